This design comes from an exercise in tuning for small area on the open sky130 flow, not from production work.
At most, simulation tests tie the RTL to the original design; equivalence was not proved.
The runs stand in the order in which they began. Some may have run side by side, so a run need not build on the results above it, and the first need not be the original design.
Not every run is shown, and edits may drop behaviour that the tests do not exercise.
Only the layout flow was run in runs 4 to 8; the RTL was not checked for function there.
No driver is modelled on the clock port, so clocking that relies on it looks cheaper here than on a real chip.

--- flow/constraint.sdc ---
create_clock -name core_clock -period 8.0 [get_ports {clk}]
set_input_delay 1.6000 -clock core_clock [delete_from_list [all_inputs] [get_ports {clk}]]
set_output_delay 1.6000 -clock core_clock [all_outputs]
set_load 0.01 [all_outputs]
--- flow/design.v ---
module MULTI_32bit(clk, rst,A, B, F);
   input clk, rst;
   input [31:0]A;
   input [31:0]B;
   output [31:0]F;
   reg [31:0]F;
reg [62:0] P1;
reg [66:0] P2;
reg [31:1] P3;
wire [1:0]sign;
wire [49:0]mantissa;
assign sign = A[31]+B[31];
always @ ( posedge clk )
begin
	P1[0] <= (sign == 1'b1) ? 1'b1 : 1'b0;
	P1[31:1] <= A[30:0];
	P1[62:32] <= B[30:0];
	P2[0] <= P1[0];
	P2[50:1] <= P1[23:1] * P1[54:32];
	P2[58:51] <= P1[31:24];
	P2[66:59] <= P1[62:55];
	F[31] <= P2[0];
	F[30:0] <= P3[31:1];
end
always @ (*)
begin
	if(P2[50:24] == 0) begin
	   P3[23:1] = P2[23:1];
	   P3[31:24] = P2[58:51] + P2[66:59] - 8'b01111111 + 8'h00;
	end
	else if(P2[50] == 1) begin
	   P3[23:1] = P2[49:27];
	   P3[31:24] = P2[58:51] + P2[66:59] - 8'b01111111 + 8'h1a;
	end
	else if(P2[49] == 1) begin
	   P3[23:1] = P2[48:26];
	   P3[31:24] = P2[58:51] + P2[66:59] - 8'b01111111 + 8'h19;
	end
	else if(P2[48] == 1) begin
	   P3[23:1] = P2[47:25];
	   P3[31:24] = P2[58:51] + P2[66:59] - 8'b01111111 + 8'h18;
	end
	else if(P2[47] == 1) begin
	   P3[23:1] = P2[46:24];
	   P3[31:24] = P2[58:51] + P2[66:59] - 8'b01111111 + 8'h17;
	end			
	else if(P2[46] == 1) begin
	   P3[23:1] = P2[45:23];
	   P3[31:24] = P2[58:51] + P2[66:59] - 8'b01111111 + 8'h16;
	end	
	else if(P2[45] == 1) begin
	   P3[23:1] = P2[44:22];
	   P3[31:24] = P2[58:51] + P2[66:59] - 8'b01111111 + 8'h15;
	end	
	else if(P2[44] == 1) begin
	   P3[23:1] = P2[43:21];
	   P3[31:24] = P2[58:51] + P2[66:59] - 8'b01111111 + 8'h14;
	end
	else if(P2[43] == 1) begin
	   P3[23:1] = P2[42:20];
	   P3[31:24] = P2[58:51] + P2[66:59] - 8'b01111111 + 8'h13;
	end
	else if(P2[42] == 1) begin
	   P3[23:1] = P2[41:19];
	   P3[31:24] = P2[58:51] + P2[66:59] - 8'b01111111 + 8'h12;
	end
	else if(P2[41] == 1) begin
	   P3[23:1] = P2[40:18];
	   P3[31:24] = P2[58:51] + P2[66:59] - 8'b01111111 + 8'h11;
	end
	else if(P2[40] == 1) begin
	   P3[23:1] = P2[39:17];
	   P3[31:24] = P2[58:51] + P2[66:59] - 8'b01111111 + 8'h10;
	end
	else if(P2[39] == 1) begin
	   P3[23:1] = P2[38:16];
	   P3[31:24] = P2[58:51] + P2[66:59] - 8'b01111111 + 8'h0f;
	end
	else if(P2[38] == 1) begin
	   P3[23:1] = P2[37:15];
	   P3[31:24] = P2[58:51] + P2[66:59] - 8'b01111111 + 8'h0e;
	end
	else if(P2[37] == 1) begin
	   P3[23:1] = P2[36:14];
	   P3[31:24] = P2[58:51] + P2[66:59] - 8'b01111111 + 8'h0d;
	end
	else if(P2[36] == 1) begin
	   P3[23:1] = P2[35:13];
	   P3[31:24] = P2[58:51] + P2[66:59] - 8'b01111111 + 8'h0c;
	end
	else if(P2[35] == 1) begin
	   P3[23:1] = P2[34:12];
	   P3[31:24] = P2[58:51] + P2[66:59] - 8'b01111111 + 8'h0b;
	end
	else if(P2[34] == 1) begin
	   P3[23:1] = P2[33:11];
	   P3[31:24] = P2[58:51] + P2[66:59] - 8'b01111111 + 8'h0a;
	end
	else if(P2[33] == 1) begin
	   P3[23:1] = P2[32:10];
	   P3[31:24] = P2[58:51] + P2[66:59] - 8'b01111111 + 8'h09;
	end
	else if(P2[32] == 1) begin
	   P3[23:1] = P2[31:09];
	   P3[31:24] = P2[58:51] + P2[66:59] - 8'b01111111 + 8'h08;
	end
	else if(P2[31] == 1) begin
	   P3[23:1] = P2[30:08];
	   P3[31:24] = P2[58:51] + P2[66:59] - 8'b01111111 + 8'h07;
	end
	else if(P2[30] == 1) begin
	   P3[23:1] = P2[29:07];
	   P3[31:24] = P2[58:51] + P2[66:59] - 8'b01111111 + 8'h06;
	end
	else if(P2[29] == 1) begin
	   P3[23:1] = P2[28:06];
	   P3[31:24] = P2[58:51] + P2[66:59] - 8'b01111111 + 8'h05;
	end
	else if(P2[28] == 1) begin
	   P3[23:1] = P2[27:05];
	   P3[31:24] = P2[58:51] + P2[66:59] - 8'b01111111 + 8'h04;
	end
	else if(P2[27] == 1) begin
	   P3[23:1] = P2[26:04];
	   P3[31:24] = P2[58:51] + P2[66:59] - 8'b01111111 + 8'h03;
	end
	else if(P2[26] == 1) begin
	   P3[23:1] = P2[25:03];
	   P3[31:24] = P2[58:51] + P2[66:59] - 8'b01111111 + 8'h02;
	end
	else begin
	   P3[23:1] = P2[24:02];
	   P3[31:24] = P2[58:51] + P2[66:59] - 8'b01111111 + 8'h01;
	end
end
endmodule
--- flow/config.mk ---
export PLATFORM = sky130hd
export DESIGN_NAME = MULTI_32bit
export DESIGN_NICKNAME = MULTI_32bit
export VERILOG_FILES = /design/flow/design.v
export SDC_FILE = /design/flow/constraint.sdc
export NUM_CORES = 4
export LEC_CHECK = 0
export CAP_MARGIN = 20
export CORE_MARGIN = 2
export CORE_UTILIZATION = 40
export SLEW_MARGIN = 20
--- flow/run.sh ---
#!/bin/bash
# synth_recipe.tcl (not shown) runs the flow's synth.tcl, then flattens the netlist and writes it again
# the make line also repeats each setting of config.mk as NAME=value (left out here)
make -C /OpenROAD-flow-scripts/flow DESIGN_CONFIG=/design/flow/config.mk WORK_HOME=/design/flow/orfs CLKGATE_MAP_FILE= SYNTH_SCRIPT=/design/flow/synth_recipe.tcl finish
==> summary.txt, run 1 <==
- Port Buffers: 96
- Postcts setup bufs: 0
- Clock transition at path regs: around 0.070 ns
- Detailed-router iteration count before antenna repair: 9
- Worst endpoint required time: between 8 and 9 ns
- Starting density of the core: ~40%
- CP Data Arrival Time: a little under 8 ns
- Die area: ~73000 um^2
- Unrepaired setup endpoints after global routing: no
- Wirelength, routed: roughly 87000 um
- Buf/Inv on CP: 6
- Fin area: about 30000 um^2
- Status: finished clean
- CP cell instances: buf_4 > nand2_1 > fa_1 > inv_1 > fa_1 > inv_1 > fa_1 > inv_1 > fa_1 > fa_1 > fa_1 > inv_1 > fa_1 > inv_1 > ha_1 > a21o_1 > a21oi_1 > o21ai_0 > a21oi_1 > o41a_2 > o211ai_2 > a311oi_1 > xnor2_1
- Hold endpoint: P2[54]$_DFF_P_
- Vias post-DR: 24.4k
- Fillers: 7020
- Final core occ: between 40% and 50%
- Placed Area: 29900 um^2
- Mux contribution to synthesized area: less than 1%
- Clock Sinks: ~160
- Reg2reg end: P2[45]$_DFF_P_
- CP Launch Type: register
- Initial DRC Count: approximately 2.4k
- First-pass GRT wire length: between 100000 and 150000 um
- Antenna cells: 0
- Most common cell after layout, fill and taps aside: inv_1
- Final setup vio count: 0
- FF/Latch Area: roughly 3200 um^2
- Core box area: about 70000 um^2
- Worst slew margin: ~5.7%
- R2R Setup Slk: about 0.58 ns
- Max Clk Rate: 135 MHz
- Initial antenna violation count: 2
- Reg2reg start: P1[41]$_DFF_P_
- Multi-input gate area: 21800 um^2
- Synth Area in Compound Gates: approximately 18%
- Post-Synth XOR/XNOR Area: around 2.5%
- Final period util: roughly 90%
- Setup tns final: 0 ns
- CP Class: register to register
- CTS tree: built
- Min-Delay Path Class: register to register
- Ys async rst share: 0%
- Routed wl met2: between 30000 and 40000 um
- Cells after synthesis: 3414
- Most frequent cells in the layout: inv_1 (543), nand2_1 (443), fa_1 (439), and2_1 (230), ha_1 (203)
- Simple-Gate Fraction of Synth Area: between 10% and 20%
- Slew at the pin closest to its max-slew limit: approximately 1.4 ns
- Sequential-to-total area share from yosys stat: between 10 and 15%
- Share of layout cells above drive strength 1: around 4.6%
- WL/cell: slightly above 20 um
- Largest family of logic cells by synthesized area: adder cells
- Worst R2R Path Depth: 23
- Routed wl met3: between 7000 and 8000 um
- Avg Inst Size Synth: just over 8 um^2
- H-tree levels: 4
- Crit end category: register
- Adder-Cell Fraction of Synth Area: between 40% and 50%
- Largest net degree at the start of global routing: 61
- Top Ports: between 90 and 100
- Vias in the first global route: ~25k
- Grt ovf: 0
- Final hold viol count: 0
- Gp weighted congestion: between 0.9 and 1
- Most frequent CP cell: fa_1
- Ys flop type: dfxtp_1
- HPWL Detailed: ~64000 um
- Worst path max stage delay: approximately 0.84 ns
- Gr usage total: 24.1%
- Yosys Warn Count: 1
- Vias per cell: approximately 5.7
- Clock Latency Late Sink: between 0.5 and 0.6 ns
- Layout Skew: just under 0.03 ns
- Fin crit period: approximately 7.4 ns
- Crit-path leading delay family: adder cells
- Die Y: 269 um
- Hold buffers post-CTS: 0
- Post-synth EDFFs: 0
- Seq cells post-synth: roughly 160
- Width of the die: 269 um
- Inserted Clock Buffers: 17
- Final #Nets: around 4k
- Crit. Startpoint: P1[41]$_DFF_P_
- DRC errors left: 0
- Top Metal Used: met4
- Max Cap Viol: 0
- Slowest cell on crit path: dfxtp_1
- PostCTS Resize Cnt: 0
- Max clock buf depth: 2
- Post-synthesis cell type count: 85
- CP max FO: 17
- Synth-to-Final Area Change: 8.30%
- Max-slew violations: 0
- Hold path depth: 0
- M1 WL: roughly 36000 um
- Site Rows: 97
- Clk root buf: clkbuf_16
- ANT nets after route: 0
- Worst Min Path Start: P1[27]$_DFF_P_
- Synth Cell Area: around 28000 um^2
-- per-layer routing --
| layer | up-vias | track usage, % |
|---|---|---|
| met5 | - | 0 |
| li1 | 11000 | - |
| met3 | 257 | 4.51 |
| met1 | 12000 | 31.6 |
| met2 | 1124 | 38.8 |
| met4 | 0 | 10.4 |
-- worst register-to-register path, stage by stage (launching register included) --
cell	delay [ns]
dfxtp_1	0.84
buf_4	0.29
nand2_1	0.08
fa_1	0.55
inv_1	0.06
fa_1	0.53
inv_1	0.05
fa_1	0.49
inv_1	0.05
fa_1	0.60
fa_1	0.45
fa_1	0.49
inv_1	0.05
fa_1	0.47
inv_1	0.04
ha_1	0.37
a21o_1	0.23
a21oi_1	0.27
o21ai_0	0.18
a21oi_1	0.40
o41a_2	0.25
o211ai_2	0.12
a311oi_1	0.34
xnor2_1	0.15
-- worst max path at each step --
stage / to / slack, ns / cells after the start
after CTS: P2[45]$_DFF_P_ / 0.56 / 23
after global placement: P2[43]$_DFF_P_ / 0.63 / 23
after detailed placement: P2[45]$_DFF_P_ / 0.59 / 23
final: P2[45]$_DFF_P_ / 0.58 / 23
after global routing: P2[45]$_DFF_P_ / 0.19 / 23
after floorplan: P2[45]$_DFF_P_ / 1.51 / 24
-- through the flow --
step	hold WS (ns)	worst slack (ns)	cells
after floorplan	0.310	1.51	3414
after global placement	0.310	0.633	4269
after detailed placement	0.313	0.591	4269
after CTS	0.331	0.557	4301
after global routing	0.336	0.191	4301
final	0.329	0.582	4301
-- final cells by class --
class / instances / share of cell area (%)
Multi-Input combinational cell: 2436 / 71.6
Sequential cell: 158 / 10.4
Inverter: 552 / 6.80
Timing Repair Buffer: 183 / 5.29
Tap cell: 940 / 3.86
Clock buffer: 17 / 1.39
Clock inverter: 15 / 0.656
-- logic make-up (layout without fill, tap and decap cells) --
logic type	count (synthesis)	in the layout
simple gates	960	960
compound gates	730	730
mux	26	26
xor+xnor	78	78
flops	158	158
buf+inv	820	767
fa+ha+maj	642	642
-- synth_stat cells, types with 20 or more instances --
master    count  share of area (%)
o31ai_1      31               0.83
buf_2        22               0.39
o311ai_0     24               0.75
dfxtp_1     158                 11
fa_1        439                 31
mux2i_1      20               0.71
and2_1      230                5.1
a211oi_1     59                1.6
o21ai_0      99                1.8
a31oi_1      31               0.69
o221ai_1     24               0.75
clkbuf_1    222                3.0
o211ai_1     27               0.72
nor3_1       39               0.69
xnor2_1      63                2.0
inv_1       543                7.2
a221oi_1     38                1.2
nor2_1      128                1.7
nand3_1      32               0.57
ha_1        203                9.0
o22ai_1      26               0.58
nor2b_1      27               0.60
nand2_1     443                5.9
a21oi_1     192                3.4
-- registers in the layout, summed over array words and instances (netlist names) --
register / flops
P1: 63
P2: 63
F: 32
Power of run 1 is left out: the tool's default activity adds up to more than one toggle a clock period on the data nets, which glitch-free logic cannot reach.
==> run 2: too many edits to list; what changed since run 1 <==
flow/design.v: 136 -> 2558 lines; modules unchanged: 0
  MULTI_32bit: edited, 136 -> 2526 lines, shown in part
  fa_cell: new, 6 lines
  ha_cell: new, 6 lines
  xnor_cell: new, 5 lines
  xor_cell: new, 5 lines
  or_cell: new, 5 lines
  nor_cell: new, 5 lines
==> module MULTI_32bit as of run 2, first 56 of 2526 lines <==
module MULTI_32bit(clk, rst, A, B, F);
  input clk, rst;
  input [31:0] A;
  input [31:0] B;
  output reg [31:0] F;
  wire [45:0] prod;
  wire pp_0_0 = ~(A[0] & B[0]);
  wire pp_0_1 = ~(A[0] & B[1]);
  wire pp_0_2 = ~(A[0] & B[2]);
  wire pp_0_3 = ~(A[0] & B[3]);
  wire pp_0_4 = ~(A[0] & B[4]);
  wire pp_0_5 = ~(A[0] & B[5]);
  wire pp_0_6 = ~(A[0] & B[6]);
  wire pp_0_7 = ~(A[0] & B[7]);
  wire pp_0_8 = ~(A[0] & B[8]);
  wire pp_0_9 = ~(A[0] & B[9]);
  wire pp_0_10 = ~(A[0] & B[10]);
  wire pp_0_11 = ~(A[0] & B[11]);
  wire pp_0_12 = ~(A[0] & B[12]);
  wire pp_0_13 = ~(A[0] & B[13]);
  wire pp_0_14 = ~(A[0] & B[14]);
  wire pp_0_15 = ~(A[0] & B[15]);
  wire pp_0_16 = ~(A[0] & B[16]);
  wire pp_0_17 = ~(A[0] & B[17]);
  wire pp_0_18 = ~(A[0] & B[18]);
  wire pp_0_19 = ~(A[0] & B[19]);
  wire pp_0_20 = ~(A[0] & B[20]);
  wire pp_0_21 = ~(A[0] & B[21]);
  wire pp_0_22 = ~(A[0] & B[22]);
  wire pp_1_0 = ~(A[1] & B[0]);
  wire pp_1_1 = ~(A[1] & B[1]);
  wire pp_1_2 = ~(A[1] & B[2]);
  wire pp_1_3 = ~(A[1] & B[3]);
  wire pp_1_4 = ~(A[1] & B[4]);
  wire pp_1_5 = ~(A[1] & B[5]);
  wire pp_1_6 = ~(A[1] & B[6]);
  wire pp_1_7 = ~(A[1] & B[7]);
  wire pp_1_8 = ~(A[1] & B[8]);
  wire pp_1_9 = ~(A[1] & B[9]);
  wire pp_1_10 = ~(A[1] & B[10]);
  wire pp_1_11 = ~(A[1] & B[11]);
  wire pp_1_12 = ~(A[1] & B[12]);
  wire pp_1_13 = ~(A[1] & B[13]);
  wire pp_1_14 = ~(A[1] & B[14]);
  wire pp_1_15 = ~(A[1] & B[15]);
  wire pp_1_16 = ~(A[1] & B[16]);
  wire pp_1_17 = ~(A[1] & B[17]);
  wire pp_1_18 = ~(A[1] & B[18]);
  wire pp_1_19 = ~(A[1] & B[19]);
  wire pp_1_20 = ~(A[1] & B[20]);
  wire pp_1_21 = ~(A[1] & B[21]);
  wire pp_1_22 = ~(A[1] & B[22]);
  wire pp_2_0 = ~(A[2] & B[0]);
  wire pp_2_1 = ~(A[2] & B[1]);
  wire pp_2_2 = ~(A[2] & B[2]);
  wire pp_2_3 = ~(A[2] & B[3]);
==> module fa_cell as of run 2 <==
module fa_cell(a, b, c, s, co);
  input a, b, c;
  output s, co;
  assign s = a ^ b ^ c;
  assign co = (a & b) | (a & c) | (b & c);
endmodule
==> module ha_cell as of run 2 <==
module ha_cell(a, b, s, co);
  input a, b;
  output s, co;
  assign s = a ^ b;
  assign co = a & b;
endmodule
==> module xnor_cell as of run 2 <==
module xnor_cell(a, b, y);
  input a, b;
  output y;
  assign y = ~(a ^ b);
endmodule
==> module xor_cell as of run 2 <==
module xor_cell(a, b, y);
  input a, b;
  output y;
  assign y = a ^ b;
endmodule
==> module or_cell as of run 2 <==
module or_cell(a, b, y);
  input a, b;
  output y;
  assign y = a | b;
endmodule
==> module nor_cell as of run 2 <==
module nor_cell(a, b, y);
  input a, b;
  output y;
  assign y = ~(a | b);
endmodule
--- a/flow/config.mk
+++ b/flow/config.mk
@@ -11 +11,3 @@
 export SLEW_MARGIN = 20
+export SYNTH_HIERARCHICAL = 1
+export SYNTH_MINIMUM_KEEP_SIZE = 0
==> run 2 against run 1 <==
Critical endpoint is now r1p[45]$_DFF_P_. Critical path type is now input port to register. Synthesized cell count is 46% lower. Sequential cell count is 39 lower. Via count is 43% lower. Worst setup slack worse by 0.36 ns. Final area is 29% lower. Largest cell class unchanged.
==> summary.txt, run 2 <==
- Setup ws final: between 0.2 and 0.25 ns
- Gr usage total: roughly 22%
- Gp weighted congestion: 0.901
- Non-Filler Instances: 2615
- Worst path max stage delay: 0.57 ns
- Antenna cells: 0
- Vias in the first global route: about 16k
- Most numerous cell in the Yosys netlist: nand2_1
- Postcts setup bufs: 0
- Placed Cells incl. Taps: 2583
- Most common cell after layout, fill and taps aside: nand2_1
- WL/cell: about 19 um
- Synth top area share: between 40% and 50%
- Top Ports: 98
- Unrepaired setup endpoints after global routing: no
- Wirelength, routed: slightly above 50000 um
- Final hold viol count: 0
- Final core occ: between 40% and 50%
- Slew at the pin closest to its max-slew limit: approximately 0.92 ns
- Most flops, register: r1p
- Share of layout cells above drive strength 1: 11.0%
- Multi-input gate area: 15200 um^2
- Seq cells post-synth: 119
- Max Cap Viol: 0
- Clock Latency Late Sink: 0.41 ns
- CP Class: input port to register
- Yosys Warn Count: 7
- Die Y: between 200 and 250 um
- Min-Delay Path Class: register to register
- Die area: about 47000 um^2
- Final period util: between 90% and 100%
- Starting density of the core: 40.3%
- Buf/Inv on CP: 4
- Post-synthesis cell type count: 59
- Synth-to-Final Area Change: 19.4%
- Max-slew violations: 0
- Site Rows: between 70 and 80
- Clock Sinks: roughly 120
- Vias per cell: roughly 5.4
- Top Registers: r1p (46), F (32), r2 (32)
- Area leader, netlist: fa_1
- Width of the die: 217 um
- Post-synth EDFFs: 0
- CP cell instances: clkdlybuf4s50_1 > buf_4 > buf_6 > nand2_1 > fa_1 > fa_1 > fa_1 > fa_1 > fa_1 > fa_1 > xor2_1 > a21oi_1 > o21ai_0 > a221oi_2 > o21ai_1 > buf_4 > a31o_2 > o31a_1 > a31o_2 > nand3_1 > nand2_1 > ha_1 > or2_2
- Ys flop type: dfxtp_1
- Most frequent CP cell: fa_1
- R2R Setup Slk: about 3.9 ns
- Avg Inst Size Synth: between 9 and 10 um^2
- Crit-path leading delay family: adder cells
- CP Data Arrival Time: around 8.1 ns
- Setup WS pre-CTS: -0.454 ns
- ANT nets after route: 0
- Top cells by area, synth: fa_1 (49%), dfxtp_1 (13%), nand2_1 (12%)
- Detailed-router iteration count before antenna repair: 5
- Largest net degree at the start of global routing: 37
- DRC errors left: 0
- Cells after synthesis: between 1.5k and 2k
- CP Launch Type: input port
- Initial antenna violation count: 0
- Clk root buf: clkbuf_16
- HPWL Detailed: slightly above 40000 um
- Slowest cell on crit path: clkdlybuf4s50_1
- Final #Nets: roughly 2.6k
- FF/Latch Area: ~2400 um^2
- Worst slew margin: between 30% and 40%
- Ys async rst share: 0%
- Final setup vio count: 0
- Crit end category: register
- Sequential-to-total area share from yosys stat: a little over an eighth
- Worst endpoint required time: 8.30 ns
- Synth Cell Area: about 18000 um^2
- Max Clk Rate: approximately 130 MHz
- First-pass GRT wire length: between 80000 and 90000 um
- Grt ovf: 0
- Most frequent cells in the layout: nand2_1 (558), fa_1 (442), buf_4 (132), dfxtp_1 (119)
- Initial DRC Count: about 1.1k
- Vias post-DR: about 14k
- H-tree levels: 4
- Clock transition at path regs: about 0.06 ns
- Status: finished clean
- Max FFs per register: 46
- Top cells by count, synth: nand2_1 (558), fa_1 (442), dfxtp_1 (119), clkbuf_1 (98), nor2_1 (93)
- Fillers: roughly 4.2k
- Port Buffers: between 90 and 100
- Inserted Clock Buffers: 17
- Core box area: approximately 45000 um^2
- Fin crit period: a little under 8 ns
- Layout Skew: about 0.011 ns
- CTS tree: built
- CP max FO: 18
- Max clock buf depth: 2
[run 2: changes by cell type in the layout (fill, tap and decap cells not counted), moves of 45 or more]
| cell | previous run | this run |
|---|---|---|
| and2_1 | 230 | 2 |
| buf_4 | 87 | 132 |
| ha_1 | 203 | 40 |
| nand2_1 | 443 | 558 |
| a21oi_1 | 192 | 35 |
| a211oi_1 | 59 | 5 |
| o21ai_0 | 99 | 30 |
| mux2i_1 | 20 | 86 |
| inv_1 | 543 | 38 |
[run 2: routing by layer]
metal,GRT usage (%),share of wire (%),vias to the layer above
met1,29.0,42,7110
met3,4.04,7.8,92
met4,5.71,2.3,0
met2,37.8,48,630
li1,-,-,6165
met5,0,0,-
[run 2: cell families after synthesis]
group	after synthesis	synth area share [%]
adders and majority gates	482	51.4
and+or+nand+nor	719	15.7
buffers and inverters	153	3.51
muxes	92	5.10
AOI/OAI and AO/OA	171	6.37
xor gates and xnor gates	101	4.86
DFF	119	13.1
[run 2: area by class of cell]
cell class | instances | area share (%)
clock buffer | 17 | 1.96
clock inverter | 15 | 1.10
sequential | 119 | 11.0
inverter | 41 | 0.731
tap | 600 | 3.45
timing repair buffer | 258 | 11.7
multi-input combinational | 1565 | 70.1
[run 2: per-module statistics from Yosys (local to each module, per instance)]
module	copies in the design	cell area (um^2)	cells	flip-flops and latches
nor_cell	44	3.75	1	0
fa_cell	440	20.0	1	0
or_cell	22	6.26	1	0
MULTI_32bit	1	8510	1265	119
xor_cell	44	8.76	1	0
xnor_cell	22	8.76	1	0
[run 2: through the flow]
step	hold WS [ns]	instance area [um^2]	setup TNS (ns)
after floorplan	0.310	18200	0
after detailed placement	0.312	21000	-3.28
after global placement	0.313	21000	-0.506
after CTS	0.322	21700	0
final	0.321	21700	0
after global routing	0.323	21700	0
[run 2: worst paths after layout]
path                         from              end  cells after the start
setup / recovery             A[2]  r1p[45]$_DFF_P_                     23
hold / removal     r2[20]$_DFF_P_    F[20]$_DFF_P_                      0
setup reg to reg  r1p[38]$_DFF_P_   r2[30]$_DFF_P_                      9
hold reg to reg    r2[20]$_DFF_P_    F[20]$_DFF_P_                      0
[run 2: timing repair]
| item | 4_1_cts | 5_1_grt |
|---|---|---|
| endpoints found under the hold margin | 0 | 0 |
| setup endpoints to repair | 1 | 9 |
| gates resized for setup | 1 | 14 |
| hold buffers | 0 | 0 |
| pin swaps | 0 | 0 |
Power of run 2 is not shown: the default activity estimate is doubtful for this run.
==> run 3: changes to the inputs <==
--- a/flow/config.mk
+++ b/flow/config.mk
@@ -9,3 +9,4 @@
 export CORE_MARGIN = 2
-export CORE_UTILIZATION = 40
+export CORE_UTILIZATION = 55
+export CTS_BUF_LIST = sky130_fd_sc_hd__clkbuf_4
 export SLEW_MARGIN = 20
==> run 3 against run 2 <==
Still clean on timing, DRC and antenna. Synthesized area unchanged. Synthesized cell count unchanged. Clock-buffer cell count is the same. Sequential share of layout area grew 0.32 points. Global-route usage grew 8.4 points. Clock skew up 0.010 ns. Critical path type unchanged. Highest routed layer unchanged.
==> summary.txt, run 3 <==
- Clk root buf: clkbuf_4
- Status: finished clean
- Avg Inst Size Synth: 9.91 um^2
- Multi-input gate area: 15200 um^2
- Worst slew margin: 42.6%
- Largest net degree at the start of global routing: 37
- Post-synth EDFFs: 0
- Site Rows: 66
- Max FFs per register: 46
- Die area: 34600 um^2
- Core box area: approximately 33000 um^2
- Width of the die: between 150 and 200 um
- Wirelength, routed: between 40000 and 50000 um
- Max Clk Rate: around 130 MHz
- Top Ports: 98
- Vias in the first global route: between 15k and 20k
- DRC errors left: 0
- WL/cell: about 20 um
- Clock Sinks: 119
- Initial DRC Count: approximately 960
- Fin crit period: just under 8 ns
- Port Buffers: 96
- Vias per cell: about 5.7
- Die Y: around 190 um
- Max-slew violations: 0
- CTS tree: built
- Sequential-to-total area share from yosys stat: a little over an eighth
- H-tree levels: 4
- First-pass GRT wire length: around 80000 um
- Postcts setup bufs: 0
- Top cells by count, synth: nand2_1 (558), fa_1 (442), dfxtp_1 (119), clkbuf_1 (98), nor2_1 (93)
- Max clock buf depth: 2
- Ys flop type: dfxtp_1
- Gp weighted congestion: between 0.8 and 0.9
- Ys async rst share: 0%
- Post-synthesis cell type count: around 60
- Final setup vio count: 0
- Fillers: 2770
- Setup ws final: slightly below 0.3 ns
- Starting density of the core: between 50% and 60%
- Detailed-router iteration count before antenna repair: 5
- FF/Latch Area: 2380 um^2
- Unrepaired setup endpoints after global routing: no
- Synth-to-Final Area Change: 16.0%
- Inserted Clock Buffers: 17
- Worst endpoint required time: approximately 8.4 ns
- Min-Delay Path Class: register to register
- Setup WS pre-CTS: -0.315 ns
- Slew at the pin closest to its max-slew limit: 0.839 ns
- Clock Latency Late Sink: around 0.53 ns
- CP Data Arrival Time: 8.12 ns
- Layout Skew: approximately 0.022 ns
- ANT nets after route: 0
- Grt ovf: 0
- Final hold viol count: 0
- Final core occ: between 60 and 70%
- Share of layout cells above drive strength 1: between 10% and 20%
- Clock transition at path regs: 0.10 ns
- CP Class: input port to register
- Gr usage total: 30.6%
- Yosys Warn Count: 7
- Vias post-DR: ~14k
- Area leader, netlist: fa_1
- CP Launch Type: input port
- HPWL Detailed: 39900 um
- Most frequent cells in the layout: nand2_1 (558), fa_1 (442), buf_4 (122), dfxtp_1 (119), clkdlybuf4s50_1 (95)
- Initial antenna violation count: 1
- Synth Cell Area: 18200 um^2
- Final #Nets: 2542
- Most numerous cell in the Yosys netlist: nand2_1
- CP max FO: 7
- Most flops, register: r1p
- Synth top area share: approximately 49%
- Seq cells post-synth: 119
- Most common cell after layout, fill and taps aside: nand2_1
- Hold buffers post-CTS: 0
- PostCTS Resize Cnt: 0
- Top cells by area, synth: fa_1 (49%), dfxtp_1 (13%), nand2_1 (12%)
- Final period util: a little over nine tenths
- Crit end category: register
- Max Cap Viol: 0
- Top Registers: r1p (46), F (32), r2 (32)
- Cells after synthesis: 1837
-- run 3: cell counts after synthesis --
No cell type changed its count.
-- run 3: cells by family after synthesis --
logic type / after synthesis / share of synthesized area, %
AOI/OAI and AO/OA: 171 / 6.37
xor gates and xnor gates: 101 / 4.86
adders and majority gates: 482 / 51.4
buffers and inverters: 153 / 3.51
DFF: 119 / 13.1
muxes: 92 / 5.10
and+or+nand+nor: 719 / 15.7
-- run 3: path summary, 6_finish.rpt --
check | slack (ns) | start | endpoint | cells after the start
max | 0.29 | A[4] | r1p[45]$_DFF_P_ | 22
min | 0.33 | r2[2]$_DFF_P_ | F[2]$_DFF_P_ | 0
max reg2reg | 3.93 | r1p[38]$_DFF_P_ | r2[30]$_DFF_P_ | 9
min reg2reg | 0.33 | r2[2]$_DFF_P_ | F[2]$_DFF_P_ | 0
-- run 3: critical path, stage by stage --
cell and delay, ns:
clkdlybuf4s50_1 0.52, buf_12 0.13, nand2_1 0.08, fa_1 0.46, fa_1 0.62, fa_1 0.45
fa_1 0.41, fa_1 0.53, fa_1 0.42, fa_1 0.48, xor2_1 0.19, a21oi_1 0.19
o21ai_0 0.16, a2111oi_1 0.43, a211oi_1 0.09, a31o_2 0.24, o31a_1 0.26, a31o_2 0.27
nand3_1 0.08, nand2_1 0.05, ha_1 0.16, or2_2 0.28
-- run 3: modules after synthesis (local to each module, per instance) --
module | flops+latches | cell area (um^2) | times used | cells inside
MULTI_32bit | 119 | 8510 | 1 | 1265
fa_cell | 0 | 20.0 | 440 | 1
nor_cell | 0 | 3.75 | 44 | 1
or_cell | 0 | 6.26 | 22 | 1
xnor_cell | 0 | 8.76 | 22 | 1
xor_cell | 0 | 8.76 | 44 | 1
-- run 3: area by class of cell --
cell class | count | share of cell area, %
diodes | 1 | 0.0119
well taps | 442 | 2.62
inverters | 41 | 0.753
clock inverters | 15 | 0.842
clock buffers | 17 | 0.604
flip-flops and latches | 119 | 11.3
repair buffers | 250 | 11.9
multi-input cells | 1565 | 72.0
-- run 3: per-stage QoR --
stage                     instances  instance area (um^2)  hold WS (ns)  setup TNS (ns)
final                          2450                 21100         0.335               0
after global routing           2450                 21100         0.337               0
after CTS                      2449                 21100         0.331               0
after detailed placement       2417                 20800         0.312           -1.10
after global placement         2417                 20800         0.310          -0.523
after floorplan                1837                 18200         0.310               0
-- run 3: layer usage --
metal  global-route usage [%]  share of wire [%]  up-vias
met2                     52.3                 49      623
met3                     4.72                8.4       75
met5                        0                  0        -
li1                         -                  -     6150
met1                     40.9                 40     7106
met4                     8.03                1.8        0
Power of run 3 is not shown: the default activity estimate is doubtful for this run.
==> run 4: too many edits to list; what changed since run 3 <==
flow/design.v: 2558 -> 2083 lines; modules unchanged: 6
  MULTI_32bit: edited, 2526 -> 2029 lines, shown in part
  bsel: new, 7 lines
  aoi22_cell: new, 5 lines
  bsel1: new, 5 lines
  bsel_pos: new, 5 lines
==> module MULTI_32bit as of run 4, first 37 of 2029 lines <==
module MULTI_32bit(clk, rst, A, B, F);
  input clk, rst;
  input [31:0] A;
  input [31:0] B;
  output reg [31:0] F;
  wire [45:0] prod;
  wire bone_0 = B[0] ^ 1'b0;
  wire btwo_0 = (B[1] & ~B[0] & ~1'b0) | (~B[1] & B[0] & 1'b0);
  wire bneg_0 = B[1] & ~(B[0] & 1'b0);
  wire bnegc_0 = ~bneg_0;
  wire pp_0_0;
  bsel1 u_pp_0_0 (.a(A[0]), .s(bone_0), .neg(bneg_0), .y(pp_0_0));
  wire pp_0_1;
  bsel u_pp_0_1 (.a0(A[1]), .a1(A[0]), .one(bone_0), .two(btwo_0), .neg(bneg_0), .y(pp_0_1));
  wire pp_0_2;
  bsel u_pp_0_2 (.a0(A[2]), .a1(A[1]), .one(bone_0), .two(btwo_0), .neg(bneg_0), .y(pp_0_2));
  wire pp_0_3;
  bsel u_pp_0_3 (.a0(A[3]), .a1(A[2]), .one(bone_0), .two(btwo_0), .neg(bneg_0), .y(pp_0_3));
  wire pp_0_4;
  bsel u_pp_0_4 (.a0(A[4]), .a1(A[3]), .one(bone_0), .two(btwo_0), .neg(bneg_0), .y(pp_0_4));
  wire pp_0_5;
  bsel u_pp_0_5 (.a0(A[5]), .a1(A[4]), .one(bone_0), .two(btwo_0), .neg(bneg_0), .y(pp_0_5));
  wire pp_0_6;
  bsel u_pp_0_6 (.a0(A[6]), .a1(A[5]), .one(bone_0), .two(btwo_0), .neg(bneg_0), .y(pp_0_6));
  wire pp_0_7;
  bsel u_pp_0_7 (.a0(A[7]), .a1(A[6]), .one(bone_0), .two(btwo_0), .neg(bneg_0), .y(pp_0_7));
  wire pp_0_8;
  bsel u_pp_0_8 (.a0(A[8]), .a1(A[7]), .one(bone_0), .two(btwo_0), .neg(bneg_0), .y(pp_0_8));
  wire pp_0_9;
  bsel u_pp_0_9 (.a0(A[9]), .a1(A[8]), .one(bone_0), .two(btwo_0), .neg(bneg_0), .y(pp_0_9));
  wire pp_0_10;
  bsel u_pp_0_10 (.a0(A[10]), .a1(A[9]), .one(bone_0), .two(btwo_0), .neg(bneg_0), .y(pp_0_10));
  wire pp_0_11;
  bsel u_pp_0_11 (.a0(A[11]), .a1(A[10]), .one(bone_0), .two(btwo_0), .neg(bneg_0), .y(pp_0_11));
  wire pp_0_12;
  bsel u_pp_0_12 (.a0(A[12]), .a1(A[11]), .one(bone_0), .two(btwo_0), .neg(bneg_0), .y(pp_0_12));
  wire pp_0_13;
==> module bsel as of run 4 <==
module bsel(a0, a1, one, two, neg, y);
  input a0, a1, one, two, neg;
  output y;
  wire t;
  aoi22_cell u_aoi (.a0(a0), .a1(a1), .one(one), .two(two), .y(t));
  xor_cell u_x (.a(t), .b(neg), .y(y));
endmodule
==> module aoi22_cell as of run 4 <==
module aoi22_cell(a0, a1, one, two, y);
  input a0, a1, one, two;
  output y;
  assign y = ~((one & a0) | (two & a1));
endmodule
==> module bsel1 as of run 4 <==
module bsel1(a, s, neg, y);
  input a, s, neg;
  output y;
  assign y = ~(s & a) ^ neg;
endmodule
==> module bsel_pos as of run 4 <==
module bsel_pos(a0, a1, one, two, y);
  input a0, a1, one, two;
  output y;
  assign y = ~((one & a0) | (two & a1));
endmodule
==> run 4 against run 3 <==
Still clean. Synthesized area up 0.23%. Final cell count down 2.9%. Via count up 5.4%. Hold slack worse by 0.0010 ns. Clock skew down 0.0067 ns. Routed wire length up 8.0%. Highest routed layer unchanged.
==> summary.txt, run 4 <==
- Most frequent cells in the layout: xor2_1 (316), a22oi_2 (264), fa_1 (221), dfxtp_1 (119), nor2_1 (112)
- Sequential-to-total area share from yosys stat: a little over an eighth
- Seq cells post-synth: 119
- Clk root buf: clkbuf_4
- Yosys Warn Count: 7
- Post-synthesis cell type count: 76
- Clock Sinks: between 100 and 150
- Fin crit period: 7.74 ns
- Synth top area share: 24.3%
- Vias in the first global route: 15.0k
- Die area: around 35000 um^2
- First-pass GRT wire length: approximately 84000 um
- Crit end category: register
- Most numerous cell in the Yosys netlist: xor2_1
- Slew at the pin closest to its max-slew limit: about 1 ns
- Gr usage total: 31.7%
- Top Ports: between 90 and 100
- Vias per cell: between 6 and 7
- Initial DRC Count: 1198
- Final core occ: about two thirds
- CP Launch Type: input port
- Cells after synthesis: 1728
- Final period util: a little over nine tenths
- Vias post-DR: between 10k and 15k
- Clock transition at path regs: 0.10 ns
- Area leader, netlist: fa_1
- Most common cell after layout, fill and taps aside: xor2_1
- Synth Cell Area: between 15000 and 20000 um^2
- Site Rows: 66
- Top cells by area, synth: fa_1 (24%), a22oi_2 (18%), xor2_1 (15%)
- Gp weighted congestion: 0.905
- Min-Delay Path Class: register to register
- Final setup vio count: 0
- Synth-to-Final Area Change: 15.7%
- WL/cell: approximately 22 um
- Inserted Clock Buffers: 17
- Starting density of the core: 55.9%
- Ys async rst share: 0%
- Worst slew margin: between 30% and 40%
- Share of layout cells above drive strength 1: 23.5%
- Max clock buf depth: 2
- Unrepaired setup endpoints after global routing: no
- CP Data Arrival Time: approximately 8 ns
- Most flops, register: r1p
- Hold buffers post-CTS: 0
- Worst endpoint required time: 8.45 ns
- Grt ovf: 0
- Layout Skew: 0.0151 ns
- Status: finished clean
- Top Registers: r1p (46), F (32), r2 (32)
- Clock Latency Late Sink: roughly 0.53 ns
- CP max FO: 6
- Avg Inst Size Synth: between 10 and 15 um^2
- Ys flop type: dfxtp_1
- Max FFs per register: 46
- Core box area: between 30000 and 40000 um^2
- ANT nets after route: 0
- CP Class: input port to register
- Top cells by count, synth: xor2_1 (316), a22oi_2 (264), fa_1 (221), dfxtp_1 (119), nor2_1 (113)
- H-tree levels: 4
- Die Y: approximately 190 um
- Detailed-router iteration count before antenna repair: 5
- HPWL Detailed: 39700 um
- Final hold viol count: 0
- DRC errors left: 0
- Width of the die: between 150 and 200 um
- Largest net degree at the start of global routing: between 60 and 70
- Max Clk Rate: approximately 130 MHz
- Final #Nets: around 2.3k
- Max Cap Viol: 0
- Post-synth EDFFs: 0
- Initial antenna violation count: 2
- Max-slew violations: 0
- Port Buffers: 96
- CTS tree: built
- Wirelength, routed: about 53000 um
run 4: cell count changes after synthesis, moves of 23 or more:
cell	delta
mux2i_1	-48
a22oi_2	+264
xor2_1	+265
ha_1	+23
nand2_1	-493
clkbuf_1	-85
fa_1	-221
run 4: modules after synthesis, one instance, submodules excluded, excerpt:
module | flops+latches | times used | cell area [um^2] | cells inside
nor_cell | 0 | 44 | 3.75 | 1
xnor_cell | 0 | 31 | 8.76 | 1
bsel1 | 0 | 22 | 12.5 | 2
xor_cell | 0 | 287 | 8.76 | 1
or_cell | 0 | 31 | 6.26 | 1
ha_cell | 0 | 11 | 12.5 | 1
aoi22_cell | 0 | 242 | 12.5 | 1
bsel_pos | 0 | 22 | 12.5 | 1
MULTI_32bit | 119 | 1 | 7000 | 797
fa_cell | 0 | 219 | 20.0 | 1
run 4: worst max-delay path, stage by stage:
cell,delay (ns)
clkdlybuf4s50_1,0.59
nand2b_1,0.11
o21ai_2,0.33
a22oi_2,0.10
xor2_1,0.26
fa_1,0.50
fa_1,0.49
fa_1,0.41
fa_1,0.53
fa_1,0.45
xor2_1,0.21
nand4_1,0.18
nor2_1,0.08
a2111oi_0,0.57
o41ai_2,0.29
a41o_1,0.35
a31o_2,0.27
a41oi_1,0.29
a21oi_1,0.12
ha_1,0.19
nor2_1,0.12
xnor2_1,0.14
run 4: routing by layer:
layer | wire length, um | up-vias | global-route usage, %
met1 | 22800 | 7362 | 42.7
met2 | 25200 | 602 | 53.0
met5 | 0 | - | 0
met4 | 1170 | 0 | 9.04
li1 | - | 6640 | -
met3 | 3900 | 107 | 4.87
run 4: stage by stage:
step	instances	instance area (um^2)	setup WS, ns	setup TNS (ns)	hold WS, ns
2_1_floorplan	1728	18200	0.0455	0	0.310
3_3_place_gp	2344	20800	-0.164	-0.427	0.310
3_5_place_dp	2344	20800	-0.317	-1.36	0.312
4_1_cts	2376	21100	0.275	0	0.334
5_1_grt	2377	21100	0.0304	0	0.330
6_report	2378	21100	0.256	0	0.334
run 4: cell families (layout without fill, tap and decap cells):
family,after synthesis,in the layout,share of synthesized area (%)
buffers and inverters,86,292,2.08
muxes,56,56,3.20
other,0,2,0
and+or+nand+nor,305,305,8.05
DFF,119,119,13.1
adders and majority gates,284,284,28.6
xor gates and xnor gates,376,376,18.1
AOI/OAI and AO/OA,502,502,27.0
run 4: path summary, 6_finish.rpt:
check        cells after the start  slack (ns)         endpoint            start
max                             22        0.26  r1p[45]$_DFF_P_             B[3]
min                              0        0.33     F[8]$_DFF_P_    r2[8]$_DFF_P_
max reg2reg                     12        3.72   r2[30]$_DFF_P_  r1p[45]$_DFF_P_
min reg2reg                      0        0.33     F[8]$_DFF_P_    r2[8]$_DFF_P_
run 4: area by class of cell:
type	count	area, um^2
antenna	2	5.00
clock buffer	17	128
clock inverter	15	133
fill	2727	11500
inverter	53	201
multi-input combinational	1523	15500
sequential	119	2380
tap	442	553
timing repair buffer	207	2160
run 4: timing repair:
action	in CTS	in global routing
gates resized for setup	0	2
setup endpoints to repair	0	1
setup buffers	0	0
Power of run 4 is left out: the tool's default activity adds up to more than one toggle a clock period on the data nets, which glitch-free logic cannot reach.
==> run 5: changes to the inputs <==
==> flow/flow/run.sh (new file) <==
#!/bin/bash
# Own layout flow: the standard ORFS flow (standard.sh, unchanged synthesis) with
#  - port buffers of a small buffer cell instead of the default delay buffer,
#  - every combinational cell set to its smallest drive strength after floorplan,
#    so that the later repair steps only upsize what timing, slew and load need.
set -euo pipefail
W=$(pwd)
export POST_FLOORPLAN_TCL=$W/flow/downsize.tcl
if [[ -f $W/flow/port_buffer ]]; then
  export BUFFER_PORTS_ARGS="-buffer_cell $(cat $W/flow/port_buffer)"
fi
bash standard.sh > $W/standard_flow.log 2>&1
==> flow/flow/downsize.tcl (new file) <==
# Generated table: each combinational cell -> the smallest-area cell with the same footprint and function.
set downsize_map [dict create \
  sky130_fd_sc_hd__a2111o_2 sky130_fd_sc_hd__a2111o_1 \
  sky130_fd_sc_hd__a2111o_4 sky130_fd_sc_hd__a2111o_1 \
  sky130_fd_sc_hd__a2111oi_1 sky130_fd_sc_hd__a2111oi_0 \
  sky130_fd_sc_hd__a2111oi_2 sky130_fd_sc_hd__a2111oi_0 \
  sky130_fd_sc_hd__a2111oi_4 sky130_fd_sc_hd__a2111oi_0 \
  sky130_fd_sc_hd__a211o_2 sky130_fd_sc_hd__a211o_1 \
  sky130_fd_sc_hd__a211o_4 sky130_fd_sc_hd__a211o_1 \
  sky130_fd_sc_hd__a211oi_2 sky130_fd_sc_hd__a211oi_1 \
  sky130_fd_sc_hd__a211oi_4 sky130_fd_sc_hd__a211oi_1 \
  sky130_fd_sc_hd__a21bo_4 sky130_fd_sc_hd__a21bo_1 \
  sky130_fd_sc_hd__a21boi_2 sky130_fd_sc_hd__a21boi_0 \
  sky130_fd_sc_hd__a21boi_4 sky130_fd_sc_hd__a21boi_0 \
  sky130_fd_sc_hd__a21o_2 sky130_fd_sc_hd__a21o_1 \
  sky130_fd_sc_hd__a21o_4 sky130_fd_sc_hd__a21o_1 \
  sky130_fd_sc_hd__a21oi_2 sky130_fd_sc_hd__a21oi_1 \
  sky130_fd_sc_hd__a21oi_4 sky130_fd_sc_hd__a21oi_1 \
  sky130_fd_sc_hd__a221o_2 sky130_fd_sc_hd__a221o_1 \
  sky130_fd_sc_hd__a221o_4 sky130_fd_sc_hd__a221o_1 \
  sky130_fd_sc_hd__a221oi_2 sky130_fd_sc_hd__a221oi_1 \
  sky130_fd_sc_hd__a221oi_4 sky130_fd_sc_hd__a221oi_1 \
  sky130_fd_sc_hd__a22o_2 sky130_fd_sc_hd__a22o_1 \
  sky130_fd_sc_hd__a22o_4 sky130_fd_sc_hd__a22o_1 \
  sky130_fd_sc_hd__a22oi_2 sky130_fd_sc_hd__a22oi_1 \
  sky130_fd_sc_hd__a22oi_4 sky130_fd_sc_hd__a22oi_1 \
  sky130_fd_sc_hd__a2bb2o_2 sky130_fd_sc_hd__a2bb2o_1 \
  sky130_fd_sc_hd__a2bb2o_4 sky130_fd_sc_hd__a2bb2o_1 \
  sky130_fd_sc_hd__a2bb2oi_2 sky130_fd_sc_hd__a2bb2oi_1 \
  sky130_fd_sc_hd__a2bb2oi_4 sky130_fd_sc_hd__a2bb2oi_1 \
  sky130_fd_sc_hd__a311o_2 sky130_fd_sc_hd__a311o_1 \
  sky130_fd_sc_hd__a311o_4 sky130_fd_sc_hd__a311o_1 \
  sky130_fd_sc_hd__a311oi_2 sky130_fd_sc_hd__a311oi_1 \
  sky130_fd_sc_hd__a311oi_4 sky130_fd_sc_hd__a311oi_1 \
  sky130_fd_sc_hd__a31o_4 sky130_fd_sc_hd__a31o_1 \
  sky130_fd_sc_hd__a31oi_2 sky130_fd_sc_hd__a31oi_1 \
  sky130_fd_sc_hd__a31oi_4 sky130_fd_sc_hd__a31oi_1 \
  sky130_fd_sc_hd__a32o_2 sky130_fd_sc_hd__a32o_1 \
  sky130_fd_sc_hd__a32o_4 sky130_fd_sc_hd__a32o_1 \
  sky130_fd_sc_hd__a32oi_2 sky130_fd_sc_hd__a32oi_1 \
  sky130_fd_sc_hd__a32oi_4 sky130_fd_sc_hd__a32oi_1 \
  sky130_fd_sc_hd__a41o_2 sky130_fd_sc_hd__a41o_1 \
  sky130_fd_sc_hd__a41o_4 sky130_fd_sc_hd__a41o_1 \
  sky130_fd_sc_hd__a41oi_2 sky130_fd_sc_hd__a41oi_1 \
  sky130_fd_sc_hd__a41oi_4 sky130_fd_sc_hd__a41oi_1 \
  sky130_fd_sc_hd__and2_2 sky130_fd_sc_hd__and2_0 \
  sky130_fd_sc_hd__and2_4 sky130_fd_sc_hd__and2_0 \
  sky130_fd_sc_hd__and2b_2 sky130_fd_sc_hd__and2b_1 \
  sky130_fd_sc_hd__and2b_4 sky130_fd_sc_hd__and2b_1 \
  sky130_fd_sc_hd__and3_2 sky130_fd_sc_hd__and3_1 \
  sky130_fd_sc_hd__and3_4 sky130_fd_sc_hd__and3_1 \
  sky130_fd_sc_hd__and3b_2 sky130_fd_sc_hd__and3b_1 \
  sky130_fd_sc_hd__and3b_4 sky130_fd_sc_hd__and3b_1 \
  sky130_fd_sc_hd__and4_2 sky130_fd_sc_hd__and4_1 \
  sky130_fd_sc_hd__and4_4 sky130_fd_sc_hd__and4_1 \
  sky130_fd_sc_hd__and4b_2 sky130_fd_sc_hd__and4b_1 \
  sky130_fd_sc_hd__and4b_4 sky130_fd_sc_hd__and4b_1 \
  sky130_fd_sc_hd__and4bb_4 sky130_fd_sc_hd__and4bb_1 \
  sky130_fd_sc_hd__buf_12 sky130_fd_sc_hd__buf_1 \
  sky130_fd_sc_hd__buf_16 sky130_fd_sc_hd__buf_1 \
  sky130_fd_sc_hd__buf_2 sky130_fd_sc_hd__buf_1 \
  sky130_fd_sc_hd__buf_4 sky130_fd_sc_hd__buf_1 \
  sky130_fd_sc_hd__buf_6 sky130_fd_sc_hd__buf_1 \
  sky130_fd_sc_hd__buf_8 sky130_fd_sc_hd__buf_1 \
  sky130_fd_sc_hd__bufbuf_16 sky130_fd_sc_hd__buf_1 \
  sky130_fd_sc_hd__bufbuf_8 sky130_fd_sc_hd__buf_1 \
  sky130_fd_sc_hd__bufinv_16 sky130_fd_sc_hd__inv_1 \
  sky130_fd_sc_hd__bufinv_8 sky130_fd_sc_hd__inv_1 \
  sky130_fd_sc_hd__clkbuf_16 sky130_fd_sc_hd__clkbuf_1 \
  sky130_fd_sc_hd__clkbuf_2 sky130_fd_sc_hd__clkbuf_1 \
  sky130_fd_sc_hd__clkbuf_4 sky130_fd_sc_hd__clkbuf_1 \
  sky130_fd_sc_hd__clkbuf_8 sky130_fd_sc_hd__clkbuf_1 \
  sky130_fd_sc_hd__clkinv_16 sky130_fd_sc_hd__clkinv_1 \
  sky130_fd_sc_hd__clkinv_2 sky130_fd_sc_hd__clkinv_1 \
  sky130_fd_sc_hd__clkinv_4 sky130_fd_sc_hd__clkinv_1 \
  sky130_fd_sc_hd__clkinv_8 sky130_fd_sc_hd__clkinv_1 \
  sky130_fd_sc_hd__clkinvlp_2 sky130_fd_sc_hd__inv_1 \
  sky130_fd_sc_hd__clkinvlp_4 sky130_fd_sc_hd__inv_1 \
  sky130_fd_sc_hd__ebufn_2 sky130_fd_sc_hd__ebufn_1 \
  sky130_fd_sc_hd__ebufn_4 sky130_fd_sc_hd__ebufn_1 \
  sky130_fd_sc_hd__ebufn_8 sky130_fd_sc_hd__ebufn_1 \
  sky130_fd_sc_hd__einvn_1 sky130_fd_sc_hd__einvn_0 \
  sky130_fd_sc_hd__einvn_2 sky130_fd_sc_hd__einvn_0 \
  sky130_fd_sc_hd__einvn_4 sky130_fd_sc_hd__einvn_0 \
  sky130_fd_sc_hd__einvn_8 sky130_fd_sc_hd__einvn_0 \
  sky130_fd_sc_hd__einvp_2 sky130_fd_sc_hd__einvp_1 \
  sky130_fd_sc_hd__einvp_4 sky130_fd_sc_hd__einvp_1 \
  sky130_fd_sc_hd__einvp_8 sky130_fd_sc_hd__einvp_1 \
  sky130_fd_sc_hd__fa_2 sky130_fd_sc_hd__fa_1 \
  sky130_fd_sc_hd__fa_4 sky130_fd_sc_hd__fa_1 \
  sky130_fd_sc_hd__ha_2 sky130_fd_sc_hd__ha_1 \
  sky130_fd_sc_hd__ha_4 sky130_fd_sc_hd__ha_1 \
  sky130_fd_sc_hd__inv_12 sky130_fd_sc_hd__inv_1 \
  sky130_fd_sc_hd__inv_16 sky130_fd_sc_hd__inv_1 \
  sky130_fd_sc_hd__inv_4 sky130_fd_sc_hd__inv_1 \
  sky130_fd_sc_hd__inv_6 sky130_fd_sc_hd__inv_1 \
  sky130_fd_sc_hd__inv_8 sky130_fd_sc_hd__inv_1 \
  sky130_fd_sc_hd__maj3_2 sky130_fd_sc_hd__maj3_1 \
  sky130_fd_sc_hd__maj3_4 sky130_fd_sc_hd__maj3_1 \
  sky130_fd_sc_hd__mux2_4 sky130_fd_sc_hd__mux2_1 \
  sky130_fd_sc_hd__mux2_8 sky130_fd_sc_hd__mux2_1 \
  sky130_fd_sc_hd__mux2i_2 sky130_fd_sc_hd__mux2i_1 \
  sky130_fd_sc_hd__mux2i_4 sky130_fd_sc_hd__mux2i_1 \
  sky130_fd_sc_hd__mux4_1 sky130_fd_sc_hd__mux4_2 \
  sky130_fd_sc_hd__mux4_4 sky130_fd_sc_hd__mux4_2 \
  sky130_fd_sc_hd__nand2_2 sky130_fd_sc_hd__nand2_1 \
  sky130_fd_sc_hd__nand2_4 sky130_fd_sc_hd__nand2_1 \
  sky130_fd_sc_hd__nand2_8 sky130_fd_sc_hd__nand2_1 \
  sky130_fd_sc_hd__nand2b_2 sky130_fd_sc_hd__nand2b_1 \
  sky130_fd_sc_hd__nand2b_4 sky130_fd_sc_hd__nand2b_1 \
  sky130_fd_sc_hd__nand3_2 sky130_fd_sc_hd__nand3_1 \
  sky130_fd_sc_hd__nand3_4 sky130_fd_sc_hd__nand3_1 \
  sky130_fd_sc_hd__nand3b_2 sky130_fd_sc_hd__nand3b_1 \
  sky130_fd_sc_hd__nand3b_4 sky130_fd_sc_hd__nand3b_1 \
  sky130_fd_sc_hd__nand4_2 sky130_fd_sc_hd__nand4_1 \
  sky130_fd_sc_hd__nand4_4 sky130_fd_sc_hd__nand4_1 \
  sky130_fd_sc_hd__nand4b_2 sky130_fd_sc_hd__nand4b_1 \
  sky130_fd_sc_hd__nand4b_4 sky130_fd_sc_hd__nand4b_1 \
  sky130_fd_sc_hd__nand4bb_2 sky130_fd_sc_hd__nand4bb_1 \
  sky130_fd_sc_hd__nand4bb_4 sky130_fd_sc_hd__nand4bb_1 \
  sky130_fd_sc_hd__nor2_2 sky130_fd_sc_hd__nor2_1 \
  sky130_fd_sc_hd__nor2_4 sky130_fd_sc_hd__nor2_1 \
  sky130_fd_sc_hd__nor2_8 sky130_fd_sc_hd__nor2_1 \
  sky130_fd_sc_hd__nor2b_2 sky130_fd_sc_hd__nor2b_1 \
  sky130_fd_sc_hd__nor2b_4 sky130_fd_sc_hd__nor2b_1 \
  sky130_fd_sc_hd__nor3_2 sky130_fd_sc_hd__nor3_1 \
  sky130_fd_sc_hd__nor3_4 sky130_fd_sc_hd__nor3_1 \
  sky130_fd_sc_hd__nor3b_2 sky130_fd_sc_hd__nor3b_1 \
  sky130_fd_sc_hd__nor3b_4 sky130_fd_sc_hd__nor3b_1 \
  sky130_fd_sc_hd__nor4_2 sky130_fd_sc_hd__nor4_1 \
  sky130_fd_sc_hd__nor4_4 sky130_fd_sc_hd__nor4_1 \
  sky130_fd_sc_hd__nor4b_2 sky130_fd_sc_hd__nor4b_1 \
  sky130_fd_sc_hd__nor4b_4 sky130_fd_sc_hd__nor4b_1 \
  sky130_fd_sc_hd__nor4bb_2 sky130_fd_sc_hd__nor4bb_1 \
  sky130_fd_sc_hd__nor4bb_4 sky130_fd_sc_hd__nor4bb_1 \
  sky130_fd_sc_hd__o2111a_2 sky130_fd_sc_hd__o2111a_1 \
  sky130_fd_sc_hd__o2111a_4 sky130_fd_sc_hd__o2111a_1 \
  sky130_fd_sc_hd__o2111ai_2 sky130_fd_sc_hd__o2111ai_1 \
  sky130_fd_sc_hd__o2111ai_4 sky130_fd_sc_hd__o2111ai_1 \
  sky130_fd_sc_hd__o211a_4 sky130_fd_sc_hd__o211a_1 \
  sky130_fd_sc_hd__o211ai_2 sky130_fd_sc_hd__o211ai_1 \
  sky130_fd_sc_hd__o211ai_4 sky130_fd_sc_hd__o211ai_1 \
  sky130_fd_sc_hd__o21a_2 sky130_fd_sc_hd__o21a_1 \
  sky130_fd_sc_hd__o21a_4 sky130_fd_sc_hd__o21a_1 \
  sky130_fd_sc_hd__o21ai_2 sky130_fd_sc_hd__o21ai_0 \
  sky130_fd_sc_hd__o21ai_4 sky130_fd_sc_hd__o21ai_0 \
  sky130_fd_sc_hd__o21ba_4 sky130_fd_sc_hd__o21ba_1 \
  sky130_fd_sc_hd__o21bai_2 sky130_fd_sc_hd__o21bai_1 \
  sky130_fd_sc_hd__o21bai_4 sky130_fd_sc_hd__o21bai_1 \
  sky130_fd_sc_hd__o221a_4 sky130_fd_sc_hd__o221a_1 \
  sky130_fd_sc_hd__o221ai_2 sky130_fd_sc_hd__o221ai_1 \
  sky130_fd_sc_hd__o221ai_4 sky130_fd_sc_hd__o221ai_1 \
  sky130_fd_sc_hd__o22a_2 sky130_fd_sc_hd__o22a_1 \
  sky130_fd_sc_hd__o22a_4 sky130_fd_sc_hd__o22a_1 \
  sky130_fd_sc_hd__o22ai_2 sky130_fd_sc_hd__o22ai_1 \
  sky130_fd_sc_hd__o22ai_4 sky130_fd_sc_hd__o22ai_1 \
  sky130_fd_sc_hd__o2bb2a_2 sky130_fd_sc_hd__o2bb2a_1 \
  sky130_fd_sc_hd__o2bb2a_4 sky130_fd_sc_hd__o2bb2a_1 \
  sky130_fd_sc_hd__o2bb2ai_2 sky130_fd_sc_hd__o2bb2ai_1 \
  sky130_fd_sc_hd__o2bb2ai_4 sky130_fd_sc_hd__o2bb2ai_1 \
  sky130_fd_sc_hd__o311a_2 sky130_fd_sc_hd__o311a_1 \
  sky130_fd_sc_hd__o311a_4 sky130_fd_sc_hd__o311a_1 \
  sky130_fd_sc_hd__o311ai_2 sky130_fd_sc_hd__o311ai_0 \
  sky130_fd_sc_hd__o311ai_4 sky130_fd_sc_hd__o311ai_0 \
  sky130_fd_sc_hd__o31a_2 sky130_fd_sc_hd__o31a_1 \
  sky130_fd_sc_hd__o31a_4 sky130_fd_sc_hd__o31a_1 \
  sky130_fd_sc_hd__o31ai_2 sky130_fd_sc_hd__o31ai_1 \
  sky130_fd_sc_hd__o31ai_4 sky130_fd_sc_hd__o31ai_1 \
  sky130_fd_sc_hd__o32a_2 sky130_fd_sc_hd__o32a_1 \
  sky130_fd_sc_hd__o32a_4 sky130_fd_sc_hd__o32a_1 \
  sky130_fd_sc_hd__o32ai_2 sky130_fd_sc_hd__o32ai_1 \
  sky130_fd_sc_hd__o32ai_4 sky130_fd_sc_hd__o32ai_1 \
  sky130_fd_sc_hd__o41a_2 sky130_fd_sc_hd__o41a_1 \
  sky130_fd_sc_hd__o41a_4 sky130_fd_sc_hd__o41a_1 \
  sky130_fd_sc_hd__o41ai_2 sky130_fd_sc_hd__o41ai_1 \
  sky130_fd_sc_hd__o41ai_4 sky130_fd_sc_hd__o41ai_1 \
  sky130_fd_sc_hd__or2_4 sky130_fd_sc_hd__or2_0 \
  sky130_fd_sc_hd__or2b_2 sky130_fd_sc_hd__or2b_1 \
  sky130_fd_sc_hd__or2b_4 sky130_fd_sc_hd__or2b_1 \
  sky130_fd_sc_hd__or3_2 sky130_fd_sc_hd__or3_1 \
  sky130_fd_sc_hd__or3_4 sky130_fd_sc_hd__or3_1 \
  sky130_fd_sc_hd__or3b_4 sky130_fd_sc_hd__or3b_1 \
  sky130_fd_sc_hd__or4_2 sky130_fd_sc_hd__or4_1 \
  sky130_fd_sc_hd__or4_4 sky130_fd_sc_hd__or4_1 \
  sky130_fd_sc_hd__or4b_4 sky130_fd_sc_hd__or4b_1 \
  sky130_fd_sc_hd__or4bb_2 sky130_fd_sc_hd__or4bb_1 \
  sky130_fd_sc_hd__or4bb_4 sky130_fd_sc_hd__or4bb_1 \
  sky130_fd_sc_hd__xnor2_2 sky130_fd_sc_hd__xnor2_1 \
  sky130_fd_sc_hd__xnor2_4 sky130_fd_sc_hd__xnor2_1 \
  sky130_fd_sc_hd__xnor3_2 sky130_fd_sc_hd__xnor3_1 \
  sky130_fd_sc_hd__xnor3_4 sky130_fd_sc_hd__xnor3_1 \
  sky130_fd_sc_hd__xor2_2 sky130_fd_sc_hd__xor2_1 \
  sky130_fd_sc_hd__xor2_4 sky130_fd_sc_hd__xor2_1 \
  sky130_fd_sc_hd__xor3_2 sky130_fd_sc_hd__xor3_1 \
  sky130_fd_sc_hd__xor3_4 sky130_fd_sc_hd__xor3_1 \
]
set n_down 0
set area_before 0.0
foreach inst [[ord::get_db_block] getInsts] {
  set m [[$inst getMaster] getName]
  if {[dict exists $downsize_map $m]} {
    replace_cell [$inst getName] [dict get $downsize_map $m]
    incr n_down
  }
}
puts "downsize.tcl: set $n_down instances to their smallest cell"
==> flow/standard.sh (new file) <==
#!/bin/bash
# synth_recipe.tcl (not shown) runs the flow's synth.tcl, then flattens the netlist and writes it again
# the make line also repeats each setting of config.mk as NAME=value (left out here)
make -C /OpenROAD-flow-scripts/flow DESIGN_CONFIG=/design/flow/config.mk WORK_HOME=/design/flow/orfs CLKGATE_MAP_FILE= SYNTH_SCRIPT=/design/flow/synth_recipe.tcl "${@:-finish}"
removed: flow/run.sh
==> run 5 against run 4 <==
Sequential share of layout area grew 0.84 points. Register-to-register slack improved by 0.13 ns. Die area stayed put. Hold slack worse by 0.012 ns. First-iteration DRC count increased by 24%. Critical endpoint unchanged.
==> summary.txt, run 5 <==
- Status: finished clean
- Final setup vio count: 0
- Layout Skew: 0.0227 ns
- R2R Setup Slk: slightly below 4 ns
- Clock Latency Late Sink: roughly 0.52 ns
- Inserted Clock Buffers: 17
- Initial DRC Count: 1484
- Initial antenna violation count: 1
- Max Cap Viol: 0
- Die Y: 186 um
- CP cell instances: clkdlybuf4s50_1 > nand3b_1 > o21ai_1 > buf_4 > a22oi_1 > xor2_1 > fa_1 > fa_1 > fa_1 > fa_1 > fa_1 > xor2_1 > nand4_1 > o41ai_1 > a41o_1 > a31o_2 > a41oi_1 > a21oi_1 > ha_1 > nor2_1 > xnor2_1
- CP Data Arrival Time: roughly 8.1 ns
- Max FFs per register: 46
- Synth-to-Final Area Change: 7.67%
- CP Class: input port to register
- Vias in the first global route: between 10k and 15k
- Hold buffers post-CTS: 0
- Post-synth EDFFs: 0
- Top cells by count, synth: xor2_1 (316), a22oi_2 (264), fa_1 (221), dfxtp_1 (119), nor2_1 (113)
- Starting density of the core: between 50% and 60%
- Synth Cell Area: between 15000 and 20000 um^2
- Final #Nets: 2266
- Max Clk Rate: 130 MHz
- Max clock buf depth: 2
- Sequential-to-total area share from yosys stat: about an eighth
- Slowest cell on crit path: o41ai_1
- Unrepaired setup endpoints after global routing: no
- CTS tree: built
- Worst path max stage delay: roughly 0.97 ns
- Port Buffers: 96
- ANT nets after route: 0
- Die area: 34600 um^2
- Final core occ: between 60% and 70%
- Width of the die: between 150 and 200 um
- Worst slew margin: around a quarter
- Vias per cell: 6.16
- Final hold viol count: 0
- Most numerous cell in the Yosys netlist: xor2_1
- Worst endpoint required time: ~8.4 ns
- Clk root buf: clkbuf_4
- WL/cell: between 20 and 25 um
- Crit end category: register
- Crit-path leading delay family: adder cells
- Cells after synthesis: roughly 1.7k
- Vias post-DR: 14.6k
- Core box area: approximately 33000 um^2
- Top Registers: r1p (46), F (32), r2 (32)
- Most frequent CP cell: fa_1
- Fin crit period: approximately 7.7 ns
- CP Launch Type: input port
- Wirelength, routed: 52200 um
- Site Rows: 66
- Seq cells post-synth: about 120
- Share of layout cells above drive strength 1: 8.50%
- Yosys Warn Count: 7
- Min-Delay Path Class: register to register
- First-pass GRT wire length: around 83000 um
- Largest net degree at the start of global routing: 62
- Clock Sinks: ~120
- Top Ports: 98
- Most flops, register: r1p
- Most frequent cells in the layout: xor2_1 (316), a22oi_1 (272), fa_1 (221), dfxtp_1 (119), nor2_1 (114)
- DRC errors left: 0
- Max-slew violations: 0
- Slew at the pin closest to its max-slew limit: about 1.1 ns
- Gr usage total: 31.0%
- Avg Inst Size Synth: 10.6 um^2
- Final period util: approximately 96%
- Synth top area share: around 24%
- CP max FO: 6
- HPWL Detailed: about 38000 um
- Most common cell after layout, fill and taps aside: xor2_1
- Postcts setup bufs: 0
- Top cells by area, synth: fa_1 (24%), a22oi_2 (18%), xor2_1 (15%)
- Clock transition at path regs: 0.12 ns
- Area leader, netlist: fa_1
- H-tree levels: 4
- Buf/Inv on CP: 2
- PostCTS Resize Cnt: 0
- Grt ovf: 0
- Post-synthesis cell type count: 76
- Ys flop type: dfxtp_1
- Gp weighted congestion: about 0.91
- Detailed-router iteration count before antenna repair: 7
- Ys async rst share: 0%
## run 5: cell counts after synthesis
Identical to the previous run, type by type.
## run 5: cells by family (layout without fill, tap and decap cells)
logic type | Yosys count | count (layout) | share of synthesized area [%]
buf+inv | 86 | 287 | 2.08
other cells | 0 | 1 | 0
xor+xnor | 376 | 376 | 18.1
simple gates | 305 | 305 | 8.05
mux | 56 | 56 | 3.20
compound gates | 502 | 502 | 27.0
fa+ha+maj | 284 | 284 | 28.6
flops | 119 | 119 | 13.1
## run 5: layout make-up
class                      count  area, um^2
tap                          442         553
sequential                   119        2380
timing repair buffer         202        2080
inverter                      53         199
clock buffer                  18         135
fill                        2851       13000
clock inverter                14         173
multi-input combinational   1523       14100
antenna                        1        2.50
## run 5: worst paths after layout
path	depth (start not counted)	start	endpoint
worst min-delay path	0	r2[19]$_DFF_P_	F[19]$_DFF_P_
worst max register to register	12	r1p[45]$_DFF_P_	r2[30]$_DFF_P_
worst min register to register	0	r2[19]$_DFF_P_	F[19]$_DFF_P_
worst max-delay path	21	B[3]	r1p[45]$_DFF_P_
## run 5: layer usage
| layer | share of wire [%] | GRT usage, % |
|---|---|---|
| met1 | 42 | 42.0 |
| met2 | 47 | 50.2 |
| met4 | 2.3 | 9.70 |
| met3 | 8.4 | 5.83 |
| met5 | 0 | 0 |
## run 5: metrics by stage
stage	setup TNS (ns)	std cells	instance area, um^2	hold slack [ns]	setup slack, ns
2_1_floorplan	0	1728	18200	0.310	0.0455
3_3_place_gp	-0.309	2339	19300	0.310	-0.140
3_5_place_dp	-0.334	2339	19300	0.312	-0.130
4_1_cts	0	2371	19600	0.336	0.403
5_1_grt	0	2372	19600	0.336	0.0671
6_report	0	2372	19600	0.322	0.319
## run 5: Yosys stat by module (local to each module, per instance), excerpt
module	flops+latches	cells
MULTI_32bit	119	797
xnor_cell	0	1
xor_cell	0	1
bsel1	0	2
or_cell	0	1
ha_cell	0	1
Power of run 5 is left out for the same reason.
==> run 6: changes to the inputs <==
==> flow/flow/port_buffer (new file) <==
sky130_fd_sc_hd__buf_1
==> run 6 against run 5 <==
Register-to-register slack lost 0.05 ns. Global-route usage shrank 0.079 points. Clock skew shrank 0.0032 ns. Synthesized cell count is the same. Fmax grew 2.2%. Clock-buffer cell count shrank 1. Critical path type unchanged. Highest routed layer unchanged.
==> summary.txt, run 6 <==
- Final hold viol count: 0
- Slowest cell on crit path: fa_1
- Unrepaired setup endpoints after global routing: no
- CTS tree: built
- CP Data Arrival Time: around 8 ns
- Most frequent cells in the layout: xor2_1 (316), a22oi_1 (272), fa_1 (221), dfxtp_1 (119), nor2_1 (114)
- Vias in the first global route: 14.9k
- Worst endpoint required time: around 8.5 ns
- WL/cell: approximately 22 um
- ANT nets after route: 0
- Final #Nets: approximately 2.3k
- Final period util: about 94%
- Port Buffers: 96
- CP Class: input port to register
- Initial DRC Count: approximately 1.4k
- HPWL Detailed: ~38000 um
- R2R Setup Slk: approximately 3.8 ns
- CP Launch Type: input port
- Post-Synth XOR/XNOR Area: 18.1%
- Gr usage total: 30.9%
- CP cell instances: clkbuf_2 > ha_1 > nand2b_1 > inv_1 > xor2_1 > fa_1 > fa_1 > fa_1 > fa_1 > fa_1 > xor2_1 > nand4_1 > nor2_1 > a2111oi_0 > o41ai_1 > buf_4 > a41o_1 > a211oi_1 > nor2_1 > a221o_1 > ha_1 > nor2_1 > xnor2_1
- Site Rows: 66
- Starting density of the core: approximately 56%
- Simple-Gate Fraction of Synth Area: ~8%
- Worst slew margin: a little under two fifths
- Gp weighted congestion: around 0.9
- Synth-to-Final Area Change: 2.78%
- Clk root buf: clkbuf_4
- Max-slew violations: 0
- Worst path max stage delay: between 0.5 and 0.6 ns
- Crit path to: r1p[37]$_DFF_P_
- Reg2reg start: r1p[45]$_DFF_P_
- Buf/Inv on CP: 3
- Setup WS pre-CTS: about 0.065 ns
- Synth Area in Compound Gates: roughly 27%
- Mux contribution to synthesized area: under 10%
- Reg2reg end: r2[30]$_DFF_P_
- Vias per cell: between 6 and 7
- Clock transition at path regs: 0.12 ns
- Clock Latency Late Sink: approximately 0.53 ns
- Max clock buf depth: 2
- Seq cells post-synth: ~120
- Crit. Startpoint: B[1]
- Most flops, register: r1p
- Max Clk Rate: 133 MHz
- Area leader, netlist: fa_1
- Avg Inst Size Synth: about 11 um^2
- Setup ws final: 0.483 ns
- Post-synth EDFFs: 0
- Inserted Clock Buffers: 17
- PostCTS Resize Cnt: 0
- Hold buffers post-CTS: 0
- Largest family of logic cells by synthesized area: adder cells
- Hold_ws: ~0.32 ns
- Status: finished clean
- Most numerous cell in the Yosys netlist: xor2_1
- Fillers: around 3.0k
- Vias post-DR: about 15k
- Synth Cell Area: roughly 18000 um^2
- Top cells by area, synth: fa_1 (24%), a22oi_2 (18%), xor2_1 (15%)
- Wirelength, routed: between 50000 and 60000 um
- Min-Delay Path Class: register to register
- Synth top area share: about a quarter
- CP max FO: 10
- WP depth: 23
- Crit-path leading delay family: adder cells
- Most common cell after layout, fill and taps aside: xor2_1
- Top cells by count, synth: xor2_1 (316), a22oi_2 (264), fa_1 (221), dfxtp_1 (119), nor2_1 (113)
- Max FFs per register: 46
- Top Registers: r1p (46), F (32), r2 (32)
- Adder-Cell Fraction of Synth Area: between 20% and 30%
- Cells after synthesis: 1728
- Ys async rst share: 0%
- Ys flop type: dfxtp_1
- Initial antenna violation count: 2
- Die area: 34600 um^2
- Postcts setup bufs: 0
- Layout Skew: around 0.02 ns
- Detailed-router iteration count before antenna repair: 6
- Non-Filler Instances: 2362
- Die Y: ~190 um
- Max Cap Viol: 0
- Clock Sinks: roughly 120
- Post-synthesis cell type count: between 70 and 80
- Worst R2R Path Depth: 12
- Fin crit period: ~7.5 ns
- Width of the die: between 150 and 200 um
- Setup tns final: 0 ns
- Top Ports: 98
- Share of layout cells above drive strength 1: 8.03%
- First-pass GRT wire length: just over 80000 um
- Crit end category: register
- Core box area: between 30000 and 40000 um^2
- Largest net degree at the start of global routing: between 60 and 70
- Grt ovf: 0
- Final setup vio count: 0
- Sequential-to-total area share from yosys stat: 13.1%
- Placed Cells incl. Taps: between 2k and 2.5k
- DRC errors left: 0
- H-tree levels: 4
- Yosys Warn Count: 7
- Most frequent CP cell: fa_1
- Slew at the pin closest to its max-slew limit: ~0.94 ns
==> run 6: cell counts after synthesis <==
No cell type changed its count.
==> run 6: per-module statistics from Yosys (local to each module, per instance), a selection <==
module | copies in the design | cells inside | flip-flops and latches | area, um^2
aoi22_cell | 242 | 1 | 0 | 12.5
fa_cell | 219 | 1 | 0 | 20.0
bsel1 | 22 | 2 | 0 | 12.5
bsel_pos | 22 | 1 | 0 | 12.5
or_cell | 31 | 1 | 0 | 6.26
nor_cell | 44 | 1 | 0 | 3.75
MULTI_32bit | 1 | 797 | 119 | 7000
xnor_cell | 31 | 1 | 0 | 8.76
==> run 6: area by class of cell <==
type	count	area, um^2	share of cell area (%)
inverter	53	199	1.06
clock inverter	15	145	0.774
sequential	119	2380	12.7
clock buffer	17	128	0.681
antenna	2	5.00	0.0267
multi-input combinational	1523	14100	75.3
timing repair buffer	191	1210	6.47
tap	442	553	2.95
==> run 6: cells by family (layout without fill, tap and decap cells) <==
group	count (synthesis)	in the layout
AND/OR/NAND/NOR	305	305
AO/OA/AOI/OAI	502	502
XOR/XNOR	376	376
multiplexers	56	56
adder cells (fa/ha/maj)	284	284
buffers and inverters	86	276
flip-flops	119	119
other	0	2
==> run 6: worst min-delay path by stage <==
| stage | startpoint | endpoint | slack (ns) | cells past startpoint |
|---|---|---|---|---|
| finish | r2[23]$_DFF_P_ | F[23]$_DFF_P_ | 0.32 | 0 |
| global route | r2[23]$_DFF_P_ | F[23]$_DFF_P_ | 0.32 | 0 |
| CTS | r2[23]$_DFF_P_ | F[23]$_DFF_P_ | 0.33 | 0 |
| detailed placement | r2[28]$_DFF_P_ | F[28]$_DFF_P_ | 0.31 | 0 |
| global placement | r2[29]$_DFF_P_ | F[29]$_DFF_P_ | 0.31 | 0 |
| floorplan | r2[0]$_DFF_P_ | F[0]$_DFF_P_ | 0.31 | 0 |
==> run 6: metal layers <==
layer	GRT usage, %	vias to the layer above	wire, um
li1	-	6596	-
met1	42.1	7131	22000
met2	50.6	750	23800
met3	5.24	82	4690
met4	8.94	0	1140
met5	0	-	0
==> run 6: worst register-to-register path: cells and delay by family, from the launching register on <==
family	cells	cell delay, ns
AO/OA/AOI/OAI	4	0.70
XOR/XNOR	1	0.16
adder cells (fa/ha/maj)	1	0.64
buffers and inverters	3	1.40
flip-flops	1	0.32
AND/OR/NAND/NOR	3	0.90
==> run 6: metrics by stage <==
stage          area (um^2)  utilization [%]
3_3_place_gp         18500             56.6
5_1_grt              18700             57.5
6_report             18700             57.5
3_5_place_dp         18500             56.6
2_1_floorplan        18200                -
4_1_cts              18700             57.4
Power of run 6 is left out for the same reason.
==> run 7: changes to the inputs <==
--- a/flow/design.v
+++ b/flow/design.v
@@ -5,627 +5,636 @@
   output reg [31:0] F;
+  reg [22:0] r1a, r1b;
+  reg [7:0] r1e;
+  reg r1s;
+  always @(posedge clk) begin
+    r1a <= A[22:0];
+    r1b <= B[22:0];
+    r1e <= A[30:23] + B[30:23] + 8'd151;  
+    r1s <= A[31] ^ B[31];
+  end
   wire [45:0] prod;
-  wire bone_0 = B[0] ^ 1'b0;
-  wire btwo_0 = (B[1] & ~B[0] & ~1'b0) | (~B[1] & B[0] & 1'b0);
-  wire bneg_0 = B[1] & ~(B[0] & 1'b0);
+  wire bone_0 = r1b[0] ^ 1'b0;
+  wire btwo_0 = (r1b[1] & ~r1b[0] & ~1'b0) | (~r1b[1] & r1b[0] & 1'b0);
+  wire bneg_0 = r1b[1] & ~(r1b[0] & 1'b0);
   wire bnegc_0 = ~bneg_0;
   wire pp_0_0;
-  bsel1 u_pp_0_0 (.a(A[0]), .s(bone_0), .neg(bneg_0), .y(pp_0_0));
+  bsel1 u_pp_0_0 (.a(r1a[0]), .s(bone_0), .neg(bneg_0), .y(pp_0_0));
   wire pp_0_1;
-  bsel u_pp_0_1 (.a0(A[1]), .a1(A[0]), .one(bone_0), .two(btwo_0), .neg(bneg_0), .y(pp_0_1));
+  bsel u_pp_0_1 (.a0(r1a[1]), .a1(r1a[0]), .one(bone_0), .two(btwo_0), .neg(bneg_0), .y(pp_0_1));
   wire pp_0_2;
-  bsel u_pp_0_2 (.a0(A[2]), .a1(A[1]), .one(bone_0), .two(btwo_0), .neg(bneg_0), .y(pp_0_2));
+  bsel u_pp_0_2 (.a0(r1a[2]), .a1(r1a[1]), .one(bone_0), .two(btwo_0), .neg(bneg_0), .y(pp_0_2));
   wire pp_0_3;
-  bsel u_pp_0_3 (.a0(A[3]), .a1(A[2]), .one(bone_0), .two(btwo_0), .neg(bneg_0), .y(pp_0_3));
+  bsel u_pp_0_3 (.a0(r1a[3]), .a1(r1a[2]), .one(bone_0), .two(btwo_0), .neg(bneg_0), .y(pp_0_3));
   wire pp_0_4;
-  bsel u_pp_0_4 (.a0(A[4]), .a1(A[3]), .one(bone_0), .two(btwo_0), .neg(bneg_0), .y(pp_0_4));
+  bsel u_pp_0_4 (.a0(r1a[4]), .a1(r1a[3]), .one(bone_0), .two(btwo_0), .neg(bneg_0), .y(pp_0_4));
   wire pp_0_5;
-  bsel u_pp_0_5 (.a0(A[5]), .a1(A[4]), .one(bone_0), .two(btwo_0), .neg(bneg_0), .y(pp_0_5));
+  bsel u_pp_0_5 (.a0(r1a[5]), .a1(r1a[4]), .one(bone_0), .two(btwo_0), .neg(bneg_0), .y(pp_0_5));
   wire pp_0_6;
-  bsel u_pp_0_6 (.a0(A[6]), .a1(A[5]), .one(bone_0), .two(btwo_0), .neg(bneg_0), .y(pp_0_6));
+  bsel u_pp_0_6 (.a0(r1a[6]), .a1(r1a[5]), .one(bone_0), .two(btwo_0), .neg(bneg_0), .y(pp_0_6));
   wire pp_0_7;
-  bsel u_pp_0_7 (.a0(A[7]), .a1(A[6]), .one(bone_0), .two(btwo_0), .neg(bneg_0), .y(pp_0_7));
+  bsel u_pp_0_7 (.a0(r1a[7]), .a1(r1a[6]), .one(bone_0), .two(btwo_0), .neg(bneg_0), .y(pp_0_7));
   wire pp_0_8;
-  bsel u_pp_0_8 (.a0(A[8]), .a1(A[7]), .one(bone_0), .two(btwo_0), .neg(bneg_0), .y(pp_0_8));
+  bsel u_pp_0_8 (.a0(r1a[8]), .a1(r1a[7]), .one(bone_0), .two(btwo_0), .neg(bneg_0), .y(pp_0_8));
   wire pp_0_9;
-  bsel u_pp_0_9 (.a0(A[9]), .a1(A[8]), .one(bone_0), .two(btwo_0), .neg(bneg_0), .y(pp_0_9));
+  bsel u_pp_0_9 (.a0(r1a[9]), .a1(r1a[8]), .one(bone_0), .two(btwo_0), .neg(bneg_0), .y(pp_0_9));
   wire pp_0_10;
-  bsel u_pp_0_10 (.a0(A[10]), .a1(A[9]), .one(bone_0), .two(btwo_0), .neg(bneg_0), .y(pp_0_10));
+  bsel u_pp_0_10 (.a0(r1a[10]), .a1(r1a[9]), .one(bone_0), .two(btwo_0), .neg(bneg_0), .y(pp_0_10));
   wire pp_0_11;
-  bsel u_pp_0_11 (.a0(A[11]), .a1(A[10]), .one(bone_0), .two(btwo_0), .neg(bneg_0), .y(pp_0_11));
+  bsel u_pp_0_11 (.a0(r1a[11]), .a1(r1a[10]), .one(bone_0), .two(btwo_0), .neg(bneg_0), .y(pp_0_11));
   wire pp_0_12;
-  bsel u_pp_0_12 (.a0(A[12]), .a1(A[11]), .one(bone_0), .two(btwo_0), .neg(bneg_0), .y(pp_0_12));
+  bsel u_pp_0_12 (.a0(r1a[12]), .a1(r1a[11]), .one(bone_0), .two(btwo_0), .neg(bneg_0), .y(pp_0_12));
   wire pp_0_13;
-  bsel u_pp_0_13 (.a0(A[13]), .a1(A[12]), .one(bone_0), .two(btwo_0), .neg(bneg_0), .y(pp_0_13));
+  bsel u_pp_0_13 (.a0(r1a[13]), .a1(r1a[12]), .one(bone_0), .two(btwo_0), .neg(bneg_0), .y(pp_0_13));
   wire pp_0_14;
-  bsel u_pp_0_14 (.a0(A[14]), .a1(A[13]), .one(bone_0), .two(btwo_0), .neg(bneg_0), .y(pp_0_14));
+  bsel u_pp_0_14 (.a0(r1a[14]), .a1(r1a[13]), .one(bone_0), .two(btwo_0), .neg(bneg_0), .y(pp_0_14));
   wire pp_0_15;
-  bsel u_pp_0_15 (.a0(A[15]), .a1(A[14]), .one(bone_0), .two(btwo_0), .neg(bneg_0), .y(pp_0_15));
+  bsel u_pp_0_15 (.a0(r1a[15]), .a1(r1a[14]), .one(bone_0), .two(btwo_0), .neg(bneg_0), .y(pp_0_15));
   wire pp_0_16;
-  bsel u_pp_0_16 (.a0(A[16]), .a1(A[15]), .one(bone_0), .two(btwo_0), .neg(bneg_0), .y(pp_0_16));
+  bsel u_pp_0_16 (.a0(r1a[16]), .a1(r1a[15]), .one(bone_0), .two(btwo_0), .neg(bneg_0), .y(pp_0_16));
   wire pp_0_17;
-  bsel u_pp_0_17 (.a0(A[17]), .a1(A[16]), .one(bone_0), .two(btwo_0), .neg(bneg_0), .y(pp_0_17));
+  bsel u_pp_0_17 (.a0(r1a[17]), .a1(r1a[16]), .one(bone_0), .two(btwo_0), .neg(bneg_0), .y(pp_0_17));
   wire pp_0_18;
-  bsel u_pp_0_18 (.a0(A[18]), .a1(A[17]), .one(bone_0), .two(btwo_0), .neg(bneg_0), .y(pp_0_18));
+  bsel u_pp_0_18 (.a0(r1a[18]), .a1(r1a[17]), .one(bone_0), .two(btwo_0), .neg(bneg_0), .y(pp_0_18));
   wire pp_0_19;
-  bsel u_pp_0_19 (.a0(A[19]), .a1(A[18]), .one(bone_0), .two(btwo_0), .neg(bneg_0), .y(pp_0_19));
+  bsel u_pp_0_19 (.a0(r1a[19]), .a1(r1a[18]), .one(bone_0), .two(btwo_0), .neg(bneg_0), .y(pp_0_19));
   wire pp_0_20;
-  bsel u_pp_0_20 (.a0(A[20]), .a1(A[19]), .one(bone_0), .two(btwo_0), .neg(bneg_0), .y(pp_0_20));
+  bsel u_pp_0_20 (.a0(r1a[20]), .a1(r1a[19]), .one(bone_0), .two(btwo_0), .neg(bneg_0), .y(pp_0_20));
   wire pp_0_21;
-  bsel u_pp_0_21 (.a0(A[21]), .a1(A[20]), .one(bone_0), .two(btwo_0), .neg(bneg_0), .y(pp_0_21));
+  bsel u_pp_0_21 (.a0(r1a[21]), .a1(r1a[20]), .one(bone_0), .two(btwo_0), .neg(bneg_0), .y(pp_0_21));
   wire pp_0_22;
-  bsel u_pp_0_22 (.a0(A[22]), .a1(A[21]), .one(bone_0), .two(btwo_0), .neg(bneg_0), .y(pp_0_22));
+  bsel u_pp_0_22 (.a0(r1a[22]), .a1(r1a[21]), .one(bone_0), .two(btwo_0), .neg(bneg_0), .y(pp_0_22));
   wire pp_0_23;
-  bsel1 u_pp_0_23 (.a(A[22]), .s(btwo_0), .neg(bneg_0), .y(pp_0_23));
-  wire bone_1 = B[2] ^ B[1];
-  wire btwo_1 = (B[3] & ~B[2] & ~B[1]) | (~B[3] & B[2] & B[1]);
-  wire bneg_1 = B[3] & ~(B[2] & B[1]);
+  bsel1 u_pp_0_23 (.a(r1a[22]), .s(btwo_0), .neg(bneg_0), .y(pp_0_23));
+  wire bone_1 = r1b[2] ^ r1b[1];
+  wire btwo_1 = (r1b[3] & ~r1b[2] & ~r1b[1]) | (~r1b[3] & r1b[2] & r1b[1]);
+  wire bneg_1 = r1b[3] & ~(r1b[2] & r1b[1]);
   wire bnegc_1 = ~bneg_1;
   wire pp_1_0;
-  bsel1 u_pp_1_0 (.a(A[0]), .s(bone_1), .neg(bneg_1), .y(pp_1_0));
+  bsel1 u_pp_1_0 (.a(r1a[0]), .s(bone_1), .neg(bneg_1), .y(pp_1_0));
   wire pp_1_1;
-  bsel u_pp_1_1 (.a0(A[1]), .a1(A[0]), .one(bone_1), .two(btwo_1), .neg(bneg_1), .y(pp_1_1));
+  bsel u_pp_1_1 (.a0(r1a[1]), .a1(r1a[0]), .one(bone_1), .two(btwo_1), .neg(bneg_1), .y(pp_1_1));
   wire pp_1_2;
-  bsel u_pp_1_2 (.a0(A[2]), .a1(A[1]), .one(bone_1), .two(btwo_1), .neg(bneg_1), .y(pp_1_2));
+  bsel u_pp_1_2 (.a0(r1a[2]), .a1(r1a[1]), .one(bone_1), .two(btwo_1), .neg(bneg_1), .y(pp_1_2));
   wire pp_1_3;
-  bsel u_pp_1_3 (.a0(A[3]), .a1(A[2]), .one(bone_1), .two(btwo_1), .neg(bneg_1), .y(pp_1_3));
+  bsel u_pp_1_3 (.a0(r1a[3]), .a1(r1a[2]), .one(bone_1), .two(btwo_1), .neg(bneg_1), .y(pp_1_3));
   wire pp_1_4;
-  bsel u_pp_1_4 (.a0(A[4]), .a1(A[3]), .one(bone_1), .two(btwo_1), .neg(bneg_1), .y(pp_1_4));
+  bsel u_pp_1_4 (.a0(r1a[4]), .a1(r1a[3]), .one(bone_1), .two(btwo_1), .neg(bneg_1), .y(pp_1_4));
   wire pp_1_5;
-  bsel u_pp_1_5 (.a0(A[5]), .a1(A[4]), .one(bone_1), .two(btwo_1), .neg(bneg_1), .y(pp_1_5));
+  bsel u_pp_1_5 (.a0(r1a[5]), .a1(r1a[4]), .one(bone_1), .two(btwo_1), .neg(bneg_1), .y(pp_1_5));
   wire pp_1_6;
-  bsel u_pp_1_6 (.a0(A[6]), .a1(A[5]), .one(bone_1), .two(btwo_1), .neg(bneg_1), .y(pp_1_6));
+  bsel u_pp_1_6 (.a0(r1a[6]), .a1(r1a[5]), .one(bone_1), .two(btwo_1), .neg(bneg_1), .y(pp_1_6));
   wire pp_1_7;
-  bsel u_pp_1_7 (.a0(A[7]), .a1(A[6]), .one(bone_1), .two(btwo_1), .neg(bneg_1), .y(pp_1_7));
+  bsel u_pp_1_7 (.a0(r1a[7]), .a1(r1a[6]), .one(bone_1), .two(btwo_1), .neg(bneg_1), .y(pp_1_7));
   wire pp_1_8;
-  bsel u_pp_1_8 (.a0(A[8]), .a1(A[7]), .one(bone_1), .two(btwo_1), .neg(bneg_1), .y(pp_1_8));
+  bsel u_pp_1_8 (.a0(r1a[8]), .a1(r1a[7]), .one(bone_1), .two(btwo_1), .neg(bneg_1), .y(pp_1_8));
   wire pp_1_9;
-  bsel u_pp_1_9 (.a0(A[9]), .a1(A[8]), .one(bone_1), .two(btwo_1), .neg(bneg_1), .y(pp_1_9));
+  bsel u_pp_1_9 (.a0(r1a[9]), .a1(r1a[8]), .one(bone_1), .two(btwo_1), .neg(bneg_1), .y(pp_1_9));
   wire pp_1_10;
-  bsel u_pp_1_10 (.a0(A[10]), .a1(A[9]), .one(bone_1), .two(btwo_1), .neg(bneg_1), .y(pp_1_10));
+  bsel u_pp_1_10 (.a0(r1a[10]), .a1(r1a[9]), .one(bone_1), .two(btwo_1), .neg(bneg_1), .y(pp_1_10));
   wire pp_1_11;
-  bsel u_pp_1_11 (.a0(A[11]), .a1(A[10]), .one(bone_1), .two(btwo_1), .neg(bneg_1), .y(pp_1_11));
+  bsel u_pp_1_11 (.a0(r1a[11]), .a1(r1a[10]), .one(bone_1), .two(btwo_1), .neg(bneg_1), .y(pp_1_11));
   wire pp_1_12;
-  bsel u_pp_1_12 (.a0(A[12]), .a1(A[11]), .one(bone_1), .two(btwo_1), .neg(bneg_1), .y(pp_1_12));
+  bsel u_pp_1_12 (.a0(r1a[12]), .a1(r1a[11]), .one(bone_1), .two(btwo_1), .neg(bneg_1), .y(pp_1_12));
   wire pp_1_13;
-  bsel u_pp_1_13 (.a0(A[13]), .a1(A[12]), .one(bone_1), .two(btwo_1), .neg(bneg_1), .y(pp_1_13));
+  bsel u_pp_1_13 (.a0(r1a[13]), .a1(r1a[12]), .one(bone_1), .two(btwo_1), .neg(bneg_1), .y(pp_1_13));
   wire pp_1_14;
-  bsel u_pp_1_14 (.a0(A[14]), .a1(A[13]), .one(bone_1), .two(btwo_1), .neg(bneg_1), .y(pp_1_14));
+  bsel u_pp_1_14 (.a0(r1a[14]), .a1(r1a[13]), .one(bone_1), .two(btwo_1), .neg(bneg_1), .y(pp_1_14));
   wire pp_1_15;
-  bsel u_pp_1_15 (.a0(A[15]), .a1(A[14]), .one(bone_1), .two(btwo_1), .neg(bneg_1), .y(pp_1_15));
+  bsel u_pp_1_15 (.a0(r1a[15]), .a1(r1a[14]), .one(bone_1), .two(btwo_1), .neg(bneg_1), .y(pp_1_15));
   wire pp_1_16;
-  bsel u_pp_1_16 (.a0(A[16]), .a1(A[15]), .one(bone_1), .two(btwo_1), .neg(bneg_1), .y(pp_1_16));
+  bsel u_pp_1_16 (.a0(r1a[16]), .a1(r1a[15]), .one(bone_1), .two(btwo_1), .neg(bneg_1), .y(pp_1_16));
   wire pp_1_17;
-  bsel u_pp_1_17 (.a0(A[17]), .a1(A[16]), .one(bone_1), .two(btwo_1), .neg(bneg_1), .y(pp_1_17));
+  bsel u_pp_1_17 (.a0(r1a[17]), .a1(r1a[16]), .one(bone_1), .two(btwo_1), .neg(bneg_1), .y(pp_1_17));
   wire pp_1_18;
-  bsel u_pp_1_18 (.a0(A[18]), .a1(A[17]), .one(bone_1), .two(btwo_1), .neg(bneg_1), .y(pp_1_18));
+  bsel u_pp_1_18 (.a0(r1a[18]), .a1(r1a[17]), .one(bone_1), .two(btwo_1), .neg(bneg_1), .y(pp_1_18));
   wire pp_1_19;
-  bsel u_pp_1_19 (.a0(A[19]), .a1(A[18]), .one(bone_1), .two(btwo_1), .neg(bneg_1), .y(pp_1_19));
+  bsel u_pp_1_19 (.a0(r1a[19]), .a1(r1a[18]), .one(bone_1), .two(btwo_1), .neg(bneg_1), .y(pp_1_19));
   wire pp_1_20;
-  bsel u_pp_1_20 (.a0(A[20]), .a1(A[19]), .one(bone_1), .two(btwo_1), .neg(bneg_1), .y(pp_1_20));
+  bsel u_pp_1_20 (.a0(r1a[20]), .a1(r1a[19]), .one(bone_1), .two(btwo_1), .neg(bneg_1), .y(pp_1_20));
   wire pp_1_21;
-  bsel u_pp_1_21 (.a0(A[21]), .a1(A[20]), .one(bone_1), .two(btwo_1), .neg(bneg_1), .y(pp_1_21));
+  bsel u_pp_1_21 (.a0(r1a[21]), .a1(r1a[20]), .one(bone_1), .two(btwo_1), .neg(bneg_1), .y(pp_1_21));
   wire pp_1_22;
-  bsel u_pp_1_22 (.a0(A[22]), .a1(A[21]), .one(bone_1), .two(btwo_1), .neg(bneg_1), .y(pp_1_22));
+  bsel u_pp_1_22 (.a0(r1a[22]), .a1(r1a[21]), .one(bone_1), .two(btwo_1), .neg(bneg_1), .y(pp_1_22));
   wire pp_1_23;
-  bsel1 u_pp_1_23 (.a(A[22]), .s(btwo_1), .neg(bneg_1), .y(pp_1_23));
-  wire bone_2 = B[4] ^ B[3];
-  wire btwo_2 = (B[5] & ~B[4] & ~B[3]) | (~B[5] & B[4] & B[3]);
-  wire bneg_2 = B[5] & ~(B[4] & B[3]);
+  bsel1 u_pp_1_23 (.a(r1a[22]), .s(btwo_1), .neg(bneg_1), .y(pp_1_23));
+  wire bone_2 = r1b[4] ^ r1b[3];
+  wire btwo_2 = (r1b[5] & ~r1b[4] & ~r1b[3]) | (~r1b[5] & r1b[4] & r1b[3]);
+  wire bneg_2 = r1b[5] & ~(r1b[4] & r1b[3]);
   wire bnegc_2 = ~bneg_2;
   wire pp_2_0;
-  bsel1 u_pp_2_0 (.a(A[0]), .s(bone_2), .neg(bneg_2), .y(pp_2_0));
+  bsel1 u_pp_2_0 (.a(r1a[0]), .s(bone_2), .neg(bneg_2), .y(pp_2_0));
   wire pp_2_1;
-  bsel u_pp_2_1 (.a0(A[1]), .a1(A[0]), .one(bone_2), .two(btwo_2), .neg(bneg_2), .y(pp_2_1));
+  bsel u_pp_2_1 (.a0(r1a[1]), .a1(r1a[0]), .one(bone_2), .two(btwo_2), .neg(bneg_2), .y(pp_2_1));
   wire pp_2_2;
-  bsel u_pp_2_2 (.a0(A[2]), .a1(A[1]), .one(bone_2), .two(btwo_2), .neg(bneg_2), .y(pp_2_2));
+  bsel u_pp_2_2 (.a0(r1a[2]), .a1(r1a[1]), .one(bone_2), .two(btwo_2), .neg(bneg_2), .y(pp_2_2));
   wire pp_2_3;
-  bsel u_pp_2_3 (.a0(A[3]), .a1(A[2]), .one(bone_2), .two(btwo_2), .neg(bneg_2), .y(pp_2_3));
+  bsel u_pp_2_3 (.a0(r1a[3]), .a1(r1a[2]), .one(bone_2), .two(btwo_2), .neg(bneg_2), .y(pp_2_3));
   wire pp_2_4;
-  bsel u_pp_2_4 (.a0(A[4]), .a1(A[3]), .one(bone_2), .two(btwo_2), .neg(bneg_2), .y(pp_2_4));
+  bsel u_pp_2_4 (.a0(r1a[4]), .a1(r1a[3]), .one(bone_2), .two(btwo_2), .neg(bneg_2), .y(pp_2_4));
   wire pp_2_5;
-  bsel u_pp_2_5 (.a0(A[5]), .a1(A[4]), .one(bone_2), .two(btwo_2), .neg(bneg_2), .y(pp_2_5));
+  bsel u_pp_2_5 (.a0(r1a[5]), .a1(r1a[4]), .one(bone_2), .two(btwo_2), .neg(bneg_2), .y(pp_2_5));
   wire pp_2_6;
-  bsel u_pp_2_6 (.a0(A[6]), .a1(A[5]), .one(bone_2), .two(btwo_2), .neg(bneg_2), .y(pp_2_6));
+  bsel u_pp_2_6 (.a0(r1a[6]), .a1(r1a[5]), .one(bone_2), .two(btwo_2), .neg(bneg_2), .y(pp_2_6));
   wire pp_2_7;
-  bsel u_pp_2_7 (.a0(A[7]), .a1(A[6]), .one(bone_2), .two(btwo_2), .neg(bneg_2), .y(pp_2_7));
+  bsel u_pp_2_7 (.a0(r1a[7]), .a1(r1a[6]), .one(bone_2), .two(btwo_2), .neg(bneg_2), .y(pp_2_7));
   wire pp_2_8;
-  bsel u_pp_2_8 (.a0(A[8]), .a1(A[7]), .one(bone_2), .two(btwo_2), .neg(bneg_2), .y(pp_2_8));
+  bsel u_pp_2_8 (.a0(r1a[8]), .a1(r1a[7]), .one(bone_2), .two(btwo_2), .neg(bneg_2), .y(pp_2_8));
   wire pp_2_9;
-  bsel u_pp_2_9 (.a0(A[9]), .a1(A[8]), .one(bone_2), .two(btwo_2), .neg(bneg_2), .y(pp_2_9));
+  bsel u_pp_2_9 (.a0(r1a[9]), .a1(r1a[8]), .one(bone_2), .two(btwo_2), .neg(bneg_2), .y(pp_2_9));
   wire pp_2_10;
-  bsel u_pp_2_10 (.a0(A[10]), .a1(A[9]), .one(bone_2), .two(btwo_2), .neg(bneg_2), .y(pp_2_10));
+  bsel u_pp_2_10 (.a0(r1a[10]), .a1(r1a[9]), .one(bone_2), .two(btwo_2), .neg(bneg_2), .y(pp_2_10));
   wire pp_2_11;
-  bsel u_pp_2_11 (.a0(A[11]), .a1(A[10]), .one(bone_2), .two(btwo_2), .neg(bneg_2), .y(pp_2_11));
+  bsel u_pp_2_11 (.a0(r1a[11]), .a1(r1a[10]), .one(bone_2), .two(btwo_2), .neg(bneg_2), .y(pp_2_11));
   wire pp_2_12;
-  bsel u_pp_2_12 (.a0(A[12]), .a1(A[11]), .one(bone_2), .two(btwo_2), .neg(bneg_2), .y(pp_2_12));
+  bsel u_pp_2_12 (.a0(r1a[12]), .a1(r1a[11]), .one(bone_2), .two(btwo_2), .neg(bneg_2), .y(pp_2_12));
   wire pp_2_13;
-  bsel u_pp_2_13 (.a0(A[13]), .a1(A[12]), .one(bone_2), .two(btwo_2), .neg(bneg_2), .y(pp_2_13));
+  bsel u_pp_2_13 (.a0(r1a[13]), .a1(r1a[12]), .one(bone_2), .two(btwo_2), .neg(bneg_2), .y(pp_2_13));
   wire pp_2_14;
-  bsel u_pp_2_14 (.a0(A[14]), .a1(A[13]), .one(bone_2), .two(btwo_2), .neg(bneg_2), .y(pp_2_14));
+  bsel u_pp_2_14 (.a0(r1a[14]), .a1(r1a[13]), .one(bone_2), .two(btwo_2), .neg(bneg_2), .y(pp_2_14));
   wire pp_2_15;
-  bsel u_pp_2_15 (.a0(A[15]), .a1(A[14]), .one(bone_2), .two(btwo_2), .neg(bneg_2), .y(pp_2_15));
+  bsel u_pp_2_15 (.a0(r1a[15]), .a1(r1a[14]), .one(bone_2), .two(btwo_2), .neg(bneg_2), .y(pp_2_15));
   wire pp_2_16;
-  bsel u_pp_2_16 (.a0(A[16]), .a1(A[15]), .one(bone_2), .two(btwo_2), .neg(bneg_2), .y(pp_2_16));
+  bsel u_pp_2_16 (.a0(r1a[16]), .a1(r1a[15]), .one(bone_2), .two(btwo_2), .neg(bneg_2), .y(pp_2_16));
   wire pp_2_17;
-  bsel u_pp_2_17 (.a0(A[17]), .a1(A[16]), .one(bone_2), .two(btwo_2), .neg(bneg_2), .y(pp_2_17));
+  bsel u_pp_2_17 (.a0(r1a[17]), .a1(r1a[16]), .one(bone_2), .two(btwo_2), .neg(bneg_2), .y(pp_2_17));
   wire pp_2_18;
-  bsel u_pp_2_18 (.a0(A[18]), .a1(A[17]), .one(bone_2), .two(btwo_2), .neg(bneg_2), .y(pp_2_18));
+  bsel u_pp_2_18 (.a0(r1a[18]), .a1(r1a[17]), .one(bone_2), .two(btwo_2), .neg(bneg_2), .y(pp_2_18));
   wire pp_2_19;
-  bsel u_pp_2_19 (.a0(A[19]), .a1(A[18]), .one(bone_2), .two(btwo_2), .neg(bneg_2), .y(pp_2_19));
+  bsel u_pp_2_19 (.a0(r1a[19]), .a1(r1a[18]), .one(bone_2), .two(btwo_2), .neg(bneg_2), .y(pp_2_19));
   wire pp_2_20;
-  bsel u_pp_2_20 (.a0(A[20]), .a1(A[19]), .one(bone_2), .two(btwo_2), .neg(bneg_2), .y(pp_2_20));
+  bsel u_pp_2_20 (.a0(r1a[20]), .a1(r1a[19]), .one(bone_2), .two(btwo_2), .neg(bneg_2), .y(pp_2_20));
   wire pp_2_21;
-  bsel u_pp_2_21 (.a0(A[21]), .a1(A[20]), .one(bone_2), .two(btwo_2), .neg(bneg_2), .y(pp_2_21));
+  bsel u_pp_2_21 (.a0(r1a[21]), .a1(r1a[20]), .one(bone_2), .two(btwo_2), .neg(bneg_2), .y(pp_2_21));
   wire pp_2_22;
-  bsel u_pp_2_22 (.a0(A[22]), .a1(A[21]), .one(bone_2), .two(btwo_2), .neg(bneg_2), .y(pp_2_22));
+  bsel u_pp_2_22 (.a0(r1a[22]), .a1(r1a[21]), .one(bone_2), .two(btwo_2), .neg(bneg_2), .y(pp_2_22));
   wire pp_2_23;
-  bsel1 u_pp_2_23 (.a(A[22]), .s(btwo_2), .neg(bneg_2), .y(pp_2_23));
-  wire bone_3 = B[6] ^ B[5];
-  wire btwo_3 = (B[7] & ~B[6] & ~B[5]) | (~B[7] & B[6] & B[5]);
-  wire bneg_3 = B[7] & ~(B[6] & B[5]);
+  bsel1 u_pp_2_23 (.a(r1a[22]), .s(btwo_2), .neg(bneg_2), .y(pp_2_23));
+  wire bone_3 = r1b[6] ^ r1b[5];
+  wire btwo_3 = (r1b[7] & ~r1b[6] & ~r1b[5]) | (~r1b[7] & r1b[6] & r1b[5]);
+  wire bneg_3 = r1b[7] & ~(r1b[6] & r1b[5]);
   wire bnegc_3 = ~bneg_3;
   wire pp_3_0;
-  bsel1 u_pp_3_0 (.a(A[0]), .s(bone_3), .neg(bneg_3), .y(pp_3_0));
+  bsel1 u_pp_3_0 (.a(r1a[0]), .s(bone_3), .neg(bneg_3), .y(pp_3_0));
   wire pp_3_1;
-  bsel u_pp_3_1 (.a0(A[1]), .a1(A[0]), .one(bone_3), .two(btwo_3), .neg(bneg_3), .y(pp_3_1));
+  bsel u_pp_3_1 (.a0(r1a[1]), .a1(r1a[0]), .one(bone_3), .two(btwo_3), .neg(bneg_3), .y(pp_3_1));
   wire pp_3_2;
-  bsel u_pp_3_2 (.a0(A[2]), .a1(A[1]), .one(bone_3), .two(btwo_3), .neg(bneg_3), .y(pp_3_2));
+  bsel u_pp_3_2 (.a0(r1a[2]), .a1(r1a[1]), .one(bone_3), .two(btwo_3), .neg(bneg_3), .y(pp_3_2));
   wire pp_3_3;
-  bsel u_pp_3_3 (.a0(A[3]), .a1(A[2]), .one(bone_3), .two(btwo_3), .neg(bneg_3), .y(pp_3_3));
+  bsel u_pp_3_3 (.a0(r1a[3]), .a1(r1a[2]), .one(bone_3), .two(btwo_3), .neg(bneg_3), .y(pp_3_3));
   wire pp_3_4;
-  bsel u_pp_3_4 (.a0(A[4]), .a1(A[3]), .one(bone_3), .two(btwo_3), .neg(bneg_3), .y(pp_3_4));
+  bsel u_pp_3_4 (.a0(r1a[4]), .a1(r1a[3]), .one(bone_3), .two(btwo_3), .neg(bneg_3), .y(pp_3_4));
   wire pp_3_5;
-  bsel u_pp_3_5 (.a0(A[5]), .a1(A[4]), .one(bone_3), .two(btwo_3), .neg(bneg_3), .y(pp_3_5));
+  bsel u_pp_3_5 (.a0(r1a[5]), .a1(r1a[4]), .one(bone_3), .two(btwo_3), .neg(bneg_3), .y(pp_3_5));
   wire pp_3_6;
-  bsel u_pp_3_6 (.a0(A[6]), .a1(A[5]), .one(bone_3), .two(btwo_3), .neg(bneg_3), .y(pp_3_6));
+  bsel u_pp_3_6 (.a0(r1a[6]), .a1(r1a[5]), .one(bone_3), .two(btwo_3), .neg(bneg_3), .y(pp_3_6));
   wire pp_3_7;
-  bsel u_pp_3_7 (.a0(A[7]), .a1(A[6]), .one(bone_3), .two(btwo_3), .neg(bneg_3), .y(pp_3_7));
+  bsel u_pp_3_7 (.a0(r1a[7]), .a1(r1a[6]), .one(bone_3), .two(btwo_3), .neg(bneg_3), .y(pp_3_7));
   wire pp_3_8;
-  bsel u_pp_3_8 (.a0(A[8]), .a1(A[7]), .one(bone_3), .two(btwo_3), .neg(bneg_3), .y(pp_3_8));
+  bsel u_pp_3_8 (.a0(r1a[8]), .a1(r1a[7]), .one(bone_3), .two(btwo_3), .neg(bneg_3), .y(pp_3_8));
   wire pp_3_9;
-  bsel u_pp_3_9 (.a0(A[9]), .a1(A[8]), .one(bone_3), .two(btwo_3), .neg(bneg_3), .y(pp_3_9));
+  bsel u_pp_3_9 (.a0(r1a[9]), .a1(r1a[8]), .one(bone_3), .two(btwo_3), .neg(bneg_3), .y(pp_3_9));
   wire pp_3_10;
-  bsel u_pp_3_10 (.a0(A[10]), .a1(A[9]), .one(bone_3), .two(btwo_3), .neg(bneg_3), .y(pp_3_10));
+  bsel u_pp_3_10 (.a0(r1a[10]), .a1(r1a[9]), .one(bone_3), .two(btwo_3), .neg(bneg_3), .y(pp_3_10));
   wire pp_3_11;
-  bsel u_pp_3_11 (.a0(A[11]), .a1(A[10]), .one(bone_3), .two(btwo_3), .neg(bneg_3), .y(pp_3_11));
+  bsel u_pp_3_11 (.a0(r1a[11]), .a1(r1a[10]), .one(bone_3), .two(btwo_3), .neg(bneg_3), .y(pp_3_11));
   wire pp_3_12;
-  bsel u_pp_3_12 (.a0(A[12]), .a1(A[11]), .one(bone_3), .two(btwo_3), .neg(bneg_3), .y(pp_3_12));
+  bsel u_pp_3_12 (.a0(r1a[12]), .a1(r1a[11]), .one(bone_3), .two(btwo_3), .neg(bneg_3), .y(pp_3_12));
   wire pp_3_13;
-  bsel u_pp_3_13 (.a0(A[13]), .a1(A[12]), .one(bone_3), .two(btwo_3), .neg(bneg_3), .y(pp_3_13));
+  bsel u_pp_3_13 (.a0(r1a[13]), .a1(r1a[12]), .one(bone_3), .two(btwo_3), .neg(bneg_3), .y(pp_3_13));
   wire pp_3_14;
-  bsel u_pp_3_14 (.a0(A[14]), .a1(A[13]), .one(bone_3), .two(btwo_3), .neg(bneg_3), .y(pp_3_14));
+  bsel u_pp_3_14 (.a0(r1a[14]), .a1(r1a[13]), .one(bone_3), .two(btwo_3), .neg(bneg_3), .y(pp_3_14));
   wire pp_3_15;
-  bsel u_pp_3_15 (.a0(A[15]), .a1(A[14]), .one(bone_3), .two(btwo_3), .neg(bneg_3), .y(pp_3_15));
+  bsel u_pp_3_15 (.a0(r1a[15]), .a1(r1a[14]), .one(bone_3), .two(btwo_3), .neg(bneg_3), .y(pp_3_15));
   wire pp_3_16;
-  bsel u_pp_3_16 (.a0(A[16]), .a1(A[15]), .one(bone_3), .two(btwo_3), .neg(bneg_3), .y(pp_3_16));
+  bsel u_pp_3_16 (.a0(r1a[16]), .a1(r1a[15]), .one(bone_3), .two(btwo_3), .neg(bneg_3), .y(pp_3_16));
   wire pp_3_17;
-  bsel u_pp_3_17 (.a0(A[17]), .a1(A[16]), .one(bone_3), .two(btwo_3), .neg(bneg_3), .y(pp_3_17));
+  bsel u_pp_3_17 (.a0(r1a[17]), .a1(r1a[16]), .one(bone_3), .two(btwo_3), .neg(bneg_3), .y(pp_3_17));
   wire pp_3_18;
-  bsel u_pp_3_18 (.a0(A[18]), .a1(A[17]), .one(bone_3), .two(btwo_3), .neg(bneg_3), .y(pp_3_18));
+  bsel u_pp_3_18 (.a0(r1a[18]), .a1(r1a[17]), .one(bone_3), .two(btwo_3), .neg(bneg_3), .y(pp_3_18));
   wire pp_3_19;
-  bsel u_pp_3_19 (.a0(A[19]), .a1(A[18]), .one(bone_3), .two(btwo_3), .neg(bneg_3), .y(pp_3_19));
+  bsel u_pp_3_19 (.a0(r1a[19]), .a1(r1a[18]), .one(bone_3), .two(btwo_3), .neg(bneg_3), .y(pp_3_19));
   wire pp_3_20;
-  bsel u_pp_3_20 (.a0(A[20]), .a1(A[19]), .one(bone_3), .two(btwo_3), .neg(bneg_3), .y(pp_3_20));
+  bsel u_pp_3_20 (.a0(r1a[20]), .a1(r1a[19]), .one(bone_3), .two(btwo_3), .neg(bneg_3), .y(pp_3_20));
   wire pp_3_21;
-  bsel u_pp_3_21 (.a0(A[21]), .a1(A[20]), .one(bone_3), .two(btwo_3), .neg(bneg_3), .y(pp_3_21));
+  bsel u_pp_3_21 (.a0(r1a[21]), .a1(r1a[20]), .one(bone_3), .two(btwo_3), .neg(bneg_3), .y(pp_3_21));
   wire pp_3_22;
-  bsel u_pp_3_22 (.a0(A[22]), .a1(A[21]), .one(bone_3), .two(btwo_3), .neg(bneg_3), .y(pp_3_22));
+  bsel u_pp_3_22 (.a0(r1a[22]), .a1(r1a[21]), .one(bone_3), .two(btwo_3), .neg(bneg_3), .y(pp_3_22));
   wire pp_3_23;
-  bsel1 u_pp_3_23 (.a(A[22]), .s(btwo_3), .neg(bneg_3), .y(pp_3_23));
-  wire bone_4 = B[8] ^ B[7];
-  wire btwo_4 = (B[9] & ~B[8] & ~B[7]) | (~B[9] & B[8] & B[7]);
-  wire bneg_4 = B[9] & ~(B[8] & B[7]);
+  bsel1 u_pp_3_23 (.a(r1a[22]), .s(btwo_3), .neg(bneg_3), .y(pp_3_23));
+  wire bone_4 = r1b[8] ^ r1b[7];
+  wire btwo_4 = (r1b[9] & ~r1b[8] & ~r1b[7]) | (~r1b[9] & r1b[8] & r1b[7]);
+  wire bneg_4 = r1b[9] & ~(r1b[8] & r1b[7]);
   wire bnegc_4 = ~bneg_4;
   wire pp_4_0;
-  bsel1 u_pp_4_0 (.a(A[0]), .s(bone_4), .neg(bneg_4), .y(pp_4_0));
+  bsel1 u_pp_4_0 (.a(r1a[0]), .s(bone_4), .neg(bneg_4), .y(pp_4_0));
   wire pp_4_1;
-  bsel u_pp_4_1 (.a0(A[1]), .a1(A[0]), .one(bone_4), .two(btwo_4), .neg(bneg_4), .y(pp_4_1));
+  bsel u_pp_4_1 (.a0(r1a[1]), .a1(r1a[0]), .one(bone_4), .two(btwo_4), .neg(bneg_4), .y(pp_4_1));
   wire pp_4_2;
-  bsel u_pp_4_2 (.a0(A[2]), .a1(A[1]), .one(bone_4), .two(btwo_4), .neg(bneg_4), .y(pp_4_2));
+  bsel u_pp_4_2 (.a0(r1a[2]), .a1(r1a[1]), .one(bone_4), .two(btwo_4), .neg(bneg_4), .y(pp_4_2));
   wire pp_4_3;
-  bsel u_pp_4_3 (.a0(A[3]), .a1(A[2]), .one(bone_4), .two(btwo_4), .neg(bneg_4), .y(pp_4_3));
+  bsel u_pp_4_3 (.a0(r1a[3]), .a1(r1a[2]), .one(bone_4), .two(btwo_4), .neg(bneg_4), .y(pp_4_3));
   wire pp_4_4;
-  bsel u_pp_4_4 (.a0(A[4]), .a1(A[3]), .one(bone_4), .two(btwo_4), .neg(bneg_4), .y(pp_4_4));
+  bsel u_pp_4_4 (.a0(r1a[4]), .a1(r1a[3]), .one(bone_4), .two(btwo_4), .neg(bneg_4), .y(pp_4_4));
   wire pp_4_5;
-  bsel u_pp_4_5 (.a0(A[5]), .a1(A[4]), .one(bone_4), .two(btwo_4), .neg(bneg_4), .y(pp_4_5));
+  bsel u_pp_4_5 (.a0(r1a[5]), .a1(r1a[4]), .one(bone_4), .two(btwo_4), .neg(bneg_4), .y(pp_4_5));
   wire pp_4_6;
-  bsel u_pp_4_6 (.a0(A[6]), .a1(A[5]), .one(bone_4), .two(btwo_4), .neg(bneg_4), .y(pp_4_6));
+  bsel u_pp_4_6 (.a0(r1a[6]), .a1(r1a[5]), .one(bone_4), .two(btwo_4), .neg(bneg_4), .y(pp_4_6));
   wire pp_4_7;
-  bsel u_pp_4_7 (.a0(A[7]), .a1(A[6]), .one(bone_4), .two(btwo_4), .neg(bneg_4), .y(pp_4_7));
+  bsel u_pp_4_7 (.a0(r1a[7]), .a1(r1a[6]), .one(bone_4), .two(btwo_4), .neg(bneg_4), .y(pp_4_7));
   wire pp_4_8;
-  bsel u_pp_4_8 (.a0(A[8]), .a1(A[7]), .one(bone_4), .two(btwo_4), .neg(bneg_4), .y(pp_4_8));
+  bsel u_pp_4_8 (.a0(r1a[8]), .a1(r1a[7]), .one(bone_4), .two(btwo_4), .neg(bneg_4), .y(pp_4_8));
   wire pp_4_9;
-  bsel u_pp_4_9 (.a0(A[9]), .a1(A[8]), .one(bone_4), .two(btwo_4), .neg(bneg_4), .y(pp_4_9));
+  bsel u_pp_4_9 (.a0(r1a[9]), .a1(r1a[8]), .one(bone_4), .two(btwo_4), .neg(bneg_4), .y(pp_4_9));
   wire pp_4_10;
-  bsel u_pp_4_10 (.a0(A[10]), .a1(A[9]), .one(bone_4), .two(btwo_4), .neg(bneg_4), .y(pp_4_10));
+  bsel u_pp_4_10 (.a0(r1a[10]), .a1(r1a[9]), .one(bone_4), .two(btwo_4), .neg(bneg_4), .y(pp_4_10));
   wire pp_4_11;
-  bsel u_pp_4_11 (.a0(A[11]), .a1(A[10]), .one(bone_4), .two(btwo_4), .neg(bneg_4), .y(pp_4_11));
+  bsel u_pp_4_11 (.a0(r1a[11]), .a1(r1a[10]), .one(bone_4), .two(btwo_4), .neg(bneg_4), .y(pp_4_11));
   wire pp_4_12;
-  bsel u_pp_4_12 (.a0(A[12]), .a1(A[11]), .one(bone_4), .two(btwo_4), .neg(bneg_4), .y(pp_4_12));
+  bsel u_pp_4_12 (.a0(r1a[12]), .a1(r1a[11]), .one(bone_4), .two(btwo_4), .neg(bneg_4), .y(pp_4_12));
   wire pp_4_13;
-  bsel u_pp_4_13 (.a0(A[13]), .a1(A[12]), .one(bone_4), .two(btwo_4), .neg(bneg_4), .y(pp_4_13));
+  bsel u_pp_4_13 (.a0(r1a[13]), .a1(r1a[12]), .one(bone_4), .two(btwo_4), .neg(bneg_4), .y(pp_4_13));
   wire pp_4_14;
-  bsel u_pp_4_14 (.a0(A[14]), .a1(A[13]), .one(bone_4), .two(btwo_4), .neg(bneg_4), .y(pp_4_14));
+  bsel u_pp_4_14 (.a0(r1a[14]), .a1(r1a[13]), .one(bone_4), .two(btwo_4), .neg(bneg_4), .y(pp_4_14));
   wire pp_4_15;
-  bsel u_pp_4_15 (.a0(A[15]), .a1(A[14]), .one(bone_4), .two(btwo_4), .neg(bneg_4), .y(pp_4_15));
+  bsel u_pp_4_15 (.a0(r1a[15]), .a1(r1a[14]), .one(bone_4), .two(btwo_4), .neg(bneg_4), .y(pp_4_15));
   wire pp_4_16;
-  bsel u_pp_4_16 (.a0(A[16]), .a1(A[15]), .one(bone_4), .two(btwo_4), .neg(bneg_4), .y(pp_4_16));
+  bsel u_pp_4_16 (.a0(r1a[16]), .a1(r1a[15]), .one(bone_4), .two(btwo_4), .neg(bneg_4), .y(pp_4_16));
   wire pp_4_17;
-  bsel u_pp_4_17 (.a0(A[17]), .a1(A[16]), .one(bone_4), .two(btwo_4), .neg(bneg_4), .y(pp_4_17));
+  bsel u_pp_4_17 (.a0(r1a[17]), .a1(r1a[16]), .one(bone_4), .two(btwo_4), .neg(bneg_4), .y(pp_4_17));
   wire pp_4_18;
-  bsel u_pp_4_18 (.a0(A[18]), .a1(A[17]), .one(bone_4), .two(btwo_4), .neg(bneg_4), .y(pp_4_18));
+  bsel u_pp_4_18 (.a0(r1a[18]), .a1(r1a[17]), .one(bone_4), .two(btwo_4), .neg(bneg_4), .y(pp_4_18));
   wire pp_4_19;
-  bsel u_pp_4_19 (.a0(A[19]), .a1(A[18]), .one(bone_4), .two(btwo_4), .neg(bneg_4), .y(pp_4_19));
+  bsel u_pp_4_19 (.a0(r1a[19]), .a1(r1a[18]), .one(bone_4), .two(btwo_4), .neg(bneg_4), .y(pp_4_19));
   wire pp_4_20;
-  bsel u_pp_4_20 (.a0(A[20]), .a1(A[19]), .one(bone_4), .two(btwo_4), .neg(bneg_4), .y(pp_4_20));
+  bsel u_pp_4_20 (.a0(r1a[20]), .a1(r1a[19]), .one(bone_4), .two(btwo_4), .neg(bneg_4), .y(pp_4_20));
   wire pp_4_21;
-  bsel u_pp_4_21 (.a0(A[21]), .a1(A[20]), .one(bone_4), .two(btwo_4), .neg(bneg_4), .y(pp_4_21));
+  bsel u_pp_4_21 (.a0(r1a[21]), .a1(r1a[20]), .one(bone_4), .two(btwo_4), .neg(bneg_4), .y(pp_4_21));
   wire pp_4_22;
-  bsel u_pp_4_22 (.a0(A[22]), .a1(A[21]), .one(bone_4), .two(btwo_4), .neg(bneg_4), .y(pp_4_22));
+  bsel u_pp_4_22 (.a0(r1a[22]), .a1(r1a[21]), .one(bone_4), .two(btwo_4), .neg(bneg_4), .y(pp_4_22));
   wire pp_4_23;
-  bsel1 u_pp_4_23 (.a(A[22]), .s(btwo_4), .neg(bneg_4), .y(pp_4_23));
-  wire bone_5 = B[10] ^ B[9];
-  wire btwo_5 = (B[11] & ~B[10] & ~B[9]) | (~B[11] & B[10] & B[9]);
-  wire bneg_5 = B[11] & ~(B[10] & B[9]);
+  bsel1 u_pp_4_23 (.a(r1a[22]), .s(btwo_4), .neg(bneg_4), .y(pp_4_23));
+  wire bone_5 = r1b[10] ^ r1b[9];
+  wire btwo_5 = (r1b[11] & ~r1b[10] & ~r1b[9]) | (~r1b[11] & r1b[10] & r1b[9]);
+  wire bneg_5 = r1b[11] & ~(r1b[10] & r1b[9]);
   wire bnegc_5 = ~bneg_5;
   wire pp_5_0;
-  bsel1 u_pp_5_0 (.a(A[0]), .s(bone_5), .neg(bneg_5), .y(pp_5_0));
+  bsel1 u_pp_5_0 (.a(r1a[0]), .s(bone_5), .neg(bneg_5), .y(pp_5_0));
   wire pp_5_1;
-  bsel u_pp_5_1 (.a0(A[1]), .a1(A[0]), .one(bone_5), .two(btwo_5), .neg(bneg_5), .y(pp_5_1));
+  bsel u_pp_5_1 (.a0(r1a[1]), .a1(r1a[0]), .one(bone_5), .two(btwo_5), .neg(bneg_5), .y(pp_5_1));
   wire pp_5_2;
-  bsel u_pp_5_2 (.a0(A[2]), .a1(A[1]), .one(bone_5), .two(btwo_5), .neg(bneg_5), .y(pp_5_2));
+  bsel u_pp_5_2 (.a0(r1a[2]), .a1(r1a[1]), .one(bone_5), .two(btwo_5), .neg(bneg_5), .y(pp_5_2));
   wire pp_5_3;
-  bsel u_pp_5_3 (.a0(A[3]), .a1(A[2]), .one(bone_5), .two(btwo_5), .neg(bneg_5), .y(pp_5_3));
+  bsel u_pp_5_3 (.a0(r1a[3]), .a1(r1a[2]), .one(bone_5), .two(btwo_5), .neg(bneg_5), .y(pp_5_3));
   wire pp_5_4;
-  bsel u_pp_5_4 (.a0(A[4]), .a1(A[3]), .one(bone_5), .two(btwo_5), .neg(bneg_5), .y(pp_5_4));
+  bsel u_pp_5_4 (.a0(r1a[4]), .a1(r1a[3]), .one(bone_5), .two(btwo_5), .neg(bneg_5), .y(pp_5_4));
   wire pp_5_5;
-  bsel u_pp_5_5 (.a0(A[5]), .a1(A[4]), .one(bone_5), .two(btwo_5), .neg(bneg_5), .y(pp_5_5));
+  bsel u_pp_5_5 (.a0(r1a[5]), .a1(r1a[4]), .one(bone_5), .two(btwo_5), .neg(bneg_5), .y(pp_5_5));
   wire pp_5_6;
-  bsel u_pp_5_6 (.a0(A[6]), .a1(A[5]), .one(bone_5), .two(btwo_5), .neg(bneg_5), .y(pp_5_6));
+  bsel u_pp_5_6 (.a0(r1a[6]), .a1(r1a[5]), .one(bone_5), .two(btwo_5), .neg(bneg_5), .y(pp_5_6));
   wire pp_5_7;
-  bsel u_pp_5_7 (.a0(A[7]), .a1(A[6]), .one(bone_5), .two(btwo_5), .neg(bneg_5), .y(pp_5_7));
+  bsel u_pp_5_7 (.a0(r1a[7]), .a1(r1a[6]), .one(bone_5), .two(btwo_5), .neg(bneg_5), .y(pp_5_7));
   wire pp_5_8;
-  bsel u_pp_5_8 (.a0(A[8]), .a1(A[7]), .one(bone_5), .two(btwo_5), .neg(bneg_5), .y(pp_5_8));
+  bsel u_pp_5_8 (.a0(r1a[8]), .a1(r1a[7]), .one(bone_5), .two(btwo_5), .neg(bneg_5), .y(pp_5_8));
   wire pp_5_9;
-  bsel u_pp_5_9 (.a0(A[9]), .a1(A[8]), .one(bone_5), .two(btwo_5), .neg(bneg_5), .y(pp_5_9));
+  bsel u_pp_5_9 (.a0(r1a[9]), .a1(r1a[8]), .one(bone_5), .two(btwo_5), .neg(bneg_5), .y(pp_5_9));
   wire pp_5_10;
-  bsel u_pp_5_10 (.a0(A[10]), .a1(A[9]), .one(bone_5), .two(btwo_5), .neg(bneg_5), .y(pp_5_10));
+  bsel u_pp_5_10 (.a0(r1a[10]), .a1(r1a[9]), .one(bone_5), .two(btwo_5), .neg(bneg_5), .y(pp_5_10));
   wire pp_5_11;
-  bsel u_pp_5_11 (.a0(A[11]), .a1(A[10]), .one(bone_5), .two(btwo_5), .neg(bneg_5), .y(pp_5_11));
+  bsel u_pp_5_11 (.a0(r1a[11]), .a1(r1a[10]), .one(bone_5), .two(btwo_5), .neg(bneg_5), .y(pp_5_11));
   wire pp_5_12;
-  bsel u_pp_5_12 (.a0(A[12]), .a1(A[11]), .one(bone_5), .two(btwo_5), .neg(bneg_5), .y(pp_5_12));
+  bsel u_pp_5_12 (.a0(r1a[12]), .a1(r1a[11]), .one(bone_5), .two(btwo_5), .neg(bneg_5), .y(pp_5_12));
   wire pp_5_13;
-  bsel u_pp_5_13 (.a0(A[13]), .a1(A[12]), .one(bone_5), .two(btwo_5), .neg(bneg_5), .y(pp_5_13));
+  bsel u_pp_5_13 (.a0(r1a[13]), .a1(r1a[12]), .one(bone_5), .two(btwo_5), .neg(bneg_5), .y(pp_5_13));
   wire pp_5_14;
-  bsel u_pp_5_14 (.a0(A[14]), .a1(A[13]), .one(bone_5), .two(btwo_5), .neg(bneg_5), .y(pp_5_14));
+  bsel u_pp_5_14 (.a0(r1a[14]), .a1(r1a[13]), .one(bone_5), .two(btwo_5), .neg(bneg_5), .y(pp_5_14));
   wire pp_5_15;
-  bsel u_pp_5_15 (.a0(A[15]), .a1(A[14]), .one(bone_5), .two(btwo_5), .neg(bneg_5), .y(pp_5_15));
+  bsel u_pp_5_15 (.a0(r1a[15]), .a1(r1a[14]), .one(bone_5), .two(btwo_5), .neg(bneg_5), .y(pp_5_15));
   wire pp_5_16;
-  bsel u_pp_5_16 (.a0(A[16]), .a1(A[15]), .one(bone_5), .two(btwo_5), .neg(bneg_5), .y(pp_5_16));
+  bsel u_pp_5_16 (.a0(r1a[16]), .a1(r1a[15]), .one(bone_5), .two(btwo_5), .neg(bneg_5), .y(pp_5_16));
   wire pp_5_17;
-  bsel u_pp_5_17 (.a0(A[17]), .a1(A[16]), .one(bone_5), .two(btwo_5), .neg(bneg_5), .y(pp_5_17));
+  bsel u_pp_5_17 (.a0(r1a[17]), .a1(r1a[16]), .one(bone_5), .two(btwo_5), .neg(bneg_5), .y(pp_5_17));
   wire pp_5_18;
-  bsel u_pp_5_18 (.a0(A[18]), .a1(A[17]), .one(bone_5), .two(btwo_5), .neg(bneg_5), .y(pp_5_18));
+  bsel u_pp_5_18 (.a0(r1a[18]), .a1(r1a[17]), .one(bone_5), .two(btwo_5), .neg(bneg_5), .y(pp_5_18));
   wire pp_5_19;
-  bsel u_pp_5_19 (.a0(A[19]), .a1(A[18]), .one(bone_5), .two(btwo_5), .neg(bneg_5), .y(pp_5_19));
+  bsel u_pp_5_19 (.a0(r1a[19]), .a1(r1a[18]), .one(bone_5), .two(btwo_5), .neg(bneg_5), .y(pp_5_19));
   wire pp_5_20;
-  bsel u_pp_5_20 (.a0(A[20]), .a1(A[19]), .one(bone_5), .two(btwo_5), .neg(bneg_5), .y(pp_5_20));
+  bsel u_pp_5_20 (.a0(r1a[20]), .a1(r1a[19]), .one(bone_5), .two(btwo_5), .neg(bneg_5), .y(pp_5_20));
   wire pp_5_21;
-  bsel u_pp_5_21 (.a0(A[21]), .a1(A[20]), .one(bone_5), .two(btwo_5), .neg(bneg_5), .y(pp_5_21));
+  bsel u_pp_5_21 (.a0(r1a[21]), .a1(r1a[20]), .one(bone_5), .two(btwo_5), .neg(bneg_5), .y(pp_5_21));
   wire pp_5_22;
-  bsel u_pp_5_22 (.a0(A[22]), .a1(A[21]), .one(bone_5), .two(btwo_5), .neg(bneg_5), .y(pp_5_22));
+  bsel u_pp_5_22 (.a0(r1a[22]), .a1(r1a[21]), .one(bone_5), .two(btwo_5), .neg(bneg_5), .y(pp_5_22));
   wire pp_5_23;
-  bsel1 u_pp_5_23 (.a(A[22]), .s(btwo_5), .neg(bneg_5), .y(pp_5_23));
-  wire bone_6 = B[12] ^ B[11];
-  wire btwo_6 = (B[13] & ~B[12] & ~B[11]) | (~B[13] & B[12] & B[11]);
-  wire bneg_6 = B[13] & ~(B[12] & B[11]);
+  bsel1 u_pp_5_23 (.a(r1a[22]), .s(btwo_5), .neg(bneg_5), .y(pp_5_23));
+  wire bone_6 = r1b[12] ^ r1b[11];
+  wire btwo_6 = (r1b[13] & ~r1b[12] & ~r1b[11]) | (~r1b[13] & r1b[12] & r1b[11]);
+  wire bneg_6 = r1b[13] & ~(r1b[12] & r1b[11]);
   wire bnegc_6 = ~bneg_6;
   wire pp_6_0;
-  bsel1 u_pp_6_0 (.a(A[0]), .s(bone_6), .neg(bneg_6), .y(pp_6_0));
+  bsel1 u_pp_6_0 (.a(r1a[0]), .s(bone_6), .neg(bneg_6), .y(pp_6_0));
   wire pp_6_1;
-  bsel u_pp_6_1 (.a0(A[1]), .a1(A[0]), .one(bone_6), .two(btwo_6), .neg(bneg_6), .y(pp_6_1));
+  bsel u_pp_6_1 (.a0(r1a[1]), .a1(r1a[0]), .one(bone_6), .two(btwo_6), .neg(bneg_6), .y(pp_6_1));
   wire pp_6_2;
-  bsel u_pp_6_2 (.a0(A[2]), .a1(A[1]), .one(bone_6), .two(btwo_6), .neg(bneg_6), .y(pp_6_2));
+  bsel u_pp_6_2 (.a0(r1a[2]), .a1(r1a[1]), .one(bone_6), .two(btwo_6), .neg(bneg_6), .y(pp_6_2));
   wire pp_6_3;
-  bsel u_pp_6_3 (.a0(A[3]), .a1(A[2]), .one(bone_6), .two(btwo_6), .neg(bneg_6), .y(pp_6_3));
+  bsel u_pp_6_3 (.a0(r1a[3]), .a1(r1a[2]), .one(bone_6), .two(btwo_6), .neg(bneg_6), .y(pp_6_3));
   wire pp_6_4;
-  bsel u_pp_6_4 (.a0(A[4]), .a1(A[3]), .one(bone_6), .two(btwo_6), .neg(bneg_6), .y(pp_6_4));
+  bsel u_pp_6_4 (.a0(r1a[4]), .a1(r1a[3]), .one(bone_6), .two(btwo_6), .neg(bneg_6), .y(pp_6_4));
   wire pp_6_5;
-  bsel u_pp_6_5 (.a0(A[5]), .a1(A[4]), .one(bone_6), .two(btwo_6), .neg(bneg_6), .y(pp_6_5));
+  bsel u_pp_6_5 (.a0(r1a[5]), .a1(r1a[4]), .one(bone_6), .two(btwo_6), .neg(bneg_6), .y(pp_6_5));
   wire pp_6_6;
-  bsel u_pp_6_6 (.a0(A[6]), .a1(A[5]), .one(bone_6), .two(btwo_6), .neg(bneg_6), .y(pp_6_6));
+  bsel u_pp_6_6 (.a0(r1a[6]), .a1(r1a[5]), .one(bone_6), .two(btwo_6), .neg(bneg_6), .y(pp_6_6));
   wire pp_6_7;
-  bsel u_pp_6_7 (.a0(A[7]), .a1(A[6]), .one(bone_6), .two(btwo_6), .neg(bneg_6), .y(pp_6_7));
+  bsel u_pp_6_7 (.a0(r1a[7]), .a1(r1a[6]), .one(bone_6), .two(btwo_6), .neg(bneg_6), .y(pp_6_7));
   wire pp_6_8;
-  bsel u_pp_6_8 (.a0(A[8]), .a1(A[7]), .one(bone_6), .two(btwo_6), .neg(bneg_6), .y(pp_6_8));
+  bsel u_pp_6_8 (.a0(r1a[8]), .a1(r1a[7]), .one(bone_6), .two(btwo_6), .neg(bneg_6), .y(pp_6_8));
   wire pp_6_9;
-  bsel u_pp_6_9 (.a0(A[9]), .a1(A[8]), .one(bone_6), .two(btwo_6), .neg(bneg_6), .y(pp_6_9));
+  bsel u_pp_6_9 (.a0(r1a[9]), .a1(r1a[8]), .one(bone_6), .two(btwo_6), .neg(bneg_6), .y(pp_6_9));
   wire pp_6_10;
-  bsel u_pp_6_10 (.a0(A[10]), .a1(A[9]), .one(bone_6), .two(btwo_6), .neg(bneg_6), .y(pp_6_10));
+  bsel u_pp_6_10 (.a0(r1a[10]), .a1(r1a[9]), .one(bone_6), .two(btwo_6), .neg(bneg_6), .y(pp_6_10));
   wire pp_6_11;
-  bsel u_pp_6_11 (.a0(A[11]), .a1(A[10]), .one(bone_6), .two(btwo_6), .neg(bneg_6), .y(pp_6_11));
+  bsel u_pp_6_11 (.a0(r1a[11]), .a1(r1a[10]), .one(bone_6), .two(btwo_6), .neg(bneg_6), .y(pp_6_11));
   wire pp_6_12;
-  bsel u_pp_6_12 (.a0(A[12]), .a1(A[11]), .one(bone_6), .two(btwo_6), .neg(bneg_6), .y(pp_6_12));
+  bsel u_pp_6_12 (.a0(r1a[12]), .a1(r1a[11]), .one(bone_6), .two(btwo_6), .neg(bneg_6), .y(pp_6_12));
   wire pp_6_13;
-  bsel u_pp_6_13 (.a0(A[13]), .a1(A[12]), .one(bone_6), .two(btwo_6), .neg(bneg_6), .y(pp_6_13));
+  bsel u_pp_6_13 (.a0(r1a[13]), .a1(r1a[12]), .one(bone_6), .two(btwo_6), .neg(bneg_6), .y(pp_6_13));
   wire pp_6_14;
-  bsel u_pp_6_14 (.a0(A[14]), .a1(A[13]), .one(bone_6), .two(btwo_6), .neg(bneg_6), .y(pp_6_14));
+  bsel u_pp_6_14 (.a0(r1a[14]), .a1(r1a[13]), .one(bone_6), .two(btwo_6), .neg(bneg_6), .y(pp_6_14));
   wire pp_6_15;
-  bsel u_pp_6_15 (.a0(A[15]), .a1(A[14]), .one(bone_6), .two(btwo_6), .neg(bneg_6), .y(pp_6_15));
+  bsel u_pp_6_15 (.a0(r1a[15]), .a1(r1a[14]), .one(bone_6), .two(btwo_6), .neg(bneg_6), .y(pp_6_15));
   wire pp_6_16;
-  bsel u_pp_6_16 (.a0(A[16]), .a1(A[15]), .one(bone_6), .two(btwo_6), .neg(bneg_6), .y(pp_6_16));
+  bsel u_pp_6_16 (.a0(r1a[16]), .a1(r1a[15]), .one(bone_6), .two(btwo_6), .neg(bneg_6), .y(pp_6_16));
   wire pp_6_17;
-  bsel u_pp_6_17 (.a0(A[17]), .a1(A[16]), .one(bone_6), .two(btwo_6), .neg(bneg_6), .y(pp_6_17));
+  bsel u_pp_6_17 (.a0(r1a[17]), .a1(r1a[16]), .one(bone_6), .two(btwo_6), .neg(bneg_6), .y(pp_6_17));
   wire pp_6_18;
-  bsel u_pp_6_18 (.a0(A[18]), .a1(A[17]), .one(bone_6), .two(btwo_6), .neg(bneg_6), .y(pp_6_18));
+  bsel u_pp_6_18 (.a0(r1a[18]), .a1(r1a[17]), .one(bone_6), .two(btwo_6), .neg(bneg_6), .y(pp_6_18));
   wire pp_6_19;
-  bsel u_pp_6_19 (.a0(A[19]), .a1(A[18]), .one(bone_6), .two(btwo_6), .neg(bneg_6), .y(pp_6_19));
+  bsel u_pp_6_19 (.a0(r1a[19]), .a1(r1a[18]), .one(bone_6), .two(btwo_6), .neg(bneg_6), .y(pp_6_19));
   wire pp_6_20;
-  bsel u_pp_6_20 (.a0(A[20]), .a1(A[19]), .one(bone_6), .two(btwo_6), .neg(bneg_6), .y(pp_6_20));
+  bsel u_pp_6_20 (.a0(r1a[20]), .a1(r1a[19]), .one(bone_6), .two(btwo_6), .neg(bneg_6), .y(pp_6_20));
   wire pp_6_21;
-  bsel u_pp_6_21 (.a0(A[21]), .a1(A[20]), .one(bone_6), .two(btwo_6), .neg(bneg_6), .y(pp_6_21));
+  bsel u_pp_6_21 (.a0(r1a[21]), .a1(r1a[20]), .one(bone_6), .two(btwo_6), .neg(bneg_6), .y(pp_6_21));
   wire pp_6_22;
-  bsel u_pp_6_22 (.a0(A[22]), .a1(A[21]), .one(bone_6), .two(btwo_6), .neg(bneg_6), .y(pp_6_22));
+  bsel u_pp_6_22 (.a0(r1a[22]), .a1(r1a[21]), .one(bone_6), .two(btwo_6), .neg(bneg_6), .y(pp_6_22));
   wire pp_6_23;
-  bsel1 u_pp_6_23 (.a(A[22]), .s(btwo_6), .neg(bneg_6), .y(pp_6_23));
-  wire bone_7 = B[14] ^ B[13];
-  wire btwo_7 = (B[15] & ~B[14] & ~B[13]) | (~B[15] & B[14] & B[13]);
-  wire bneg_7 = B[15] & ~(B[14] & B[13]);
+  bsel1 u_pp_6_23 (.a(r1a[22]), .s(btwo_6), .neg(bneg_6), .y(pp_6_23));
+  wire bone_7 = r1b[14] ^ r1b[13];
+  wire btwo_7 = (r1b[15] & ~r1b[14] & ~r1b[13]) | (~r1b[15] & r1b[14] & r1b[13]);
+  wire bneg_7 = r1b[15] & ~(r1b[14] & r1b[13]);
   wire bnegc_7 = ~bneg_7;
   wire pp_7_0;
-  bsel1 u_pp_7_0 (.a(A[0]), .s(bone_7), .neg(bneg_7), .y(pp_7_0));
+  bsel1 u_pp_7_0 (.a(r1a[0]), .s(bone_7), .neg(bneg_7), .y(pp_7_0));
   wire pp_7_1;
-  bsel u_pp_7_1 (.a0(A[1]), .a1(A[0]), .one(bone_7), .two(btwo_7), .neg(bneg_7), .y(pp_7_1));
+  bsel u_pp_7_1 (.a0(r1a[1]), .a1(r1a[0]), .one(bone_7), .two(btwo_7), .neg(bneg_7), .y(pp_7_1));
   wire pp_7_2;
-  bsel u_pp_7_2 (.a0(A[2]), .a1(A[1]), .one(bone_7), .two(btwo_7), .neg(bneg_7), .y(pp_7_2));
+  bsel u_pp_7_2 (.a0(r1a[2]), .a1(r1a[1]), .one(bone_7), .two(btwo_7), .neg(bneg_7), .y(pp_7_2));
   wire pp_7_3;
-  bsel u_pp_7_3 (.a0(A[3]), .a1(A[2]), .one(bone_7), .two(btwo_7), .neg(bneg_7), .y(pp_7_3));
+  bsel u_pp_7_3 (.a0(r1a[3]), .a1(r1a[2]), .one(bone_7), .two(btwo_7), .neg(bneg_7), .y(pp_7_3));
   wire pp_7_4;
-  bsel u_pp_7_4 (.a0(A[4]), .a1(A[3]), .one(bone_7), .two(btwo_7), .neg(bneg_7), .y(pp_7_4));
+  bsel u_pp_7_4 (.a0(r1a[4]), .a1(r1a[3]), .one(bone_7), .two(btwo_7), .neg(bneg_7), .y(pp_7_4));
   wire pp_7_5;
-  bsel u_pp_7_5 (.a0(A[5]), .a1(A[4]), .one(bone_7), .two(btwo_7), .neg(bneg_7), .y(pp_7_5));
+  bsel u_pp_7_5 (.a0(r1a[5]), .a1(r1a[4]), .one(bone_7), .two(btwo_7), .neg(bneg_7), .y(pp_7_5));
   wire pp_7_6;
-  bsel u_pp_7_6 (.a0(A[6]), .a1(A[5]), .one(bone_7), .two(btwo_7), .neg(bneg_7), .y(pp_7_6));
+  bsel u_pp_7_6 (.a0(r1a[6]), .a1(r1a[5]), .one(bone_7), .two(btwo_7), .neg(bneg_7), .y(pp_7_6));
   wire pp_7_7;
-  bsel u_pp_7_7 (.a0(A[7]), .a1(A[6]), .one(bone_7), .two(btwo_7), .neg(bneg_7), .y(pp_7_7));
+  bsel u_pp_7_7 (.a0(r1a[7]), .a1(r1a[6]), .one(bone_7), .two(btwo_7), .neg(bneg_7), .y(pp_7_7));
   wire pp_7_8;
-  bsel u_pp_7_8 (.a0(A[8]), .a1(A[7]), .one(bone_7), .two(btwo_7), .neg(bneg_7), .y(pp_7_8));
+  bsel u_pp_7_8 (.a0(r1a[8]), .a1(r1a[7]), .one(bone_7), .two(btwo_7), .neg(bneg_7), .y(pp_7_8));
   wire pp_7_9;
-  bsel u_pp_7_9 (.a0(A[9]), .a1(A[8]), .one(bone_7), .two(btwo_7), .neg(bneg_7), .y(pp_7_9));
+  bsel u_pp_7_9 (.a0(r1a[9]), .a1(r1a[8]), .one(bone_7), .two(btwo_7), .neg(bneg_7), .y(pp_7_9));
   wire pp_7_10;
-  bsel u_pp_7_10 (.a0(A[10]), .a1(A[9]), .one(bone_7), .two(btwo_7), .neg(bneg_7), .y(pp_7_10));
+  bsel u_pp_7_10 (.a0(r1a[10]), .a1(r1a[9]), .one(bone_7), .two(btwo_7), .neg(bneg_7), .y(pp_7_10));
   wire pp_7_11;
-  bsel u_pp_7_11 (.a0(A[11]), .a1(A[10]), .one(bone_7), .two(btwo_7), .neg(bneg_7), .y(pp_7_11));
+  bsel u_pp_7_11 (.a0(r1a[11]), .a1(r1a[10]), .one(bone_7), .two(btwo_7), .neg(bneg_7), .y(pp_7_11));
   wire pp_7_12;
-  bsel u_pp_7_12 (.a0(A[12]), .a1(A[11]), .one(bone_7), .two(btwo_7), .neg(bneg_7), .y(pp_7_12));
+  bsel u_pp_7_12 (.a0(r1a[12]), .a1(r1a[11]), .one(bone_7), .two(btwo_7), .neg(bneg_7), .y(pp_7_12));
   wire pp_7_13;
-  bsel u_pp_7_13 (.a0(A[13]), .a1(A[12]), .one(bone_7), .two(btwo_7), .neg(bneg_7), .y(pp_7_13));
+  bsel u_pp_7_13 (.a0(r1a[13]), .a1(r1a[12]), .one(bone_7), .two(btwo_7), .neg(bneg_7), .y(pp_7_13));
   wire pp_7_14;
-  bsel u_pp_7_14 (.a0(A[14]), .a1(A[13]), .one(bone_7), .two(btwo_7), .neg(bneg_7), .y(pp_7_14));
+  bsel u_pp_7_14 (.a0(r1a[14]), .a1(r1a[13]), .one(bone_7), .two(btwo_7), .neg(bneg_7), .y(pp_7_14));
   wire pp_7_15;
-  bsel u_pp_7_15 (.a0(A[15]), .a1(A[14]), .one(bone_7), .two(btwo_7), .neg(bneg_7), .y(pp_7_15));
+  bsel u_pp_7_15 (.a0(r1a[15]), .a1(r1a[14]), .one(bone_7), .two(btwo_7), .neg(bneg_7), .y(pp_7_15));
   wire pp_7_16;
-  bsel u_pp_7_16 (.a0(A[16]), .a1(A[15]), .one(bone_7), .two(btwo_7), .neg(bneg_7), .y(pp_7_16));
+  bsel u_pp_7_16 (.a0(r1a[16]), .a1(r1a[15]), .one(bone_7), .two(btwo_7), .neg(bneg_7), .y(pp_7_16));
   wire pp_7_17;
-  bsel u_pp_7_17 (.a0(A[17]), .a1(A[16]), .one(bone_7), .two(btwo_7), .neg(bneg_7), .y(pp_7_17));
+  bsel u_pp_7_17 (.a0(r1a[17]), .a1(r1a[16]), .one(bone_7), .two(btwo_7), .neg(bneg_7), .y(pp_7_17));
   wire pp_7_18;
-  bsel u_pp_7_18 (.a0(A[18]), .a1(A[17]), .one(bone_7), .two(btwo_7), .neg(bneg_7), .y(pp_7_18));
+  bsel u_pp_7_18 (.a0(r1a[18]), .a1(r1a[17]), .one(bone_7), .two(btwo_7), .neg(bneg_7), .y(pp_7_18));
   wire pp_7_19;
-  bsel u_pp_7_19 (.a0(A[19]), .a1(A[18]), .one(bone_7), .two(btwo_7), .neg(bneg_7), .y(pp_7_19));
+  bsel u_pp_7_19 (.a0(r1a[19]), .a1(r1a[18]), .one(bone_7), .two(btwo_7), .neg(bneg_7), .y(pp_7_19));
   wire pp_7_20;
-  bsel u_pp_7_20 (.a0(A[20]), .a1(A[19]), .one(bone_7), .two(btwo_7), .neg(bneg_7), .y(pp_7_20));
+  bsel u_pp_7_20 (.a0(r1a[20]), .a1(r1a[19]), .one(bone_7), .two(btwo_7), .neg(bneg_7), .y(pp_7_20));
   wire pp_7_21;
-  bsel u_pp_7_21 (.a0(A[21]), .a1(A[20]), .one(bone_7), .two(btwo_7), .neg(bneg_7), .y(pp_7_21));
+  bsel u_pp_7_21 (.a0(r1a[21]), .a1(r1a[20]), .one(bone_7), .two(btwo_7), .neg(bneg_7), .y(pp_7_21));
   wire pp_7_22;
-  bsel u_pp_7_22 (.a0(A[22]), .a1(A[21]), .one(bone_7), .two(btwo_7), .neg(bneg_7), .y(pp_7_22));
+  bsel u_pp_7_22 (.a0(r1a[22]), .a1(r1a[21]), .one(bone_7), .two(btwo_7), .neg(bneg_7), .y(pp_7_22));
   wire pp_7_23;
-  bsel1 u_pp_7_23 (.a(A[22]), .s(btwo_7), .neg(bneg_7), .y(pp_7_23));
-  wire bone_8 = B[16] ^ B[15];
-  wire btwo_8 = (B[17] & ~B[16] & ~B[15]) | (~B[17] & B[16] & B[15]);
-  wire bneg_8 = B[17] & ~(B[16] & B[15]);
+  bsel1 u_pp_7_23 (.a(r1a[22]), .s(btwo_7), .neg(bneg_7), .y(pp_7_23));
+  wire bone_8 = r1b[16] ^ r1b[15];
+  wire btwo_8 = (r1b[17] & ~r1b[16] & ~r1b[15]) | (~r1b[17] & r1b[16] & r1b[15]);
+  wire bneg_8 = r1b[17] & ~(r1b[16] & r1b[15]);
   wire bnegc_8 = ~bneg_8;
   wire pp_8_0;
-  bsel1 u_pp_8_0 (.a(A[0]), .s(bone_8), .neg(bneg_8), .y(pp_8_0));
+  bsel1 u_pp_8_0 (.a(r1a[0]), .s(bone_8), .neg(bneg_8), .y(pp_8_0));
   wire pp_8_1;
-  bsel u_pp_8_1 (.a0(A[1]), .a1(A[0]), .one(bone_8), .two(btwo_8), .neg(bneg_8), .y(pp_8_1));
+  bsel u_pp_8_1 (.a0(r1a[1]), .a1(r1a[0]), .one(bone_8), .two(btwo_8), .neg(bneg_8), .y(pp_8_1));
   wire pp_8_2;
-  bsel u_pp_8_2 (.a0(A[2]), .a1(A[1]), .one(bone_8), .two(btwo_8), .neg(bneg_8), .y(pp_8_2));
+  bsel u_pp_8_2 (.a0(r1a[2]), .a1(r1a[1]), .one(bone_8), .two(btwo_8), .neg(bneg_8), .y(pp_8_2));
   wire pp_8_3;
-  bsel u_pp_8_3 (.a0(A[3]), .a1(A[2]), .one(bone_8), .two(btwo_8), .neg(bneg_8), .y(pp_8_3));
+  bsel u_pp_8_3 (.a0(r1a[3]), .a1(r1a[2]), .one(bone_8), .two(btwo_8), .neg(bneg_8), .y(pp_8_3));
   wire pp_8_4;
-  bsel u_pp_8_4 (.a0(A[4]), .a1(A[3]), .one(bone_8), .two(btwo_8), .neg(bneg_8), .y(pp_8_4));
+  bsel u_pp_8_4 (.a0(r1a[4]), .a1(r1a[3]), .one(bone_8), .two(btwo_8), .neg(bneg_8), .y(pp_8_4));
   wire pp_8_5;
-  bsel u_pp_8_5 (.a0(A[5]), .a1(A[4]), .one(bone_8), .two(btwo_8), .neg(bneg_8), .y(pp_8_5));
+  bsel u_pp_8_5 (.a0(r1a[5]), .a1(r1a[4]), .one(bone_8), .two(btwo_8), .neg(bneg_8), .y(pp_8_5));
   wire pp_8_6;
-  bsel u_pp_8_6 (.a0(A[6]), .a1(A[5]), .one(bone_8), .two(btwo_8), .neg(bneg_8), .y(pp_8_6));
+  bsel u_pp_8_6 (.a0(r1a[6]), .a1(r1a[5]), .one(bone_8), .two(btwo_8), .neg(bneg_8), .y(pp_8_6));
   wire pp_8_7;
-  bsel u_pp_8_7 (.a0(A[7]), .a1(A[6]), .one(bone_8), .two(btwo_8), .neg(bneg_8), .y(pp_8_7));
+  bsel u_pp_8_7 (.a0(r1a[7]), .a1(r1a[6]), .one(bone_8), .two(btwo_8), .neg(bneg_8), .y(pp_8_7));
   wire pp_8_8;
-  bsel u_pp_8_8 (.a0(A[8]), .a1(A[7]), .one(bone_8), .two(btwo_8), .neg(bneg_8), .y(pp_8_8));
+  bsel u_pp_8_8 (.a0(r1a[8]), .a1(r1a[7]), .one(bone_8), .two(btwo_8), .neg(bneg_8), .y(pp_8_8));
   wire pp_8_9;
-  bsel u_pp_8_9 (.a0(A[9]), .a1(A[8]), .one(bone_8), .two(btwo_8), .neg(bneg_8), .y(pp_8_9));
+  bsel u_pp_8_9 (.a0(r1a[9]), .a1(r1a[8]), .one(bone_8), .two(btwo_8), .neg(bneg_8), .y(pp_8_9));
   wire pp_8_10;
-  bsel u_pp_8_10 (.a0(A[10]), .a1(A[9]), .one(bone_8), .two(btwo_8), .neg(bneg_8), .y(pp_8_10));
+  bsel u_pp_8_10 (.a0(r1a[10]), .a1(r1a[9]), .one(bone_8), .two(btwo_8), .neg(bneg_8), .y(pp_8_10));
   wire pp_8_11;
-  bsel u_pp_8_11 (.a0(A[11]), .a1(A[10]), .one(bone_8), .two(btwo_8), .neg(bneg_8), .y(pp_8_11));
+  bsel u_pp_8_11 (.a0(r1a[11]), .a1(r1a[10]), .one(bone_8), .two(btwo_8), .neg(bneg_8), .y(pp_8_11));
   wire pp_8_12;
-  bsel u_pp_8_12 (.a0(A[12]), .a1(A[11]), .one(bone_8), .two(btwo_8), .neg(bneg_8), .y(pp_8_12));
+  bsel u_pp_8_12 (.a0(r1a[12]), .a1(r1a[11]), .one(bone_8), .two(btwo_8), .neg(bneg_8), .y(pp_8_12));
   wire pp_8_13;
-  bsel u_pp_8_13 (.a0(A[13]), .a1(A[12]), .one(bone_8), .two(btwo_8), .neg(bneg_8), .y(pp_8_13));
+  bsel u_pp_8_13 (.a0(r1a[13]), .a1(r1a[12]), .one(bone_8), .two(btwo_8), .neg(bneg_8), .y(pp_8_13));
   wire pp_8_14;
-  bsel u_pp_8_14 (.a0(A[14]), .a1(A[13]), .one(bone_8), .two(btwo_8), .neg(bneg_8), .y(pp_8_14));
+  bsel u_pp_8_14 (.a0(r1a[14]), .a1(r1a[13]), .one(bone_8), .two(btwo_8), .neg(bneg_8), .y(pp_8_14));
   wire pp_8_15;
-  bsel u_pp_8_15 (.a0(A[15]), .a1(A[14]), .one(bone_8), .two(btwo_8), .neg(bneg_8), .y(pp_8_15));
+  bsel u_pp_8_15 (.a0(r1a[15]), .a1(r1a[14]), .one(bone_8), .two(btwo_8), .neg(bneg_8), .y(pp_8_15));
   wire pp_8_16;
-  bsel u_pp_8_16 (.a0(A[16]), .a1(A[15]), .one(bone_8), .two(btwo_8), .neg(bneg_8), .y(pp_8_16));
+  bsel u_pp_8_16 (.a0(r1a[16]), .a1(r1a[15]), .one(bone_8), .two(btwo_8), .neg(bneg_8), .y(pp_8_16));
   wire pp_8_17;
-  bsel u_pp_8_17 (.a0(A[17]), .a1(A[16]), .one(bone_8), .two(btwo_8), .neg(bneg_8), .y(pp_8_17));
+  bsel u_pp_8_17 (.a0(r1a[17]), .a1(r1a[16]), .one(bone_8), .two(btwo_8), .neg(bneg_8), .y(pp_8_17));
   wire pp_8_18;
-  bsel u_pp_8_18 (.a0(A[18]), .a1(A[17]), .one(bone_8), .two(btwo_8), .neg(bneg_8), .y(pp_8_18));
+  bsel u_pp_8_18 (.a0(r1a[18]), .a1(r1a[17]), .one(bone_8), .two(btwo_8), .neg(bneg_8), .y(pp_8_18));
   wire pp_8_19;
-  bsel u_pp_8_19 (.a0(A[19]), .a1(A[18]), .one(bone_8), .two(btwo_8), .neg(bneg_8), .y(pp_8_19));
+  bsel u_pp_8_19 (.a0(r1a[19]), .a1(r1a[18]), .one(bone_8), .two(btwo_8), .neg(bneg_8), .y(pp_8_19));
   wire pp_8_20;
-  bsel u_pp_8_20 (.a0(A[20]), .a1(A[19]), .one(bone_8), .two(btwo_8), .neg(bneg_8), .y(pp_8_20));
+  bsel u_pp_8_20 (.a0(r1a[20]), .a1(r1a[19]), .one(bone_8), .two(btwo_8), .neg(bneg_8), .y(pp_8_20));
   wire pp_8_21;
-  bsel u_pp_8_21 (.a0(A[21]), .a1(A[20]), .one(bone_8), .two(btwo_8), .neg(bneg_8), .y(pp_8_21));
+  bsel u_pp_8_21 (.a0(r1a[21]), .a1(r1a[20]), .one(bone_8), .two(btwo_8), .neg(bneg_8), .y(pp_8_21));
   wire pp_8_22;
-  bsel u_pp_8_22 (.a0(A[22]), .a1(A[21]), .one(bone_8), .two(btwo_8), .neg(bneg_8), .y(pp_8_22));
+  bsel u_pp_8_22 (.a0(r1a[22]), .a1(r1a[21]), .one(bone_8), .two(btwo_8), .neg(bneg_8), .y(pp_8_22));
   wire pp_8_23;
-  bsel1 u_pp_8_23 (.a(A[22]), .s(btwo_8), .neg(bneg_8), .y(pp_8_23));
-  wire bone_9 = B[18] ^ B[17];
-  wire btwo_9 = (B[19] & ~B[18] & ~B[17]) | (~B[19] & B[18] & B[17]);
-  wire bneg_9 = B[19] & ~(B[18] & B[17]);
+  bsel1 u_pp_8_23 (.a(r1a[22]), .s(btwo_8), .neg(bneg_8), .y(pp_8_23));
+  wire bone_9 = r1b[18] ^ r1b[17];
+  wire btwo_9 = (r1b[19] & ~r1b[18] & ~r1b[17]) | (~r1b[19] & r1b[18] & r1b[17]);
+  wire bneg_9 = r1b[19] & ~(r1b[18] & r1b[17]);
   wire bnegc_9 = ~bneg_9;
   wire pp_9_0;
-  bsel1 u_pp_9_0 (.a(A[0]), .s(bone_9), .neg(bneg_9), .y(pp_9_0));
+  bsel1 u_pp_9_0 (.a(r1a[0]), .s(bone_9), .neg(bneg_9), .y(pp_9_0));
   wire pp_9_1;
-  bsel u_pp_9_1 (.a0(A[1]), .a1(A[0]), .one(bone_9), .two(btwo_9), .neg(bneg_9), .y(pp_9_1));
+  bsel u_pp_9_1 (.a0(r1a[1]), .a1(r1a[0]), .one(bone_9), .two(btwo_9), .neg(bneg_9), .y(pp_9_1));
   wire pp_9_2;
-  bsel u_pp_9_2 (.a0(A[2]), .a1(A[1]), .one(bone_9), .two(btwo_9), .neg(bneg_9), .y(pp_9_2));
+  bsel u_pp_9_2 (.a0(r1a[2]), .a1(r1a[1]), .one(bone_9), .two(btwo_9), .neg(bneg_9), .y(pp_9_2));
   wire pp_9_3;
-  bsel u_pp_9_3 (.a0(A[3]), .a1(A[2]), .one(bone_9), .two(btwo_9), .neg(bneg_9), .y(pp_9_3));
+  bsel u_pp_9_3 (.a0(r1a[3]), .a1(r1a[2]), .one(bone_9), .two(btwo_9), .neg(bneg_9), .y(pp_9_3));
   wire pp_9_4;
-  bsel u_pp_9_4 (.a0(A[4]), .a1(A[3]), .one(bone_9), .two(btwo_9), .neg(bneg_9), .y(pp_9_4));
+  bsel u_pp_9_4 (.a0(r1a[4]), .a1(r1a[3]), .one(bone_9), .two(btwo_9), .neg(bneg_9), .y(pp_9_4));
   wire pp_9_5;
-  bsel u_pp_9_5 (.a0(A[5]), .a1(A[4]), .one(bone_9), .two(btwo_9), .neg(bneg_9), .y(pp_9_5));
+  bsel u_pp_9_5 (.a0(r1a[5]), .a1(r1a[4]), .one(bone_9), .two(btwo_9), .neg(bneg_9), .y(pp_9_5));
   wire pp_9_6;
-  bsel u_pp_9_6 (.a0(A[6]), .a1(A[5]), .one(bone_9), .two(btwo_9), .neg(bneg_9), .y(pp_9_6));
+  bsel u_pp_9_6 (.a0(r1a[6]), .a1(r1a[5]), .one(bone_9), .two(btwo_9), .neg(bneg_9), .y(pp_9_6));
   wire pp_9_7;
-  bsel u_pp_9_7 (.a0(A[7]), .a1(A[6]), .one(bone_9), .two(btwo_9), .neg(bneg_9), .y(pp_9_7));
+  bsel u_pp_9_7 (.a0(r1a[7]), .a1(r1a[6]), .one(bone_9), .two(btwo_9), .neg(bneg_9), .y(pp_9_7));
   wire pp_9_8;
-  bsel u_pp_9_8 (.a0(A[8]), .a1(A[7]), .one(bone_9), .two(btwo_9), .neg(bneg_9), .y(pp_9_8));
+  bsel u_pp_9_8 (.a0(r1a[8]), .a1(r1a[7]), .one(bone_9), .two(btwo_9), .neg(bneg_9), .y(pp_9_8));
   wire pp_9_9;
-  bsel u_pp_9_9 (.a0(A[9]), .a1(A[8]), .one(bone_9), .two(btwo_9), .neg(bneg_9), .y(pp_9_9));
+  bsel u_pp_9_9 (.a0(r1a[9]), .a1(r1a[8]), .one(bone_9), .two(btwo_9), .neg(bneg_9), .y(pp_9_9));
   wire pp_9_10;
-  bsel u_pp_9_10 (.a0(A[10]), .a1(A[9]), .one(bone_9), .two(btwo_9), .neg(bneg_9), .y(pp_9_10));
+  bsel u_pp_9_10 (.a0(r1a[10]), .a1(r1a[9]), .one(bone_9), .two(btwo_9), .neg(bneg_9), .y(pp_9_10));
   wire pp_9_11;
-  bsel u_pp_9_11 (.a0(A[11]), .a1(A[10]), .one(bone_9), .two(btwo_9), .neg(bneg_9), .y(pp_9_11));
+  bsel u_pp_9_11 (.a0(r1a[11]), .a1(r1a[10]), .one(bone_9), .two(btwo_9), .neg(bneg_9), .y(pp_9_11));
   wire pp_9_12;
-  bsel u_pp_9_12 (.a0(A[12]), .a1(A[11]), .one(bone_9), .two(btwo_9), .neg(bneg_9), .y(pp_9_12));
+  bsel u_pp_9_12 (.a0(r1a[12]), .a1(r1a[11]), .one(bone_9), .two(btwo_9), .neg(bneg_9), .y(pp_9_12));
   wire pp_9_13;
-  bsel u_pp_9_13 (.a0(A[13]), .a1(A[12]), .one(bone_9), .two(btwo_9), .neg(bneg_9), .y(pp_9_13));
+  bsel u_pp_9_13 (.a0(r1a[13]), .a1(r1a[12]), .one(bone_9), .two(btwo_9), .neg(bneg_9), .y(pp_9_13));
   wire pp_9_14;
-  bsel u_pp_9_14 (.a0(A[14]), .a1(A[13]), .one(bone_9), .two(btwo_9), .neg(bneg_9), .y(pp_9_14));
+  bsel u_pp_9_14 (.a0(r1a[14]), .a1(r1a[13]), .one(bone_9), .two(btwo_9), .neg(bneg_9), .y(pp_9_14));
   wire pp_9_15;
-  bsel u_pp_9_15 (.a0(A[15]), .a1(A[14]), .one(bone_9), .two(btwo_9), .neg(bneg_9), .y(pp_9_15));
+  bsel u_pp_9_15 (.a0(r1a[15]), .a1(r1a[14]), .one(bone_9), .two(btwo_9), .neg(bneg_9), .y(pp_9_15));
   wire pp_9_16;
-  bsel u_pp_9_16 (.a0(A[16]), .a1(A[15]), .one(bone_9), .two(btwo_9), .neg(bneg_9), .y(pp_9_16));
+  bsel u_pp_9_16 (.a0(r1a[16]), .a1(r1a[15]), .one(bone_9), .two(btwo_9), .neg(bneg_9), .y(pp_9_16));
   wire pp_9_17;
-  bsel u_pp_9_17 (.a0(A[17]), .a1(A[16]), .one(bone_9), .two(btwo_9), .neg(bneg_9), .y(pp_9_17));
+  bsel u_pp_9_17 (.a0(r1a[17]), .a1(r1a[16]), .one(bone_9), .two(btwo_9), .neg(bneg_9), .y(pp_9_17));
   wire pp_9_18;
-  bsel u_pp_9_18 (.a0(A[18]), .a1(A[17]), .one(bone_9), .two(btwo_9), .neg(bneg_9), .y(pp_9_18));
+  bsel u_pp_9_18 (.a0(r1a[18]), .a1(r1a[17]), .one(bone_9), .two(btwo_9), .neg(bneg_9), .y(pp_9_18));
   wire pp_9_19;
-  bsel u_pp_9_19 (.a0(A[19]), .a1(A[18]), .one(bone_9), .two(btwo_9), .neg(bneg_9), .y(pp_9_19));
+  bsel u_pp_9_19 (.a0(r1a[19]), .a1(r1a[18]), .one(bone_9), .two(btwo_9), .neg(bneg_9), .y(pp_9_19));
   wire pp_9_20;
-  bsel u_pp_9_20 (.a0(A[20]), .a1(A[19]), .one(bone_9), .two(btwo_9), .neg(bneg_9), .y(pp_9_20));
+  bsel u_pp_9_20 (.a0(r1a[20]), .a1(r1a[19]), .one(bone_9), .two(btwo_9), .neg(bneg_9), .y(pp_9_20));
   wire pp_9_21;
-  bsel u_pp_9_21 (.a0(A[21]), .a1(A[20]), .one(bone_9), .two(btwo_9), .neg(bneg_9), .y(pp_9_21));
+  bsel u_pp_9_21 (.a0(r1a[21]), .a1(r1a[20]), .one(bone_9), .two(btwo_9), .neg(bneg_9), .y(pp_9_21));
   wire pp_9_22;
-  bsel u_pp_9_22 (.a0(A[22]), .a1(A[21]), .one(bone_9), .two(btwo_9), .neg(bneg_9), .y(pp_9_22));
+  bsel u_pp_9_22 (.a0(r1a[22]), .a1(r1a[21]), .one(bone_9), .two(btwo_9), .neg(bneg_9), .y(pp_9_22));
   wire pp_9_23;
-  bsel1 u_pp_9_23 (.a(A[22]), .s(btwo_9), .neg(bneg_9), .y(pp_9_23));
-  wire bone_10 = B[20] ^ B[19];
-  wire btwo_10 = (B[21] & ~B[20] & ~B[19]) | (~B[21] & B[20] & B[19]);
-  wire bneg_10 = B[21] & ~(B[20] & B[19]);
+  bsel1 u_pp_9_23 (.a(r1a[22]), .s(btwo_9), .neg(bneg_9), .y(pp_9_23));
+  wire bone_10 = r1b[20] ^ r1b[19];
+  wire btwo_10 = (r1b[21] & ~r1b[20] & ~r1b[19]) | (~r1b[21] & r1b[20] & r1b[19]);
+  wire bneg_10 = r1b[21] & ~(r1b[20] & r1b[19]);
   wire bnegc_10 = ~bneg_10;
   wire pp_10_0;
-  bsel1 u_pp_10_0 (.a(A[0]), .s(bone_10), .neg(bneg_10), .y(pp_10_0));
+  bsel1 u_pp_10_0 (.a(r1a[0]), .s(bone_10), .neg(bneg_10), .y(pp_10_0));
   wire pp_10_1;
-  bsel u_pp_10_1 (.a0(A[1]), .a1(A[0]), .one(bone_10), .two(btwo_10), .neg(bneg_10), .y(pp_10_1));
+  bsel u_pp_10_1 (.a0(r1a[1]), .a1(r1a[0]), .one(bone_10), .two(btwo_10), .neg(bneg_10), .y(pp_10_1));
   wire pp_10_2;
-  bsel u_pp_10_2 (.a0(A[2]), .a1(A[1]), .one(bone_10), .two(btwo_10), .neg(bneg_10), .y(pp_10_2));
+  bsel u_pp_10_2 (.a0(r1a[2]), .a1(r1a[1]), .one(bone_10), .two(btwo_10), .neg(bneg_10), .y(pp_10_2));
   wire pp_10_3;
-  bsel u_pp_10_3 (.a0(A[3]), .a1(A[2]), .one(bone_10), .two(btwo_10), .neg(bneg_10), .y(pp_10_3));
+  bsel u_pp_10_3 (.a0(r1a[3]), .a1(r1a[2]), .one(bone_10), .two(btwo_10), .neg(bneg_10), .y(pp_10_3));
   wire pp_10_4;
-  bsel u_pp_10_4 (.a0(A[4]), .a1(A[3]), .one(bone_10), .two(btwo_10), .neg(bneg_10), .y(pp_10_4));
+  bsel u_pp_10_4 (.a0(r1a[4]), .a1(r1a[3]), .one(bone_10), .two(btwo_10), .neg(bneg_10), .y(pp_10_4));
   wire pp_10_5;
-  bsel u_pp_10_5 (.a0(A[5]), .a1(A[4]), .one(bone_10), .two(btwo_10), .neg(bneg_10), .y(pp_10_5));
+  bsel u_pp_10_5 (.a0(r1a[5]), .a1(r1a[4]), .one(bone_10), .two(btwo_10), .neg(bneg_10), .y(pp_10_5));
   wire pp_10_6;
-  bsel u_pp_10_6 (.a0(A[6]), .a1(A[5]), .one(bone_10), .two(btwo_10), .neg(bneg_10), .y(pp_10_6));
+  bsel u_pp_10_6 (.a0(r1a[6]), .a1(r1a[5]), .one(bone_10), .two(btwo_10), .neg(bneg_10), .y(pp_10_6));
   wire pp_10_7;
-  bsel u_pp_10_7 (.a0(A[7]), .a1(A[6]), .one(bone_10), .two(btwo_10), .neg(bneg_10), .y(pp_10_7));
+  bsel u_pp_10_7 (.a0(r1a[7]), .a1(r1a[6]), .one(bone_10), .two(btwo_10), .neg(bneg_10), .y(pp_10_7));
   wire pp_10_8;
-  bsel u_pp_10_8 (.a0(A[8]), .a1(A[7]), .one(bone_10), .two(btwo_10), .neg(bneg_10), .y(pp_10_8));
+  bsel u_pp_10_8 (.a0(r1a[8]), .a1(r1a[7]), .one(bone_10), .two(btwo_10), .neg(bneg_10), .y(pp_10_8));
   wire pp_10_9;
-  bsel u_pp_10_9 (.a0(A[9]), .a1(A[8]), .one(bone_10), .two(btwo_10), .neg(bneg_10), .y(pp_10_9));
+  bsel u_pp_10_9 (.a0(r1a[9]), .a1(r1a[8]), .one(bone_10), .two(btwo_10), .neg(bneg_10), .y(pp_10_9));
   wire pp_10_10;
-  bsel u_pp_10_10 (.a0(A[10]), .a1(A[9]), .one(bone_10), .two(btwo_10), .neg(bneg_10), .y(pp_10_10));
+  bsel u_pp_10_10 (.a0(r1a[10]), .a1(r1a[9]), .one(bone_10), .two(btwo_10), .neg(bneg_10), .y(pp_10_10));
   wire pp_10_11;
-  bsel u_pp_10_11 (.a0(A[11]), .a1(A[10]), .one(bone_10), .two(btwo_10), .neg(bneg_10), .y(pp_10_11));
+  bsel u_pp_10_11 (.a0(r1a[11]), .a1(r1a[10]), .one(bone_10), .two(btwo_10), .neg(bneg_10), .y(pp_10_11));
   wire pp_10_12;
-  bsel u_pp_10_12 (.a0(A[12]), .a1(A[11]), .one(bone_10), .two(btwo_10), .neg(bneg_10), .y(pp_10_12));
+  bsel u_pp_10_12 (.a0(r1a[12]), .a1(r1a[11]), .one(bone_10), .two(btwo_10), .neg(bneg_10), .y(pp_10_12));
   wire pp_10_13;
-  bsel u_pp_10_13 (.a0(A[13]), .a1(A[12]), .one(bone_10), .two(btwo_10), .neg(bneg_10), .y(pp_10_13));
+  bsel u_pp_10_13 (.a0(r1a[13]), .a1(r1a[12]), .one(bone_10), .two(btwo_10), .neg(bneg_10), .y(pp_10_13));
   wire pp_10_14;
-  bsel u_pp_10_14 (.a0(A[14]), .a1(A[13]), .one(bone_10), .two(btwo_10), .neg(bneg_10), .y(pp_10_14));
+  bsel u_pp_10_14 (.a0(r1a[14]), .a1(r1a[13]), .one(bone_10), .two(btwo_10), .neg(bneg_10), .y(pp_10_14));
   wire pp_10_15;
-  bsel u_pp_10_15 (.a0(A[15]), .a1(A[14]), .one(bone_10), .two(btwo_10), .neg(bneg_10), .y(pp_10_15));
+  bsel u_pp_10_15 (.a0(r1a[15]), .a1(r1a[14]), .one(bone_10), .two(btwo_10), .neg(bneg_10), .y(pp_10_15));
   wire pp_10_16;
-  bsel u_pp_10_16 (.a0(A[16]), .a1(A[15]), .one(bone_10), .two(btwo_10), .neg(bneg_10), .y(pp_10_16));
+  bsel u_pp_10_16 (.a0(r1a[16]), .a1(r1a[15]), .one(bone_10), .two(btwo_10), .neg(bneg_10), .y(pp_10_16));
   wire pp_10_17;
-  bsel u_pp_10_17 (.a0(A[17]), .a1(A[16]), .one(bone_10), .two(btwo_10), .neg(bneg_10), .y(pp_10_17));
+  bsel u_pp_10_17 (.a0(r1a[17]), .a1(r1a[16]), .one(bone_10), .two(btwo_10), .neg(bneg_10), .y(pp_10_17));
   wire pp_10_18;
-  bsel u_pp_10_18 (.a0(A[18]), .a1(A[17]), .one(bone_10), .two(btwo_10), .neg(bneg_10), .y(pp_10_18));
+  bsel u_pp_10_18 (.a0(r1a[18]), .a1(r1a[17]), .one(bone_10), .two(btwo_10), .neg(bneg_10), .y(pp_10_18));
   wire pp_10_19;
-  bsel u_pp_10_19 (.a0(A[19]), .a1(A[18]), .one(bone_10), .two(btwo_10), .neg(bneg_10), .y(pp_10_19));
+  bsel u_pp_10_19 (.a0(r1a[19]), .a1(r1a[18]), .one(bone_10), .two(btwo_10), .neg(bneg_10), .y(pp_10_19));
   wire pp_10_20;
-  bsel u_pp_10_20 (.a0(A[20]), .a1(A[19]), .one(bone_10), .two(btwo_10), .neg(bneg_10), .y(pp_10_20));
+  bsel u_pp_10_20 (.a0(r1a[20]), .a1(r1a[19]), .one(bone_10), .two(btwo_10), .neg(bneg_10), .y(pp_10_20));
   wire pp_10_21;
-  bsel u_pp_10_21 (.a0(A[21]), .a1(A[20]), .one(bone_10), .two(btwo_10), .neg(bneg_10), .y(pp_10_21));
+  bsel u_pp_10_21 (.a0(r1a[21]), .a1(r1a[20]), .one(bone_10), .two(btwo_10), .neg(bneg_10), .y(pp_10_21));
   wire pp_10_22;
-  bsel u_pp_10_22 (.a0(A[22]), .a1(A[21]), .one(bone_10), .two(btwo_10), .neg(bneg_10), .y(pp_10_22));
+  bsel u_pp_10_22 (.a0(r1a[22]), .a1(r1a[21]), .one(bone_10), .two(btwo_10), .neg(bneg_10), .y(pp_10_22));
   wire pp_10_23;
-  bsel1 u_pp_10_23 (.a(A[22]), .s(btwo_10), .neg(bneg_10), .y(pp_10_23));
-  wire bone_11 = B[22] ^ B[21];
-  wire btwo_11 = (1'b0 & ~B[22] & ~B[21]) | (~1'b0 & B[22] & B[21]);
-  wire bneg_11 = 1'b0 & ~(B[22] & B[21]);
+  bsel1 u_pp_10_23 (.a(r1a[22]), .s(btwo_10), .neg(bneg_10), .y(pp_10_23));
+  wire bone_11 = r1b[22] ^ r1b[21];
+  wire btwo_11 = (1'b0 & ~r1b[22] & ~r1b[21]) | (~1'b0 & r1b[22] & r1b[21]);
+  wire bneg_11 = 1'b0 & ~(r1b[22] & r1b[21]);
   wire bnegc_11 = ~bneg_11;
   wire pp_11_0;
-  assign pp_11_0 = ~(bone_11 & A[0]);
+  assign pp_11_0 = ~(bone_11 & r1a[0]);
   wire pp_11_1;
-  bsel_pos u_pp_11_1 (.a0(A[1]), .a1(A[0]), .one(bone_11), .two(btwo_11), .y(pp_11_1));
+  bsel_pos u_pp_11_1 (.a0(r1a[1]), .a1(r1a[0]), .one(bone_11), .two(btwo_11), .y(pp_11_1));
   wire pp_11_2;
-  bsel_pos u_pp_11_2 (.a0(A[2]), .a1(A[1]), .one(bone_11), .two(btwo_11), .y(pp_11_2));
+  bsel_pos u_pp_11_2 (.a0(r1a[2]), .a1(r1a[1]), .one(bone_11), .two(btwo_11), .y(pp_11_2));
   wire pp_11_3;
-  bsel_pos u_pp_11_3 (.a0(A[3]), .a1(A[2]), .one(bone_11), .two(btwo_11), .y(pp_11_3));
+  bsel_pos u_pp_11_3 (.a0(r1a[3]), .a1(r1a[2]), .one(bone_11), .two(btwo_11), .y(pp_11_3));
   wire pp_11_4;
-  bsel_pos u_pp_11_4 (.a0(A[4]), .a1(A[3]), .one(bone_11), .two(btwo_11), .y(pp_11_4));
+  bsel_pos u_pp_11_4 (.a0(r1a[4]), .a1(r1a[3]), .one(bone_11), .two(btwo_11), .y(pp_11_4));
   wire pp_11_5;
-  bsel_pos u_pp_11_5 (.a0(A[5]), .a1(A[4]), .one(bone_11), .two(btwo_11), .y(pp_11_5));
+  bsel_pos u_pp_11_5 (.a0(r1a[5]), .a1(r1a[4]), .one(bone_11), .two(btwo_11), .y(pp_11_5));
   wire pp_11_6;
-  bsel_pos u_pp_11_6 (.a0(A[6]), .a1(A[5]), .one(bone_11), .two(btwo_11), .y(pp_11_6));
+  bsel_pos u_pp_11_6 (.a0(r1a[6]), .a1(r1a[5]), .one(bone_11), .two(btwo_11), .y(pp_11_6));
   wire pp_11_7;
-  bsel_pos u_pp_11_7 (.a0(A[7]), .a1(A[6]), .one(bone_11), .two(btwo_11), .y(pp_11_7));
+  bsel_pos u_pp_11_7 (.a0(r1a[7]), .a1(r1a[6]), .one(bone_11), .two(btwo_11), .y(pp_11_7));
   wire pp_11_8;
-  bsel_pos u_pp_11_8 (.a0(A[8]), .a1(A[7]), .one(bone_11), .two(btwo_11), .y(pp_11_8));
+  bsel_pos u_pp_11_8 (.a0(r1a[8]), .a1(r1a[7]), .one(bone_11), .two(btwo_11), .y(pp_11_8));
   wire pp_11_9;
-  bsel_pos u_pp_11_9 (.a0(A[9]), .a1(A[8]), .one(bone_11), .two(btwo_11), .y(pp_11_9));
+  bsel_pos u_pp_11_9 (.a0(r1a[9]), .a1(r1a[8]), .one(bone_11), .two(btwo_11), .y(pp_11_9));
   wire pp_11_10;
-  bsel_pos u_pp_11_10 (.a0(A[10]), .a1(A[9]), .one(bone_11), .two(btwo_11), .y(pp_11_10));
+  bsel_pos u_pp_11_10 (.a0(r1a[10]), .a1(r1a[9]), .one(bone_11), .two(btwo_11), .y(pp_11_10));
   wire pp_11_11;
-  bsel_pos u_pp_11_11 (.a0(A[11]), .a1(A[10]), .one(bone_11), .two(btwo_11), .y(pp_11_11));
+  bsel_pos u_pp_11_11 (.a0(r1a[11]), .a1(r1a[10]), .one(bone_11), .two(btwo_11), .y(pp_11_11));
   wire pp_11_12;
-  bsel_pos u_pp_11_12 (.a0(A[12]), .a1(A[11]), .one(bone_11), .two(btwo_11), .y(pp_11_12));
+  bsel_pos u_pp_11_12 (.a0(r1a[12]), .a1(r1a[11]), .one(bone_11), .two(btwo_11), .y(pp_11_12));
   wire pp_11_13;
-  bsel_pos u_pp_11_13 (.a0(A[13]), .a1(A[12]), .one(bone_11), .two(btwo_11), .y(pp_11_13));
+  bsel_pos u_pp_11_13 (.a0(r1a[13]), .a1(r1a[12]), .one(bone_11), .two(btwo_11), .y(pp_11_13));
   wire pp_11_14;
-  bsel_pos u_pp_11_14 (.a0(A[14]), .a1(A[13]), .one(bone_11), .two(btwo_11), .y(pp_11_14));
+  bsel_pos u_pp_11_14 (.a0(r1a[14]), .a1(r1a[13]), .one(bone_11), .two(btwo_11), .y(pp_11_14));
   wire pp_11_15;
-  bsel_pos u_pp_11_15 (.a0(A[15]), .a1(A[14]), .one(bone_11), .two(btwo_11), .y(pp_11_15));
+  bsel_pos u_pp_11_15 (.a0(r1a[15]), .a1(r1a[14]), .one(bone_11), .two(btwo_11), .y(pp_11_15));
   wire pp_11_16;
-  bsel_pos u_pp_11_16 (.a0(A[16]), .a1(A[15]), .one(bone_11), .two(btwo_11), .y(pp_11_16));
+  bsel_pos u_pp_11_16 (.a0(r1a[16]), .a1(r1a[15]), .one(bone_11), .two(btwo_11), .y(pp_11_16));
   wire pp_11_17;
-  bsel_pos u_pp_11_17 (.a0(A[17]), .a1(A[16]), .one(bone_11), .two(btwo_11), .y(pp_11_17));
+  bsel_pos u_pp_11_17 (.a0(r1a[17]), .a1(r1a[16]), .one(bone_11), .two(btwo_11), .y(pp_11_17));
   wire pp_11_18;
-  bsel_pos u_pp_11_18 (.a0(A[18]), .a1(A[17]), .one(bone_11), .two(btwo_11), .y(pp_11_18));
+  bsel_pos u_pp_11_18 (.a0(r1a[18]), .a1(r1a[17]), .one(bone_11), .two(btwo_11), .y(pp_11_18));
   wire pp_11_19;
-  bsel_pos u_pp_11_19 (.a0(A[19]), .a1(A[18]), .one(bone_11), .two(btwo_11), .y(pp_11_19));
+  bsel_pos u_pp_11_19 (.a0(r1a[19]), .a1(r1a[18]), .one(bone_11), .two(btwo_11), .y(pp_11_19));
   wire pp_11_20;
-  bsel_pos u_pp_11_20 (.a0(A[20]), .a1(A[19]), .one(bone_11), .two(btwo_11), .y(pp_11_20));
+  bsel_pos u_pp_11_20 (.a0(r1a[20]), .a1(r1a[19]), .one(bone_11), .two(btwo_11), .y(pp_11_20));
   wire pp_11_21;
-  bsel_pos u_pp_11_21 (.a0(A[21]), .a1(A[20]), .one(bone_11), .two(btwo_11), .y(pp_11_21));
+  bsel_pos u_pp_11_21 (.a0(r1a[21]), .a1(r1a[20]), .one(bone_11), .two(btwo_11), .y(pp_11_21));
   wire pp_11_22;
-  bsel_pos u_pp_11_22 (.a0(A[22]), .a1(A[21]), .one(bone_11), .two(btwo_11), .y(pp_11_22));
+  bsel_pos u_pp_11_22 (.a0(r1a[22]), .a1(r1a[21]), .one(bone_11), .two(btwo_11), .y(pp_11_22));
   wire pp_11_23;
-  assign pp_11_23 = ~(btwo_11 & A[22]);
+  assign pp_11_23 = ~(btwo_11 & r1a[22]);
   wire s1;
@@ -2004,10 +2013,9 @@
   assign prod[45] = p615 ^ G778;
-  reg [45:0] r1p;
-  reg [7:0] r1e;
-  reg r1s;
-  reg [31:0] r2;
+  reg [45:0] r2p;
+  reg [7:0] r2e;
+  reg r2s;
   always @(posedge clk) begin
-    r1p <= prod;
-    r1e <= A[30:23] + B[30:23] + 8'd151;  
-    r1s <= A[31] ^ B[31];
+    r2p <= prod;
+    r2e <= r1e;
+    r2s <= r1s;
   end
@@ -2015,3 +2023,3 @@
   integer k;
-  wire [22:0] lzv = {r1p[45:25], r1p[24] | r1p[23], 1'b1};
+  wire [22:0] lzv = {r2p[45:25], r2p[24] | r2p[23], 1'b1};
   always @(*) begin
@@ -2021,9 +2029,6 @@
   end
-  wire [45:0] nsh = r1p << sh;
+  wire [45:0] nsh = r2p << sh;
   wire [22:0] nman = nsh[44:22];
-  wire [7:0] nexp = r1e - {3'b0, sh};
-  always @(posedge clk) begin
-    r2 <= {r1s, nexp, nman};
-    F <= r2;
-  end
+  wire [7:0] nexp = r2e - {3'b0, sh};
+  always @(posedge clk) F <= {r2s, nexp, nman};
 endmodule
--- a/flow/config.mk
+++ b/flow/config.mk
@@ -10,3 +10,3 @@
 export CORE_UTILIZATION = 55
-export CTS_BUF_LIST = sky130_fd_sc_hd__clkbuf_4
+export CTS_BUF_LIST = sky130_fd_sc_hd__clkbuf_4 sky130_fd_sc_hd__clkbuf_8
 export SLEW_MARGIN = 20
==> run 7 against run 6 <==
Die area increased by 2.5%. Critical path type is now register to register. Global-route usage decreased by 0.51 points. Sequential cell count increased by 23. Largest cell class unchanged. Fmax increased by 10%. Non-clock buffer count decreased by 30. First-iteration DRC count increased by 5.6%. Register-to-register slack got worse by 2.6 ns.
==> summary.txt, run 7 <==
- Status: finished clean
- Reg2reg start: r1b[15]$_DFF_P_
- Vias post-DR: 14.7k
- Setup tns final: 0 ns
- Worst slew margin: around 19%
- Hold path depth: 0
- Synth Cell Area: between 15000 and 20000 um^2
- Slowest cell on crit path: o21ai_1
- Die Y: roughly 190 um
- Gp weighted congestion: about 0.9
- Port Buffers: 96
- Unrepaired setup endpoints after global routing: no
- CTS tree: built
- Worst R2R Path Depth: 22
- CP Class: register to register
- Initial antenna violation count: 0
- Final setup vio count: 0
- Fin crit period: roughly 7 ns
- Die area: ~35000 um^2
- Inserted Clock Buffers: 17
- Initial DRC Count: 1447
- Core box area: 33500 um^2
- Clk root buf: clkbuf_8
- Avg Inst Size Synth: ~11 um^2
- Antenna cells: 0
- Top cells by area, synth: fa_1 (24%), a22oi_2 (18%), dfxtp_1 (15%)
- Post-synthesis cell type count: 76
- HPWL Detailed: approximately 37000 um
- Worst endpoint required time: ~8.4 ns
- Synth-to-Final Area Change: 1.59%
- Clock Latency Late Sink: approximately 0.5 ns
- Share of layout cells above drive strength 1: under 10%
- Final core occ: a little under three fifths
- Ys async rst share: 0%
- Wirelength, routed: between 50000 and 60000 um
- Final hold viol count: 0
- Post-synth EDFFs: 0
- Max clock buf depth: 2
- Site Rows: between 60 and 70
- H-tree levels: 4
- Max FFs per register: 46
- Final period util: around 85%
- Top cells by count, synth: xor2_1 (316), a22oi_2 (264), fa_1 (221), dfxtp_1 (142), nor2_1 (113)
- Largest net degree at the start of global routing: slightly above 60
- Sequential-to-total area share from yosys stat: 15.2%
- Fin area: about 19000 um^2
- Most frequent cells in the layout: xor2_1 (316), a22oi_1 (272), fa_1 (221), dfxtp_1 (140), nor2_1 (114)
- Ys flop type: dfxtp_1
- Gr usage total: between 30% and 40%
- Starting density of the core: a little under three fifths
- CP cell instances: nand2b_1 > o21ai_1 > buf_4 > a22oi_1 > xor2_1 > fa_1 > fa_1 > fa_1 > fa_1 > xor2_1 > nand4_1 > nor2_1 > a2111oi_0 > o41ai_1 > buf_4 > a41o_1 > a211oi_1 > nor2_1 > a221o_1 > ha_1 > nor2_1 > xnor2_1
- Grt ovf: 0
- Detailed-router iteration count before antenna repair: 6
- First-pass GRT wire length: about 84000 um
- Width of the die: 188 um
- Top Ports: a little under 100
- CP Data Arrival Time: slightly above 7 ns
- Postcts setup bufs: 0
- Most frequent CP cell: fa_1
- Reg2reg end: r2p[37]$_DFF_P_
- Seq cells post-synth: 142
- Vias in the first global route: about 15k
- Max Clk Rate: 147 MHz
- CP max FO: 14
- Max-slew violations: 0
- Most flops, register: r2p
- WL/cell: about 22 um
- Synth top area share: about a quarter
- DRC errors left: 0
- Most common cell after layout, fill and taps aside: xor2_1
- Placed Area: 18600 um^2
- Yosys Warn Count: 7
- Area leader, netlist: fa_1
- R2R Setup Slk: around 1.2 ns
- Clock Sinks: around 140
- Worst path max stage delay: around 0.85 ns
- Final #Nets: 2248
- PostCTS Resize Cnt: 0
- Min-Delay Path Class: register to register
- Hold endpoint: r2e[6]$_DFF_P_
- CP Launch Type: register
- Vias per cell: 6.21
- Crit end category: register
- Most numerous cell in the Yosys netlist: xor2_1
- Top Registers: r2p (46), F (32)
- Max Cap Viol: 0
- Clock transition at path regs: around 0.090 ns
- Fillers: 3071
- Hold buffers post-CTS: 0
- ANT nets after route: 0
- Layout Skew: approximately 0.024 ns
- Slew at the pin closest to its max-slew limit: approximately 1.2 ns
- Worst Min Path Start: r1e[6]$_DFF_P_
- Cells after synthesis: 1751
[run 7: cells by family (layout without fill, tap and decap cells)]
family                   count (synthesis)  after routing  share of synthesized area, %
AO/OA/AOI/OAI                          502            502                          26.3
XOR/XNOR                               376            376                          17.6
adder cells (fa/ha/maj)                284            284                          27.9
buffers and inverters                   86            246                          2.03
flip-flops                             142            142                          15.2
multiplexers                            56             56                          3.12
AND/OR/NAND/NOR                        305            305                          7.85
[run 7: area by class of cell]
cell class                 count  area (um^2)  share of cell area, %
multi-input combinational   1523        14100                   74.3
tap                          448          561                   2.95
inverter                      53          199                   1.05
clock inverter                15          193                   1.01
clock buffer                  17          234                   1.23
timing repair buffer         161          848                   4.47
sequential                   142         2850                   15.0
[run 7: how the worst max path moves through the flow]
stage                          from              end  slack (ns)
floorplan            r1b[1]$_DFF_P_  r2p[37]$_DFF_P_        0.11
global placement    r1b[15]$_DFF_P_  r2p[37]$_DFF_P_        1.35
detailed placement  r1b[15]$_DFF_P_  r2p[37]$_DFF_P_        1.27
CTS                 r1b[15]$_DFF_P_  r2p[37]$_DFF_P_        1.27
global route        r1b[15]$_DFF_P_  r2p[37]$_DFF_P_        0.82
finish              r1b[15]$_DFF_P_  r2p[37]$_DFF_P_        1.19
[run 7: per-stage QoR]
stage               setup WS, ns  hold WS, ns  instances
floorplan                  0.110        0.310       1751
global placement            1.35        0.312       2327
detailed placement          1.27        0.312       2327
CTS                         1.27        0.336       2359
global route               0.822        0.343       2359
finish                      1.19        0.335       2359
[run 7: worst max-delay path: cells and delay by family (launching register included)]
family,cells,cell delay [ns]
buffers and inverters,2,0.59
DFF,1,0.42
and+or+nand+nor,5,0.53
xor gates and xnor gates,3,0.58
AOI/OAI and AO/OA,7,2.46
adders and majority gates,5,2.18
[run 7: per-module statistics from Yosys, one instance, submodules excluded, excerpt]
module | cell area (um^2) | cells inside | flip-flops and latches | copies in the design
MULTI_32bit | 7460 | 820 | 142 | 1
aoi22_cell | 12.5 | 1 | 0 | 242
or_cell | 6.26 | 1 | 0 | 31
nor_cell | 3.75 | 1 | 0 | 44
xor_cell | 8.76 | 1 | 0 | 287
bsel_pos | 12.5 | 1 | 0 | 22
xnor_cell | 8.76 | 1 | 0 | 31
[run 7: layer usage]
metal | GRT usage (%) | part of all wire, %
met1 | 40.7 | 42
met2 | 49.0 | 46
met3 | 6.00 | 8.6
met4 | 11.1 | 2.7
met5 | 0 | 0
Power of run 7 is left out for the same reason.
--- run 8: outline of the changes from run 7 ---
flow/design.v: 2088 -> 2118 lines; modules unchanged: 10
  MULTI_32bit: edited, 2034 -> 2022 lines, shown in part
  nrm: new, 37 lines
  aoi222_cell: new, 5 lines
==> module MULTI_32bit, changes in run 8, first 37 of 1090 lines <==
@@ -5,636 +5,627 @@
   output reg [31:0] F;
-  reg [22:0] r1a, r1b;
-  reg [7:0] r1e;
-  reg r1s;
-  always @(posedge clk) begin
-    r1a <= A[22:0];
-    r1b <= B[22:0];
-    r1e <= A[30:23] + B[30:23] + 8'd151;  
-    r1s <= A[31] ^ B[31];
-  end
   wire [45:0] prod;
-  wire bone_0 = r1b[0] ^ 1'b0;
-  wire btwo_0 = (r1b[1] & ~r1b[0] & ~1'b0) | (~r1b[1] & r1b[0] & 1'b0);
-  wire bneg_0 = r1b[1] & ~(r1b[0] & 1'b0);
+  wire bone_0 = B[0] ^ 1'b0;
+  wire btwo_0 = (B[1] & ~B[0] & ~1'b0) | (~B[1] & B[0] & 1'b0);
+  wire bneg_0 = B[1] & ~(B[0] & 1'b0);
   wire bnegc_0 = ~bneg_0;
   wire pp_0_0;
-  bsel1 u_pp_0_0 (.a(r1a[0]), .s(bone_0), .neg(bneg_0), .y(pp_0_0));
+  bsel1 u_pp_0_0 (.a(A[0]), .s(bone_0), .neg(bneg_0), .y(pp_0_0));
   wire pp_0_1;
-  bsel u_pp_0_1 (.a0(r1a[1]), .a1(r1a[0]), .one(bone_0), .two(btwo_0), .neg(bneg_0), .y(pp_0_1));
+  bsel u_pp_0_1 (.a0(A[1]), .a1(A[0]), .one(bone_0), .two(btwo_0), .neg(bneg_0), .y(pp_0_1));
   wire pp_0_2;
-  bsel u_pp_0_2 (.a0(r1a[2]), .a1(r1a[1]), .one(bone_0), .two(btwo_0), .neg(bneg_0), .y(pp_0_2));
+  bsel u_pp_0_2 (.a0(A[2]), .a1(A[1]), .one(bone_0), .two(btwo_0), .neg(bneg_0), .y(pp_0_2));
   wire pp_0_3;
-  bsel u_pp_0_3 (.a0(r1a[3]), .a1(r1a[2]), .one(bone_0), .two(btwo_0), .neg(bneg_0), .y(pp_0_3));
+  bsel u_pp_0_3 (.a0(A[3]), .a1(A[2]), .one(bone_0), .two(btwo_0), .neg(bneg_0), .y(pp_0_3));
   wire pp_0_4;
-  bsel u_pp_0_4 (.a0(r1a[4]), .a1(r1a[3]), .one(bone_0), .two(btwo_0), .neg(bneg_0), .y(pp_0_4));
+  bsel u_pp_0_4 (.a0(A[4]), .a1(A[3]), .one(bone_0), .two(btwo_0), .neg(bneg_0), .y(pp_0_4));
   wire pp_0_5;
-  bsel u_pp_0_5 (.a0(r1a[5]), .a1(r1a[4]), .one(bone_0), .two(btwo_0), .neg(bneg_0), .y(pp_0_5));
+  bsel u_pp_0_5 (.a0(A[5]), .a1(A[4]), .one(bone_0), .two(btwo_0), .neg(bneg_0), .y(pp_0_5));
==> module nrm as of run 8 <==
module nrm(input [45:0] Dn, input [7:0] e, output [30:0] o);
  wire [7:0] Z;
  genvar g;
  generate for (g = 0; g < 7; g = g + 1) begin : zg
    if (g < 6) assign Z[g] = &Dn[45-3*g -: 3];
    else assign Z[g] = &Dn[27:25];
  end endgenerate
  assign Z[7] = 1'b0;
  wire q1 = Z[0] & Z[1] & Z[2];
  wire q2 = q1 & Z[3] & Z[4] & Z[5];
  wire qa0 = ~q1, qa1 = q1 & ~q2, qa2 = q2;
  wire zr0 = qa0 ? Z[0] : (qa1 ? Z[3] : Z[6]);
  wire zr1 = qa0 ? Z[1] : (qa1 & Z[4]);
  wire rb0 = ~zr0, rb1 = zr0 & ~zr1, rb2 = zr0 & zr1;
  wire [45:0] v1;    
  wire [45:0] v2n;   
  genvar x;
  generate for (x = 0; x < 46; x = x + 1) begin : la
    if (x < 14) assign v1[x] = 1'b0;
    else if (x < 18) aoi22_cell ua (.a0(Dn[x]), .a1(Dn[x-9]), .one(qa0), .two(qa1), .y(v1[x]));
    else aoi222_cell ua (.a(Dn[x]), .b(Dn[x-9]), .c(Dn[x-18]), .sa(qa0), .sb(qa1), .sc(qa2), .y(v1[x]));
  end endgenerate
  generate for (x = 0; x < 46; x = x + 1) begin : lb
    if (x < 20) assign v2n[x] = 1'b1;
    else aoi222_cell ub (.a(v1[x]), .b(v1[x-3]), .c(v1[x-6]), .sa(rb0), .sb(rb1), .sc(rb2), .y(v2n[x]));
  end endgenerate
  wire s21 = qa2 & rb1;
  wire t0 = ~v2n[45] | (s21 & ~Dn[23]);
  wire t1 = ~t0 & (~v2n[44] | s21);
  wire t2 = ~t0 & ~t1;
  wire [22:0] man;
  generate for (x = 0; x < 23; x = x + 1) begin : lc
    aoi222_cell uc (.a(v2n[22+x]), .b(v2n[21+x]), .c(v2n[20+x]), .sa(t0), .sb(t1), .sc(t2), .y(man[x]));
  end endgenerate
  wire [4:0] sh = (qa1 ? 5'd9 : qa2 ? 5'd18 : 5'd0) + (rb1 ? 5'd3 : rb2 ? 5'd6 : 5'd0) + (t1 ? 5'd1 : t2 ? 5'd2 : 5'd0);
  assign o = {e - {3'b0, sh}, man};
endmodule
==> module aoi222_cell as of run 8 <==
module aoi222_cell(a, b, c, sa, sb, sc, y);
  input a, b, c, sa, sb, sc;
  output y;
  assign y = ~((sa & a) | (sb & b) | (sc & c));
endmodule
--- a/flow/flow/run.sh
+++ b/flow/flow/run.sh
@@ -11,2 +11,8 @@
 fi
+if [[ -f $W/flow/recover.tcl ]]; then
+  export POST_CTS_TCL=$W/flow/recover.tcl
+fi
+if [[ -f $W/flow/cts_args ]]; then
+  export CTS_ARGS="$(cat $W/flow/cts_args)"
+fi
 bash standard.sh > $W/standard_flow.log 2>&1
==> flow/flow/cts_args (new file) <==
-sink_clustering_enable -repair_clock_nets -dont_use_dummy_load -buf_list {sky130_fd_sc_hd__clkbuf_4 sky130_fd_sc_hd__clkbuf_8}
==> flow/flow/recover.tcl (new file) <==
# After CTS: downsize cells on paths that keep positive slack, then re-legalise the placement.
estimate_parasitics -placement
puts "recover.tcl: before"; report_design_area
repair_timing -recover_power 100 -setup_margin 0.05
detailed_placement
check_placement -verbose
estimate_parasitics -placement
puts "recover.tcl: after"; report_design_area
report_worst_slack -max
--- a/flow/config.mk
+++ b/flow/config.mk
@@ -10,3 +10,2 @@
 export CORE_UTILIZATION = 55
-export CTS_BUF_LIST = sky130_fd_sc_hd__clkbuf_4 sky130_fd_sc_hd__clkbuf_8
 export SLEW_MARGIN = 20
==> run 8 against run 7 <==
Via count decreased by 10%. Synthesized area fell by 9.7%. Non-clock buffer count rose by 46. Final area down 7.4%. Hold slack got worse by 0.021 ns. Routed wire length fell by 12%. Sequential cell count shrank 23. Fmax fell by 9.4%.
==> summary.txt, run 8 <==
- Yosys Warn Count: 7
- Setup tns final: 0 ns
- First-pass GRT wire length: 73100 um
- Wirelength, routed: roughly 47000 um
- Vias in the first global route: around 13k
- Cells after synthesis: ~1.5k
- Final #Nets: roughly 2.0k
- Seq cells post-synth: around 120
- Max Clk Rate: approximately 130 MHz
- Clock Sinks: roughly 120
- Width of the die: between 150 and 200 um
- ANT nets after route: 0
- Die Y: ~180 um
- Vias post-DR: approximately 13k
- Clock transition at path regs: about 0.060 ns
- Synth top area share: approximately a quarter
- Post-synth EDFFs: 0
- Max FFs per register: 46
- Clock Latency Late Sink: roughly 0.46 ns
- Area leader, netlist: fa_1
- Share of layout cells above drive strength 1: around 8.2%
- Site Rows: 64
- Ys async rst share: 0%
- CTS tree: built
- Port Buffers: 96
- Top cells by count, synth: xor2_1 (315), a22oi_2 (268), fa_1 (224), dfxtp_1 (119), xnor2_1 (82)
- Synth-to-Final Area Change: 4.19%
- WL/cell: about 22 um
- Worst endpoint required time: between 8 and 9 ns
- Post-synthesis cell type count: 43
- Worst slew margin: 34.1%
- Buf/Inv on CP: 5
- Gr usage total: between 20% and 30%
- Final setup vio count: 0
- CP max FO: 18
- Detailed-router iteration count before antenna repair: 12
- CP cell instances: clkbuf_2 > inv_1 > nor2_1 > clkbuf_1 > a22oi_1 > xor2_1 > xnor2_1 > fa_1 > fa_1 > fa_1 > fa_1 > xor2_1 > a21oi_1 > nor2_1 > a211oi_1 > o21ai_0 > a31oi_1 > clkbuf_1 > o21ai_1 > clkbuf_1 > nand2_1 > o21ai_0 > a21o_1 > xnor2_1
- HPWL Detailed: ~36000 um
- Final hold viol count: 0
- Most frequent cells in the layout: xor2_1 (315), a22oi_1 (268), fa_1 (224), dfxtp_1 (119), buf_4 (104)
- Top cells by area, synth: fa_1 (27%), a22oi_2 (20%), xor2_1 (16%)
- Most numerous cell in the Yosys netlist: xor2_1
- Crit end category: register
- Sequential-to-total area share from yosys stat: between 10% and 20%
- Min-Delay Path Class: register to register
- Synth Cell Area: about 17000 um^2
- Antenna cells: 0
- Initial antenna violation count: 0
- Final period util: 93.9%
- DRC errors left: 0
- Top Ports: 98
- Grt ovf: 0
- Max Cap Viol: 0
- Max-slew violations: 0
- Vias per cell: 6.27
- Most common cell after layout, fill and taps aside: xor2_1
- Top Registers: r1p (46), F (32), r2 (32)
- Worst path max stage delay: 0.67 ns
- Most frequent CP cell: fa_1
- Largest net degree at the start of global routing: 31
- Ys flop type: dfxtp_1
- Slowest cell on crit path: clkbuf_1
- Most flops, register: r1p
- Die area: approximately 32000 um^2
- Status: finished clean
- Fin crit period: about 7.5 ns
- Crit-path leading delay family: adder cells
- Fillers: 2718
- Unrepaired setup endpoints after global routing: no
- CP Class: input port to register
- CP Launch Type: input port
- Core box area: ~30000 um^2
- Initial DRC Count: 1579
- CP Data Arrival Time: between 7 and 8 ns
- Gp weighted congestion: roughly 0.91
- Slew at the pin closest to its max-slew limit: approximately 0.99 ns
- Layout Skew: 0.0269 ns
- Starting density of the core: between 50% and 60%
- Avg Inst Size Synth: between 10 and 15 um^2
[run 8: cell types whose count changed after synthesis, sizes merged, moves of 19 or more]
cell	before	now
a21oi	56	20
nor2	115	55
dfxtp	142	119
o21ai	48	19
buf	20	1
mux2i	38	0
a211oi	20	1
xnor2	60	82
ha	63	42
a222oi	1	77
a21o	25	51
nand2	65	34
[run 8: through the flow]
step | hold slack, ns | cells | setup WS (ns) | util, % | cell area [um^2]
floorplan | 0.310 | 1467 | 0.207 | - | 16900
global placement | 0.311 | 2069 | 0.434 | 56.7 | 17300
detailed placement | 0.312 | 2069 | 0.423 | 56.7 | 17300
global route | 0.320 | 2094 | 0.0751 | 57.8 | 17600
finish | 0.314 | 2094 | 0.487 | 57.8 | 17600
[run 8: Yosys stat by module (local to each module, per instance), a selection]
module,times used,cell area (um^2),cells inside,flops+latches
ha_cell,11,12.5,1,0
bsel_pos,22,12.5,1,0
nrm,1,537,67,0
MULTI_32bit,1,3890,343,119
aoi222_cell,77,10.0,1,0
aoi22_cell,246,12.5,1,0
xnor_cell,76,8.76,1,0
fa_cell,219,20.0,1,0
[run 8: cell families after synthesis]
logic type / count (synthesis) / share of synthesized area (%)
AOI/OAI and AO/OA: 459 / 29.1
xor gates and xnor gates: 397 / 20.6
adders and majority gates: 266 / 29.7
and+or+nand+nor: 184 / 5.55
DFF: 119 / 14.1
buffers and inverters: 42 / 0.978
[run 8: path summary, 6_finish.rpt]
path                                       from               to  slack, ns  cells past startpoint
worst max-delay path                       B[1]  r1p[38]$_DFF_P_       0.49                     24
worst min-delay path              r2[2]$_DFF_P_     F[2]$_DFF_P_       0.31                      0
worst max register to register  r1p[40]$_DFF_P_   r2[30]$_DFF_P_       1.26                     16
worst min register to register    r2[2]$_DFF_P_     F[2]$_DFF_P_       0.31                      0
[run 8: metal layers]
metal / share of wire, % / GRT usage (%)
met1: 43 / 41.1
met2: 45 / 47.1
met3: 8.8 / 5.41
met4: 2.8 / 9.24
met5: 0 / 0
[run 8: cell type report]
class	count	area [um^2]	share of cell area [%]
multi-input combinational	1306	13000	73.9
sequential	119	2380	13.5
timing repair buffer	207	1220	6.92
tap	396	495	2.82
clock buffer	25	344	1.96
inverter	41	154	0.875
Power of run 8 is left out for the same reason.
==> run 9: changes to the inputs <==
--- a/flow/design.v
+++ b/flow/design.v
@@ -1959,47 +1959,47 @@
   assign prod[0] = ~p525;
-  xnor_cell u_sum1 (.a(p527), .b(g524), .y(prod[1]));
-  xnor_cell u_sum2 (.a(p529), .b(G616), .y(prod[2]));
-  xnor_cell u_sum3 (.a(p531), .b(G736), .y(prod[3]));
-  xnor_cell u_sum4 (.a(p533), .b(G662), .y(prod[4]));
-  xnor_cell u_sum5 (.a(p535), .b(G738), .y(prod[5]));
-  xnor_cell u_sum6 (.a(p537), .b(G714), .y(prod[6]));
-  xnor_cell u_sum7 (.a(p539), .b(G740), .y(prod[7]));
-  xnor_cell u_sum8 (.a(p541), .b(G684), .y(prod[8]));
-  xnor_cell u_sum9 (.a(p543), .b(G742), .y(prod[9]));
-  xnor_cell u_sum10 (.a(p545), .b(G716), .y(prod[10]));
-  xnor_cell u_sum11 (.a(p547), .b(G744), .y(prod[11]));
-  xnor_cell u_sum12 (.a(p549), .b(G704), .y(prod[12]));
-  xnor_cell u_sum13 (.a(p551), .b(G746), .y(prod[13]));
-  xnor_cell u_sum14 (.a(p553), .b(G718), .y(prod[14]));
-  xnor_cell u_sum15 (.a(p555), .b(G748), .y(prod[15]));
-  xnor_cell u_sum16 (.a(p557), .b(G694), .y(prod[16]));
-  xnor_cell u_sum17 (.a(p559), .b(G750), .y(prod[17]));
-  xnor_cell u_sum18 (.a(p561), .b(G720), .y(prod[18]));
-  xnor_cell u_sum19 (.a(p563), .b(G752), .y(prod[19]));
-  xnor_cell u_sum20 (.a(p565), .b(G706), .y(prod[20]));
-  xnor_cell u_sum21 (.a(p567), .b(G754), .y(prod[21]));
-  xnor_cell u_sum22 (.a(p569), .b(G722), .y(prod[22]));
-  xnor_cell u_sum23 (.a(p571), .b(G756), .y(prod[23]));
-  xnor_cell u_sum24 (.a(p573), .b(G700), .y(prod[24]));
-  xnor_cell u_sum25 (.a(p575), .b(G758), .y(prod[25]));
-  xnor_cell u_sum26 (.a(p577), .b(G724), .y(prod[26]));
-  xnor_cell u_sum27 (.a(p579), .b(G760), .y(prod[27]));
-  xnor_cell u_sum28 (.a(p581), .b(G708), .y(prod[28]));
-  xnor_cell u_sum29 (.a(p583), .b(G762), .y(prod[29]));
-  xnor_cell u_sum30 (.a(p585), .b(G726), .y(prod[30]));
-  xnor_cell u_sum31 (.a(p587), .b(G764), .y(prod[31]));
-  xnor_cell u_sum32 (.a(p589), .b(G698), .y(prod[32]));
-  xnor_cell u_sum33 (.a(p591), .b(G766), .y(prod[33]));
-  xnor_cell u_sum34 (.a(p593), .b(G728), .y(prod[34]));
-  xnor_cell u_sum35 (.a(p595), .b(G768), .y(prod[35]));
-  xnor_cell u_sum36 (.a(p597), .b(G710), .y(prod[36]));
-  xnor_cell u_sum37 (.a(p599), .b(G770), .y(prod[37]));
-  xnor_cell u_sum38 (.a(p601), .b(G730), .y(prod[38]));
-  xnor_cell u_sum39 (.a(p603), .b(G772), .y(prod[39]));
-  xnor_cell u_sum40 (.a(p605), .b(G702), .y(prod[40]));
-  xnor_cell u_sum41 (.a(p607), .b(G774), .y(prod[41]));
-  xnor_cell u_sum42 (.a(p609), .b(G732), .y(prod[42]));
-  xnor_cell u_sum43 (.a(p611), .b(G776), .y(prod[43]));
-  xnor_cell u_sum44 (.a(p613), .b(G712), .y(prod[44]));
-  xnor_cell u_sum45 (.a(p615), .b(G778), .y(prod[45]));
+  assign prod[1] = ~(p527 ^ g524);
+  assign prod[2] = ~(p529 ^ G616);
+  assign prod[3] = ~(p531 ^ G736);
+  assign prod[4] = ~(p533 ^ G662);
+  assign prod[5] = ~(p535 ^ G738);
+  assign prod[6] = ~(p537 ^ G714);
+  assign prod[7] = ~(p539 ^ G740);
+  assign prod[8] = ~(p541 ^ G684);
+  assign prod[9] = ~(p543 ^ G742);
+  assign prod[10] = ~(p545 ^ G716);
+  assign prod[11] = ~(p547 ^ G744);
+  assign prod[12] = ~(p549 ^ G704);
+  assign prod[13] = ~(p551 ^ G746);
+  assign prod[14] = ~(p553 ^ G718);
+  assign prod[15] = ~(p555 ^ G748);
+  assign prod[16] = ~(p557 ^ G694);
+  assign prod[17] = ~(p559 ^ G750);
+  assign prod[18] = ~(p561 ^ G720);
+  assign prod[19] = ~(p563 ^ G752);
+  assign prod[20] = ~(p565 ^ G706);
+  assign prod[21] = ~(p567 ^ G754);
+  assign prod[22] = ~(p569 ^ G722);
+  assign prod[23] = ~(p571 ^ G756);
+  assign prod[24] = ~(p573 ^ G700);
+  assign prod[25] = ~(p575 ^ G758);
+  assign prod[26] = ~(p577 ^ G724);
+  assign prod[27] = ~(p579 ^ G760);
+  assign prod[28] = ~(p581 ^ G708);
+  assign prod[29] = ~(p583 ^ G762);
+  assign prod[30] = ~(p585 ^ G726);
+  assign prod[31] = ~(p587 ^ G764);
+  assign prod[32] = ~(p589 ^ G698);
+  assign prod[33] = ~(p591 ^ G766);
+  assign prod[34] = ~(p593 ^ G728);
+  assign prod[35] = ~(p595 ^ G768);
+  assign prod[36] = ~(p597 ^ G710);
+  assign prod[37] = ~(p599 ^ G770);
+  assign prod[38] = ~(p601 ^ G730);
+  assign prod[39] = ~(p603 ^ G772);
+  assign prod[40] = ~(p605 ^ G702);
+  assign prod[41] = ~(p607 ^ G774);
+  assign prod[42] = ~(p609 ^ G732);
+  assign prod[43] = ~(p611 ^ G776);
+  assign prod[44] = ~(p613 ^ G712);
+  assign prod[45] = ~(p615 ^ G778);
   reg [45:0] r1p;
--- a/flow/flow/run.sh
+++ b/flow/flow/run.sh
@@ -11,5 +11,2 @@
 fi
-if [[ -f $W/flow/recover.tcl ]]; then
-  export POST_CTS_TCL=$W/flow/recover.tcl
-fi
 if [[ -f $W/flow/cts_args ]]; then
removed: flow/flow/recover.tcl
==> run 9 against run 8 <==
Routed wire length down 2.9%. Worst setup slack better by 0.038 ns. Sequential share of layout area down 0.057 points. Clock skew up 0.0030 ns. Die area up 1.0%. Synthesized area up 1.1%. Non-clock buffer count down 3. Via count up 0.30%. Critical endpoint is now r1p[45]$_DFF_P_. Final cell count up 1.1%.
==> summary.txt, run 9 <==
- Status: finished clean
- Worst endpoint required time: approximately 8.3 ns
- Clock Latency Late Sink: 0.41 ns
- Inserted Clock Buffers: 17
- DRC errors left: 0
- Detailed-router iteration count before antenna repair: 12
- ANT nets after route: 0
- H-tree levels: 4
- CP Class: input port to register
- Slowest cell on crit path: ha_1
- Largest family of logic cells by synthesized area: adder cells
- Worst path max stage delay: 0.62 ns
- Synth Cell Area: 17100 um^2
- Worst slew margin: a little under half
- Post-synth EDFFs: 0
- Vias per cell: just over 6
- Initial antenna violation count: 0
- CP Data Arrival Time: about 7.8 ns
- M1 WL: around 20000 um
- Grt ovf: 0
- Final setup vio count: 0
- Synth-to-Final Area Change: 3.53%
- Die area: roughly 32000 um^2
- Top Ports: between 90 and 100
- Unrepaired setup endpoints after global routing: no
- Core box area: between 30000 and 40000 um^2
- PostCTS Resize Cnt: 0
- Postcts setup bufs: 0
- Largest net degree at the start of global routing: 40
- Placed Area: approximately 17000 um^2
- Mux contribution to synthesized area: 0%
- Die Y: roughly 180 um
- Share of layout cells above drive strength 1: slightly below 8%
- CP max FO: 14
- Width of the die: roughly 180 um
- CP cell instances: buf_1 > ha_1 > buf_4 > a22oi_1 > xor2_1 > or2_1 > fa_1 > fa_1 > fa_1 > fa_1 > xor2_1 > and4_1 > nand3_1 > or4_1 > a2bb2oi_1 > nand3_1 > a31o_2 > a41oi_1 > a21oi_1 > ha_1 > nor2_1 > xor2_1
- Top cells by count, synth: xor2_1 (337), a22oi_2 (268), fa_1 (224), dfxtp_1 (119), a222oi_1 (77)
- CTS tree: built
- Avg Inst Size Synth: roughly 11 um^2
- Post-Synth XOR/XNOR Area: 19.2%
- Top cells by area, synth: fa_1 (26%), a22oi_2 (20%), xor2_1 (17%)
- Fin area: 17700 um^2
- Max FFs per register: 46
- Final #Nets: between 2k and 2.5k
- Non-Filler Instances: around 2.1k
- Most flops, register: r1p
- Clk root buf: clkbuf_8
- Fillers: between 2k and 3k
- Routed wl met2: about 21000 um
- Crit end category: register
- Adder-Cell Fraction of Synth Area: 31.1%
- Gr usage total: roughly 28%
- Initial DRC Count: roughly 1.5k
- Seq cells post-synth: between 100 and 150
- Yosys Warn Count: 7
- Area leader, netlist: fa_1
- Layout Skew: approximately 0.030 ns
- Ys async rst share: 0%
- Synth Area in Compound Gates: 27.9%
- First-pass GRT wire length: ~73000 um
- Site Rows: 64
- Gp weighted congestion: 0.923
- Fin crit period: 7.48 ns
- Most frequent CP cell: fa_1
- Clock Sinks: around 120
- Starting density of the core: approximately 56%
- Most frequent cells in the layout: xor2_1 (337), a22oi_1 (268), fa_1 (224), dfxtp_1 (119), buf_4 (103)
- Min-Delay Path Class: register to register
- Wirelength, routed: 45200 um
- Setup tns final: 0 ns
- Top Registers: r1p (46), F (32), r2 (32)
- Vias post-DR: ~13k
- Ys flop type: dfxtp_1
- Hold_ws: approximately 0.30 ns
- Post-synthesis cell type count: 48
- Final period util: about 93%
- Max Clk Rate: around 130 MHz
- Max-slew violations: 0
- Simple-Gate Fraction of Synth Area: ~6.4%
- WL/cell: around 21 um
- Routed wl met3: 3780 um
- Clock transition at path regs: roughly 0.080 ns
- Placed Cells incl. Taps: ~2.1k
- Max clock buf depth: 2
- Top Metal Used: met4
- Sequential-to-total area share from yosys stat: between 10 and 15%
- Most numerous cell in the Yosys netlist: xor2_1
- Synth top area share: between 20% and 30%
- Antenna cells: 0
- Port Buffers: 96
- Cells after synthesis: 1501
- Max Cap Viol: 0
- Final hold viol count: 0
- HPWL Detailed: roughly 36000 um
- Hold buffers post-CTS: 0
- CP Launch Type: input port
- Vias in the first global route: approximately 13k
- Most common cell after layout, fill and taps aside: xor2_1
- Slew at the pin closest to its max-slew limit: around 0.81 ns
[run 9: changes by cell type in the layout (fill, tap and decap cells not counted), moves of 3 or more]
| cell | change |
|---|---|
| o211ai_1 | +3 |
| nand4_1 | -3 |
| and4_1 | +3 |
| clkbuf_8 | -8 |
| a31o_1 | -4 |
| ha_1 | +23 |
| a21o_1 | -25 |
| nor2_1 | +19 |
| xnor2_1 | -45 |
| nand3_1 | +5 |
| xor2_1 | +22 |
| clkbuf_1 | -4 |
| inv_1 | +23 |
| nor3_1 | +3 |
[run 9: layout make-up]
class	count	area [um^2]	area share [%]
Multi-Input combinational cell	1317	13100	74.0
Clock buffer	17	234	1.32
Timing Repair Buffer	204	1230	6.99
Inverter	64	240	1.36
Tap cell	396	495	2.80
Sequential cell	119	2380	13.5
[run 9: modules after synthesis, one instance, submodules excluded, excerpt]
| module | cells inside | flip-flops and latches | copies in the design |
|---|---|---|---|
| bsel1 | 2 | 0 | 22 |
| or_cell | 1 | 0 | 31 |
| xnor_cell | 1 | 0 | 31 |
| xor_cell | 1 | 0 | 287 |
| aoi22_cell | 1 | 0 | 246 |
| MULTI_32bit | 422 | 119 | 1 |
| aoi222_cell | 1 | 0 | 77 |
| bsel_pos | 1 | 0 | 22 |
| nor_cell | 1 | 0 | 44 |
| ha_cell | 1 | 0 | 11 |
| nrm | 67 | 0 | 1 |
| fa_cell | 1 | 0 | 219 |
[run 9: worst paths after layout]
kind / start / endpoint / slack (ns) / depth (start not counted)
worst max register to register: r1p[40]$_DFF_P_ / r2[30]$_DFF_P_ / 2.08 / 17
worst max-delay path: B[5] / r1p[45]$_DFF_P_ / 0.52 / 22
worst min register to register: r2[13]$_DFF_P_ / F[13]$_DFF_P_ / 0.30 / 0
worst min-delay path: r2[13]$_DFF_P_ / F[13]$_DFF_P_ / 0.30 / 0
[run 9: kinds of logic after synthesis]
family	count (synthesis)
AND/OR/NAND/NOR	217
flip-flops	119
XOR/XNOR	374
AO/OA/AOI/OAI	437
buffers and inverters	65
adder cells (fa/ha/maj)	289
[run 9: per-layer routing]
metal	track usage, %	up-vias
li1	-	5975
met5	0	-
met4	5.58	0
met3	4.39	50
met1	39.8	6519
met2	45.7	619
[run 9: through the flow]
stage | setup slack, ns | utilization (%)
2_1_floorplan | 0.0136 | -
3_3_place_gp | 0.287 | 57.0
3_5_place_dp | 0.156 | 57.0
4_1_cts | 0.570 | 57.7
5_1_grt | 0.214 | 57.7
6_report | 0.525 | 57.7
[run 9: critical path, delay by kind of cell]
family                     cells  cell delay (ns)
adders and majority gates      6             2.80
and+or+nand+nor                6             1.44
AOI/OAI and AO/OA              5             0.82
xor gates and xnor gates       3             0.60
buffers and inverters          2             0.47
Power of run 9 is left out for the same reason.
## Run 10: large edit since run 9, in outline
flow/design.v: 2118 -> 2347 lines; modules unchanged: 12
  MULTI_32bit: edited, 2022 -> 2246 lines, shown in part
  and_cell: new, 5 lines
==> module MULTI_32bit, changes in run 10, first 59 of 3624 lines <==
@@ -5,2018 +5,2242 @@
   output reg [31:0] F;
+  reg [22:0] r1a, r1b;
+  reg [7:0] r1e;
+  reg r1s;
+  always @(posedge clk) begin
+    r1a <= A[22:0];
+    r1b <= B[22:0];
+    r1e <= A[30:23] + B[30:23] + 8'd151;  
+    r1s <= A[31] ^ B[31];
+  end
   wire [45:0] prod;
-  wire bone_0 = B[0] ^ 1'b0;
-  wire btwo_0 = (B[1] & ~B[0] & ~1'b0) | (~B[1] & B[0] & 1'b0);
-  wire bneg_0 = B[1] & ~(B[0] & 1'b0);
-  wire bnegc_0 = ~bneg_0;
+  wire [24:0] t3;   
+  wire ag1;
+  wire ap2;
+  assign ag1 = 1'b0;
+  assign ap2 = r1a[0];
+  wire ag3;
+  wire ap4;
+  and_cell u_ag3 (.a(r1a[1]), .b(r1a[0]), .y(ag3));
+  xor_cell u_ap4 (.a(r1a[1]), .b(r1a[0]), .y(ap4));
+  wire ag5;
+  wire ap6;
+  and_cell u_ag5 (.a(r1a[2]), .b(r1a[1]), .y(ag5));
+  xor_cell u_ap6 (.a(r1a[2]), .b(r1a[1]), .y(ap6));
+  wire ag7;
+  wire ap8;
+  and_cell u_ag7 (.a(r1a[3]), .b(r1a[2]), .y(ag7));
+  xor_cell u_ap8 (.a(r1a[3]), .b(r1a[2]), .y(ap8));
+  wire ag9;
+  wire ap10;
+  and_cell u_ag9 (.a(r1a[4]), .b(r1a[3]), .y(ag9));
+  xor_cell u_ap10 (.a(r1a[4]), .b(r1a[3]), .y(ap10));
+  wire ag11;
+  wire ap12;
+  and_cell u_ag11 (.a(r1a[5]), .b(r1a[4]), .y(ag11));
+  xor_cell u_ap12 (.a(r1a[5]), .b(r1a[4]), .y(ap12));
+  wire ag13;
+  wire ap14;
+  and_cell u_ag13 (.a(r1a[6]), .b(r1a[5]), .y(ag13));
+  xor_cell u_ap14 (.a(r1a[6]), .b(r1a[5]), .y(ap14));
+  wire ag15;
+  wire ap16;
+  and_cell u_ag15 (.a(r1a[7]), .b(r1a[6]), .y(ag15));
+  xor_cell u_ap16 (.a(r1a[7]), .b(r1a[6]), .y(ap16));
+  wire ag17;
+  wire ap18;
+  and_cell u_ag17 (.a(r1a[8]), .b(r1a[7]), .y(ag17));
+  xor_cell u_ap18 (.a(r1a[8]), .b(r1a[7]), .y(ap18));
+  wire ag19;
+  wire ap20;
+  and_cell u_ag19 (.a(r1a[9]), .b(r1a[8]), .y(ag19));
+  xor_cell u_ap20 (.a(r1a[9]), .b(r1a[8]), .y(ap20));
+  wire ag21;
+  wire ap22;
==> module and_cell as of run 10 <==
module and_cell(a, b, y);
  input a, b;
  output y;
  assign y = a & b;
endmodule
--- a/flow/flow/run.sh
+++ b/flow/flow/run.sh
@@ -11,2 +11,5 @@
 fi
+if [[ -f $W/flow/recover.tcl ]]; then
+  export POST_CTS_TCL=$W/flow/recover.tcl
+fi
 if [[ -f $W/flow/cts_args ]]; then
--- a/flow/config.mk
+++ b/flow/config.mk
@@ -9,3 +9,4 @@
 export CORE_MARGIN = 2
-export CORE_UTILIZATION = 55
+export CORE_UTILIZATION = 40
+export PLACE_DENSITY = 0.5
 export SLEW_MARGIN = 20
==> run 10 against run 9 <==
Still clean on timing, DRC and antenna. Routed wire length increased by 21%. Final cell count fell by 7.3%. Hold slack improved by 0.019 ns. Die area up 17%. Via count is 4.9% higher.
==> summary.txt, run 10 <==
- Yosys Warn Count: 7
- Crit. Startpoint: r1a[12]$_DFF_P_
- HPWL Detailed: approximately 38000 um
- Most common cell after layout, fill and taps aside: a222oi_1
- Top Ports: ~100
- Final hold viol count: 0
- DRC errors left: 0
- Port Buffers: 96
- Synth Cell Area: ~15000 um^2
- Seq cells post-synth: ~140
- Clock transition at path regs: 0.08 ns
- Worst R2R Path Depth: 26
- First-pass GRT wire length: approximately 83000 um
- Grt ovf: 0
- Fin crit period: 7.55 ns
- Most flops, register: r2p
- Most frequent cells in the layout: a222oi_1 (319), fa_1 (214), dfxtp_1 (142), buf_4 (101), buf_1 (96)
- Final period util: between 90% and 100%
- Final #Nets: between 1.5k and 2k
- Top Registers: r2p (46), F (32)
- CTS tree: built
- Synth-to-Final Area Change: 12.6%
- Vias in the first global route: around 14k
- Slew at the pin closest to its max-slew limit: between 1 and 1.5 ns
- Vias per cell: approximately 7.0
- Antenna cells: 0
- Vias post-DR: approximately 14k
- Final setup vio count: 0
- Starting density of the core: about two fifths
- Post-synthesis cell type count: 52
- Most numerous cell in the Yosys netlist: a222oi_1
- Post-synth EDFFs: 0
- Clock Sinks: approximately 140
- Cells after synthesis: 1289
- Wirelength, routed: about 55000 um
- Largest net degree at the start of global routing: 40
- Layout Skew: roughly 0.018 ns
- Reg2reg start: r1a[12]$_DFF_P_
- Worst Min Path Start: r1e[2]$_DFF_P_
- CP Class: register to register
- Top cells by area, synth: fa_1 (29%), a222oi_1 (22%), dfxtp_1 (20%)
- Sequential-to-total area share from yosys stat: between 10% and 20%
- Worst slew margin: 21.6%
- Ys async rst share: 0%
- Avg Inst Size Synth: about 11 um^2
- Die Y: a little under 200 um
- Site Rows: slightly below 70
- Unrepaired setup endpoints after global routing: no
- ANT nets after route: 0
- Setup tns final: 0 ns
- Fillers: 3425
- Max FFs per register: between 40 and 50
- Max-slew violations: 0
- Initial antenna violation count: 1
- Die area: 37800 um^2
- Status: finished clean
- Max Clk Rate: approximately 130 MHz
- Ys flop type: dfxtp_1
- Core box area: roughly 36000 um^2
- Initial DRC Count: approximately 3.6k
- CP Data Arrival Time: ~7.9 ns
- Gr usage total: around 29%
- Max Cap Viol: 0
- Gp weighted congestion: around 0.88
- WL/cell: roughly 28 um
- Crit end category: register
- Area leader, netlist: fa_1
- Share of layout cells above drive strength 1: 8.53%
- Hold path depth: 0
- Worst endpoint required time: between 8 and 9 ns
- Min-Delay Path Class: register to register
- CP Launch Type: register
- Width of the die: roughly 190 um
- CP max FO: 11
- Synth top area share: between 20 and 30%
- Detailed-router iteration count before antenna repair: 15
- Clock Latency Late Sink: ~0.48 ns
- Top cells by count, synth: a222oi_1 (319), fa_1 (214), dfxtp_1 (142), xor2_1 (93), xnor2_1 (74)
[run 10: worst paths after layout]
check                                        to  slack [ns]
worst max-delay path            r2p[45]$_DFF_P_        0.45
worst min-delay path             r2e[2]$_DFF_P_        0.32
worst max register to register  r2p[45]$_DFF_P_        0.45
worst min register to register   r2e[2]$_DFF_P_        0.32
[run 10: stage by stage]
stage | hold slack [ns] | instance area, um^2 | worst slack, ns | utilization (%) | cells
after global placement | 0.311 | 16100 | 0.576 | 45.2 | 1945
after global routing | 0.324 | 16400 | 0.102 | 45.9 | 1962
final | 0.318 | 16400 | 0.449 | 45.9 | 1962
after detailed placement | 0.312 | 16100 | 0.538 | 45.2 | 1945
after floorplan | 0.310 | 14500 | 0.495 | - | 1292
[run 10: per-layer routing]
metal / vias up / GRT usage, % / wire [um]
li1: 5795 / - / -
met1: 6703 / 39.3 / 22100
met2: 1166 / 42.7 / 23300
met3: 141 / 8.88 / 7750
met4: 0 / 11.3 / 1720
met5: - / 0 / 0
[run 10: kinds of logic after synthesis]
logic type      synth area share, %
simple gates                   8.33
flops                          19.6
xor+xnor                       10.1
compound gates                 29.7
fa+ha+maj                      31.2
buf+inv                        1.11
other cells                  0.0258
[run 10: Yosys stat by module (local to each module, per instance), a selection]
module	flip-flops and latches	times used	area (um^2)	cells inside
fa_cell	0	209	20.0	1
aoi22_cell	0	15	12.5	1
nor_cell	0	43	3.75	1
xnor_cell	0	66	8.76	1
nrm	0	1	541	68
or_cell	0	21	6.26	1
MULTI_32bit	142	1	4630	437
[run 10: layout make-up]
cell class,count,area [um^2],share of cell area (%)
clock buffer,17,234,1.43
inverter,36,135,0.826
multi-input combinational,1109,11400,70.0
sequential,142,2840,17.4
tap,461,577,3.53
timing repair buffer,197,1120,6.84
[run 10: critical path, cell delays in order, from the launching register on]
cell and delay, ns:
dfxtp_1 0.34, buf_4 0.20, and2_1 0.18, a21o_1 0.15
a21o_1 0.17, a21o_1 0.20, a2111oi_0 0.38, o21ai_1 0.15
a41o_1 0.34, a21o_1 0.21, xor2_1 0.52, a222oi_1 0.23
fa_1 0.46, fa_1 0.54, fa_1 0.47, fa_1 0.41
fa_1 0.49, xor2_1 0.17, a21oi_1 0.16, nor2_1 0.06
a211oi_1 0.26, o22ai_1 0.17, nor4b_1 0.27, o21ai_1 0.13
a221o_1 0.36, a31o_1 0.24, xnor2_1 0.12
Power of run 10 is not shown: the default activity estimate is doubtful for this run.
==> run 11: changes to the inputs <==
--- a/flow/config.mk
+++ b/flow/config.mk
@@ -8,5 +8,7 @@
 export CAP_MARGIN = 20
+export CELL_PAD_IN_SITES_DETAIL_PLACEMENT = 2
+export CELL_PAD_IN_SITES_GLOBAL_PLACEMENT = 2
 export CORE_MARGIN = 2
-export CORE_UTILIZATION = 40
-export PLACE_DENSITY = 0.5
+export CORE_UTILIZATION = 35
+export PLACE_DENSITY = 0.45
 export SLEW_MARGIN = 20
==> run 11 against run 10 <==
Still clean on timing, DRC and antenna. First-iteration DRC count fell by 25%. Via count grew 2.0%. Final cell count is 4.1% higher. Clock-buffer cell count unchanged. Hold slack improved by 0.0096 ns. Sequential cell count stayed put. Utilization shrank 5.3 points. Fmax shrank 0.11%. Worst setup slack worse by 0.0083 ns. Clock skew grew 0.012 ns. Critical endpoint unchanged. Largest cell class unchanged.
==> summary.txt, run 11 <==
- CP Data Arrival Time: 8.00 ns
- Detailed-router iteration count before antenna repair: 13
- Synth top area share: 29.5%
- Top Ports: between 90 and 100
- Top cells by count, synth: a222oi_1 (319), fa_1 (214), dfxtp_1 (142), xor2_1 (93), xnor2_1 (74)
- Crit path to: r2p[45]$_DFF_P_
- Grt ovf: 0
- Clock Latency Late Sink: about 0.57 ns
- Fillers: 4384
- Final setup vio count: 0
- Sequential-to-total area share from yosys stat: between 10% and 20%
- WL/cell: 31.2 um
- Most numerous cell in the Yosys netlist: a222oi_1
- Core box area: around 40000 um^2
- Clock Sinks: between 100 and 150
- Final period util: 94.5%
- Yosys Warn Count: 7
- Final hold viol count: 0
- Setup tns final: 0 ns
- Gp weighted congestion: 0.868
- Wirelength, routed: about 64000 um
- Final #Nets: 1813
- Cells after synthesis: between 1k and 1.5k
- First-pass GRT wire length: approximately 95000 um
- CP Launch Type: register
- Ys flop type: dfxtp_1
- Vias post-DR: 14.1k
- Slew at the pin closest to its max-slew limit: around 1.2 ns
- Reg2reg start: r1a[2]$_DFF_P_
- ANT nets after route: 0
- R2R Setup Slk: around 0.44 ns
- Synth Cell Area: between 10000 and 15000 um^2
- Area leader, netlist: fa_1
- Crit end category: register
- Worst endpoint required time: ~8.4 ns
- Max Cap Viol: 0
- Most common cell after layout, fill and taps aside: a222oi_1
- Synth-to-Final Area Change: 14.3%
- Antenna cells: 0
- Site Rows: 74
- Initial antenna violation count: 0
- Hold path depth: 0
- Post-synth EDFFs: 0
- CTS tree: built
- Initial DRC Count: between 2k and 3k
- Seq cells post-synth: 142
- DRC errors left: 0
- Top Registers: r2p (46), F (32)
- Largest net degree at the start of global routing: 40
- Share of layout cells above drive strength 1: approximately a tenth
- Max-slew violations: 0
- Placed Area: between 15000 and 20000 um^2
- Max Clk Rate: ~130 MHz
- Status: finished clean
- Clock transition at path regs: about 0.07 ns
- CP Class: register to register
- Width of the die: slightly above 200 um
- Layout Skew: approximately 0.03 ns
- Vias in the first global route: roughly 15k
- Post-synthesis cell type count: 52
- Unrepaired setup endpoints after global routing: no
- Reg2reg end: r2p[45]$_DFF_P_
- Most flops, register: r2p
- Avg Inst Size Synth: 11.3 um^2
- Vias per cell: between 6 and 7
- Die Y: between 200 and 250 um
- Non-Filler Instances: ~2.0k
- Ys async rst share: 0%
- HPWL Detailed: ~45000 um
- Placed Cells incl. Taps: 2026
- Starting density of the core: approximately 35%
- Worst slew margin: around a fifth
- Max FFs per register: 46
- Port Buffers: 96
- Die area: between 40000 and 50000 um^2
- Fin area: about 17000 um^2
- Gr usage total: just under 30%
- Most frequent cells in the layout: a222oi_1 (319), fa_1 (214), dfxtp_1 (141), buf_4 (110), buf_1 (96)
- Crit. Startpoint: r1a[2]$_DFF_P_
- Fin crit period: 7.56 ns
- Top cells by area, synth: fa_1 (29%), a222oi_1 (22%), dfxtp_1 (20%)
- Worst R2R Path Depth: 24
- Min-Delay Path Class: register to register
- CP max FO: 9
==> run 11: cell counts after synthesis <==
No cell type changed its count.
==> run 11: worst min path at each step <==
stage	from	endpoint	slack (ns)
6_report	r1e[2]$_DFF_P_	r2e[2]$_DFF_P_	0.33
5_1_grt	r1e[7]$_DFF_P_	r2e[7]$_DFF_P_	0.34
3_5_place_dp	r1e[3]$_DFF_P_	r2e[3]$_DFF_P_	0.31
3_3_place_gp	r1e[4]$_DFF_P_	r2e[4]$_DFF_P_	0.31
2_1_floorplan	r2s$_DFF_P_	F[31]$_DFF_P_	0.31
==> run 11: modules after synthesis, one instance, submodules excluded <==
| module | cell area [um^2] | copies in the design | flops+latches | cells inside |
|---|---|---|---|---|
| aoi222_cell | 10.0 | 319 | 0 | 1 |
| nor_cell | 3.75 | 43 | 0 | 1 |
| and_cell | 6.26 | 22 | 0 | 1 |
| fa_cell | 20.0 | 209 | 0 | 1 |
| xnor_cell | 8.76 | 66 | 0 | 1 |
| or_cell | 6.26 | 21 | 0 | 1 |
| xor_cell | 8.76 | 89 | 0 | 1 |
| aoi22_cell | 12.5 | 15 | 0 | 1 |
| MULTI_32bit | 4630 | 1 | 142 | 437 |
| nrm | 541 | 1 | 0 | 68 |
==> run 11: layout make-up <==
class | count | area (um^2) | area share, %
flip-flops and latches | 142 | 2840 | 17.1
well taps | 532 | 666 | 4.01
inverters | 36 | 135 | 0.814
clock buffers | 17 | 234 | 1.41
multi-input cells | 1109 | 11500 | 69.4
repair buffers | 207 | 1210 | 7.27
==> run 11: cells by family (layout without fill, tap and decap cells) <==
group                    Yosys count  count (layout)  synth area share (%)
other                              1               4                0.0258
AO/OA/AOI/OAI                    464             464                  29.7
XOR/XNOR                         167             167                  10.1
AND/OR/NAND/NOR                  240             240                  8.33
adder cells (fa/ha/maj)          234             234                  31.2
flip-flops                       142             142                  19.6
buffers and inverters             41             260                  1.11
==> run 11: metal layers <==
layer	up-vias	global-route usage [%]	wire length (um)
li1	5810	-	-
met1	7247	36.8	25300
met2	895	45.6	29100
met3	134	10.2	7230
met4	0	12.0	2090
met5	-	0	0
==> run 11: through the flow <==
step,setup WS [ns],hold WS (ns),utilization [%]
finish,0.440,0.328,40.6
global route,0.0337,0.339,40.6
detailed placement,0.278,0.314,39.8
global placement,0.252,0.310,39.8
floorplan,0.495,0.310,-
==> run 11: critical path, cell delays in order, from the launching register on <==
cell and delay [ns]:
dfxtp_1 0.49, xor2_1 0.25, a21o_1 0.18, a21o_1 0.17, a21o_1 0.18, a41oi_1 0.13
buf_4 0.19, o21ai_0 0.26, a21o_1 0.21, xor2_2 0.70, a222oi_1 0.27, fa_1 0.62
fa_1 0.45, fa_1 0.40, fa_1 0.51, fa_1 0.45, xor2_1 0.21, a21oi_1 0.19
o21ai_0 0.15, o21ai_0 0.22, o31a_1 0.33, o21ai_1 0.13, a221o_1 0.36, a31o_1 0.25
xnor2_1 0.12
Power of run 11 is not shown: the default activity estimate is doubtful for this run.
## Run 12: large edit since run 11, in outline
flow/design.v: 2347 -> 2288 lines; modules unchanged: 13
  MULTI_32bit: edited, 2246 -> 2172 lines, shown in part
  aoi21_cell: new, 5 lines
  oai21_cell: new, 5 lines
  nand_cell: new, 5 lines
==> module MULTI_32bit, changes in run 12, first 65 of 2143 lines <==
@@ -117,242 +117,234 @@
   wire aG51;
-  wire aP52;
-  assign aG51 = ag3 | (ap4 & ag1);
-  assign aP52 = ap4 & ap2;
-  wire aG53;
-  wire aP54;
-  assign aG53 = ag7 | (ap8 & ag5);
-  assign aP54 = ap8 & ap6;
-  wire aG55;
-  wire aP56;
-  assign aG55 = ag11 | (ap12 & ag9);
-  assign aP56 = ap12 & ap10;
-  wire aG57;
-  wire aP58;
-  assign aG57 = ag15 | (ap16 & ag13);
-  assign aP58 = ap16 & ap14;
-  wire aG59;
-  wire aP60;
-  assign aG59 = ag19 | (ap20 & ag17);
-  assign aP60 = ap20 & ap18;
-  wire aG61;
-  wire aP62;
-  assign aG61 = ag23 | (ap24 & ag21);
-  assign aP62 = ap24 & ap22;
-  wire aG63;
-  wire aP64;
-  assign aG63 = ag27 | (ap28 & ag25);
-  assign aP64 = ap28 & ap26;
-  wire aG65;
-  wire aP66;
-  assign aG65 = ag31 | (ap32 & ag29);
-  assign aP66 = ap32 & ap30;
-  wire aG67;
-  wire aP68;
-  assign aG67 = ag35 | (ap36 & ag33);
-  assign aP68 = ap36 & ap34;
-  wire aG69;
-  wire aP70;
-  assign aG69 = ag39 | (ap40 & ag37);
-  assign aP70 = ap40 & ap38;
-  wire aG71;
-  wire aP72;
-  assign aG71 = ag43 | (ap44 & ag41);
-  assign aP72 = ap44 & ap42;
-  wire aG73;
-  wire aP74;
-  assign aG73 = ag47 | (ap48 & ag45);
-  assign aP74 = ap48 & ap46;
+  aoi21_cell u_aG51 (.a(ap4), .b(ag1), .c(ag3), .y(aG51));
+  wire aG52;
+  aoi21_cell u_aG52 (.a(ap8), .b(ag5), .c(ag7), .y(aG52));
+  wire aP53;
+  nand_cell u_aP53 (.a(ap8), .b(ap6), .y(aP53));
+  wire aG54;
+  aoi21_cell u_aG54 (.a(ap12), .b(ag9), .c(ag11), .y(aG54));
+  wire aP55;
+  nand_cell u_aP55 (.a(ap12), .b(ap10), .y(aP55));
+  wire aG56;
+  aoi21_cell u_aG56 (.a(ap16), .b(ag13), .c(ag15), .y(aG56));
+  wire aP57;
+  nand_cell u_aP57 (.a(ap16), .b(ap14), .y(aP57));
+  wire aG58;
+  aoi21_cell u_aG58 (.a(ap20), .b(ag17), .c(ag19), .y(aG58));
+  wire aP59;
==> module aoi21_cell as of run 12 <==
module aoi21_cell(a, b, c, y);
  input a, b, c;
  output y;
  assign y = ~((a & b) | c);
endmodule
==> module oai21_cell as of run 12 <==
module oai21_cell(a, b, c, y);
  input a, b, c;
  output y;
  assign y = ~((a | b) & c);
endmodule
==> module nand_cell as of run 12 <==
module nand_cell(a, b, y);
  input a, b;
  output y;
  assign y = ~(a & b);
endmodule
--- a/flow/config.mk
+++ b/flow/config.mk
@@ -8,7 +8,5 @@
 export CAP_MARGIN = 20
-export CELL_PAD_IN_SITES_DETAIL_PLACEMENT = 2
-export CELL_PAD_IN_SITES_GLOBAL_PLACEMENT = 2
 export CORE_MARGIN = 2
-export CORE_UTILIZATION = 35
-export PLACE_DENSITY = 0.45
+export CORE_UTILIZATION = 40
+export PLACE_DENSITY = 0.5
 export SLEW_MARGIN = 20
==> run 12 against run 11 <==
Routed wire length shrank 14%. Synthesized area rose by 2.8%. Fmax rose by 0.73%. Register-to-register slack gained 0.05 ns. Hold slack lost 0.015 ns. Final area fell by 1.0%. First-iteration DRC count increased by 20%. Final cell count increased by 0.44%. Sequential cell count stayed put. Non-clock buffer count down 14. Clock skew fell by 0.0098 ns. Clock-buffer cell count stayed put. Highest routed layer unchanged.
==> summary.txt, run 12 <==
- Status: finished clean
- Hold path depth: 0
- Worst Min Path Start: r1e[1]$_DFF_P_
- Final hold viol count: 0
- Area leader, netlist: fa_1
- Sequential-to-total area share from yosys stat: around a fifth
- Die area: around 39000 um^2
- Vias in the first global route: 14.1k
- Routed wl met2: around 24000 um
- Most frequent CP cell: o21ai_1
- Max FFs per register: between 40 and 50
- Ys async rst share: 0%
- Seq cells post-synth: between 100 and 150
- CTS tree: built
- Max Cap Viol: 0
- Setup tns final: 0 ns
- Site Rows: 70
- Crit end category: register
- Gp weighted congestion: roughly 0.91
- Grt ovf: 0
- Final setup vio count: 0
- Post-synthesis cell type count: 40
- Post-synth EDFFs: 0
- Fin area: approximately 16000 um^2
- Unrepaired setup endpoints after global routing: no
- Slew at the pin closest to its max-slew limit: around 1 ns
- Vias per cell: approximately 7
- Initial DRC Count: ~3.3k
- Core box area: 36700 um^2
- M1 WL: between 20000 and 25000 um
- Worst R2R Path Depth: 28
- Top cells by area, synth: fa_1 (29%), a222oi_1 (21%), dfxtp_1 (19%)
- Max Clk Rate: roughly 130 MHz
- Reg2reg end: r2p[43]$_DFF_P_
- Most common cell after layout, fill and taps aside: a222oi_1
- Starting density of the core: 40.7%
- Final #Nets: approximately 1.9k
- Worst path max stage delay: approximately 0.55 ns
- Worst slew margin: about 33%
- Top Metal Used: met4
- Synth-to-Final Area Change: 9.97%
- Top cells by count, synth: a222oi_1 (319), fa_1 (214), dfxtp_1 (142), xor2_1 (113), nand2_1 (97)
- Worst endpoint required time: about 8.4 ns
- CP max FO: 18
- Fin crit period: between 7 and 8 ns
- ANT nets after route: 0
- Placed Area: 16200 um^2
- DRC errors left: 0
- Largest net degree at the start of global routing: 38
- CP Launch Type: register
- Die Y: 197 um
- First-pass GRT wire length: ~84000 um
- Clock transition at path regs: 0.08 ns
- Antenna cells: 0
- Crit. Startpoint: r1a[2]$_DFF_P_
- Cells after synthesis: roughly 1.4k
- Top Registers: r2p (46), F (32)
- CP Data Arrival Time: about 7.9 ns
- Routed wl met3: just over 8000 um
- Avg Inst Size Synth: 10.9 um^2
- Min-Delay Path Class: register to register
- Slowest cell on crit path: fa_1
- Synth Cell Area: 14900 um^2
- Most flops, register: r2p
- Wirelength, routed: between 50000 and 60000 um
- Most numerous cell in the Yosys netlist: a222oi_1
- Width of the die: 197 um
- CP Class: register to register
- Hold endpoint: r2e[1]$_DFF_P_
- Reg2reg start: r1a[2]$_DFF_P_
- Gr usage total: approximately 28%
- Share of layout cells above drive strength 1: roughly 7.6%
- Synth top area share: between 20% and 30%
- Detailed-router iteration count before antenna repair: 17
- Yosys Warn Count: 7
- Most frequent cells in the layout: a222oi_1 (319), fa_1 (214), dfxtp_1 (142), xor2_1 (113)
- Clock Sinks: ~140
- Max-slew violations: 0
- Final period util: 93.8%
- WL/cell: between 20 and 30 um
- Ys flop type: dfxtp_1
- Clock Latency Late Sink: around 0.49 ns
- R2R Setup Slk: slightly below 0.5 ns
- HPWL Detailed: about 37000 um
- Vias post-DR: about 14k
- Port Buffers: between 90 and 100
- Initial antenna violation count: 0
- Top Ports: 98
- Layout Skew: 0.0207 ns
==> run 12: through the flow <==
step	utilization, %	hold slack, ns	worst slack (ns)	instances
after global placement	44.1	0.311	0.554	2035
after global routing	44.8	0.332	0.0231	2052
final	44.8	0.313	0.495	2052
after detailed placement	44.1	0.312	0.456	2035
after floorplan	-	0.310	0.753	1378
==> run 12: area by class of cell <==
type | count | area, um^2
Timing Repair Buffer | 193 | 1090
Clock buffer | 17 | 234
Inverter | 62 | 233
Sequential cell | 142 | 2840
Multi-Input combinational cell | 1170 | 11400
Tap cell | 468 | 586
Fill cell | 3584 | 20300
==> run 12: how the worst max path moves through the flow <==
stage                 endpoint  slack (ns)  cells after the start
3_5_place_dp   r2p[43]$_DFF_P_        0.46                     26
3_3_place_gp   r2p[43]$_DFF_P_        0.55                     26
6_report       r2p[43]$_DFF_P_        0.50                     28
2_1_floorplan  r2p[43]$_DFF_P_        0.75                     24
5_1_grt        r2p[43]$_DFF_P_        0.02                     28
==> run 12: kinds of logic after synthesis <==
kind of cell	Yosys count	synth area share, %
AOI/OAI and AO/OA	494	30.6
xor gates and xnor gates	166	9.73
and+or+nand+nor	269	8.60
DFF	142	19.0
other	1	0.0251
adders and majority gates	234	30.4
buffers and inverters	66	1.66
==> run 12: modules after synthesis, one instance, submodules excluded, a selection <==
module / times used / flip-flops and latches
fa_cell: 209 / 0
xnor_cell: 48 / 0
aoi222_cell: 319 / 0
oai21_cell: 45 / 0
MULTI_32bit: 1 / 142
nand_cell: 45 / 0
xor_cell: 107 / 0
==> run 12: metal layers <==
layer	global-route usage [%]	vias to the layer above
met5	0	-
met1	37.5	6847
met2	41.4	1154
met3	10.7	133
li1	-	6004
met4	11.2	0
==> run 12: critical path: cells and delay by family, from the launching register on <==
family	cells	cell delay [ns]
flip-flops	1	0.42
AND/OR/NAND/NOR	3	0.48
adder cells (fa/ha/maj)	5	2.48
XOR/XNOR	3	0.54
AO/OA/AOI/OAI	12	2.44
buffers and inverters	5	0.99
Power of run 12 is not shown: the default activity estimate is doubtful for this run.
==> run 13: too many edits to list; what changed since run 12 <==
flow/design.v: 2288 -> 2212 lines; modules unchanged: 16
  MULTI_32bit: edited, 2172 -> 2096 lines, shown in part
==> module MULTI_32bit, changes in run 13, first 53 of 2050 lines <==
@@ -162,164 +162,88 @@
   nand_cell u_aP73 (.a(ap48), .b(ap46), .y(aP73));
-  wire pi74;
-  assign pi74 = ~aG51;
+  wire aG74;
+  oai21_cell u_aG74 (.a(aP53), .b(aG51), .c(aG52), .y(aG74));
   wire aG75;
-  aoi21_cell u_aG75 (.a(ap6), .b(pi74), .c(ag5), .y(aG75));
-  wire aG76;
-  oai21_cell u_aG76 (.a(aP53), .b(aG51), .c(aG52), .y(aG76));
-  wire pi77;
-  assign pi77 = ~aG54;
-  wire aG78;
-  aoi21_cell u_aG78 (.a(ap14), .b(pi77), .c(ag13), .y(aG78));
-  wire pi79;
-  assign pi79 = ~aP55;
+  oai21_cell u_aG75 (.a(aP57), .b(aG54), .c(aG56), .y(aG75));
+  wire aP76;
+  nor_cell u_aP76 (.a(aP57), .b(aP55), .y(aP76));
+  wire aG77;
+  oai21_cell u_aG77 (.a(aP61), .b(aG58), .c(aG60), .y(aG77));
+  wire aP78;
+  nor_cell u_aP78 (.a(aP61), .b(aP59), .y(aP78));
+  wire aG79;
+  oai21_cell u_aG79 (.a(aP65), .b(aG62), .c(aG64), .y(aG79));
   wire aP80;
-  nand_cell u_aP80 (.a(ap14), .b(pi79), .y(aP80));
+  nor_cell u_aP80 (.a(aP65), .b(aP63), .y(aP80));
   wire aG81;
-  oai21_cell u_aG81 (.a(aP57), .b(aG54), .c(aG56), .y(aG81));
+  oai21_cell u_aG81 (.a(aP69), .b(aG66), .c(aG68), .y(aG81));
   wire aP82;
-  nor_cell u_aP82 (.a(aP57), .b(aP55), .y(aP82));
-  wire pi83;
-  assign pi83 = ~aG58;
-  wire aG84;
-  aoi21_cell u_aG84 (.a(ap22), .b(pi83), .c(ag21), .y(aG84));
-  wire pi85;
-  assign pi85 = ~aP59;
-  wire aP86;
-  nand_cell u_aP86 (.a(ap22), .b(pi85), .y(aP86));
-  wire aG87;
-  oai21_cell u_aG87 (.a(aP61), .b(aG58), .c(aG60), .y(aG87));
-  wire aP88;
-  nor_cell u_aP88 (.a(aP61), .b(aP59), .y(aP88));
-  wire pi89;
-  assign pi89 = ~aG62;
+  nor_cell u_aP82 (.a(aP69), .b(aP67), .y(aP82));
+  wire aG83;
+  oai21_cell u_aG83 (.a(aP73), .b(aG70), .c(aG72), .y(aG83));
+  wire aP84;
+  nor_cell u_aP84 (.a(aP73), .b(aP71), .y(aP84));
+  wire aG85;
==> run 13 against run 12 <==
Critical endpoint unchanged. Fmax increased by 2.0%. First-iteration DRC count rose by 4.5%. Non-clock buffer count fell by 6. Sequential cell count stayed put. Sequential share of layout area up 0.17 points. Clock-buffer cell count is the same. Critical path depth down 2. Clock skew decreased by 0.00097 ns. Via count down 1.6%. Routed wire length decreased by 0.20%. Hold slack improved by 0.0026 ns. Utilization shrank 0.23 points.
==> summary.txt, run 13 <==
- Status: finished clean
- HPWL Detailed: ~38000 um
- Clock Latency Late Sink: about 0.5 ns
- Area leader, netlist: fa_1
- Width of the die: 196 um
- Most common cell after layout, fill and taps aside: a222oi_1
- Cells after synthesis: roughly 1.3k
- DRC errors left: 0
- Worst R2R Path Depth: 26
- WL/cell: roughly 27 um
- Hold_ws: roughly 0.32 ns
- Vias per cell: 6.91
- Fin crit period: 7.36 ns
- Synth Cell Area: between 10000 and 15000 um^2
- Share of layout cells above drive strength 1: under 10%
- ANT nets after route: 0
- Die Y: just under 200 um
- Slew at the pin closest to its max-slew limit: 1.22 ns
- Vias post-DR: between 10k and 15k
- Port Buffers: 96
- Post-synth EDFFs: 0
- Final core occ: 44.5%
- Ys async rst share: 0%
- Most numerous cell in the Yosys netlist: a222oi_1
- CTS tree: built
- Max Clk Rate: 136 MHz
- Crit end category: register
- Gr usage total: approximately 29%
- Wirelength, routed: about 55000 um
- Reg2reg start: r1a[1]$_DFF_P_
- Layout Skew: between 0.015 and 0.02 ns
- Gp weighted congestion: roughly 0.9
- Most flops, register: r2p
- First-pass GRT wire length: approximately 83000 um
- R2R Setup Slk: ~0.64 ns
- Site Rows: 70
- Core box area: ~37000 um^2
- Worst endpoint required time: about 8.4 ns
- CP Class: register to register
- Unrepaired setup endpoints after global routing: no
- Detailed-router iteration count before antenna repair: 17
- Crit. Startpoint: r1a[1]$_DFF_P_
- Setup WS pre-CTS: 0.372 ns
- Initial DRC Count: 3437
- CP Data Arrival Time: roughly 7.7 ns
- Reg2reg end: r2p[43]$_DFF_P_
- Initial antenna violation count: 0
- Antenna cells: 0
- Clock transition at path regs: 0.07 ns
- Max Cap Viol: 0
- Top Registers: r2p (46), F (32)
- Max FFs per register: 46
- Ys flop type: dfxtp_1
- Setup tns final: 0 ns
- Max-slew violations: 0
- Sequential-to-total area share from yosys stat: between 10% and 20%
- CP Launch Type: register
- Vias in the first global route: about 14k
- Starting density of the core: between 40% and 50%
- Final period util: just over 90%
- Clock Sinks: 142
- Min-Delay Path Class: register to register
- Synth top area share: 29.0%
- Seq cells post-synth: roughly 140
- Top cells by area, synth: fa_1 (29%), a222oi_1 (22%), dfxtp_1 (19%)
- Final hold viol count: 0
- Hold endpoint: r2e[2]$_DFF_P_
- Largest net degree at the start of global routing: 38
- Setup ws final: ~0.64 ns
- Top Ports: 98
- Most frequent cells in the layout: a222oi_1 (319), fa_1 (214), dfxtp_1 (142), xor2_1 (110), buf_1 (96)
- Synth-to-Final Area Change: 10.0%
- Grt ovf: 0
- Avg Inst Size Synth: around 11 um^2
- Final #Nets: between 1.5k and 2k
- Yosys Warn Count: 7
- Top cells by count, synth: a222oi_1 (319), fa_1 (214), dfxtp_1 (142), xor2_1 (110), nand2_1 (90)
- CP max FO: 7
- Worst slew margin: approximately 18%
- Die area: between 30000 and 40000 um^2
- Worst Min Path Start: r1e[2]$_DFF_P_
- Final setup vio count: 0
- Hold path depth: 0
- Post-synthesis cell type count: 40
-- run 13: changes by cell type after synthesis --
cell     change
a21oi_2      -4
inv_1       -12
o21ai_1      -7
xor2_1       -3
nor2_1       -4
xnor2_1      +3
nand2_1      -7
-- run 13: cells by family (layout without fill, tap and decap cells) --
| group | Yosys count | count (layout) | share of synthesized area, % |
|---|---|---|---|
| AOI/OAI and AO/OA | 483 | 483 | 30.4 |
| xor gates and xnor gates | 166 | 166 | 9.84 |
| adders and majority gates | 234 | 234 | 30.7 |
| buffers and inverters | 54 | 254 | 1.37 |
| DFF | 142 | 142 | 19.2 |
| other | 1 | 7 | 0.0254 |
| and+or+nand+nor | 258 | 258 | 8.41 |
-- run 13: area by class of cell --
| type | count | area, um^2 |
|---|---|---|
| inverters | 50 | 188 |
| repair buffers | 187 | 1040 |
| well taps | 468 | 586 |
| flip-flops and latches | 142 | 2840 |
| multi-input cells | 1148 | 11400 |
| clock buffers | 17 | 234 |
| fillers | 3521 | 20300 |
-- run 13: worst max path at each step --
stage	end	slack, ns	cells after the start
floorplan	r2p[43]$_DFF_P_	0.59	26
global placement	r2p[43]$_DFF_P_	0.44	27
detailed placement	r2p[43]$_DFF_P_	0.37	27
global route	r2p[43]$_DFF_P_	0.03	28
finish	r2p[43]$_DFF_P_	0.64	26
-- run 13: worst max-delay path, stage by stage (launching register included) --
cell and delay [ns]:
dfxtp_1 0.42, xor2_1 0.28, nand2_1 0.09, o21ai_1 0.30, a21oi_1 0.24, buf_4 0.21
o21ai_1 0.20, a21oi_1 0.11, xnor2_1 0.79, a222oi_1 0.25, fa_1 0.64, fa_1 0.48
fa_1 0.44, fa_1 0.42, fa_1 0.55, xor2_1 0.27, a21oi_1 0.13, o21ai_1 0.18
a21oi_1 0.10, o21ai_1 0.08, a21oi_1 0.05, buf_4 0.15, o21ai_1 0.28, inv_1 0.08
o21ai_1 0.21, a21oi_1 0.11, xor2_1 0.17
-- run 13: per-layer routing --
layer | vias up | part of all wire [%] | routed length (um) | GRT usage [%]
met2 | 1162 | 43 | 23400 | 42.5
met4 | 0 | 4.1 | 2230 | 12.2
met3 | 180 | 14 | 7780 | 10.1
met1 | 6673 | 39 | 21300 | 37.6
met5 | - | 0 | 0 | 0
li1 | 5893 | - | - | -
-- run 13: modules after synthesis (local to each module, per instance) --
module       flip-flops and latches  copies in the design  cells
and_cell                          0                    22      1
aoi21_cell                        0                    83      1
nrm                               0                     1     79
nor_cell                          0                    59      1
aoi222_cell                       0                   319      1
fa_cell                           0                   209      1
aoi22_cell                        0                    15      1
nand_cell                         0                    38      1
xnor_cell                         0                    51      1
or_cell                           0                    21      1
oai21_cell                        0                    38      1
xor_cell                          0                   104      1
MULTI_32bit                     142                     1    300
-- run 13: stage by stage --
| step | cells | instance area, um^2 |
|---|---|---|
| after global placement | 1995 | 16000 |
| after floorplan | 1344 | 14800 |
| after global routing | 2012 | 16300 |
| after detailed placement | 1995 | 16000 |
| final | 2012 | 16300 |
Power of run 13 is not shown: the default activity estimate is doubtful for this run.

[separate check: timing with driven ports]
No port has a modelled driver above. Below, the same layouts with a new extraction and two added sets of constraints.
Step 1 assumes that a clkbuf_16 drives the clock port and a buf_2 every other input.
Step 2 moves the port delays by t, midway between the first and last clock arrival at a register: inputs arrive t later, outputs are due t later. That takes back most of the time a late clock gives input paths.
a / b / c = no drivers / after step 1 / after step 2; a / b = the first two.
| run | t (ns) | setup slack, ns | clock arrival spread, ns | slew at the worst register clock pin (ns) | worst data-port slew with drivers (ns) |
|---|---|---|---|---|---|
| run 1 | 0.567 | 0.582 / 0.582 / 0.582 | 0.029 / 0.029 | 0.09 / 0.09 | 0.04 |
| run 2 | 0.451 | 0.223 / 0.242 / -0.209 | 0.012 / 0.012 | 0.06 / 0.06 | 0.06 |
| run 3 | 0.560 | 0.291 / 0.254 / -0.306 | 0.025 / 0.025 | 0.13 / 0.13 | 0.07 |
| run 4 | 0.564 | 0.256 / 0.273 / -0.290 | 0.015 / 0.015 | 0.11 / 0.11 | 0.08 |
| run 5 | 0.546 | 0.319 / 0.336 / -0.210 | 0.023 / 0.024 | 0.12 / 0.12 | 0.04 |
| run 6 | 0.563 | 0.483 / 0.500 / -0.063 | 0.020 / 0.020 | 0.13 / 0.13 | 0.04 |
| run 7 | 0.544 | 1.191 / 1.191 / 1.191 | 0.027 / 0.027 | 0.12 / 0.12 | 0.04 |
| run 8 | 0.487 | 0.487 / 0.496 / 0.009 | 0.030 / 0.029 | 0.07 / 0.07 | 0.04 |
| run 9 | 0.435 | 0.525 / 0.540 / 0.105 | 0.040 / 0.040 | 0.08 / 0.08 | 0.04 |
| run 10 | 0.525 | 0.449 / 0.449 / 0.449 | 0.021 / 0.022 | 0.08 / 0.08 | 0.04 |
| run 11 | 0.607 | 0.440 / 0.440 / 0.440 | 0.031 / 0.031 | 0.09 / 0.09 | 0.07 |
| run 12 | 0.535 | 0.495 / 0.495 / 0.495 | 0.022 / 0.022 | 0.08 / 0.08 | 0.04 |
| run 13 | 0.535 | 0.639 / 0.639 / 0.639 | 0.020 / 0.020 | 0.08 / 0.08 | 0.04 |
Met with ideal ports but missed after step 2: setup timing in 5 of these runs. For run 3, which loses most, drivers alone change the setup slack by -0.037 ns; drivers and shift together by -0.597 ns.
